This design comes from an exercise in tuning for small area on the open sky130 flow, not from production work.
Function was checked by simulation only, so behaviour that the tests miss may differ from the original.
The runs stand in the order in which they began. Some may have run side by side, so a run need not build on the results above it, and the first need not be the original design.
Some runs may be left out. An edit can pass the tests and still lose a function that they never use.

`run.sh`:
```
#!/bin/bash
# synth_recipe.tcl (not shown) runs the flow's synth.tcl, then flattens the netlist and writes it again
# the make line also repeats each setting of config.mk as NAME=value (left out here)
make -C /OpenROAD-flow-scripts/flow DESIGN_CONFIG=/design/flow/config.mk WORK_HOME=/design/flow/orfs CLKGATE_MAP_FILE= SYNTH_SCRIPT=/design/flow/synth_recipe.tcl finish
```
`config.mk`:
```
export PLATFORM = sky130hd
export DESIGN_NAME = fft_bfly
export DESIGN_NICKNAME = fft_bfly
export VERILOG_FILES = /design/flow/design.v
export SDC_FILE = /design/flow/constraint.sdc
export NUM_CORES = 4
export LEC_CHECK = 0
export CAP_MARGIN = 20
export CORE_MARGIN = 2
export CORE_UTILIZATION = 40
export SLEW_MARGIN = 20
```
`constraint.sdc`:
```
create_clock -name core_clock -period 40.0 [get_ports {clk}]
set_input_delay 8.0000 -clock core_clock [delete_from_list [all_inputs] [get_ports {clk}]]
set_output_delay 8.0000 -clock core_clock [all_outputs]
set_load 0.01 [all_outputs]
```
`design.v`:
```
module priority_encoder(
			input [24:0] significand,
			input [7:0] Exponent_a,
			output reg [24:0] Significand,
			output [7:0] Exponent_sub
			);
reg [4:0] shift;
always @(significand)
begin
	casex (significand)
		25'b1_1xxx_xxxx_xxxx_xxxx_xxxx_xxxx :	begin
													Significand = significand;
									 				shift = 5'd0;
								 			  	end
		25'b1_01xx_xxxx_xxxx_xxxx_xxxx_xxxx : 	begin						
										 			Significand = significand << 1;
									 				shift = 5'd1;
								 			  	end
		25'b1_001x_xxxx_xxxx_xxxx_xxxx_xxxx : 	begin						
										 			Significand = significand << 2;
									 				shift = 5'd2;
								 				end
		25'b1_0001_xxxx_xxxx_xxxx_xxxx_xxxx : 	begin 							
													Significand = significand << 3;
								 	 				shift = 5'd3;
								 				end
		25'b1_0000_1xxx_xxxx_xxxx_xxxx_xxxx : 	begin						
									 				Significand = significand << 4;
								 	 				shift = 5'd4;
								 				end
		25'b1_0000_01xx_xxxx_xxxx_xxxx_xxxx : 	begin						
									 				Significand = significand << 5;
								 	 				shift = 5'd5;
								 				end
		25'b1_0000_001x_xxxx_xxxx_xxxx_xxxx : 	begin						 
									 				Significand = significand << 6;
								 	 				shift = 5'd6;
								 				end
		25'b1_0000_0001_xxxx_xxxx_xxxx_xxxx : 	begin						 
									 				Significand = significand << 7;
								 	 				shift = 5'd7;
								 				end
		25'b1_0000_0000_1xxx_xxxx_xxxx_xxxx : 	begin						 
									 				Significand = significand << 8;
								 	 				shift = 5'd8;
								 				end
		25'b1_0000_0000_01xx_xxxx_xxxx_xxxx : 	begin						 
									 				Significand = significand << 9;
								 	 				shift = 5'd9;
								 				end
		25'b1_0000_0000_001x_xxxx_xxxx_xxxx : 	begin						 
									 				Significand = significand << 10;
								 	 				shift = 5'd10;
								 				end
		25'b1_0000_0000_0001_xxxx_xxxx_xxxx : 	begin						 
									 				Significand = significand << 11;
								 	 				shift = 5'd11;
								 				end
		25'b1_0000_0000_0000_1xxx_xxxx_xxxx : 	begin						 
									 				Significand = significand << 12;
								 	 				shift = 5'd12;
								 				end
		25'b1_0000_0000_0000_01xx_xxxx_xxxx : 	begin						 
									 				Significand = significand << 13;
								 	 				shift = 5'd13;
								 				end
		25'b1_0000_0000_0000_001x_xxxx_xxxx : 	begin						 
									 				Significand = significand << 14;
								 	 				shift = 5'd14;
								 				end
		25'b1_0000_0000_0000_0001_xxxx_xxxx  : 	begin						 
									 				Significand = significand << 15;
								 	 				shift = 5'd15;
								 				end
		25'b1_0000_0000_0000_0000_1xxx_xxxx : 	begin						 
									 				Significand = significand << 16;
								 	 				shift = 5'd16;
								 				end
		25'b1_0000_0000_0000_0000_01xx_xxxx : 	begin						 
											 		Significand = significand << 17;
										 	 		shift = 5'd17;
												end
		25'b1_0000_0000_0000_0000_001x_xxxx : 	begin						 
									 				Significand = significand << 18;
								 	 				shift = 5'd18;
								 				end
		25'b1_0000_0000_0000_0000_0001_xxxx : 	begin						 
									 				Significand = significand << 19;
								 	 				shift = 5'd19;
												end
		25'b1_0000_0000_0000_0000_0000_1xxx :	begin						 
									 				Significand = significand << 20;
								 					shift = 5'd20;
								 				end
		25'b1_0000_0000_0000_0000_0000_01xx : 	begin						 
									 				Significand = significand << 21;
								 	 				shift = 5'd21;
								 				end
		25'b1_0000_0000_0000_0000_0000_001x : 	begin						 
									 				Significand = significand << 22;
								 	 				shift = 5'd22;
								 				end
		25'b1_0000_0000_0000_0000_0000_0001 : 	begin						 
									 				Significand = significand << 23;
								 	 				shift = 5'd23;
								 				end
		25'b1_0000_0000_0000_0000_0000_0000 : 	begin						 
								 					Significand = significand << 24;
							 	 					shift = 5'd24;
								 				end
		default : 	begin
						Significand = (~significand) + 1'b1;
						shift = 8'd0;
					end
	endcase
end
assign Exponent_sub = Exponent_a - shift;
endmodule
module Addition_Subtraction(
input [31:0] a_operand,b_operand,  
input AddBar_Sub,				   
output [31:0] result               
);
wire Exception;
wire operation_sub_addBar;
wire Comp_enable;
wire output_sign;
wire [31:0] operand_a,operand_b;
wire [23:0] significand_a,significand_b;
wire [7:0] exponent_diff;
wire [23:0] significand_b_add_sub;
wire [7:0] exponent_b_add_sub;
wire [24:0] significand_add;
wire [30:0] add_sum;
wire [23:0] significand_sub_complement;
wire [24:0] significand_sub;
wire [30:0] sub_diff;
wire [24:0] subtraction_diff; 
wire [7:0] exponent_sub;
assign {Comp_enable,operand_a,operand_b} = (a_operand[30:0] < b_operand[30:0]) ? {1'b1,b_operand,a_operand} : {1'b0,a_operand,b_operand};
assign exp_a = operand_a[30:23];
assign exp_b = operand_b[30:23];
assign Exception = (&operand_a[30:23]) | (&operand_b[30:23]);
assign output_sign = AddBar_Sub ? Comp_enable ? !operand_a[31] : operand_a[31] : operand_a[31] ;
assign operation_sub_addBar = AddBar_Sub ? operand_a[31] ^ operand_b[31] : ~(operand_a[31] ^ operand_b[31]);
assign significand_a = (|operand_a[30:23]) ? {1'b1,operand_a[22:0]} : {1'b0,operand_a[22:0]};
assign significand_b = (|operand_b[30:23]) ? {1'b1,operand_b[22:0]} : {1'b0,operand_b[22:0]};
assign exponent_diff = operand_a[30:23] - operand_b[30:23];
assign significand_b_add_sub = significand_b >> exponent_diff;
assign exponent_b_add_sub = operand_b[30:23] + exponent_diff; 
assign perform = (operand_a[30:23] == exponent_b_add_sub);
assign significand_add = (perform & operation_sub_addBar) ? (significand_a + significand_b_add_sub) : 25'd0; 
assign add_sum[22:0] = significand_add[24] ? significand_add[23:1] : significand_add[22:0];
assign add_sum[30:23] = significand_add[24] ? (1'b1 + operand_a[30:23]) : operand_a[30:23];
assign significand_sub_complement = (perform & !operation_sub_addBar) ? ~(significand_b_add_sub) + 24'd1 : 24'd0 ; 
assign significand_sub = perform ? (significand_a + significand_sub_complement) : 25'd0;
priority_encoder pe(significand_sub,operand_a[30:23],subtraction_diff,exponent_sub);
assign sub_diff[30:23] = exponent_sub;
assign sub_diff[22:0] = subtraction_diff[22:0];
assign result = Exception ? 32'b0 : ((!operation_sub_addBar) ? {output_sign,sub_diff} : {output_sign,add_sum});
endmodule
module multiplication( 
				input [31:0] A,
				input [31:0] B,
				output [31:0] Result);
wire Exception,Overflow,Underflow;
wire [8:0] exponent,sum_exponent;
wire [22:0] product_mantissa;
wire [47:0] product,product_normalised;
wire bitandA,bitandB,bitorA,bitorB,pro_man_bitand;
wire sign,product_round,normalised,zero,carry,sign_carry,not_zero,w1;
wire [31:0]ripple_result_1,ripple_result_2,ripple_result_3;
xor (sign,A[31],B[31]);  
bitand_mul C1(.bitandin(A[30:23]),.bitandout(bitandA));
bitand_mul C2(.bitandin(B[30:23]),.bitandout(bitandB));
or(Exception,bitandA,bitandB); 
bitor_mul  C3(.bitorin(A[30:23]),.bitorout(bitorA));
bitor_mul  C4(.bitorin(B[30:23]),.bitorout(bitorB));
assign product = {bitorA,A[22:0]} * {bitorB,B[22:0]};
bitor2_mul C5(.in(product[22:0]),.out(product_round));	
and(normalised,product[47],1'b1);
assign product_normalised = normalised ? product : product << 1;
assign product_mantissa = product_normalised[46:24] + (product_normalised[23] & product_round);
bitand2_mul C6(.in(product_mantissa[22:0]),.out(pro_man_bitand));
mux_mul C7(.fi(pro_man_bitand),.si(1'b0),.SL(Exception),.Y(zero));
rca8bit_mul  C8(.A(A[30:23]),.B(B[30:23]),.Cin(1'b0),.Sum(sum_exponent[7:0]),.Cout(sum_exponent[8]));
rca9bit_mul  C10( .A(sum_exponent[8:0]), .B(9'b110000001), .Cin(normalised),       .Sum(exponent[8:0]), .Cout(sign_carry));
not(Underflow,sign_carry);
and(Overflow,sign_carry,exponent[8]);
mux_multi_mul C13( .A({sign,exponent[7:0],product_mantissa}), .B(32'b00000000000000000000000000000000),       .SL(Exception),    .O(ripple_result_1[31:0]));
mux_multi_mul C14( .A(ripple_result_1[31:0]),                 .B({sign,31'b0000000000000000000000000000000}), .SL(zero),         .O(ripple_result_2[31:0]));
mux_multi_mul C15( .A(ripple_result_2[31:0]),                 .B({sign,31'b1111111100000000000000000000000}), .SL(Overflow),     .O(ripple_result_3[31:0]));
mux_multi_mul C16( .A(ripple_result_3[31:0]),                 .B({sign,31'b0000000000000000000000000000000}), .SL(Underflow),    .O(Result[31:0])         );
endmodule
module bitand_mul(
	 input [7:0]bitandin,
	 output bitandout
	 );
and(bitandout,bitandin[7],bitandin[6],bitandin[5],bitandin[4],bitandin[3],bitandin[2],bitandin[1],bitandin[0]);
endmodule
module bitor_mul(
	 input [7:0]bitorin,
	 output bitorout
	 );
or(bitorout,bitorin[7],bitorin[6],bitorin[5],bitorin[4],bitorin[3],bitorin[2],bitorin[1],bitorin[0]);
endmodule
module bitor2_mul(
	 input [22:0]in,
	 output out
	 );
or(out,in[22],in[21],in[20],in[19],in[18],in[17],in[16],in[15],in[14],in[13],in[12],in[11],in[10],in[9],in[8],in[7],in[6],in[5],in[4],in[3],in[2],in[1],in[0]);
endmodule
module bitand2_mul(
	 input [22:0]in,
	 output out
	 );
and(out,in[22],in[21],in[20],in[19],in[18],in[17],in[16],in[15],in[14],in[13],in[12],in[11],in[10],in[9],in[8],in[7],in[6],in[5],in[4],in[3],in[2],in[1],in[0]);
endmodule
module mux_mul(
	 input fi,
	 input si,
	 input SL,
	 output Y
	 );
wire invSL,and1,and2,or1;
and(and1,SL,si);
not(invSL,SL);
and(and2,invSL,fi);
or(Y,and1,and2);
endmodule
module rca9bit_mul(
    input [8:0] A,
    input [8:0] B,
    input Cin,
    output [8:0] Sum,
    output Cout
    );
rca8bit_mul adder0(.A(A[7:0]),  .B(B[7:0]), .Cin(Cin),  .Sum(Sum[7:0]),  .Cout(ripple));
adder_full_mul fa0(.a(A[8]),  .b(B[8]),  .cin(ripple),  .sum(Sum[8]),  .carry(Cout));
endmodule
module rca8bit_mul(
    input [7:0] A,
    input [7:0] B,
	 input Cin,
	 output [7:0] Sum,
	 output Cout
    );
adder4_mul F0( .a(A[3:0]),  .b(B[3:0]),  .cin(Cin),      .sum(Sum[3:0]),  .carry(ripple));
adder4_mul F1( .a(A[7:4]),  .b(B[7:4]),  .cin(ripple),   .sum(Sum[7:4]),  .carry(Cout));
endmodule
module adder4_mul(
	 input [3:0]a,
	 input [3:0]b,
	 input cin,
	 output [3:0]sum,
	 output carry
	 );
wire w1,w2,w3;
adder_full_mul G0(.a(a[0]),  .b(b[0]),  .cin(cin),  .sum(sum[0]),  .carry(w1));
adder_full_mul G1(.a(a[1]),  .b(b[1]),  .cin(w1),   .sum(sum[1]),  .carry(w2));
adder_full_mul G2(.a(a[2]),  .b(b[2]),  .cin(w2),   .sum(sum[2]),  .carry(w3));
adder_full_mul G3(.a(a[3]),  .b(b[3]),  .cin(w3),   .sum(sum[3]),  .carry(carry));
endmodule
module adder_full_mul(
	 input a,
	 input b,
	 input cin,
	 output sum,
	 output carry
	 );
wire w1,w2,w3;
adder_half_mul H0(.a(a),    .b(b),    .sum(w1),   .carry(w2));
adder_half_mul H1(.a(w1),   .b(cin),  .sum(sum),  .carry(w3));
or(carry,w2,w3);
endmodule
module adder_half_mul(
	 input a,
	 input b,
	 output sum,
	 output carry
	 );
xor(sum,a,b);
and(carry,a,b);
endmodule
module mux_multi_mul(
	 input [31:0]A,
	 input [31:0]B,
	 input SL,
	 output [31:0]O
	 );
mux_mul M01 (.fi(A[31]),.si(B[31]),.SL(SL),.Y(O[31]));
mux_mul M02 (.fi(A[30]),.si(B[30]),.SL(SL),.Y(O[30]));
mux_mul M03 (.fi(A[29]),.si(B[29]),.SL(SL),.Y(O[29]));
mux_mul M04 (.fi(A[28]),.si(B[28]),.SL(SL),.Y(O[28]));
mux_mul M05 (.fi(A[27]),.si(B[27]),.SL(SL),.Y(O[27]));
mux_mul M06 (.fi(A[26]),.si(B[26]),.SL(SL),.Y(O[26]));
mux_mul M07 (.fi(A[25]),.si(B[25]),.SL(SL),.Y(O[25]));
mux_mul M08 (.fi(A[24]),.si(B[24]),.SL(SL),.Y(O[24]));
mux_mul M09 (.fi(A[23]),.si(B[23]),.SL(SL),.Y(O[23]));
mux_mul M10 (.fi(A[22]),.si(B[22]),.SL(SL),.Y(O[22]));
mux_mul M11 (.fi(A[21]),.si(B[21]),.SL(SL),.Y(O[21]));
mux_mul M12 (.fi(A[20]),.si(B[20]),.SL(SL),.Y(O[20]));
mux_mul M13 (.fi(A[19]),.si(B[19]),.SL(SL),.Y(O[19]));
mux_mul M14 (.fi(A[18]),.si(B[18]),.SL(SL),.Y(O[18]));
mux_mul M15 (.fi(A[17]),.si(B[17]),.SL(SL),.Y(O[17]));
mux_mul M16 (.fi(A[16]),.si(B[16]),.SL(SL),.Y(O[16]));
mux_mul M17 (.fi(A[15]),.si(B[15]),.SL(SL),.Y(O[15]));
mux_mul M18 (.fi(A[14]),.si(B[14]),.SL(SL),.Y(O[14]));
mux_mul M19 (.fi(A[13]),.si(B[13]),.SL(SL),.Y(O[13]));
mux_mul M20 (.fi(A[12]),.si(B[12]),.SL(SL),.Y(O[12]));
mux_mul M21 (.fi(A[11]),.si(B[11]),.SL(SL),.Y(O[11]));
mux_mul M22 (.fi(A[10]),.si(B[10]),.SL(SL),.Y(O[10]));
mux_mul M23 (.fi(A[9]) ,.si(B[9]) ,.SL(SL),.Y(O[9]) );
mux_mul M24 (.fi(A[8]) ,.si(B[8]) ,.SL(SL),.Y(O[8]) );
mux_mul M25 (.fi(A[7]) ,.si(B[7]) ,.SL(SL),.Y(O[7]) );
mux_mul M26 (.fi(A[6]) ,.si(B[6]) ,.SL(SL),.Y(O[6]) );
mux_mul M27 (.fi(A[5]) ,.si(B[5]) ,.SL(SL),.Y(O[5]) );
mux_mul M28 (.fi(A[4]) ,.si(B[4]) ,.SL(SL),.Y(O[4]) );
mux_mul M29 (.fi(A[3]) ,.si(B[3]) ,.SL(SL),.Y(O[3]) );
mux_mul M30 (.fi(A[2]) ,.si(B[2]) ,.SL(SL),.Y(O[2]) );
mux_mul M31 (.fi(A[1]) ,.si(B[1]) ,.SL(SL),.Y(O[1]) );
mux_mul M32 (.fi(A[0]) ,.si(B[0]) ,.SL(SL),.Y(O[0]) );
endmodule
module bfly4_4(xr,xi,yr,yi,wr,wi,x0r,x0i,x1r,x1i); 
input signed [31:0]xr,xi,yr,yi;
input signed [31:0]wr,wi;
output [31:0] x0r,x0i,x1r,x1i;
wire [31:0] p1,p2,p3,p4;
wire [31:0] tmp1,tmp2,tmp3,tmp4;
multiplication m1(wr,yr,p1);
multiplication m2(wi,yi,p2);
multiplication m3(wr,yi,p3);
multiplication m4(wi,yr,p4);
Addition_Subtraction t1(p1,p2,1,tmp1);
Addition_Subtraction t2(tmp1,xr,0,x0r);
Addition_Subtraction t3(p3,p4,0,tmp2);
Addition_Subtraction t4(tmp2,xi,0,x0i);
Addition_Subtraction t5(xr,tmp1,1,x1r);
Addition_Subtraction t6(xi,tmp2,1,x1i);
endmodule
module fft_bfly(
    input             clk,
    input      [31:0] xr, xi, yr, yi,
    input      [31:0] wr, wi,
    output reg [31:0] x0r, x0i, x1r, x1i
);
reg  [31:0] xr_q, xi_q, yr_q, yi_q, wr_q, wi_q;
wire [31:0] x0r_d, x0i_d, x1r_d, x1i_d;
always @(posedge clk) begin
    xr_q <= xr;
    xi_q <= xi;
    yr_q <= yr;
    yi_q <= yi;
    wr_q <= wr;
    wi_q <= wi;
end
bfly4_4 u_bfly(xr_q, xi_q, yr_q, yi_q, wr_q, wi_q, x0r_d, x0i_d, x1r_d, x1i_d);
always @(posedge clk) begin
    x0r <= x0r_d;
    x0i <= x0i_d;
    x1r <= x1r_d;
    x1i <= x1i_d;
end
endmodule
```
==> results of run 1 <==
-- cell usage after synthesis, drive strengths merged (93+ instances only) --
| cell | n |
|---|---|
| inv | 2734 |
| nand2 | 2703 |
| fa | 1981 |
| nor2 | 1326 |
| ha | 1265 |
| clkbuf | 1128 |
| and2 | 1036 |
| a21oi | 958 |
| o21ai | 909 |
| xnor2 | 540 |
| nor3 | 533 |
| nand3 | 447 |
| dfxtp | 320 |
| o22ai | 277 |
| mux2i | 235 |
| nand4 | 234 |
| a21o | 229 |
| nor4 | 226 |
| xor2 | 223 |
| a211oi | 199 |
| a31oi | 178 |
| o211ai | 160 |
| and3 | 146 |
| a22oi | 136 |
| o221ai | 134 |
| or3 | 134 |
| nand2b | 133 |
| buf | 130 |
| or2 | 125 |
| a221oi | 120 |
| mux2 | 106 |
| o21bai | 103 |
| o21a | 95 |
| a21boi | 93 |
-- worst min path at each step --
stage             start       to  slack [ns]
6_report       xr_q[31]  x1r[31]        0.77
3_3_place_gp   xr_q[31]  x1r[31]        0.73
4_1_cts        xr_q[31]  x1r[31]        0.76
5_1_grt        xr_q[31]  x1r[31]        0.76
3_5_place_dp   xr_q[31]  x1r[31]        0.74
2_1_floorplan  xi_q[31]  x1i[31]        0.52
-- cells by family (layout without fill, tap and decap cells) --
| group | after synthesis | after routing |
|---|---|---|
| xor+xnor | 767 | 767 |
| flops | 320 | 320 |
| fa+ha+maj | 3249 | 3249 |
| buf+inv | 4005 | 4333 |
| other cells | 0 | 68 |
| mux | 393 | 393 |
| compound gates | 4424 | 4425 |
| simple gates | 7369 | 7369 |
-- cell type report --
cell class / instances / share of cell area
multi-input cells: 16200 / 0.781
repair buffers: 1499 / 0.0729
inverters: 2747 / 0.0602
flip-flops and latches: 320 / 0.0388
well taps: 5038 / 0.0368
clock buffers: 60 / 0.00756
clock inverters: 27 / 0.00202
diodes: 68 / 0.000993
-- cell usage in the layout, fill, tap and decap left out, types with 64 or more instances in the layout --
cell type and n:
sky130_fd_sc_hd__a211oi_1 182, sky130_fd_sc_hd__a21boi_0 64, sky130_fd_sc_hd__a21o_1 229, sky130_fd_sc_hd__a21oi_1 922, sky130_fd_sc_hd__a221oi_1 117, sky130_fd_sc_hd__a22oi_1 135
sky130_fd_sc_hd__a31oi_1 171, sky130_fd_sc_hd__and2_1 1026, sky130_fd_sc_hd__and3_1 145, sky130_fd_sc_hd__buf_4 1119, sky130_fd_sc_hd__clkdlybuf4s50_1 320, sky130_fd_sc_hd__dfxtp_1 230
sky130_fd_sc_hd__diode_2 68, sky130_fd_sc_hd__fa_1 1981, sky130_fd_sc_hd__ha_1 1246, sky130_fd_sc_hd__inv_1 2718, sky130_fd_sc_hd__mux2_2 106, sky130_fd_sc_hd__mux2i_1 228
sky130_fd_sc_hd__nand2_1 2692, sky130_fd_sc_hd__nand2b_1 132, sky130_fd_sc_hd__nand3_1 442, sky130_fd_sc_hd__nand4_1 234, sky130_fd_sc_hd__nor2_1 1313, sky130_fd_sc_hd__nor2b_1 85
sky130_fd_sc_hd__nor3_1 507, sky130_fd_sc_hd__nor4_1 202, sky130_fd_sc_hd__o211ai_1 158, sky130_fd_sc_hd__o21a_1 94, sky130_fd_sc_hd__o21ai_0 834, sky130_fd_sc_hd__o21bai_1 103
sky130_fd_sc_hd__o221ai_1 131, sky130_fd_sc_hd__o22ai_1 276, sky130_fd_sc_hd__o31ai_1 66, sky130_fd_sc_hd__or2_2 116, sky130_fd_sc_hd__or3_1 128, sky130_fd_sc_hd__xnor2_1 525
sky130_fd_sc_hd__xor2_1 209
-- sequential cells by signal, indices dropped and copies added (netlist names) --
signal  flops
x0i        32
xr_q       32
wr_q       32
x1r        32
yr_q       32
wi_q       32
yi_q       32
x0r        32
xi_q       32
x1i        32
-- metrics by stage --
step,util,setup TNS (ns),setup WS (ns),std cells
global route,0.448,-0.402,-0.130,26000
global placement,0.438,-9.32,-0.762,25800
CTS,0.443,0,0.0425,25900
floorplan,-,0,0.0205,20500
finish,0.448,0,1.77,26000
detailed placement,0.438,-9.78,-0.753,25800
-- metal layers --
| metal | GRT usage | vias up | part of all wire |
|---|---|---|---|
| met3 | 0.0774 | 1827 | 0.098 |
| met2 | 0.548 | 8501 | 0.43 |
| met4 | 0.167 | 28 | 0.055 |
| met1 | 0.476 | 78700 | 0.42 |
| li1 | - | 70500 | - |
| met5 | 0 | - | 0.00036 |
-- worst min-delay path, stage by stage, from the launching register on --
cell and delay (ns):
sky130_fd_sc_hd__dfxtp_1 0.42, sky130_fd_sc_hd__nor2_1 0.15, sky130_fd_sc_hd__nor3_1 0.12
-- repair_timing --
action                                  4_1_cts  5_1_grt
endpoints found under the setup margin       57      124
setup buffers                                 1       29
resized for setup                            17      357
cloned                                        0        1
pin swaps                                     1       31
==> results.txt, run 1 <==
outcome complete, no violations; adder and majority gate portion of the synthesized area 0.361; worst path bufs/invs 21; Placeable Area between 0.3 and 0.4 mm2; largest net degree at the start of global routing 66; initial cell density of the core 0.402; Worst path most repeated cell sky130_fd_sc_hd__o21ai_0; Avg Vias per Cell 6.14; maximum buffer depth of the clock tree 3; number of antenna violations at the first check in global routing 59; Mapped Area between 0.15 and 0.2 mm2; required time at the endpoint of the critical path just over 40 ns; clock tree from TritonCTS yes; final-report hold violation count 0; area leader, netlist sky130_fd_sc_hd__fa_1; Sequential Area approximately 0.0066 mm2; H-Tree Depth 2; mux cell area share after synthesis 0.0307; layout filler cell count ~39000; Top FF cell, synth sky130_fd_sc_hd__dfxtp_1; height of the die 624 um; Worst Path Max Fanout 25; largest family of logic cells by synthesized area adder cells; top cells by area, synth sky130_fd_sc_hd__fa_1 26%, sky130_fd_sc_hd__ha_1 10%, sky130_fd_sc_hd__inv_1 6.6%, sky130_fd_sc_hd__nand2_1 6.6%, sky130_fd_sc_hd__and2_1 4.2%; final count of pins violating max slew 0; CP Depth around 170; number of primary I/O pins about 320; critical path's top delay family simple AND/OR/NAND/NOR gates; global-route usage over all layers 0.356; DP Area around 0.17 mm2; proportion of netlist area held by the largest area contributor 0.258; clk slew on worst S/H paths 0.06 ns; WS Path Type flip-flop to flip-flop; violation count after the first detailed-routing iteration 18100; fraction of layout instances using a drive strength above 1 0.0955; capture point of the worst path x1r[30]; number of buffers created by CTS 47; synthesis warning total 13; crit end category flip-flop; multi-input combinational cell area roughly 0.13 mm2; hold-critical path depth 2; slowest cell delay on critical path 0.59 ns; classification of the worst-slack hold path flip-flop to flip-flop; wire length of the first global-routing pass ~1100000 um; via count of the first global-routing pass 158000; share of flip-flops with an asynchronous set or reset after synthesis 0; antenna-violating nets left 0; routed wire length slightly above 700000 um; post-route minimum period around 38 ns; headroom to the max-slew limit 0.130; gate count after technology mapping between 20000 and 25000; kind of start point of the critical path flip-flop; Site Rows roughly 230; vias post-DR approximately 160k; worst hold slack after final layout between 0.7 and 0.8 ns; routability cong. between 1 and 1.5; total congestion overflow after global routing 0; Critical path origin yi_q[10]; post-route clock period utilization 0.956; # setup viols final 0; root buf cell sky130_fd_sc_hd__clkbuf_16; residual DRC count 0; Slew @ Worst Pin ~1.3 ns; count of buffers from port buffering 320; first-pass detailed-route iteration total 12; worst reg-to-reg setup slack roughly 1.8 ns; Max Freq between 0.02 and 0.03 GHz; count of cell types in the netlist approximately 120; area of all placed cells without fillers roughly 0.17 mm2; Reg2Reg Launch Point yi_q[10]; synthesized-area fraction occupied by and/or/nand/nor cells 0.231; cell with the largest stage delay on the worst path sky130_fd_sc_hd__dfxtp_4; arrival time of the worst setup path about 39 ns; die span in x ~620 um; sequential cell area fraction in the yosys report 0.0417; xor/xnor share of the synthesized area 0.0441; number of synthesized flops with an enable pin 0; max-cap violation count 0; area fraction in compound gates after synthesis 0.193; WL per Instance roughly 27 um; number of synthesized register bits between 300 and 400; number of hold-repair buffers added at the cts stage 0; clock latency on the worst-skew pair 0.78 ns; synthesized area per cell around 7.5 um2; net total in the final layout approximately 24000; Net Count, Synth 24000; HPWL reported at the end of detailed placement around 570000 um; worst-case reg-to-reg path depth approximately 170; signed area change from the synthesized netlist to the final layout 11.5%; clock net sink count 320; total die area just under 0.4 mm2; capture point of the worst reg-to-reg path x1r[30]; final worst clock skew about 0.06 ns
Power of run 1 is left out: the tool's default activity adds up to more than one toggle a clock period on the data nets, which glitch-free logic cannot reach.
--- run 2: outline of the changes from run 1 ---
design.v: 364 -> 1840 lines; modules unchanged: 0
  priority_encoder: edited, 118 -> 21 lines
  rca: new, 16 lines
  ltcmp: new, 13 lines
  fp_align: new, 25 lines
  fp_addpath: new, 8 lines
  fp_subpath: new, 16 lines
  Addition_Subtraction: edited, 43 -> 22 lines
  fp_addsub2_a: new, 16 lines
  fp_addsub2_b: new, 23 lines
  multiplication: edited, 33 -> 26 lines
  mul24: new, 1599 lines, shown in part
  bfly4_4_front: new, 9 lines
  bfly4_4_mid: new, 10 lines
  bfly4_4_back: new, 7 lines
  fft_bfly: edited, 24 -> 29 lines
  removed: bitand_mul, bitor_mul, bitor2_mul, bitand2_mul, mux_mul, rca9bit_mul, rca8bit_mul, adder4_mul, adder_full_mul, adder_half_mul, mux_multi_mul, bfly4_4
==> module priority_encoder as of run 2 <==
module priority_encoder(
    input  [23:0] d,
    input         hold,
    output [22:0] m,
    output [4:0]  k,
    output        zero
);
wire s4 = ~hold & ~|d[23:8];
wire [23:0] v1 = s4 ? {d[7:0], 16'd0} : d;
wire s3 = ~hold & ~|v1[23:16];
wire [23:0] v2 = s3 ? {v1[15:0], 8'd0} : v1;
wire s2 = ~hold & ~|v2[23:20];
wire [23:0] v3 = s2 ? {v2[19:0], 4'd0} : v2;
wire s1 = ~hold & ~|v3[23:22];
wire [23:0] v4 = s1 ? {v3[21:0], 2'd0} : v3;
wire s0 = ~hold & ~v4[23];
wire [23:0] v5 = s0 ? {v4[22:0], 1'd0} : v4;
assign m    = v5[22:0];
assign k    = {s4, s3, s2, s1, s0};
assign zero = ~|d;
endmodule
==> module rca as of run 2 <==
module rca #(parameter W = 8) (
    input  [W-1:0] a,
    input  [W-1:0] b,
    input          cin,
    output [W-1:0] s,
    output         cout
);
wire [W:0] c;
assign c[0] = cin;
genvar i;
generate for (i = 0; i < W; i = i + 1) begin : bit_
    assign s[i]   = a[i] ^ b[i] ^ c[i];
    assign c[i+1] = (a[i] & b[i]) | (c[i] & (a[i] ^ b[i]));
end endgenerate
assign cout = c[W];
endmodule
==> module ltcmp as of run 2 <==
module ltcmp #(parameter W = 31) (
    input  [W-1:0] a,
    input  [W-1:0] b,
    output         lt
);
wire [W:0] c;
assign c[0] = 1'b0;
genvar i;
generate for (i = 0; i < W; i = i + 1) begin : bit_
    assign c[i+1] = (~a[i] & b[i]) | (c[i] & ~(a[i] ^ b[i]));
end endgenerate
assign lt = c[W];
endmodule
==> module fp_align as of run 2 <==
module fp_align(
    input  [30:0] a,           
    input  [30:0] b,
    output        swap,        
    output [7:0]  ea,          
    output [23:0] siga,        
    output [23:0] sh,          
    output        z,           
    output        exc
);
ltcmp #(31) u_lt(.a(a), .b(b), .lt(swap));
wire [30:0] A = swap ? b : a;
wire [30:0] B = swap ? a : b;
assign ea   = A[30:23];
wire [7:0] eb = B[30:23];
assign siga = {|ea, A[22:0]};
wire [23:0] sigb = {|eb, B[22:0]};
wire [7:0] diff;
wire unused_c;
rca #(8) u_diff(.a(ea), .b(~eb), .cin(1'b1), .s(diff), .cout(unused_c));
wire [23:0] shr = sigb >> diff[4:0];
assign sh  = (|diff[7:5]) ? 24'd0 : shr;
assign z   = ~|sh;
assign exc = (&a[30:23]) | (&b[30:23]);
endmodule
==> module fp_addpath as of run 2 <==
module fp_addpath(
    input  [7:0]  ea,
    input  [24:0] s,
    output [30:0] r
);
wire [7:0] e1 = ea + 8'd1;
assign r = s[24] ? {e1, s[23:1]} : {ea, s[22:0]};
endmodule
==> module fp_subpath as of run 2 <==
module fp_subpath(
    input  [7:0]  ea,
    input  [23:0] d,
    input         hold,
    output [30:0] r,
    output        dzero
);
wire [22:0] m;
wire [4:0]  k;
priority_encoder u_pe(.d(d), .hold(hold), .m(m), .k(k), .zero(dzero));
wire [7:0] kk = {3'd0, k[4:3], k[2:0] & {3{~dzero}}};
wire [7:0] e;
wire unused_c;
rca #(8) u_e(.a(ea), .b(~kk), .cin(1'b1), .s(e), .cout(unused_c));
assign r = {e, m};
endmodule
==> module Addition_Subtraction as of run 2 <==
module Addition_Subtraction(
    input  [31:0] a_operand,
    input  [31:0] b_operand,
    input         AddBar_Sub,
    output [31:0] result
);
wire        swap, z, exc;
wire [7:0]  ea;
wire [23:0] siga, sh;
fp_align u_al(.a(a_operand[30:0]), .b(b_operand[30:0]), .swap(swap), .ea(ea),
              .siga(siga), .sh(sh), .z(z), .exc(exc));
wire es   = a_operand[31] ^ b_operand[31] ^ AddBar_Sub;
wire sign = swap ? (b_operand[31] ^ AddBar_Sub) : a_operand[31];
wire [23:0] xs;
wire        xc;
rca #(24) u_add(.a(siga), .b(sh ^ {24{es}}), .cin(es & ~z), .s(xs), .cout(xc));
wire [30:0] ra, rs;
wire dzero;
fp_addpath u_ap(.ea(ea), .s({xc, xs}), .r(ra));
fp_subpath u_sp(.ea(ea), .d(xs ^ {24{z}}), .hold(z), .r(rs), .dzero(dzero));
assign result = exc ? 32'd0 : {sign, es ? rs : ra};
endmodule
==> module fp_addsub2_a as of run 2 <==
module fp_addsub2_a(
    input  [31:0] t,
    input  [31:0] x,
    output [61:0] st
);
wire        c, z, exc;
wire [7:0]  ea;
wire [23:0] siga, sh;
fp_align u_al(.a(t[30:0]), .b(x[30:0]), .swap(c), .ea(ea),
              .siga(siga), .sh(sh), .z(z), .exc(exc));
wire [23:0] ss, ds;
wire        sc, dc;
rca #(24) u_add(.a(siga), .b(sh), .cin(1'b0), .s(ss), .cout(sc));
rca #(24) u_sub(.a(siga), .b(~sh), .cin(~z), .s(ds), .cout(dc));
assign st = {t[31], x[31], c, exc, z, ea, sc, ss, ds};
endmodule
==> module fp_addsub2_b as of run 2 <==
module fp_addsub2_b(
    input  [61:0] st,
    output [31:0] x0,
    output [31:0] x1
);
wire        ts  = st[61];
wire        xs  = st[60];
wire        c   = st[59];
wire        exc = st[58];
wire        z   = st[57];
wire [7:0]  ea  = st[56:49];
wire [24:0] s   = st[48:24];
wire [23:0] ds  = st[23:0];
wire [30:0] ra, rs;
wire eq;
fp_addpath u_ap(.ea(ea), .s(s), .r(ra));
fp_subpath u_sp(.ea(ea), .d(ds ^ {24{z}}), .hold(z), .r(rs), .dzero(eq));
wire es0   = ts ^ xs;
wire sign0 = c ? xs : ts;
wire sign1 = (~c & ~eq) ? ~ts : xs;
assign x0 = exc ? 32'd0 : {sign0, es0 ? rs : ra};
assign x1 = exc ? 32'd0 : {sign1, es0 ? ra : rs};
endmodule
==> module multiplication as of run 2 <==
module multiplication(
    input  [31:0] A,
    input  [31:0] B,
    output [31:0] Result
);
wire sign = A[31] ^ B[31];
wire exc  = (&A[30:23]) | (&B[30:23]);
wire ha   = |A[30:23];
wire hb   = |B[30:23];
wire [47:0] p;
mul24 u_mul(.a({ha, A[22:0]}), .b({hb, B[22:0]}), .p(p));
wire norm   = p[47];
wire sticky = |p[22:0];
wire [22:0] top = norm ? p[46:24] : p[45:23];
wire inc        = norm ? (p[23] & sticky) : p[22];
wire [22:0] mant = top + {22'd0, inc};
wire zero = ~exc & (&mant);
wire [9:0] T = {2'b00, A[30:23]} + {2'b00, B[30:23]} + 10'd385 + {9'd0, norm};
wire underflow = ~T[9];
wire overflow  = T[9] & T[8];
assign Result = underflow ? {sign, 31'd0} :
                overflow  ? {sign, 8'hff, 23'd0} :
                zero      ? {sign, 31'd0} :
                exc       ? 32'd0 :
                            {sign, T[7:0], mant};
endmodule
==> module mul24 as of run 2, first 62 of 1599 lines <==
module mul24(input [23:0] a, input [23:0] b, output [47:0] p);
wire pp_0_0 = a[0] & b[0];
wire pp_0_1 = a[0] & b[1];
wire pp_0_2 = a[0] & b[2];
wire pp_0_3 = a[0] & b[3];
wire pp_0_4 = a[0] & b[4];
wire pp_0_5 = a[0] & b[5];
wire pp_0_6 = a[0] & b[6];
wire pp_0_7 = a[0] & b[7];
wire pp_0_8 = a[0] & b[8];
wire pp_0_9 = a[0] & b[9];
wire pp_0_10 = a[0] & b[10];
wire pp_0_11 = a[0] & b[11];
wire pp_0_12 = a[0] & b[12];
wire pp_0_13 = a[0] & b[13];
wire pp_0_14 = a[0] & b[14];
wire pp_0_15 = a[0] & b[15];
wire pp_0_16 = a[0] & b[16];
wire pp_0_17 = a[0] & b[17];
wire pp_0_18 = a[0] & b[18];
wire pp_0_19 = a[0] & b[19];
wire pp_0_20 = a[0] & b[20];
wire pp_0_21 = a[0] & b[21];
wire pp_0_22 = a[0] & b[22];
wire pp_0_23 = a[0] & b[23];
wire pp_1_0 = a[1] & b[0];
wire pp_1_1 = a[1] & b[1];
wire pp_1_2 = a[1] & b[2];
wire pp_1_3 = a[1] & b[3];
wire pp_1_4 = a[1] & b[4];
wire pp_1_5 = a[1] & b[5];
wire pp_1_6 = a[1] & b[6];
wire pp_1_7 = a[1] & b[7];
wire pp_1_8 = a[1] & b[8];
wire pp_1_9 = a[1] & b[9];
wire pp_1_10 = a[1] & b[10];
wire pp_1_11 = a[1] & b[11];
wire pp_1_12 = a[1] & b[12];
wire pp_1_13 = a[1] & b[13];
wire pp_1_14 = a[1] & b[14];
wire pp_1_15 = a[1] & b[15];
wire pp_1_16 = a[1] & b[16];
wire pp_1_17 = a[1] & b[17];
wire pp_1_18 = a[1] & b[18];
wire pp_1_19 = a[1] & b[19];
wire pp_1_20 = a[1] & b[20];
wire pp_1_21 = a[1] & b[21];
wire pp_1_22 = a[1] & b[22];
wire pp_1_23 = a[1] & b[23];
wire pp_2_0 = a[2] & b[0];
wire pp_2_1 = a[2] & b[1];
wire pp_2_2 = a[2] & b[2];
wire pp_2_3 = a[2] & b[3];
wire pp_2_4 = a[2] & b[4];
wire pp_2_5 = a[2] & b[5];
wire pp_2_6 = a[2] & b[6];
wire pp_2_7 = a[2] & b[7];
wire pp_2_8 = a[2] & b[8];
wire pp_2_9 = a[2] & b[9];
wire pp_2_10 = a[2] & b[10];
wire pp_2_11 = a[2] & b[11];
wire pp_2_12 = a[2] & b[12];
==> module bfly4_4_front as of run 2 <==
module bfly4_4_front(
    input  [31:0] yr, yi, wr, wi,
    output [31:0] p1, p2, p3, p4
);
multiplication m1(wr, yr, p1);
multiplication m2(wi, yi, p2);
multiplication m3(wr, yi, p3);
multiplication m4(wi, yr, p4);
endmodule
==> module bfly4_4_mid as of run 2 <==
module bfly4_4_mid(
    input  [31:0] xr, xi, p1, p2, p3, p4,
    output [61:0] str, sti
);
wire [31:0] t1, t2;
Addition_Subtraction u_t1(p1, p2, 1'b1, t1);
Addition_Subtraction u_t2(p3, p4, 1'b0, t2);
fp_addsub2_a u_r(.t(t1), .x(xr), .st(str));
fp_addsub2_a u_i(.t(t2), .x(xi), .st(sti));
endmodule
==> module bfly4_4_back as of run 2 <==
module bfly4_4_back(
    input  [61:0] str, sti,
    output [31:0] x0r, x0i, x1r, x1i
);
fp_addsub2_b u_r(.st(str), .x0(x0r), .x1(x1r));
fp_addsub2_b u_i(.st(sti), .x0(x0i), .x1(x1i));
endmodule
==> module fft_bfly as of run 2 <==
module fft_bfly(
    input             clk,
    input      [31:0] xr, xi, yr, yi,
    input      [31:0] wr, wi,
    output     [31:0] x0r, x0i, x1r, x1i
);
wire [31:0] p1_d, p2_d, p3_d, p4_d;
reg  [31:0] xr_q, xi_q, p1_q, p2_q, p3_q, p4_q;
wire [61:0] str_d, sti_d;
reg  [61:0] str_q, sti_q;
bfly4_4_front u_front(.yr(yr), .yi(yi), .wr(wr), .wi(wi),
                      .p1(p1_d), .p2(p2_d), .p3(p3_d), .p4(p4_d));
always @(posedge clk) begin
    xr_q <= xr;
    xi_q <= xi;
    p1_q <= p1_d;
    p2_q <= p2_d;
    p3_q <= p3_d;
    p4_q <= p4_d;
end
bfly4_4_mid u_mid(.xr(xr_q), .xi(xi_q), .p1(p1_q), .p2(p2_q), .p3(p3_q), .p4(p4_q),
                  .str(str_d), .sti(sti_d));
always @(posedge clk) begin
    str_q <= str_d;
    sti_q <= sti_d;
end
bfly4_4_back u_back(.str(str_q), .sti(sti_q),
                    .x0r(x0r), .x0i(x0i), .x1r(x1r), .x1i(x1i));
endmodule
--- a/config.mk
+++ b/config.mk
@@ -7,5 +7,6 @@
 export LEC_CHECK = 0
+export ABC_AREA = 1
 export CAP_MARGIN = 20
 export CORE_MARGIN = 2
-export CORE_UTILIZATION = 40
+export CORE_UTILIZATION = 50
 export SLEW_MARGIN = 20
==> run 2 against run 1 <==
- critical path depth is 75 higher
- flip-flop and latch count is 4 lower
- critical path type unchanged
- register-to-register slack better by 1.1 ns
- still clean on timing, DRC and antenna
- clock skew is 0.021 ns lower
- first-iteration DRC count is 54% lower
- synthesized area is 33% lower
- cell count is 35% lower
- non-clock buffer count is 955 lower
- critical endpoint is now sti_q[23]
- synthesized cell count is 31% lower
- wire length is 48% lower
==> results.txt, run 2 <==
Sequential Area around 0.0063 mm2; post-route clock period utilization 0.929; cell with the most instances after synthesis sky130_fd_sc_hd__nand2_1; final count of pins violating max slew 0; xor/xnor share of the synthesized area 0.0176; vias post-DR between 90000 and 100k; initial cell density of the core 0.502; outcome complete, no violations; signed area change from the synthesized netlist to the final layout 5.93%; Max Freq around 0.027 GHz; required time at the endpoint of the critical path approximately 40 ns; Worst Path Max Fanout between 40 and 50; final worst clock skew between 0.03 and 0.04 ns; largest family of logic cells by synthesized area adder cells; Placeable Area between 0.2 and 0.25 mm2; classification of the worst-slack hold path flip-flop to flip-flop; first-pass detailed-route iteration total 9; clk slew on worst S/H paths roughly 0.060 ns; post-route minimum period 37.16 ns; fraction of layout instances using a drive strength above 1 0.0369; global-route usage over all layers 0.356; area fraction in compound gates after synthesis 0.0428; residual DRC count 0; critical path's top delay family adder cells; WS Path Type flip-flop to flip-flop; clock latency on the worst-skew pair a little over 0.6 ns; commonest cells after routing, fill and taps aside 4265 x sky130_fd_sc_hd__nand2_1, 3484 x sky130_fd_sc_hd__inv_1, 2272 x sky130_fd_sc_hd__fa_1; routed wire length 373000 um; kind of start point of the critical path flip-flop; antenna-violating nets left 0; count of cell types in the netlist between 50 and 60; share of flip-flops with an asynchronous set or reset after synthesis 0; crit end category flip-flop; number of synthesized register bits 316; sequential cell area fraction in the yosys report 0.0610; clock tree from TritonCTS yes; number of buffers created by CTS 37; HPWL reported at the end of detailed placement ~290000 um; violation count after the first detailed-routing iteration slightly above 8000; # setup viols final 0; multi-input combinational cell area roughly 0.081 mm2; total die area around 0.21 mm2; final-report hold violation count 0; Net Count, Synth ~17000; gate count after technology mapping 14300; area of all placed cells without fillers roughly 0.11 mm2; via count of the first global-routing pass between 90000 and 100k; worst reg-to-reg setup slack between 2 and 3 ns; mux cell area share after synthesis 0.00511; maximum buffer depth of the clock tree 3; arrival time of the worst setup path ~38 ns; max-cap violation count 0; count of buffers from port buffering 320; die span in x around 460 um; Post-Route Setup TNS 0 ns; adder and majority gate portion of the synthesized area 0.480; top cells by area, synth sky130_fd_sc_hd__fa_1 44%, sky130_fd_sc_hd__nand2_1 15%, sky130_fd_sc_hd__inv_1 13%, sky130_fd_sc_hd__dfxtp_1 6.1%, sky130_fd_sc_hd__ha_1 4.1%; largest net degree at the start of global routing between 100 and 150; layout filler cell count 20300; number of synthesized flops with an enable pin 0; registers with the most flip-flops sti_q: 62 flops, str_q: 62 flops; Avg Vias per Cell roughly 5.5; Top FF cell, synth sky130_fd_sc_hd__dfxtp_1; number of antenna violations at the first check in global routing 24; routability cong. approximately 0.96; synthesized-area fraction occupied by and/or/nand/nor cells 0.235; worst path bufs/invs 14; Commonest cells post-synth 4268 x sky130_fd_sc_hd__nand2_1, 3485 x sky130_fd_sc_hd__inv_1, 2272 x sky130_fd_sc_hd__fa_1; Site Rows approximately 170; synthesis warning total 1; Worst path most repeated cell sky130_fd_sc_hd__nand2_1; area leader, netlist sky130_fd_sc_hd__fa_1; number of primary I/O pins ~320; most frequent standard cell in the layout excluding fill and tap cells sky130_fd_sc_hd__nand2_1; proportion of netlist area held by the largest area contributor 0.439; slowest cell delay on critical path roughly 0.45 ns; Slew @ Worst Pin between 1 and 1.5 ns; synthesized area per cell 7.27 um2; Util after Layout 0.532; headroom to the max-slew limit 0.235; WL per Instance ~22 um; Mapped Area 0.104 mm2; total congestion overflow after global routing 0; net total in the final layout about 17000; wire length of the first global-routing pass about 570000 um; H-Tree Depth 2; root buf cell sky130_fd_sc_hd__clkbuf_16; height of the die roughly 460 um; cell with the largest stage delay on the worst path sky130_fd_sc_hd__fa_1; DP Area about 0.11 mm2; clock net sink count about 320
run 2: cell types whose count changed after synthesis, sizes merged, moves of 442 or more:
cell    change
nand2    +1590
and2     -1030
ha        -921
nor2      -838
a21oi     -782
inv       +782
clkbuf    -602
nor3      -485
xnor2     -481
o21ai     -442
run 2: repair_timing:
action,4_1_cts,5_1_grt
hold buffers,0,0
buffers inserted,0,3
hold endpoints to repair,0,0
endpoints found under the setup margin,0,15
gates resized for setup,0,13
run 2: final cells by class:
type                    instances  share of cell area
well taps                    2704              0.0308
diodes                         16            0.000364
multi-input cells            9615               0.737
clock buffers                  48             0.00945
flip-flops and latches        316              0.0576
repair buffers                544              0.0410
repair inverters                1           0.0000456
inverters                    3537               0.121
clock inverters                18             0.00245
run 2: cells by family (layout without fill, tap and decap cells):
family                     after synthesis  count (layout)
AOI/OAI and AO/OA                      806             806
xor gates and xnor gates               208             208
adders and majority gates             2616            2616
buffers and inverters                 4331            4148
DFF                                    316             316
muxes                                   53              53
other                                    0              16
and+or+nand+nor                       5929            5932
run 2: worst paths after layout:
check,start,end,cells after the start
worst max-delay path,p3_q[1],sti_q[23],248
worst min-delay path,xr_q[31],str_q[60],0
worst max register to register,p3_q[1],sti_q[23],248
worst min register to register,xr_q[31],str_q[60],0
run 2: metrics by stage:
stage | hold WS, ns | setup WS [ns] | cells
2_1_floorplan | 0.310 | 5.64 | 14300
4_1_cts | 0.332 | 2.07 | 16800
6_report | 0.328 | 2.84 | 16800
3_3_place_gp | 0.326 | 2.35 | 16700
5_1_grt | 0.333 | -0.0167 | 16800
3_5_place_dp | 0.316 | 2.27 | 16700
run 2: worst reg2reg max path, delay by kind of cell (launching register included):
family          cells  cell delay (ns)
compound gates     14             2.32
xor+xnor            1             0.13
fa+ha+maj          61            21.33
buf+inv            14             1.30
flops               1             0.30
simple gates      158            11.60
run 2: per-layer routing:
metal	wire, um	up-vias	global-route usage
met5	178	-	0
met2	172000	4601	0.586
met1	146000	45400	0.461
met3	35400	982	0.0624
li1	-	40800	-
met4	19900	28	0.157
Power of run 2 is left out for the same reason.
==> run 3, diff against run 2 <==
==> design.v (replaced) <==
module priority_encoder(
    input  [23:0] d,
    input         hold,
    output [22:0] m,
    output [4:0]  k,
    output        zero
);
wire s4 = ~hold & ~|d[23:8];
wire [23:0] v1 = s4 ? {d[7:0], 16'd0} : d;
wire s3 = ~hold & ~|v1[23:16];
wire [23:0] v2 = s3 ? {v1[15:0], 8'd0} : v1;
wire s2 = ~hold & ~|v2[23:20];
wire [23:0] v3 = s2 ? {v2[19:0], 4'd0} : v2;
wire s1 = ~hold & ~|v3[23:22];
wire [23:0] v4 = s1 ? {v3[21:0], 2'd0} : v3;
wire s0 = ~hold & ~v4[23];
wire [23:0] v5 = s0 ? {v4[22:0], 1'd0} : v4;
assign m    = v5[22:0];
assign k    = {s4, s3, s2, s1, s0};
assign zero = ~|d;
endmodule
module rca #(parameter W = 8) (
    input  [W-1:0] a,
    input  [W-1:0] b,
    input          cin,
    output [W-1:0] s,
    output         cout
);
wire [W:0] c;
assign c[0] = cin;
genvar i;
generate for (i = 0; i < W; i = i + 1) begin : bit_
    assign s[i]   = a[i] ^ b[i] ^ c[i];
    assign c[i+1] = (a[i] & b[i]) | (c[i] & (a[i] ^ b[i]));
end endgenerate
assign cout = c[W];
endmodule
module ltcmp #(parameter W = 31) (
    input  [W-1:0] a,
    input  [W-1:0] b,
    output         lt
);
wire [W:0] c;
assign c[0] = 1'b0;
genvar i;
generate for (i = 0; i < W; i = i + 1) begin : bit_
    assign c[i+1] = (~a[i] & b[i]) | (c[i] & ~(a[i] ^ b[i]));
end endgenerate
assign lt = c[W];
endmodule
module fp_align(
    input  [30:0] a,           
    input  [30:0] b,
    output        swap,        
    output [7:0]  ea,          
    output [23:0] siga,        
    output [23:0] sh,          
    output        z,           
    output        exc
);
ltcmp #(31) u_lt(.a(a), .b(b), .lt(swap));
wire [30:0] A = swap ? b : a;
wire [30:0] B = swap ? a : b;
assign ea   = A[30:23];
wire [7:0] eb = B[30:23];
assign siga = {|ea, A[22:0]};
wire [23:0] sigb = {|eb, B[22:0]};
wire [7:0] diff;
wire unused_c;
rca #(8) u_diff(.a(ea), .b(~eb), .cin(1'b1), .s(diff), .cout(unused_c));
wire [23:0] shr = sigb >> diff[4:0];
assign sh  = (|diff[7:5]) ? 24'd0 : shr;
assign z   = ~|sh;
assign exc = (&a[30:23]) | (&b[30:23]);
endmodule
module fp_addpath(
    input  [7:0]  ea,
    input  [24:0] s,
    output [30:0] r
);
wire [7:0] e1 = ea + 8'd1;
assign r = s[24] ? {e1, s[23:1]} : {ea, s[22:0]};
endmodule
module fp_subpath(
    input  [7:0]  ea,
    input  [23:0] d,
    input         hold,
    output [30:0] r,
    output        dzero
);
wire [22:0] m;
wire [4:0]  k;
priority_encoder u_pe(.d(d), .hold(hold), .m(m), .k(k), .zero(dzero));
wire [7:0] kk = {3'd0, k[4:3], k[2:0] & {3{~dzero}}};
wire [7:0] e;
wire unused_c;
rca #(8) u_e(.a(ea), .b(~kk), .cin(1'b1), .s(e), .cout(unused_c));
assign r = {e, m};
endmodule
module Addition_Subtraction(
    input  [31:0] a_operand,
    input  [31:0] b_operand,
    input         AddBar_Sub,
    output [31:0] result
);
wire        swap, z, exc;
wire [7:0]  ea;
wire [23:0] siga, sh;
fp_align u_al(.a(a_operand[30:0]), .b(b_operand[30:0]), .swap(swap), .ea(ea),
              .siga(siga), .sh(sh), .z(z), .exc(exc));
wire es   = a_operand[31] ^ b_operand[31] ^ AddBar_Sub;
wire sign = swap ? (b_operand[31] ^ AddBar_Sub) : a_operand[31];
wire [23:0] xs;
wire        xc;
rca #(24) u_add(.a(siga), .b(sh ^ {24{es}}), .cin(es & ~z), .s(xs), .cout(xc));
wire [30:0] ra, rs;
wire dzero;
fp_addpath u_ap(.ea(ea), .s({xc, xs}), .r(ra));
fp_subpath u_sp(.ea(ea), .d(xs ^ {24{z}}), .hold(z), .r(rs), .dzero(dzero));
assign result = exc ? 32'd0 : {sign, es ? rs : ra};
endmodule
module fp_addsub2_a(
    input  [31:0] t,
    input  [31:0] x,
    output [61:0] st
);
wire        c, z, exc;
wire [7:0]  ea;
wire [23:0] siga, sh;
fp_align u_al(.a(t[30:0]), .b(x[30:0]), .swap(c), .ea(ea),
              .siga(siga), .sh(sh), .z(z), .exc(exc));
wire [23:0] ss, ds;
wire        sc, dc;
rca #(24) u_add(.a(siga), .b(sh), .cin(1'b0), .s(ss), .cout(sc));
rca #(24) u_sub(.a(siga), .b(~sh), .cin(~z), .s(ds), .cout(dc));
assign st = {t[31], x[31], c, exc, z, ea, sc, ss, ds};
endmodule
module fp_addsub2_b(
    input  [61:0] st,
    output [31:0] x0,
    output [31:0] x1
);
wire        ts  = st[61];
wire        xs  = st[60];
wire        c   = st[59];
wire        exc = st[58];
wire        z   = st[57];
wire [7:0]  ea  = st[56:49];
wire [24:0] s   = st[48:24];
wire [23:0] ds  = st[23:0];
wire [30:0] ra, rs;
wire eq;
fp_addpath u_ap(.ea(ea), .s(s), .r(ra));
fp_subpath u_sp(.ea(ea), .d(ds ^ {24{z}}), .hold(z), .r(rs), .dzero(eq));
wire es0   = ts ^ xs;
wire sign0 = c ? xs : ts;
wire sign1 = (~c & ~eq) ? ~ts : xs;
assign x0 = exc ? 32'd0 : {sign0, es0 ? rs : ra};
assign x1 = exc ? 32'd0 : {sign1, es0 ? ra : rs};
endmodule
module multiplication(
    input  [31:0] A,
    input  [31:0] B,
    output [31:0] Result
);
wire sign = A[31] ^ B[31];
wire exc  = (&A[30:23]) | (&B[30:23]);
wire ha   = |A[30:23];
wire hb   = |B[30:23];
wire [47:0] p;
mul24 u_mul(.a({ha, A[22:0]}), .b({hb, B[22:0]}), .p(p));
wire norm   = p[47];
wire sticky = |p[22:0];
wire [22:0] top = norm ? p[46:24] : p[45:23];
wire inc        = norm ? (p[23] & sticky) : p[22];
wire [22:0] mant = top + {22'd0, inc};
wire zero = ~exc & (&mant);
wire [9:0] T = {2'b00, A[30:23]} + {2'b00, B[30:23]} + 10'd385 + {9'd0, norm};
wire underflow = ~T[9];
wire overflow  = T[9] & T[8];
assign Result = underflow ? {sign, 31'd0} :
                overflow  ? {sign, 8'hff, 23'd0} :
                zero      ? {sign, 31'd0} :
                exc       ? 32'd0 :
                            {sign, T[7:0], mant};
endmodule
module mul24(input [23:0] a, input [23:0] b, output [47:0] p);
wire one_0 = b[0] ^ 1'b0;
wire two_0 = (b[1] & ~b[0] & ~1'b0) | (~b[1] & b[0] & 1'b0);
wire neg_0 = b[1];
wire pp_0_0 = ((one_0 & a[0])) ^ neg_0;
wire pp_0_1 = ((one_0 & a[1]) | (two_0 & a[0])) ^ neg_0;
wire pp_0_2 = ((one_0 & a[2]) | (two_0 & a[1])) ^ neg_0;
wire pp_0_3 = ((one_0 & a[3]) | (two_0 & a[2])) ^ neg_0;
wire pp_0_4 = ((one_0 & a[4]) | (two_0 & a[3])) ^ neg_0;
wire pp_0_5 = ((one_0 & a[5]) | (two_0 & a[4])) ^ neg_0;
wire pp_0_6 = ((one_0 & a[6]) | (two_0 & a[5])) ^ neg_0;
wire pp_0_7 = ((one_0 & a[7]) | (two_0 & a[6])) ^ neg_0;
wire pp_0_8 = ((one_0 & a[8]) | (two_0 & a[7])) ^ neg_0;
wire pp_0_9 = ((one_0 & a[9]) | (two_0 & a[8])) ^ neg_0;
wire pp_0_10 = ((one_0 & a[10]) | (two_0 & a[9])) ^ neg_0;
wire pp_0_11 = ((one_0 & a[11]) | (two_0 & a[10])) ^ neg_0;
wire pp_0_12 = ((one_0 & a[12]) | (two_0 & a[11])) ^ neg_0;
wire pp_0_13 = ((one_0 & a[13]) | (two_0 & a[12])) ^ neg_0;
wire pp_0_14 = ((one_0 & a[14]) | (two_0 & a[13])) ^ neg_0;
wire pp_0_15 = ((one_0 & a[15]) | (two_0 & a[14])) ^ neg_0;
wire pp_0_16 = ((one_0 & a[16]) | (two_0 & a[15])) ^ neg_0;
wire pp_0_17 = ((one_0 & a[17]) | (two_0 & a[16])) ^ neg_0;
wire pp_0_18 = ((one_0 & a[18]) | (two_0 & a[17])) ^ neg_0;
wire pp_0_19 = ((one_0 & a[19]) | (two_0 & a[18])) ^ neg_0;
wire pp_0_20 = ((one_0 & a[20]) | (two_0 & a[19])) ^ neg_0;
wire pp_0_21 = ((one_0 & a[21]) | (two_0 & a[20])) ^ neg_0;
wire pp_0_22 = ((one_0 & a[22]) | (two_0 & a[21])) ^ neg_0;
wire pp_0_23 = ((one_0 & a[23]) | (two_0 & a[22])) ^ neg_0;
wire pp_0_24 = ((two_0 & a[23])) ^ neg_0;
wire ns_0 = ~neg_0;
wire one_1 = b[2] ^ b[1];
wire two_1 = (b[3] & ~b[2] & ~b[1]) | (~b[3] & b[2] & b[1]);
wire neg_1 = b[3];
wire pp_1_0 = ((one_1 & a[0])) ^ neg_1;
wire pp_1_1 = ((one_1 & a[1]) | (two_1 & a[0])) ^ neg_1;
wire pp_1_2 = ((one_1 & a[2]) | (two_1 & a[1])) ^ neg_1;
wire pp_1_3 = ((one_1 & a[3]) | (two_1 & a[2])) ^ neg_1;
wire pp_1_4 = ((one_1 & a[4]) | (two_1 & a[3])) ^ neg_1;
wire pp_1_5 = ((one_1 & a[5]) | (two_1 & a[4])) ^ neg_1;
wire pp_1_6 = ((one_1 & a[6]) | (two_1 & a[5])) ^ neg_1;
wire pp_1_7 = ((one_1 & a[7]) | (two_1 & a[6])) ^ neg_1;
wire pp_1_8 = ((one_1 & a[8]) | (two_1 & a[7])) ^ neg_1;
wire pp_1_9 = ((one_1 & a[9]) | (two_1 & a[8])) ^ neg_1;
wire pp_1_10 = ((one_1 & a[10]) | (two_1 & a[9])) ^ neg_1;
wire pp_1_11 = ((one_1 & a[11]) | (two_1 & a[10])) ^ neg_1;
wire pp_1_12 = ((one_1 & a[12]) | (two_1 & a[11])) ^ neg_1;
wire pp_1_13 = ((one_1 & a[13]) | (two_1 & a[12])) ^ neg_1;
wire pp_1_14 = ((one_1 & a[14]) | (two_1 & a[13])) ^ neg_1;
wire pp_1_15 = ((one_1 & a[15]) | (two_1 & a[14])) ^ neg_1;
wire pp_1_16 = ((one_1 & a[16]) | (two_1 & a[15])) ^ neg_1;
wire pp_1_17 = ((one_1 & a[17]) | (two_1 & a[16])) ^ neg_1;
wire pp_1_18 = ((one_1 & a[18]) | (two_1 & a[17])) ^ neg_1;
wire pp_1_19 = ((one_1 & a[19]) | (two_1 & a[18])) ^ neg_1;
wire pp_1_20 = ((one_1 & a[20]) | (two_1 & a[19])) ^ neg_1;
wire pp_1_21 = ((one_1 & a[21]) | (two_1 & a[20])) ^ neg_1;
wire pp_1_22 = ((one_1 & a[22]) | (two_1 & a[21])) ^ neg_1;
wire pp_1_23 = ((one_1 & a[23]) | (two_1 & a[22])) ^ neg_1;
wire pp_1_24 = ((two_1 & a[23])) ^ neg_1;
wire ns_1 = ~neg_1;
wire one_2 = b[4] ^ b[3];
wire two_2 = (b[5] & ~b[4] & ~b[3]) | (~b[5] & b[4] & b[3]);
wire neg_2 = b[5];
wire pp_2_0 = ((one_2 & a[0])) ^ neg_2;
wire pp_2_1 = ((one_2 & a[1]) | (two_2 & a[0])) ^ neg_2;
wire pp_2_2 = ((one_2 & a[2]) | (two_2 & a[1])) ^ neg_2;
wire pp_2_3 = ((one_2 & a[3]) | (two_2 & a[2])) ^ neg_2;
wire pp_2_4 = ((one_2 & a[4]) | (two_2 & a[3])) ^ neg_2;
wire pp_2_5 = ((one_2 & a[5]) | (two_2 & a[4])) ^ neg_2;
wire pp_2_6 = ((one_2 & a[6]) | (two_2 & a[5])) ^ neg_2;
wire pp_2_7 = ((one_2 & a[7]) | (two_2 & a[6])) ^ neg_2;
wire pp_2_8 = ((one_2 & a[8]) | (two_2 & a[7])) ^ neg_2;
wire pp_2_9 = ((one_2 & a[9]) | (two_2 & a[8])) ^ neg_2;
wire pp_2_10 = ((one_2 & a[10]) | (two_2 & a[9])) ^ neg_2;
wire pp_2_11 = ((one_2 & a[11]) | (two_2 & a[10])) ^ neg_2;
wire pp_2_12 = ((one_2 & a[12]) | (two_2 & a[11])) ^ neg_2;
wire pp_2_13 = ((one_2 & a[13]) | (two_2 & a[12])) ^ neg_2;
wire pp_2_14 = ((one_2 & a[14]) | (two_2 & a[13])) ^ neg_2;
wire pp_2_15 = ((one_2 & a[15]) | (two_2 & a[14])) ^ neg_2;
wire pp_2_16 = ((one_2 & a[16]) | (two_2 & a[15])) ^ neg_2;
wire pp_2_17 = ((one_2 & a[17]) | (two_2 & a[16])) ^ neg_2;
wire pp_2_18 = ((one_2 & a[18]) | (two_2 & a[17])) ^ neg_2;
wire pp_2_19 = ((one_2 & a[19]) | (two_2 & a[18])) ^ neg_2;
wire pp_2_20 = ((one_2 & a[20]) | (two_2 & a[19])) ^ neg_2;
wire pp_2_21 = ((one_2 & a[21]) | (two_2 & a[20])) ^ neg_2;
wire pp_2_22 = ((one_2 & a[22]) | (two_2 & a[21])) ^ neg_2;
wire pp_2_23 = ((one_2 & a[23]) | (two_2 & a[22])) ^ neg_2;
wire pp_2_24 = ((two_2 & a[23])) ^ neg_2;
wire ns_2 = ~neg_2;
wire one_3 = b[6] ^ b[5];
wire two_3 = (b[7] & ~b[6] & ~b[5]) | (~b[7] & b[6] & b[5]);
wire neg_3 = b[7];
wire pp_3_0 = ((one_3 & a[0])) ^ neg_3;
wire pp_3_1 = ((one_3 & a[1]) | (two_3 & a[0])) ^ neg_3;
wire pp_3_2 = ((one_3 & a[2]) | (two_3 & a[1])) ^ neg_3;
wire pp_3_3 = ((one_3 & a[3]) | (two_3 & a[2])) ^ neg_3;
wire pp_3_4 = ((one_3 & a[4]) | (two_3 & a[3])) ^ neg_3;
wire pp_3_5 = ((one_3 & a[5]) | (two_3 & a[4])) ^ neg_3;
wire pp_3_6 = ((one_3 & a[6]) | (two_3 & a[5])) ^ neg_3;
wire pp_3_7 = ((one_3 & a[7]) | (two_3 & a[6])) ^ neg_3;
wire pp_3_8 = ((one_3 & a[8]) | (two_3 & a[7])) ^ neg_3;
wire pp_3_9 = ((one_3 & a[9]) | (two_3 & a[8])) ^ neg_3;
wire pp_3_10 = ((one_3 & a[10]) | (two_3 & a[9])) ^ neg_3;
wire pp_3_11 = ((one_3 & a[11]) | (two_3 & a[10])) ^ neg_3;
wire pp_3_12 = ((one_3 & a[12]) | (two_3 & a[11])) ^ neg_3;
wire pp_3_13 = ((one_3 & a[13]) | (two_3 & a[12])) ^ neg_3;
wire pp_3_14 = ((one_3 & a[14]) | (two_3 & a[13])) ^ neg_3;
wire pp_3_15 = ((one_3 & a[15]) | (two_3 & a[14])) ^ neg_3;
wire pp_3_16 = ((one_3 & a[16]) | (two_3 & a[15])) ^ neg_3;
wire pp_3_17 = ((one_3 & a[17]) | (two_3 & a[16])) ^ neg_3;
wire pp_3_18 = ((one_3 & a[18]) | (two_3 & a[17])) ^ neg_3;
wire pp_3_19 = ((one_3 & a[19]) | (two_3 & a[18])) ^ neg_3;
wire pp_3_20 = ((one_3 & a[20]) | (two_3 & a[19])) ^ neg_3;
wire pp_3_21 = ((one_3 & a[21]) | (two_3 & a[20])) ^ neg_3;
wire pp_3_22 = ((one_3 & a[22]) | (two_3 & a[21])) ^ neg_3;
wire pp_3_23 = ((one_3 & a[23]) | (two_3 & a[22])) ^ neg_3;
wire pp_3_24 = ((two_3 & a[23])) ^ neg_3;
wire ns_3 = ~neg_3;
wire one_4 = b[8] ^ b[7];
wire two_4 = (b[9] & ~b[8] & ~b[7]) | (~b[9] & b[8] & b[7]);
wire neg_4 = b[9];
wire pp_4_0 = ((one_4 & a[0])) ^ neg_4;
wire pp_4_1 = ((one_4 & a[1]) | (two_4 & a[0])) ^ neg_4;
wire pp_4_2 = ((one_4 & a[2]) | (two_4 & a[1])) ^ neg_4;
wire pp_4_3 = ((one_4 & a[3]) | (two_4 & a[2])) ^ neg_4;
wire pp_4_4 = ((one_4 & a[4]) | (two_4 & a[3])) ^ neg_4;
wire pp_4_5 = ((one_4 & a[5]) | (two_4 & a[4])) ^ neg_4;
wire pp_4_6 = ((one_4 & a[6]) | (two_4 & a[5])) ^ neg_4;
wire pp_4_7 = ((one_4 & a[7]) | (two_4 & a[6])) ^ neg_4;
wire pp_4_8 = ((one_4 & a[8]) | (two_4 & a[7])) ^ neg_4;
wire pp_4_9 = ((one_4 & a[9]) | (two_4 & a[8])) ^ neg_4;
wire pp_4_10 = ((one_4 & a[10]) | (two_4 & a[9])) ^ neg_4;
wire pp_4_11 = ((one_4 & a[11]) | (two_4 & a[10])) ^ neg_4;
wire pp_4_12 = ((one_4 & a[12]) | (two_4 & a[11])) ^ neg_4;
wire pp_4_13 = ((one_4 & a[13]) | (two_4 & a[12])) ^ neg_4;
wire pp_4_14 = ((one_4 & a[14]) | (two_4 & a[13])) ^ neg_4;
wire pp_4_15 = ((one_4 & a[15]) | (two_4 & a[14])) ^ neg_4;
wire pp_4_16 = ((one_4 & a[16]) | (two_4 & a[15])) ^ neg_4;
wire pp_4_17 = ((one_4 & a[17]) | (two_4 & a[16])) ^ neg_4;
wire pp_4_18 = ((one_4 & a[18]) | (two_4 & a[17])) ^ neg_4;
wire pp_4_19 = ((one_4 & a[19]) | (two_4 & a[18])) ^ neg_4;
wire pp_4_20 = ((one_4 & a[20]) | (two_4 & a[19])) ^ neg_4;
wire pp_4_21 = ((one_4 & a[21]) | (two_4 & a[20])) ^ neg_4;
wire pp_4_22 = ((one_4 & a[22]) | (two_4 & a[21])) ^ neg_4;
wire pp_4_23 = ((one_4 & a[23]) | (two_4 & a[22])) ^ neg_4;
wire pp_4_24 = ((two_4 & a[23])) ^ neg_4;
wire ns_4 = ~neg_4;
wire one_5 = b[10] ^ b[9];
wire two_5 = (b[11] & ~b[10] & ~b[9]) | (~b[11] & b[10] & b[9]);
wire neg_5 = b[11];
wire pp_5_0 = ((one_5 & a[0])) ^ neg_5;
wire pp_5_1 = ((one_5 & a[1]) | (two_5 & a[0])) ^ neg_5;
wire pp_5_2 = ((one_5 & a[2]) | (two_5 & a[1])) ^ neg_5;
wire pp_5_3 = ((one_5 & a[3]) | (two_5 & a[2])) ^ neg_5;
wire pp_5_4 = ((one_5 & a[4]) | (two_5 & a[3])) ^ neg_5;
wire pp_5_5 = ((one_5 & a[5]) | (two_5 & a[4])) ^ neg_5;
wire pp_5_6 = ((one_5 & a[6]) | (two_5 & a[5])) ^ neg_5;
wire pp_5_7 = ((one_5 & a[7]) | (two_5 & a[6])) ^ neg_5;
wire pp_5_8 = ((one_5 & a[8]) | (two_5 & a[7])) ^ neg_5;
wire pp_5_9 = ((one_5 & a[9]) | (two_5 & a[8])) ^ neg_5;
wire pp_5_10 = ((one_5 & a[10]) | (two_5 & a[9])) ^ neg_5;
wire pp_5_11 = ((one_5 & a[11]) | (two_5 & a[10])) ^ neg_5;
wire pp_5_12 = ((one_5 & a[12]) | (two_5 & a[11])) ^ neg_5;
wire pp_5_13 = ((one_5 & a[13]) | (two_5 & a[12])) ^ neg_5;
wire pp_5_14 = ((one_5 & a[14]) | (two_5 & a[13])) ^ neg_5;
wire pp_5_15 = ((one_5 & a[15]) | (two_5 & a[14])) ^ neg_5;
wire pp_5_16 = ((one_5 & a[16]) | (two_5 & a[15])) ^ neg_5;
wire pp_5_17 = ((one_5 & a[17]) | (two_5 & a[16])) ^ neg_5;
wire pp_5_18 = ((one_5 & a[18]) | (two_5 & a[17])) ^ neg_5;
wire pp_5_19 = ((one_5 & a[19]) | (two_5 & a[18])) ^ neg_5;
wire pp_5_20 = ((one_5 & a[20]) | (two_5 & a[19])) ^ neg_5;
wire pp_5_21 = ((one_5 & a[21]) | (two_5 & a[20])) ^ neg_5;
wire pp_5_22 = ((one_5 & a[22]) | (two_5 & a[21])) ^ neg_5;
wire pp_5_23 = ((one_5 & a[23]) | (two_5 & a[22])) ^ neg_5;
wire pp_5_24 = ((two_5 & a[23])) ^ neg_5;
wire ns_5 = ~neg_5;
wire one_6 = b[12] ^ b[11];
wire two_6 = (b[13] & ~b[12] & ~b[11]) | (~b[13] & b[12] & b[11]);
wire neg_6 = b[13];
wire pp_6_0 = ((one_6 & a[0])) ^ neg_6;
wire pp_6_1 = ((one_6 & a[1]) | (two_6 & a[0])) ^ neg_6;
wire pp_6_2 = ((one_6 & a[2]) | (two_6 & a[1])) ^ neg_6;
wire pp_6_3 = ((one_6 & a[3]) | (two_6 & a[2])) ^ neg_6;
wire pp_6_4 = ((one_6 & a[4]) | (two_6 & a[3])) ^ neg_6;
wire pp_6_5 = ((one_6 & a[5]) | (two_6 & a[4])) ^ neg_6;
wire pp_6_6 = ((one_6 & a[6]) | (two_6 & a[5])) ^ neg_6;
wire pp_6_7 = ((one_6 & a[7]) | (two_6 & a[6])) ^ neg_6;
wire pp_6_8 = ((one_6 & a[8]) | (two_6 & a[7])) ^ neg_6;
wire pp_6_9 = ((one_6 & a[9]) | (two_6 & a[8])) ^ neg_6;
wire pp_6_10 = ((one_6 & a[10]) | (two_6 & a[9])) ^ neg_6;
wire pp_6_11 = ((one_6 & a[11]) | (two_6 & a[10])) ^ neg_6;
wire pp_6_12 = ((one_6 & a[12]) | (two_6 & a[11])) ^ neg_6;
wire pp_6_13 = ((one_6 & a[13]) | (two_6 & a[12])) ^ neg_6;
wire pp_6_14 = ((one_6 & a[14]) | (two_6 & a[13])) ^ neg_6;
wire pp_6_15 = ((one_6 & a[15]) | (two_6 & a[14])) ^ neg_6;
wire pp_6_16 = ((one_6 & a[16]) | (two_6 & a[15])) ^ neg_6;
wire pp_6_17 = ((one_6 & a[17]) | (two_6 & a[16])) ^ neg_6;
wire pp_6_18 = ((one_6 & a[18]) | (two_6 & a[17])) ^ neg_6;
wire pp_6_19 = ((one_6 & a[19]) | (two_6 & a[18])) ^ neg_6;
wire pp_6_20 = ((one_6 & a[20]) | (two_6 & a[19])) ^ neg_6;
wire pp_6_21 = ((one_6 & a[21]) | (two_6 & a[20])) ^ neg_6;
wire pp_6_22 = ((one_6 & a[22]) | (two_6 & a[21])) ^ neg_6;
wire pp_6_23 = ((one_6 & a[23]) | (two_6 & a[22])) ^ neg_6;
wire pp_6_24 = ((two_6 & a[23])) ^ neg_6;
wire ns_6 = ~neg_6;
wire one_7 = b[14] ^ b[13];
wire two_7 = (b[15] & ~b[14] & ~b[13]) | (~b[15] & b[14] & b[13]);
wire neg_7 = b[15];
wire pp_7_0 = ((one_7 & a[0])) ^ neg_7;
wire pp_7_1 = ((one_7 & a[1]) | (two_7 & a[0])) ^ neg_7;
wire pp_7_2 = ((one_7 & a[2]) | (two_7 & a[1])) ^ neg_7;
wire pp_7_3 = ((one_7 & a[3]) | (two_7 & a[2])) ^ neg_7;
wire pp_7_4 = ((one_7 & a[4]) | (two_7 & a[3])) ^ neg_7;
wire pp_7_5 = ((one_7 & a[5]) | (two_7 & a[4])) ^ neg_7;
wire pp_7_6 = ((one_7 & a[6]) | (two_7 & a[5])) ^ neg_7;
wire pp_7_7 = ((one_7 & a[7]) | (two_7 & a[6])) ^ neg_7;
wire pp_7_8 = ((one_7 & a[8]) | (two_7 & a[7])) ^ neg_7;
wire pp_7_9 = ((one_7 & a[9]) | (two_7 & a[8])) ^ neg_7;
wire pp_7_10 = ((one_7 & a[10]) | (two_7 & a[9])) ^ neg_7;
wire pp_7_11 = ((one_7 & a[11]) | (two_7 & a[10])) ^ neg_7;
wire pp_7_12 = ((one_7 & a[12]) | (two_7 & a[11])) ^ neg_7;
wire pp_7_13 = ((one_7 & a[13]) | (two_7 & a[12])) ^ neg_7;
wire pp_7_14 = ((one_7 & a[14]) | (two_7 & a[13])) ^ neg_7;
wire pp_7_15 = ((one_7 & a[15]) | (two_7 & a[14])) ^ neg_7;
wire pp_7_16 = ((one_7 & a[16]) | (two_7 & a[15])) ^ neg_7;
wire pp_7_17 = ((one_7 & a[17]) | (two_7 & a[16])) ^ neg_7;
wire pp_7_18 = ((one_7 & a[18]) | (two_7 & a[17])) ^ neg_7;
wire pp_7_19 = ((one_7 & a[19]) | (two_7 & a[18])) ^ neg_7;
wire pp_7_20 = ((one_7 & a[20]) | (two_7 & a[19])) ^ neg_7;
wire pp_7_21 = ((one_7 & a[21]) | (two_7 & a[20])) ^ neg_7;
wire pp_7_22 = ((one_7 & a[22]) | (two_7 & a[21])) ^ neg_7;
wire pp_7_23 = ((one_7 & a[23]) | (two_7 & a[22])) ^ neg_7;
wire pp_7_24 = ((two_7 & a[23])) ^ neg_7;
wire ns_7 = ~neg_7;
wire one_8 = b[16] ^ b[15];
wire two_8 = (b[17] & ~b[16] & ~b[15]) | (~b[17] & b[16] & b[15]);
wire neg_8 = b[17];
wire pp_8_0 = ((one_8 & a[0])) ^ neg_8;
wire pp_8_1 = ((one_8 & a[1]) | (two_8 & a[0])) ^ neg_8;
wire pp_8_2 = ((one_8 & a[2]) | (two_8 & a[1])) ^ neg_8;
wire pp_8_3 = ((one_8 & a[3]) | (two_8 & a[2])) ^ neg_8;
wire pp_8_4 = ((one_8 & a[4]) | (two_8 & a[3])) ^ neg_8;
wire pp_8_5 = ((one_8 & a[5]) | (two_8 & a[4])) ^ neg_8;
wire pp_8_6 = ((one_8 & a[6]) | (two_8 & a[5])) ^ neg_8;
wire pp_8_7 = ((one_8 & a[7]) | (two_8 & a[6])) ^ neg_8;
wire pp_8_8 = ((one_8 & a[8]) | (two_8 & a[7])) ^ neg_8;
wire pp_8_9 = ((one_8 & a[9]) | (two_8 & a[8])) ^ neg_8;
wire pp_8_10 = ((one_8 & a[10]) | (two_8 & a[9])) ^ neg_8;
wire pp_8_11 = ((one_8 & a[11]) | (two_8 & a[10])) ^ neg_8;
wire pp_8_12 = ((one_8 & a[12]) | (two_8 & a[11])) ^ neg_8;
wire pp_8_13 = ((one_8 & a[13]) | (two_8 & a[12])) ^ neg_8;
wire pp_8_14 = ((one_8 & a[14]) | (two_8 & a[13])) ^ neg_8;
wire pp_8_15 = ((one_8 & a[15]) | (two_8 & a[14])) ^ neg_8;
wire pp_8_16 = ((one_8 & a[16]) | (two_8 & a[15])) ^ neg_8;
wire pp_8_17 = ((one_8 & a[17]) | (two_8 & a[16])) ^ neg_8;
wire pp_8_18 = ((one_8 & a[18]) | (two_8 & a[17])) ^ neg_8;
wire pp_8_19 = ((one_8 & a[19]) | (two_8 & a[18])) ^ neg_8;
wire pp_8_20 = ((one_8 & a[20]) | (two_8 & a[19])) ^ neg_8;
wire pp_8_21 = ((one_8 & a[21]) | (two_8 & a[20])) ^ neg_8;
wire pp_8_22 = ((one_8 & a[22]) | (two_8 & a[21])) ^ neg_8;
wire pp_8_23 = ((one_8 & a[23]) | (two_8 & a[22])) ^ neg_8;
wire pp_8_24 = ((two_8 & a[23])) ^ neg_8;
wire ns_8 = ~neg_8;
wire one_9 = b[18] ^ b[17];
wire two_9 = (b[19] & ~b[18] & ~b[17]) | (~b[19] & b[18] & b[17]);
wire neg_9 = b[19];
wire pp_9_0 = ((one_9 & a[0])) ^ neg_9;
wire pp_9_1 = ((one_9 & a[1]) | (two_9 & a[0])) ^ neg_9;
wire pp_9_2 = ((one_9 & a[2]) | (two_9 & a[1])) ^ neg_9;
wire pp_9_3 = ((one_9 & a[3]) | (two_9 & a[2])) ^ neg_9;
wire pp_9_4 = ((one_9 & a[4]) | (two_9 & a[3])) ^ neg_9;
wire pp_9_5 = ((one_9 & a[5]) | (two_9 & a[4])) ^ neg_9;
wire pp_9_6 = ((one_9 & a[6]) | (two_9 & a[5])) ^ neg_9;
wire pp_9_7 = ((one_9 & a[7]) | (two_9 & a[6])) ^ neg_9;
wire pp_9_8 = ((one_9 & a[8]) | (two_9 & a[7])) ^ neg_9;
wire pp_9_9 = ((one_9 & a[9]) | (two_9 & a[8])) ^ neg_9;
wire pp_9_10 = ((one_9 & a[10]) | (two_9 & a[9])) ^ neg_9;
wire pp_9_11 = ((one_9 & a[11]) | (two_9 & a[10])) ^ neg_9;
wire pp_9_12 = ((one_9 & a[12]) | (two_9 & a[11])) ^ neg_9;
wire pp_9_13 = ((one_9 & a[13]) | (two_9 & a[12])) ^ neg_9;
wire pp_9_14 = ((one_9 & a[14]) | (two_9 & a[13])) ^ neg_9;
wire pp_9_15 = ((one_9 & a[15]) | (two_9 & a[14])) ^ neg_9;
wire pp_9_16 = ((one_9 & a[16]) | (two_9 & a[15])) ^ neg_9;
wire pp_9_17 = ((one_9 & a[17]) | (two_9 & a[16])) ^ neg_9;
wire pp_9_18 = ((one_9 & a[18]) | (two_9 & a[17])) ^ neg_9;
wire pp_9_19 = ((one_9 & a[19]) | (two_9 & a[18])) ^ neg_9;
wire pp_9_20 = ((one_9 & a[20]) | (two_9 & a[19])) ^ neg_9;
wire pp_9_21 = ((one_9 & a[21]) | (two_9 & a[20])) ^ neg_9;
wire pp_9_22 = ((one_9 & a[22]) | (two_9 & a[21])) ^ neg_9;
wire pp_9_23 = ((one_9 & a[23]) | (two_9 & a[22])) ^ neg_9;
wire pp_9_24 = ((two_9 & a[23])) ^ neg_9;
wire ns_9 = ~neg_9;
wire one_10 = b[20] ^ b[19];
wire two_10 = (b[21] & ~b[20] & ~b[19]) | (~b[21] & b[20] & b[19]);
wire neg_10 = b[21];
wire pp_10_0 = ((one_10 & a[0])) ^ neg_10;
wire pp_10_1 = ((one_10 & a[1]) | (two_10 & a[0])) ^ neg_10;
wire pp_10_2 = ((one_10 & a[2]) | (two_10 & a[1])) ^ neg_10;
wire pp_10_3 = ((one_10 & a[3]) | (two_10 & a[2])) ^ neg_10;
wire pp_10_4 = ((one_10 & a[4]) | (two_10 & a[3])) ^ neg_10;
wire pp_10_5 = ((one_10 & a[5]) | (two_10 & a[4])) ^ neg_10;
wire pp_10_6 = ((one_10 & a[6]) | (two_10 & a[5])) ^ neg_10;
wire pp_10_7 = ((one_10 & a[7]) | (two_10 & a[6])) ^ neg_10;
wire pp_10_8 = ((one_10 & a[8]) | (two_10 & a[7])) ^ neg_10;
wire pp_10_9 = ((one_10 & a[9]) | (two_10 & a[8])) ^ neg_10;
wire pp_10_10 = ((one_10 & a[10]) | (two_10 & a[9])) ^ neg_10;
wire pp_10_11 = ((one_10 & a[11]) | (two_10 & a[10])) ^ neg_10;
wire pp_10_12 = ((one_10 & a[12]) | (two_10 & a[11])) ^ neg_10;
wire pp_10_13 = ((one_10 & a[13]) | (two_10 & a[12])) ^ neg_10;
wire pp_10_14 = ((one_10 & a[14]) | (two_10 & a[13])) ^ neg_10;
wire pp_10_15 = ((one_10 & a[15]) | (two_10 & a[14])) ^ neg_10;
wire pp_10_16 = ((one_10 & a[16]) | (two_10 & a[15])) ^ neg_10;
wire pp_10_17 = ((one_10 & a[17]) | (two_10 & a[16])) ^ neg_10;
wire pp_10_18 = ((one_10 & a[18]) | (two_10 & a[17])) ^ neg_10;
wire pp_10_19 = ((one_10 & a[19]) | (two_10 & a[18])) ^ neg_10;
wire pp_10_20 = ((one_10 & a[20]) | (two_10 & a[19])) ^ neg_10;
wire pp_10_21 = ((one_10 & a[21]) | (two_10 & a[20])) ^ neg_10;
wire pp_10_22 = ((one_10 & a[22]) | (two_10 & a[21])) ^ neg_10;
wire pp_10_23 = ((one_10 & a[23]) | (two_10 & a[22])) ^ neg_10;
wire pp_10_24 = ((two_10 & a[23])) ^ neg_10;
wire ns_10 = ~neg_10;
wire one_11 = b[22] ^ b[21];
wire two_11 = (b[23] & ~b[22] & ~b[21]) | (~b[23] & b[22] & b[21]);
wire neg_11 = b[23];
wire pp_11_0 = ((one_11 & a[0])) ^ neg_11;
wire pp_11_1 = ((one_11 & a[1]) | (two_11 & a[0])) ^ neg_11;
wire pp_11_2 = ((one_11 & a[2]) | (two_11 & a[1])) ^ neg_11;
wire pp_11_3 = ((one_11 & a[3]) | (two_11 & a[2])) ^ neg_11;
wire pp_11_4 = ((one_11 & a[4]) | (two_11 & a[3])) ^ neg_11;
wire pp_11_5 = ((one_11 & a[5]) | (two_11 & a[4])) ^ neg_11;
wire pp_11_6 = ((one_11 & a[6]) | (two_11 & a[5])) ^ neg_11;
wire pp_11_7 = ((one_11 & a[7]) | (two_11 & a[6])) ^ neg_11;
wire pp_11_8 = ((one_11 & a[8]) | (two_11 & a[7])) ^ neg_11;
wire pp_11_9 = ((one_11 & a[9]) | (two_11 & a[8])) ^ neg_11;
wire pp_11_10 = ((one_11 & a[10]) | (two_11 & a[9])) ^ neg_11;
wire pp_11_11 = ((one_11 & a[11]) | (two_11 & a[10])) ^ neg_11;
wire pp_11_12 = ((one_11 & a[12]) | (two_11 & a[11])) ^ neg_11;
wire pp_11_13 = ((one_11 & a[13]) | (two_11 & a[12])) ^ neg_11;
wire pp_11_14 = ((one_11 & a[14]) | (two_11 & a[13])) ^ neg_11;
wire pp_11_15 = ((one_11 & a[15]) | (two_11 & a[14])) ^ neg_11;
wire pp_11_16 = ((one_11 & a[16]) | (two_11 & a[15])) ^ neg_11;
wire pp_11_17 = ((one_11 & a[17]) | (two_11 & a[16])) ^ neg_11;
wire pp_11_18 = ((one_11 & a[18]) | (two_11 & a[17])) ^ neg_11;
wire pp_11_19 = ((one_11 & a[19]) | (two_11 & a[18])) ^ neg_11;
wire pp_11_20 = ((one_11 & a[20]) | (two_11 & a[19])) ^ neg_11;
wire pp_11_21 = ((one_11 & a[21]) | (two_11 & a[20])) ^ neg_11;
wire pp_11_22 = ((one_11 & a[22]) | (two_11 & a[21])) ^ neg_11;
wire pp_11_23 = ((one_11 & a[23]) | (two_11 & a[22])) ^ neg_11;
wire pp_11_24 = ((two_11 & a[23])) ^ neg_11;
wire ns_11 = ~neg_11;
wire pp_12_0 = a[0] & b[23];
wire pp_12_1 = a[1] & b[23];
wire pp_12_2 = a[2] & b[23];
wire pp_12_3 = a[3] & b[23];
wire pp_12_4 = a[4] & b[23];
wire pp_12_5 = a[5] & b[23];
wire pp_12_6 = a[6] & b[23];
wire pp_12_7 = a[7] & b[23];
wire pp_12_8 = a[8] & b[23];
wire pp_12_9 = a[9] & b[23];
wire pp_12_10 = a[10] & b[23];
wire pp_12_11 = a[11] & b[23];
wire pp_12_12 = a[12] & b[23];
wire pp_12_13 = a[13] & b[23];
wire pp_12_14 = a[14] & b[23];
wire pp_12_15 = a[15] & b[23];
wire pp_12_16 = a[16] & b[23];
wire pp_12_17 = a[17] & b[23];
wire pp_12_18 = a[18] & b[23];
wire pp_12_19 = a[19] & b[23];
wire pp_12_20 = a[20] & b[23];
wire pp_12_21 = a[21] & b[23];
wire pp_12_22 = a[22] & b[23];
wire pp_12_23 = a[23] & b[23];
wire s1 = ns_0 ^ pp_1_23;
wire c2 = ns_0 & pp_1_23;
wire s3 = pp_1_24 ^ pp_2_22;
wire c4 = pp_1_24 & pp_2_22;
wire s5 = pp_0_16 ^ pp_1_14;
wire c6 = pp_0_16 & pp_1_14;
wire s7 = pp_0_17 ^ pp_1_15;
wire c8 = pp_0_17 & pp_1_15;
wire s9 = pp_0_18 ^ pp_1_16 ^ pp_2_14;
wire c10 = (pp_0_18 & pp_1_16) | (pp_2_14 & (pp_0_18 ^ pp_1_16));
wire s11 = pp_3_12 ^ pp_4_10;
wire c12 = pp_3_12 & pp_4_10;
wire s13 = pp_0_19 ^ pp_1_17 ^ pp_2_15;
wire c14 = (pp_0_19 & pp_1_17) | (pp_2_15 & (pp_0_19 ^ pp_1_17));
wire s15 = pp_3_13 ^ pp_4_11;
wire c16 = pp_3_13 & pp_4_11;
wire s17 = pp_0_20 ^ pp_1_18 ^ pp_2_16;
wire c18 = (pp_0_20 & pp_1_18) | (pp_2_16 & (pp_0_20 ^ pp_1_18));
wire s19 = pp_3_14 ^ pp_4_12 ^ pp_5_10;
wire c20 = (pp_3_14 & pp_4_12) | (pp_5_10 & (pp_3_14 ^ pp_4_12));
wire s21 = pp_6_8 ^ pp_7_6;
wire c22 = pp_6_8 & pp_7_6;
wire s23 = pp_0_21 ^ pp_1_19 ^ pp_2_17;
wire c24 = (pp_0_21 & pp_1_19) | (pp_2_17 & (pp_0_21 ^ pp_1_19));
wire s25 = pp_3_15 ^ pp_4_13 ^ pp_5_11;
wire c26 = (pp_3_15 & pp_4_13) | (pp_5_11 & (pp_3_15 ^ pp_4_13));
wire s27 = pp_6_9 ^ pp_7_7;
wire c28 = pp_6_9 & pp_7_7;
wire s29 = pp_0_22 ^ pp_1_20 ^ pp_2_18;
wire c30 = (pp_0_22 & pp_1_20) | (pp_2_18 & (pp_0_22 ^ pp_1_20));
wire s31 = pp_3_16 ^ pp_4_14 ^ pp_5_12;
wire c32 = (pp_3_16 & pp_4_14) | (pp_5_12 & (pp_3_16 ^ pp_4_14));
wire s33 = pp_6_10 ^ pp_7_8 ^ pp_8_6;
wire c34 = (pp_6_10 & pp_7_8) | (pp_8_6 & (pp_6_10 ^ pp_7_8));
wire s35 = pp_9_4 ^ pp_10_2;
wire c36 = pp_9_4 & pp_10_2;
wire s37 = pp_0_23 ^ pp_1_21 ^ pp_2_19;
wire c38 = (pp_0_23 & pp_1_21) | (pp_2_19 & (pp_0_23 ^ pp_1_21));
wire s39 = pp_3_17 ^ pp_4_15 ^ pp_5_13;
wire c40 = (pp_3_17 & pp_4_15) | (pp_5_13 & (pp_3_17 ^ pp_4_15));
wire s41 = pp_6_11 ^ pp_7_9 ^ pp_8_7;
wire c42 = (pp_6_11 & pp_7_9) | (pp_8_7 & (pp_6_11 ^ pp_7_9));
wire s43 = pp_9_5 ^ pp_10_3;
wire c44 = pp_9_5 & pp_10_3;
wire s45 = pp_0_24 ^ pp_1_22 ^ pp_2_20;
wire c46 = (pp_0_24 & pp_1_22) | (pp_2_20 & (pp_0_24 ^ pp_1_22));
wire s47 = pp_3_18 ^ pp_4_16 ^ pp_5_14;
wire c48 = (pp_3_18 & pp_4_16) | (pp_5_14 & (pp_3_18 ^ pp_4_16));
wire s49 = pp_6_12 ^ pp_7_10 ^ pp_8_8;
wire c50 = (pp_6_12 & pp_7_10) | (pp_8_8 & (pp_6_12 ^ pp_7_10));
wire s51 = pp_9_6 ^ pp_10_4 ^ pp_11_2;
wire c52 = (pp_9_6 & pp_10_4) | (pp_11_2 & (pp_9_6 ^ pp_10_4));
wire s53 = pp_2_21 ^ pp_3_19 ^ pp_4_17;
wire c54 = (pp_2_21 & pp_3_19) | (pp_4_17 & (pp_2_21 ^ pp_3_19));
wire s55 = pp_5_15 ^ pp_6_13 ^ pp_7_11;
wire c56 = (pp_5_15 & pp_6_13) | (pp_7_11 & (pp_5_15 ^ pp_6_13));
wire s57 = pp_8_9 ^ pp_9_7 ^ pp_10_5;
wire c58 = (pp_8_9 & pp_9_7) | (pp_10_5 & (pp_8_9 ^ pp_9_7));
wire s59 = pp_11_3 ^ pp_12_1 ^ 1'b1;
wire c60 = (pp_11_3 & pp_12_1) | (1'b1 & (pp_11_3 ^ pp_12_1));
wire s61 = pp_3_20 ^ pp_4_18 ^ pp_5_16;
wire c62 = (pp_3_20 & pp_4_18) | (pp_5_16 & (pp_3_20 ^ pp_4_18));
wire s63 = pp_6_14 ^ pp_7_12 ^ pp_8_10;
wire c64 = (pp_6_14 & pp_7_12) | (pp_8_10 & (pp_6_14 ^ pp_7_12));
wire s65 = pp_9_8 ^ pp_10_6 ^ pp_11_4;
wire c66 = (pp_9_8 & pp_10_6) | (pp_11_4 & (pp_9_8 ^ pp_10_6));
wire s67 = pp_12_2 ^ 1'b1 ^ c2;
wire c68 = (pp_12_2 & 1'b1) | (c2 & (pp_12_2 ^ 1'b1));
wire s69 = ns_1 ^ pp_2_23 ^ pp_3_21;
wire c70 = (ns_1 & pp_2_23) | (pp_3_21 & (ns_1 ^ pp_2_23));
wire s71 = pp_4_19 ^ pp_5_17 ^ pp_6_15;
wire c72 = (pp_4_19 & pp_5_17) | (pp_6_15 & (pp_4_19 ^ pp_5_17));
wire s73 = pp_7_13 ^ pp_8_11 ^ pp_9_9;
wire c74 = (pp_7_13 & pp_8_11) | (pp_9_9 & (pp_7_13 ^ pp_8_11));
wire s75 = pp_10_7 ^ pp_11_5 ^ pp_12_3;
wire c76 = (pp_10_7 & pp_11_5) | (pp_12_3 & (pp_10_7 ^ pp_11_5));
wire s77 = pp_2_24 ^ pp_3_22 ^ pp_4_20;
wire c78 = (pp_2_24 & pp_3_22) | (pp_4_20 & (pp_2_24 ^ pp_3_22));
wire s79 = pp_5_18 ^ pp_6_16 ^ pp_7_14;
wire c80 = (pp_5_18 & pp_6_16) | (pp_7_14 & (pp_5_18 ^ pp_6_16));
wire s81 = pp_8_12 ^ pp_9_10 ^ pp_10_8;
wire c82 = (pp_8_12 & pp_9_10) | (pp_10_8 & (pp_8_12 ^ pp_9_10));
wire s83 = pp_11_6 ^ pp_12_4;
wire c84 = pp_11_6 & pp_12_4;
wire s85 = ns_2 ^ pp_3_23 ^ pp_4_21;
wire c86 = (ns_2 & pp_3_23) | (pp_4_21 & (ns_2 ^ pp_3_23));
wire s87 = pp_5_19 ^ pp_6_17 ^ pp_7_15;
wire c88 = (pp_5_19 & pp_6_17) | (pp_7_15 & (pp_5_19 ^ pp_6_17));
wire s89 = pp_8_13 ^ pp_9_11 ^ pp_10_9;
wire c90 = (pp_8_13 & pp_9_11) | (pp_10_9 & (pp_8_13 ^ pp_9_11));
wire s91 = pp_3_24 ^ pp_4_22 ^ pp_5_20;
wire c92 = (pp_3_24 & pp_4_22) | (pp_5_20 & (pp_3_24 ^ pp_4_22));
wire s93 = pp_6_18 ^ pp_7_16 ^ pp_8_14;
wire c94 = (pp_6_18 & pp_7_16) | (pp_8_14 & (pp_6_18 ^ pp_7_16));
wire s95 = pp_9_12 ^ pp_10_10;
wire c96 = pp_9_12 & pp_10_10;
wire s97 = ns_3 ^ pp_4_23 ^ pp_5_21;
wire c98 = (ns_3 & pp_4_23) | (pp_5_21 & (ns_3 ^ pp_4_23));
wire s99 = pp_6_19 ^ pp_7_17 ^ pp_8_15;
wire c100 = (pp_6_19 & pp_7_17) | (pp_8_15 & (pp_6_19 ^ pp_7_17));
wire s101 = pp_4_24 ^ pp_5_22 ^ pp_6_20;
wire c102 = (pp_4_24 & pp_5_22) | (pp_6_20 & (pp_4_24 ^ pp_5_22));
wire s103 = pp_7_18 ^ pp_8_16;
wire c104 = pp_7_18 & pp_8_16;
wire s105 = ns_4 ^ pp_5_23 ^ pp_6_21;
wire c106 = (ns_4 & pp_5_23) | (pp_6_21 & (ns_4 ^ pp_5_23));
wire s107 = pp_5_24 ^ pp_6_22;
wire c108 = pp_5_24 & pp_6_22;
wire s109 = pp_0_10 ^ pp_1_8;
wire c110 = pp_0_10 & pp_1_8;
wire s111 = pp_0_11 ^ pp_1_9;
wire c112 = pp_0_11 & pp_1_9;
wire s113 = pp_0_12 ^ pp_1_10 ^ pp_2_8;
wire c114 = (pp_0_12 & pp_1_10) | (pp_2_8 & (pp_0_12 ^ pp_1_10));
wire s115 = pp_3_6 ^ pp_4_4;
wire c116 = pp_3_6 & pp_4_4;
wire s117 = pp_0_13 ^ pp_1_11 ^ pp_2_9;
wire c118 = (pp_0_13 & pp_1_11) | (pp_2_9 & (pp_0_13 ^ pp_1_11));
wire s119 = pp_3_7 ^ pp_4_5;
wire c120 = pp_3_7 & pp_4_5;
wire s121 = pp_0_14 ^ pp_1_12 ^ pp_2_10;
wire c122 = (pp_0_14 & pp_1_12) | (pp_2_10 & (pp_0_14 ^ pp_1_12));
wire s123 = pp_3_8 ^ pp_4_6 ^ pp_5_4;
wire c124 = (pp_3_8 & pp_4_6) | (pp_5_4 & (pp_3_8 ^ pp_4_6));
wire s125 = pp_6_2 ^ pp_7_0;
wire c126 = pp_6_2 & pp_7_0;
wire s127 = pp_0_15 ^ pp_1_13 ^ pp_2_11;
wire c128 = (pp_0_15 & pp_1_13) | (pp_2_11 & (pp_0_15 ^ pp_1_13));
wire s129 = pp_3_9 ^ pp_4_7 ^ pp_5_5;
wire c130 = (pp_3_9 & pp_4_7) | (pp_5_5 & (pp_3_9 ^ pp_4_7));
wire s131 = pp_6_3 ^ pp_7_1;
wire c132 = pp_6_3 & pp_7_1;
wire s133 = pp_2_12 ^ pp_3_10 ^ pp_4_8;
wire c134 = (pp_2_12 & pp_3_10) | (pp_4_8 & (pp_2_12 ^ pp_3_10));
wire s135 = pp_5_6 ^ pp_6_4 ^ pp_7_2;
wire c136 = (pp_5_6 & pp_6_4) | (pp_7_2 & (pp_5_6 ^ pp_6_4));
wire s137 = pp_8_0 ^ neg_8 ^ s5;
wire c138 = (pp_8_0 & neg_8) | (s5 & (pp_8_0 ^ neg_8));
wire s139 = pp_2_13 ^ pp_3_11 ^ pp_4_9;
wire c140 = (pp_2_13 & pp_3_11) | (pp_4_9 & (pp_2_13 ^ pp_3_11));
wire s141 = pp_5_7 ^ pp_6_5 ^ pp_7_3;
wire c142 = (pp_5_7 & pp_6_5) | (pp_7_3 & (pp_5_7 ^ pp_6_5));
wire s143 = pp_8_1 ^ c6 ^ s7;
wire c144 = (pp_8_1 & c6) | (s7 & (pp_8_1 ^ c6));
wire s145 = pp_5_8 ^ pp_6_6 ^ pp_7_4;
wire c146 = (pp_5_8 & pp_6_6) | (pp_7_4 & (pp_5_8 ^ pp_6_6));
wire s147 = pp_8_2 ^ pp_9_0 ^ neg_9;
wire c148 = (pp_8_2 & pp_9_0) | (neg_9 & (pp_8_2 ^ pp_9_0));
wire s149 = c8 ^ s9 ^ s11;
wire c150 = (c8 & s9) | (s11 & (c8 ^ s9));
wire s151 = pp_5_9 ^ pp_6_7 ^ pp_7_5;
wire c152 = (pp_5_9 & pp_6_7) | (pp_7_5 & (pp_5_9 ^ pp_6_7));
wire s153 = pp_8_3 ^ pp_9_1 ^ c10;
wire c154 = (pp_8_3 & pp_9_1) | (c10 & (pp_8_3 ^ pp_9_1));
wire s155 = c12 ^ s13 ^ s15;
wire c156 = (c12 & s13) | (s15 & (c12 ^ s13));
wire s157 = pp_8_4 ^ pp_9_2 ^ pp_10_0;
wire c158 = (pp_8_4 & pp_9_2) | (pp_10_0 & (pp_8_4 ^ pp_9_2));
wire s159 = neg_10 ^ c14 ^ c16;
wire c160 = (neg_10 & c14) | (c16 & (neg_10 ^ c14));
wire s161 = s17 ^ s19 ^ s21;
wire c162 = (s17 & s19) | (s21 & (s17 ^ s19));
wire s163 = pp_8_5 ^ pp_9_3 ^ pp_10_1;
wire c164 = (pp_8_5 & pp_9_3) | (pp_10_1 & (pp_8_5 ^ pp_9_3));
wire s165 = c18 ^ c20 ^ c22;
wire c166 = (c18 & c20) | (c22 & (c18 ^ c20));
wire s167 = s23 ^ s25 ^ s27;
wire c168 = (s23 & s25) | (s27 & (s23 ^ s25));
wire s169 = pp_11_0 ^ neg_11 ^ c24;
wire c170 = (pp_11_0 & neg_11) | (c24 & (pp_11_0 ^ neg_11));
wire s171 = c26 ^ c28 ^ s29;
wire c172 = (c26 & c28) | (s29 & (c26 ^ c28));
wire s173 = s31 ^ s33 ^ s35;
wire c174 = (s31 & s33) | (s35 & (s31 ^ s33));
wire s175 = pp_11_1 ^ c30 ^ c32;
wire c176 = (pp_11_1 & c30) | (c32 & (pp_11_1 ^ c30));
wire s177 = c34 ^ c36 ^ s37;
wire c178 = (c34 & c36) | (s37 & (c34 ^ c36));
wire s179 = s39 ^ s41 ^ s43;
wire c180 = (s39 & s41) | (s43 & (s39 ^ s41));
wire s181 = pp_12_0 ^ c38 ^ c40;
wire c182 = (pp_12_0 & c38) | (c40 & (pp_12_0 ^ c38));
wire s183 = c42 ^ c44 ^ s45;
wire c184 = (c42 & c44) | (s45 & (c42 ^ c44));
wire s185 = s47 ^ s49 ^ s51;
wire c186 = (s47 & s49) | (s51 & (s47 ^ s49));
wire s187 = s1 ^ c46 ^ c48;
wire c188 = (s1 & c46) | (c48 & (s1 ^ c46));
wire s189 = c50 ^ c52 ^ s53;
wire c190 = (c50 & c52) | (s53 & (c50 ^ c52));
wire s191 = s55 ^ s57 ^ s59;
wire c192 = (s55 & s57) | (s59 & (s55 ^ s57));
wire s193 = s3 ^ c54 ^ c56;
wire c194 = (s3 & c54) | (c56 & (s3 ^ c54));
wire s195 = c58 ^ c60 ^ s61;
wire c196 = (c58 & c60) | (s61 & (c58 ^ c60));
wire s197 = s63 ^ s65 ^ s67;
wire c198 = (s63 & s65) | (s67 & (s63 ^ s65));
wire s199 = c4 ^ c62 ^ c64;
wire c200 = (c4 & c62) | (c64 & (c4 ^ c62));
wire s201 = c66 ^ c68 ^ s69;
wire c202 = (c66 & c68) | (s69 & (c66 ^ c68));
wire s203 = s71 ^ s73 ^ s75;
wire c204 = (s71 & s73) | (s75 & (s71 ^ s73));
wire s205 = 1'b1 ^ c70 ^ c72;
wire c206 = (1'b1 & c70) | (c72 & (1'b1 ^ c70));
wire s207 = c74 ^ c76 ^ s77;
wire c208 = (c74 & c76) | (s77 & (c74 ^ c76));
wire s209 = s79 ^ s81 ^ s83;
wire c210 = (s79 & s81) | (s83 & (s79 ^ s81));
wire s211 = pp_11_7 ^ pp_12_5 ^ c78;
wire c212 = (pp_11_7 & pp_12_5) | (c78 & (pp_11_7 ^ pp_12_5));
wire s213 = c80 ^ c82 ^ c84;
wire c214 = (c80 & c82) | (c84 & (c80 ^ c82));
wire s215 = s85 ^ s87 ^ s89;
wire c216 = (s85 & s87) | (s89 & (s85 ^ s87));
wire s217 = pp_11_8 ^ pp_12_6 ^ 1'b1;
wire c218 = (pp_11_8 & pp_12_6) | (1'b1 & (pp_11_8 ^ pp_12_6));
wire s219 = c86 ^ c88 ^ c90;
wire c220 = (c86 & c88) | (c90 & (c86 ^ c88));
wire s221 = s91 ^ s93 ^ s95;
wire c222 = (s91 & s93) | (s95 & (s91 ^ s93));
wire s223 = pp_9_13 ^ pp_10_11 ^ pp_11_9;
wire c224 = (pp_9_13 & pp_10_11) | (pp_11_9 & (pp_9_13 ^ pp_10_11));
wire s225 = pp_12_7 ^ c92 ^ c94;
wire c226 = (pp_12_7 & c92) | (c94 & (pp_12_7 ^ c92));
wire s227 = c96 ^ s97 ^ s99;
wire c228 = (c96 & s97) | (s99 & (c96 ^ s97));
wire s229 = pp_9_14 ^ pp_10_12 ^ pp_11_10;
wire c230 = (pp_9_14 & pp_10_12) | (pp_11_10 & (pp_9_14 ^ pp_10_12));
wire s231 = pp_12_8 ^ 1'b1 ^ c98;
wire c232 = (pp_12_8 & 1'b1) | (c98 & (pp_12_8 ^ 1'b1));
wire s233 = c100 ^ s101 ^ s103;
wire c234 = (c100 & s101) | (s103 & (c100 ^ s101));
wire s235 = pp_7_19 ^ pp_8_17 ^ pp_9_15;
wire c236 = (pp_7_19 & pp_8_17) | (pp_9_15 & (pp_7_19 ^ pp_8_17));
wire s237 = pp_10_13 ^ pp_11_11 ^ pp_12_9;
wire c238 = (pp_10_13 & pp_11_11) | (pp_12_9 & (pp_10_13 ^ pp_11_11));
wire s239 = c102 ^ c104 ^ s105;
wire c240 = (c102 & c104) | (s105 & (c102 ^ c104));
wire s241 = pp_7_20 ^ pp_8_18 ^ pp_9_16;
wire c242 = (pp_7_20 & pp_8_18) | (pp_9_16 & (pp_7_20 ^ pp_8_18));
wire s243 = pp_10_14 ^ pp_11_12 ^ pp_12_10;
wire c244 = (pp_10_14 & pp_11_12) | (pp_12_10 & (pp_10_14 ^ pp_11_12));
wire s245 = 1'b1 ^ c106 ^ s107;
wire c246 = (1'b1 & c106) | (s107 & (1'b1 ^ c106));
wire s247 = ns_5 ^ pp_6_23 ^ pp_7_21;
wire c248 = (ns_5 & pp_6_23) | (pp_7_21 & (ns_5 ^ pp_6_23));
wire s249 = pp_8_19 ^ pp_9_17 ^ pp_10_15;
wire c250 = (pp_8_19 & pp_9_17) | (pp_10_15 & (pp_8_19 ^ pp_9_17));
wire s251 = pp_11_13 ^ pp_12_11 ^ c108;
wire c252 = (pp_11_13 & pp_12_11) | (c108 & (pp_11_13 ^ pp_12_11));
wire s253 = pp_6_24 ^ pp_7_22 ^ pp_8_20;
wire c254 = (pp_6_24 & pp_7_22) | (pp_8_20 & (pp_6_24 ^ pp_7_22));
wire s255 = pp_9_18 ^ pp_10_16 ^ pp_11_14;
wire c256 = (pp_9_18 & pp_10_16) | (pp_11_14 & (pp_9_18 ^ pp_10_16));
wire s257 = pp_12_12 ^ 1'b1;
wire c258 = pp_12_12 & 1'b1;
wire s259 = ns_6 ^ pp_7_23 ^ pp_8_21;
wire c260 = (ns_6 & pp_7_23) | (pp_8_21 & (ns_6 ^ pp_7_23));
wire s261 = pp_9_19 ^ pp_10_17 ^ pp_11_15;
wire c262 = (pp_9_19 & pp_10_17) | (pp_11_15 & (pp_9_19 ^ pp_10_17));
wire s263 = pp_7_24 ^ pp_8_22 ^ pp_9_20;
wire c264 = (pp_7_24 & pp_8_22) | (pp_9_20 & (pp_7_24 ^ pp_8_22));
wire s265 = pp_10_18 ^ pp_11_16;
wire c266 = pp_10_18 & pp_11_16;
wire s267 = ns_7 ^ pp_8_23 ^ pp_9_21;
wire c268 = (ns_7 & pp_8_23) | (pp_9_21 & (ns_7 ^ pp_8_23));
wire s269 = pp_8_24 ^ pp_9_22;
wire c270 = pp_8_24 & pp_9_22;
wire s271 = pp_0_6 ^ pp_1_4;
wire c272 = pp_0_6 & pp_1_4;
wire s273 = pp_0_7 ^ pp_1_5;
wire c274 = pp_0_7 & pp_1_5;
wire s275 = pp_0_8 ^ pp_1_6 ^ pp_2_4;
wire c276 = (pp_0_8 & pp_1_6) | (pp_2_4 & (pp_0_8 ^ pp_1_6));
wire s277 = pp_3_2 ^ pp_4_0;
wire c278 = pp_3_2 & pp_4_0;
wire s279 = pp_0_9 ^ pp_1_7 ^ pp_2_5;
wire c280 = (pp_0_9 & pp_1_7) | (pp_2_5 & (pp_0_9 ^ pp_1_7));
wire s281 = pp_3_3 ^ pp_4_1;
wire c282 = pp_3_3 & pp_4_1;
wire s283 = pp_2_6 ^ pp_3_4 ^ pp_4_2;
wire c284 = (pp_2_6 & pp_3_4) | (pp_4_2 & (pp_2_6 ^ pp_3_4));
wire s285 = pp_5_0 ^ neg_5 ^ s109;
wire c286 = (pp_5_0 & neg_5) | (s109 & (pp_5_0 ^ neg_5));
wire s287 = pp_2_7 ^ pp_3_5 ^ pp_4_3;
wire c288 = (pp_2_7 & pp_3_5) | (pp_4_3 & (pp_2_7 ^ pp_3_5));
wire s289 = pp_5_1 ^ c110 ^ s111;
wire c290 = (pp_5_1 & c110) | (s111 & (pp_5_1 ^ c110));
wire s291 = pp_5_2 ^ pp_6_0 ^ neg_6;
wire c292 = (pp_5_2 & pp_6_0) | (neg_6 & (pp_5_2 ^ pp_6_0));
wire s293 = c112 ^ s113 ^ s115;
wire c294 = (c112 & s113) | (s115 & (c112 ^ s113));
wire s295 = pp_5_3 ^ pp_6_1 ^ c114;
wire c296 = (pp_5_3 & pp_6_1) | (c114 & (pp_5_3 ^ pp_6_1));
wire s297 = c116 ^ s117 ^ s119;
wire c298 = (c116 & s117) | (s119 & (c116 ^ s117));
wire s299 = neg_7 ^ c118 ^ c120;
wire c300 = (neg_7 & c118) | (c120 & (neg_7 ^ c118));
wire s301 = s121 ^ s123 ^ s125;
wire c302 = (s121 & s123) | (s125 & (s121 ^ s123));
wire s303 = c122 ^ c124 ^ c126;
wire c304 = (c122 & c124) | (c126 & (c122 ^ c124));
wire s305 = s127 ^ s129 ^ s131;
wire c306 = (s127 & s129) | (s131 & (s127 ^ s129));
wire s307 = c128 ^ c130 ^ c132;
wire c308 = (c128 & c130) | (c132 & (c128 ^ c130));
wire s309 = s133 ^ s135 ^ s137;
wire c310 = (s133 & s135) | (s137 & (s133 ^ s135));
wire s311 = c134 ^ c136 ^ c138;
wire c312 = (c134 & c136) | (c138 & (c134 ^ c136));
wire s313 = s139 ^ s141 ^ s143;
wire c314 = (s139 & s141) | (s143 & (s139 ^ s141));
wire s315 = c140 ^ c142 ^ c144;
wire c316 = (c140 & c142) | (c144 & (c140 ^ c142));
wire s317 = s145 ^ s147 ^ s149;
wire c318 = (s145 & s147) | (s149 & (s145 ^ s147));
wire s319 = c146 ^ c148 ^ c150;
wire c320 = (c146 & c148) | (c150 & (c146 ^ c148));
wire s321 = s151 ^ s153 ^ s155;
wire c322 = (s151 & s153) | (s155 & (s151 ^ s153));
wire s323 = c152 ^ c154 ^ c156;
wire c324 = (c152 & c154) | (c156 & (c152 ^ c154));
wire s325 = s157 ^ s159 ^ s161;
wire c326 = (s157 & s159) | (s161 & (s157 ^ s159));
wire s327 = c158 ^ c160 ^ c162;
wire c328 = (c158 & c160) | (c162 & (c158 ^ c160));
wire s329 = s163 ^ s165 ^ s167;
wire c330 = (s163 & s165) | (s167 & (s163 ^ s165));
wire s331 = c164 ^ c166 ^ c168;
wire c332 = (c164 & c166) | (c168 & (c164 ^ c166));
wire s333 = s169 ^ s171 ^ s173;
wire c334 = (s169 & s171) | (s173 & (s169 ^ s171));
wire s335 = c170 ^ c172 ^ c174;
wire c336 = (c170 & c172) | (c174 & (c170 ^ c172));
wire s337 = s175 ^ s177 ^ s179;
wire c338 = (s175 & s177) | (s179 & (s175 ^ s177));
wire s339 = c176 ^ c178 ^ c180;
wire c340 = (c176 & c178) | (c180 & (c176 ^ c178));
wire s341 = s181 ^ s183 ^ s185;
wire c342 = (s181 & s183) | (s185 & (s181 ^ s183));
wire s343 = c182 ^ c184 ^ c186;
wire c344 = (c182 & c184) | (c186 & (c182 ^ c184));
wire s345 = s187 ^ s189 ^ s191;
wire c346 = (s187 & s189) | (s191 & (s187 ^ s189));
wire s347 = c188 ^ c190 ^ c192;
wire c348 = (c188 & c190) | (c192 & (c188 ^ c190));
wire s349 = s193 ^ s195 ^ s197;
wire c350 = (s193 & s195) | (s197 & (s193 ^ s195));
wire s351 = c194 ^ c196 ^ c198;
wire c352 = (c194 & c196) | (c198 & (c194 ^ c196));
wire s353 = s199 ^ s201 ^ s203;
wire c354 = (s199 & s201) | (s203 & (s199 ^ s201));
wire s355 = c200 ^ c202 ^ c204;
wire c356 = (c200 & c202) | (c204 & (c200 ^ c202));
wire s357 = s205 ^ s207 ^ s209;
wire c358 = (s205 & s207) | (s209 & (s205 ^ s207));
wire s359 = c206 ^ c208 ^ c210;
wire c360 = (c206 & c208) | (c210 & (c206 ^ c208));
wire s361 = s211 ^ s213 ^ s215;
wire c362 = (s211 & s213) | (s215 & (s211 ^ s213));
wire s363 = c212 ^ c214 ^ c216;
wire c364 = (c212 & c214) | (c216 & (c212 ^ c214));
wire s365 = s217 ^ s219 ^ s221;
wire c366 = (s217 & s219) | (s221 & (s217 ^ s219));
wire s367 = c218 ^ c220 ^ c222;
wire c368 = (c218 & c220) | (c222 & (c218 ^ c220));
wire s369 = s223 ^ s225 ^ s227;
wire c370 = (s223 & s225) | (s227 & (s223 ^ s225));
wire s371 = c224 ^ c226 ^ c228;
wire c372 = (c224 & c226) | (c228 & (c224 ^ c226));
wire s373 = s229 ^ s231 ^ s233;
wire c374 = (s229 & s231) | (s233 & (s229 ^ s231));
wire s375 = c230 ^ c232 ^ c234;
wire c376 = (c230 & c232) | (c234 & (c230 ^ c232));
wire s377 = s235 ^ s237 ^ s239;
wire c378 = (s235 & s237) | (s239 & (s235 ^ s237));
wire s379 = c236 ^ c238 ^ c240;
wire c380 = (c236 & c238) | (c240 & (c236 ^ c238));
wire s381 = s241 ^ s243 ^ s245;
wire c382 = (s241 & s243) | (s245 & (s241 ^ s243));
wire s383 = c242 ^ c244 ^ c246;
wire c384 = (c242 & c244) | (c246 & (c242 ^ c244));
wire s385 = s247 ^ s249 ^ s251;
wire c386 = (s247 & s249) | (s251 & (s247 ^ s249));
wire s387 = c248 ^ c250 ^ c252;
wire c388 = (c248 & c250) | (c252 & (c248 ^ c250));
wire s389 = s253 ^ s255 ^ s257;
wire c390 = (s253 & s255) | (s257 & (s253 ^ s255));
wire s391 = pp_12_13 ^ c254 ^ c256;
wire c392 = (pp_12_13 & c254) | (c256 & (pp_12_13 ^ c254));
wire s393 = c258 ^ s259 ^ s261;
wire c394 = (c258 & s259) | (s261 & (c258 ^ s259));
wire s395 = pp_12_14 ^ 1'b1 ^ c260;
wire c396 = (pp_12_14 & 1'b1) | (c260 & (pp_12_14 ^ 1'b1));
wire s397 = c262 ^ s263 ^ s265;
wire c398 = (c262 & s263) | (s265 & (c262 ^ s263));
wire s399 = pp_10_19 ^ pp_11_17 ^ pp_12_15;
wire c400 = (pp_10_19 & pp_11_17) | (pp_12_15 & (pp_10_19 ^ pp_11_17));
wire s401 = c264 ^ c266 ^ s267;
wire c402 = (c264 & c266) | (s267 & (c264 ^ c266));
wire s403 = pp_10_20 ^ pp_11_18 ^ pp_12_16;
wire c404 = (pp_10_20 & pp_11_18) | (pp_12_16 & (pp_10_20 ^ pp_11_18));
wire s405 = 1'b1 ^ c268 ^ s269;
wire c406 = (1'b1 & c268) | (s269 & (1'b1 ^ c268));
wire s407 = ns_8 ^ pp_9_23 ^ pp_10_21;
wire c408 = (ns_8 & pp_9_23) | (pp_10_21 & (ns_8 ^ pp_9_23));
wire s409 = pp_11_19 ^ pp_12_17 ^ c270;
wire c410 = (pp_11_19 & pp_12_17) | (c270 & (pp_11_19 ^ pp_12_17));
wire s411 = pp_9_24 ^ pp_10_22 ^ pp_11_20;
wire c412 = (pp_9_24 & pp_10_22) | (pp_11_20 & (pp_9_24 ^ pp_10_22));
wire s413 = pp_12_18 ^ 1'b1;
wire c414 = pp_12_18 & 1'b1;
wire s415 = ns_9 ^ pp_10_23 ^ pp_11_21;
wire c416 = (ns_9 & pp_10_23) | (pp_11_21 & (ns_9 ^ pp_10_23));
wire s417 = pp_10_24 ^ pp_11_22;
wire c418 = pp_10_24 & pp_11_22;
wire s419 = pp_0_4 ^ pp_1_2;
wire c420 = pp_0_4 & pp_1_2;
wire s421 = pp_0_5 ^ pp_1_3;
wire c422 = pp_0_5 & pp_1_3;
wire s423 = pp_2_2 ^ pp_3_0 ^ neg_3;
wire c424 = (pp_2_2 & pp_3_0) | (neg_3 & (pp_2_2 ^ pp_3_0));
wire s425 = pp_2_3 ^ pp_3_1 ^ c272;
wire c426 = (pp_2_3 & pp_3_1) | (c272 & (pp_2_3 ^ pp_3_1));
wire s427 = neg_4 ^ c274 ^ s275;
wire c428 = (neg_4 & c274) | (s275 & (neg_4 ^ c274));
wire s429 = c276 ^ c278 ^ s279;
wire c430 = (c276 & c278) | (s279 & (c276 ^ c278));
wire s431 = c280 ^ c282 ^ s283;
wire c432 = (c280 & c282) | (s283 & (c280 ^ c282));
wire s433 = c284 ^ c286 ^ s287;
wire c434 = (c284 & c286) | (s287 & (c284 ^ c286));
wire s435 = c288 ^ c290 ^ s291;
wire c436 = (c288 & c290) | (s291 & (c288 ^ c290));
wire s437 = c292 ^ c294 ^ s295;
wire c438 = (c292 & c294) | (s295 & (c292 ^ c294));
wire s439 = c296 ^ c298 ^ s299;
wire c440 = (c296 & c298) | (s299 & (c296 ^ c298));
wire s441 = c300 ^ c302 ^ s303;
wire c442 = (c300 & c302) | (s303 & (c300 ^ c302));
wire s443 = c304 ^ c306 ^ s307;
wire c444 = (c304 & c306) | (s307 & (c304 ^ c306));
wire s445 = c308 ^ c310 ^ s311;
wire c446 = (c308 & c310) | (s311 & (c308 ^ c310));
wire s447 = c312 ^ c314 ^ s315;
wire c448 = (c312 & c314) | (s315 & (c312 ^ c314));
wire s449 = c316 ^ c318 ^ s319;
wire c450 = (c316 & c318) | (s319 & (c316 ^ c318));
wire s451 = c320 ^ c322 ^ s323;
wire c452 = (c320 & c322) | (s323 & (c320 ^ c322));
wire s453 = c324 ^ c326 ^ s327;
wire c454 = (c324 & c326) | (s327 & (c324 ^ c326));
wire s455 = c328 ^ c330 ^ s331;
wire c456 = (c328 & c330) | (s331 & (c328 ^ c330));
wire s457 = c332 ^ c334 ^ s335;
wire c458 = (c332 & c334) | (s335 & (c332 ^ c334));
wire s459 = c336 ^ c338 ^ s339;
wire c460 = (c336 & c338) | (s339 & (c336 ^ c338));
wire s461 = c340 ^ c342 ^ s343;
wire c462 = (c340 & c342) | (s343 & (c340 ^ c342));
wire s463 = c344 ^ c346 ^ s347;
wire c464 = (c344 & c346) | (s347 & (c344 ^ c346));
wire s465 = c348 ^ c350 ^ s351;
wire c466 = (c348 & c350) | (s351 & (c348 ^ c350));
wire s467 = c352 ^ c354 ^ s355;
wire c468 = (c352 & c354) | (s355 & (c352 ^ c354));
wire s469 = c356 ^ c358 ^ s359;
wire c470 = (c356 & c358) | (s359 & (c356 ^ c358));
wire s471 = c360 ^ c362 ^ s363;
wire c472 = (c360 & c362) | (s363 & (c360 ^ c362));
wire s473 = c364 ^ c366 ^ s367;
wire c474 = (c364 & c366) | (s367 & (c364 ^ c366));
wire s475 = c368 ^ c370 ^ s371;
wire c476 = (c368 & c370) | (s371 & (c368 ^ c370));
wire s477 = c372 ^ c374 ^ s375;
wire c478 = (c372 & c374) | (s375 & (c372 ^ c374));
wire s479 = c376 ^ c378 ^ s379;
wire c480 = (c376 & c378) | (s379 & (c376 ^ c378));
wire s481 = c380 ^ c382 ^ s383;
wire c482 = (c380 & c382) | (s383 & (c380 ^ c382));
wire s483 = c384 ^ c386 ^ s387;
wire c484 = (c384 & c386) | (s387 & (c384 ^ c386));
wire s485 = c388 ^ c390 ^ s391;
wire c486 = (c388 & c390) | (s391 & (c388 ^ c390));
wire s487 = c392 ^ c394 ^ s395;
wire c488 = (c392 & c394) | (s395 & (c392 ^ c394));
wire s489 = c396 ^ c398 ^ s399;
wire c490 = (c396 & c398) | (s399 & (c396 ^ c398));
wire s491 = c400 ^ c402 ^ s403;
wire c492 = (c400 & c402) | (s403 & (c400 ^ c402));
wire s493 = c404 ^ c406 ^ s407;
wire c494 = (c404 & c406) | (s407 & (c404 ^ c406));
wire s495 = c408 ^ c410 ^ s411;
wire c496 = (c408 & c410) | (s411 & (c408 ^ c410));
wire s497 = pp_12_19 ^ c412 ^ c414;
wire c498 = (pp_12_19 & c412) | (c414 & (pp_12_19 ^ c412));
wire s499 = pp_12_20 ^ 1'b1 ^ c416;
wire c500 = (pp_12_20 & 1'b1) | (c416 & (pp_12_20 ^ 1'b1));
wire s501 = ns_10 ^ pp_11_23 ^ pp_12_21;
wire c502 = (ns_10 & pp_11_23) | (pp_12_21 & (ns_10 ^ pp_11_23));
wire s503 = pp_11_24 ^ pp_12_22;
wire c504 = pp_11_24 & pp_12_22;
wire s505 = pp_0_2 ^ pp_1_0;
wire c506 = pp_0_2 & pp_1_0;
wire s507 = pp_0_3 ^ pp_1_1;
wire c508 = pp_0_3 & pp_1_1;
wire s509 = pp_2_0 ^ neg_2 ^ s419;
wire c510 = (pp_2_0 & neg_2) | (s419 & (pp_2_0 ^ neg_2));
wire s511 = pp_2_1 ^ c420 ^ s421;
wire c512 = (pp_2_1 & c420) | (s421 & (pp_2_1 ^ c420));
wire s513 = s271 ^ c422 ^ s423;
wire c514 = (s271 & c422) | (s423 & (s271 ^ c422));
wire s515 = s273 ^ c424 ^ s425;
wire c516 = (s273 & c424) | (s425 & (s273 ^ c424));
wire s517 = s277 ^ c426 ^ s427;
wire c518 = (s277 & c426) | (s427 & (s277 ^ c426));
wire s519 = s281 ^ c428 ^ s429;
wire c520 = (s281 & c428) | (s429 & (s281 ^ c428));
wire s521 = s285 ^ c430 ^ s431;
wire c522 = (s285 & c430) | (s431 & (s285 ^ c430));
wire s523 = s289 ^ c432 ^ s433;
wire c524 = (s289 & c432) | (s433 & (s289 ^ c432));
wire s525 = s293 ^ c434 ^ s435;
wire c526 = (s293 & c434) | (s435 & (s293 ^ c434));
wire s527 = s297 ^ c436 ^ s437;
wire c528 = (s297 & c436) | (s437 & (s297 ^ c436));
wire s529 = s301 ^ c438 ^ s439;
wire c530 = (s301 & c438) | (s439 & (s301 ^ c438));
wire s531 = s305 ^ c440 ^ s441;
wire c532 = (s305 & c440) | (s441 & (s305 ^ c440));
wire s533 = s309 ^ c442 ^ s443;
wire c534 = (s309 & c442) | (s443 & (s309 ^ c442));
wire s535 = s313 ^ c444 ^ s445;
wire c536 = (s313 & c444) | (s445 & (s313 ^ c444));
wire s537 = s317 ^ c446 ^ s447;
wire c538 = (s317 & c446) | (s447 & (s317 ^ c446));
wire s539 = s321 ^ c448 ^ s449;
wire c540 = (s321 & c448) | (s449 & (s321 ^ c448));
wire s541 = s325 ^ c450 ^ s451;
wire c542 = (s325 & c450) | (s451 & (s325 ^ c450));
wire s543 = s329 ^ c452 ^ s453;
wire c544 = (s329 & c452) | (s453 & (s329 ^ c452));
wire s545 = s333 ^ c454 ^ s455;
wire c546 = (s333 & c454) | (s455 & (s333 ^ c454));
wire s547 = s337 ^ c456 ^ s457;
wire c548 = (s337 & c456) | (s457 & (s337 ^ c456));
wire s549 = s341 ^ c458 ^ s459;
wire c550 = (s341 & c458) | (s459 & (s341 ^ c458));
wire s551 = s345 ^ c460 ^ s461;
wire c552 = (s345 & c460) | (s461 & (s345 ^ c460));
wire s553 = s349 ^ c462 ^ s463;
wire c554 = (s349 & c462) | (s463 & (s349 ^ c462));
wire s555 = s353 ^ c464 ^ s465;
wire c556 = (s353 & c464) | (s465 & (s353 ^ c464));
wire s557 = s357 ^ c466 ^ s467;
wire c558 = (s357 & c466) | (s467 & (s357 ^ c466));
wire s559 = s361 ^ c468 ^ s469;
wire c560 = (s361 & c468) | (s469 & (s361 ^ c468));
wire s561 = s365 ^ c470 ^ s471;
wire c562 = (s365 & c470) | (s471 & (s365 ^ c470));
wire s563 = s369 ^ c472 ^ s473;
wire c564 = (s369 & c472) | (s473 & (s369 ^ c472));
wire s565 = s373 ^ c474 ^ s475;
wire c566 = (s373 & c474) | (s475 & (s373 ^ c474));
wire s567 = s377 ^ c476 ^ s477;
wire c568 = (s377 & c476) | (s477 & (s377 ^ c476));
wire s569 = s381 ^ c478 ^ s479;
wire c570 = (s381 & c478) | (s479 & (s381 ^ c478));
wire s571 = s385 ^ c480 ^ s481;
wire c572 = (s385 & c480) | (s481 & (s385 ^ c480));
wire s573 = s389 ^ c482 ^ s483;
wire c574 = (s389 & c482) | (s483 & (s389 ^ c482));
wire s575 = s393 ^ c484 ^ s485;
wire c576 = (s393 & c484) | (s485 & (s393 ^ c484));
wire s577 = s397 ^ c486 ^ s487;
wire c578 = (s397 & c486) | (s487 & (s397 ^ c486));
wire s579 = s401 ^ c488 ^ s489;
wire c580 = (s401 & c488) | (s489 & (s401 ^ c488));
wire s581 = s405 ^ c490 ^ s491;
wire c582 = (s405 & c490) | (s491 & (s405 ^ c490));
wire s583 = s409 ^ c492 ^ s493;
wire c584 = (s409 & c492) | (s493 & (s409 ^ c492));
wire s585 = s413 ^ c494 ^ s495;
wire c586 = (s413 & c494) | (s495 & (s413 ^ c494));
wire s587 = s415 ^ c496 ^ s497;
wire c588 = (s415 & c496) | (s497 & (s415 ^ c496));
wire s589 = s417 ^ c498 ^ s499;
wire c590 = (s417 & c498) | (s499 & (s417 ^ c498));
wire s591 = c418 ^ c500 ^ s501;
wire c592 = (c418 & c500) | (s501 & (c418 ^ c500));
wire s593 = 1'b1 ^ c502 ^ s503;
wire c594 = (1'b1 & c502) | (s503 & (1'b1 ^ c502));
wire s595 = ns_11 ^ pp_12_23 ^ c504;
wire c596 = (ns_11 & pp_12_23) | (c504 & (ns_11 ^ pp_12_23));
wire [47:0] ra = {c594, c592, c590, c588, c586, c584, c582, c580, c578, c576, c574, c572, c570, c568, c566, c564, c562, c560, c558, c556, c554, c552, c550, c548, c546, c544, c542, c540, c538, c536, c534, c532, c530, c528, c526, c524, c522, c520, c518, c516, c514, c512, c510, c508, c506, neg_1, pp_0_1, pp_0_0};
wire [47:0] rb = {s595, s593, s591, s589, s587, s585, s583, s581, s579, s577, s575, s573, s571, s569, s567, s565, s563, s561, s559, s557, s555, s553, s551, s549, s547, s545, s543, s541, s539, s537, s535, s533, s531, s529, s527, s525, s523, s521, s519, s517, s515, s513, s511, s509, s507, s505, 1'b0, neg_0};
wire [48:0] cy;
assign cy[0] = 1'b0;
genvar g;
generate for (g = 0; g < 48; g = g + 1) begin : cpa
    assign p[g]    = ra[g] ^ rb[g] ^ cy[g];
    assign cy[g+1] = (ra[g] & rb[g]) | (cy[g] & (ra[g] ^ rb[g]));
end endgenerate
endmodule
module bfly4_4_front(
    input  [31:0] yr, yi, wr, wi,
    output [31:0] p1, p2, p3, p4
);
multiplication m1(wr, yr, p1);
multiplication m2(wi, yi, p2);
multiplication m3(wr, yi, p3);
multiplication m4(wi, yr, p4);
endmodule
module bfly4_4_mid(
    input  [31:0] xr, xi, p1, p2, p3, p4,
    output [61:0] str, sti
);
wire [31:0] t1, t2;
Addition_Subtraction u_t1(p1, p2, 1'b1, t1);
Addition_Subtraction u_t2(p3, p4, 1'b0, t2);
fp_addsub2_a u_r(.t(t1), .x(xr), .st(str));
fp_addsub2_a u_i(.t(t2), .x(xi), .st(sti));
endmodule
module bfly4_4_back(
    input  [61:0] str, sti,
    output [31:0] x0r, x0i, x1r, x1i
);
fp_addsub2_b u_r(.st(str), .x0(x0r), .x1(x1r));
fp_addsub2_b u_i(.st(sti), .x0(x0i), .x1(x1i));
endmodule
module fft_bfly(
    input             clk,
    input      [31:0] xr, xi, yr, yi,
    input      [31:0] wr, wi,
    output     [31:0] x0r, x0i, x1r, x1i
);
wire [31:0] p1_d, p2_d, p3_d, p4_d;
reg  [31:0] xr_q, xi_q, p1_q, p2_q, p3_q, p4_q;
wire [61:0] str_d, sti_d;
reg  [61:0] str_q, sti_q;
bfly4_4_front u_front(.yr(yr), .yi(yi), .wr(wr), .wi(wi),
                      .p1(p1_d), .p2(p2_d), .p3(p3_d), .p4(p4_d));
always @(posedge clk) begin
    xr_q <= xr;
    xi_q <= xi;
    p1_q <= p1_d;
    p2_q <= p2_d;
    p3_q <= p3_d;
    p4_q <= p4_d;
end
bfly4_4_mid u_mid(.xr(xr_q), .xi(xi_q), .p1(p1_q), .p2(p2_q), .p3(p3_q), .p4(p4_q),
                  .str(str_d), .sti(sti_d));
always @(posedge clk) begin
    str_q <= str_d;
    sti_q <= sti_d;
end
bfly4_4_back u_back(.str(str_q), .sti(sti_q),
                    .x0r(x0r), .x0i(x0i), .x1r(x1r), .x1i(x1i));
endmodule
==> run 3 against run 2 <==
- non-clock buffer count rose by 23
- flip-flop and latch count unchanged
- first-iteration DRC count is 6.7% higher
- critical path depth down 7
- via count decreased by 5.6%
- synthesized area down 13%
- wire length is 3.9% lower
- design area down 12%
- setup slack worse by 0.13 ns
- global-route usage increased by 2.5 points
- critical path type unchanged
- largest cell class unchanged
- highest routed layer unchanged
==> results.txt, run 3 <==
slowest cell delay on critical path 0.49 ns; violation count after the first detailed-routing iteration approximately 8900; net total in the final layout roughly 14000; synthesized area per cell between 7 and 8 um2; first-pass detailed-route iteration total 6; share of flip-flops with an asynchronous set or reset after synthesis 0; max-cap violation count 0; root buf cell sky130_fd_sc_hd__clkbuf_16; required time at the endpoint of the critical path approximately 40 ns; count of cell types in the netlist 60; clk slew on worst S/H paths about 0.070 ns; kind of start point of the critical path flip-flop; count of buffers from port buffering between 300 and 400; gate count after technology mapping around 12000; proportion of netlist area held by the largest area contributor 0.292; number of primary I/O pins ~320; number of buffers created by CTS 35; total congestion overflow after global routing 0; largest net degree at the start of global routing 90; routability cong. roughly 1; final worst clock skew around 0.025 ns; initial cell density of the core 0.502; WS Path Type flip-flop to flip-flop; number of synthesized register bits around 320; Placeable Area between 0.15 and 0.2 mm2; # setup viols final 0; worst-case reg-to-reg path depth roughly 240; final count of pins violating max slew 0; commonest cells after routing, fill and taps aside 2053 x sky130_fd_sc_hd__nand2_1, 2038 x sky130_fd_sc_hd__inv_1, 1337 x sky130_fd_sc_hd__xor2_1; WL per Instance 24.8 um; arrival time of the worst setup path ~38 ns; antenna-violating nets left 0; synthesis warning total 1; most frequent standard cell in the layout excluding fill and tap cells sky130_fd_sc_hd__nand2_1; worst slack, placed approximately 2.4 ns; H-Tree Depth 2; classification of the worst-slack hold path flip-flop to flip-flop; startpoint of the most critical hold path xi_q[31]; worst hold slack after final layout 0.323 ns; fraction of layout instances using a drive strength above 1 0.0425; Mapped Area 0.0907 mm2; routed wire length ~360000 um; sequential cell area fraction in the yosys report 0.0697; clock net sink count ~320; total die area 0.185 mm2; hold-critical path depth 0; worst reg-to-reg setup slack between 2 and 3 ns; number of synthesized flops with an enable pin 0; vias post-DR 86700; capture point of the worst reg-to-reg path sti_q[47]; Final WS setup 2.71 ns; top cells by area, synth sky130_fd_sc_hd__fa_1 29%, sky130_fd_sc_hd__xor2_1 13%, sky130_fd_sc_hd__inv_1 8.6%, sky130_fd_sc_hd__nand2_1 8.5%, sky130_fd_sc_hd__o22ai_1 7.6%; Commonest cells post-synth 2076 x sky130_fd_sc_hd__inv_1, 2057 x sky130_fd_sc_hd__nand2_1, 1338 x sky130_fd_sc_hd__xor2_1; crit end category flip-flop; setup repair after global routing missed its margin no; Top FF cell, synth sky130_fd_sc_hd__dfxtp_1; post-route minimum period 37.29 ns; Worst Path Max Fanout 30; signed area change from the synthesized netlist to the final layout 6.49%; post-route clock period utilization 0.932; Post-Route Setup TNS 0 ns; clock tree from TritonCTS yes; wire length of the first global-routing pass about 540000 um; via count of the first global-routing pass 87100; Worst path most repeated cell sky130_fd_sc_hd__nand2_1; clock latency on the worst-skew pair roughly 0.6 ns; cell with the largest stage delay on the worst path sky130_fd_sc_hd__fa_1; die span in x 430 um; maximum buffer depth of the clock tree 3; headroom to the max-slew limit 0.268; Avg Vias per Cell ~6; height of the die around 430 um; global-route usage over all layers 0.381; Site Rows around 160; number of antenna violations at the first check in global routing 10; HPWL reported at the end of detailed placement 265000 um; registers with the most flip-flops sti_q: 62 flops, str_q: 62 flops; outcome complete, no violations; layout filler cell count 17800; end of the worst hold path sti_q[60]; Reg2Reg Launch Point p3_q[1]; final-report hold violation count 0; residual DRC count 0; Max Freq 0.0268 GHz; Net Count, Synth about 14000; area leader, netlist sky130_fd_sc_hd__fa_1; cell with the most instances after synthesis sky130_fd_sc_hd__inv_1; Slew @ Worst Pin between 1 and 1.5 ns
[run 3: layout make-up]
cell class	instances	area, um2	share of cell area
repair buffers	567	4970	0.0514
clock buffers	42	973	0.0101
diodes	6	15.0	0.000155
multi-input cells	8975	73000	0.756
inverters	2152	8090	0.0837
well taps	2370	2970	0.0307
clock inverters	22	244	0.00253
flip-flops and latches	316	6330	0.0655
[run 3: cells by family after synthesis]
kind of cell / Yosys count / synth area share
fa+ha+maj: 1748 / 0.351
buf+inv: 3065 / 0.129
flops: 316 / 0.0697
simple gates: 3729 / 0.175
compound gates: 2027 / 0.133
xor+xnor: 1393 / 0.134
mux: 78 / 0.00861
[run 3: how the worst max path moves through the flow]
stage | from | to | depth (start not counted)
after floorplan | p3_q[1] | sti_q[23] | 250
after global placement | p3_q[1] | sti_q[47] | 240
after detailed placement | p3_q[1] | sti_q[47] | 240
after CTS | p3_q[1] | sti_q[47] | 240
after global routing | p3_q[1] | sti_q[23] | 248
final | p3_q[1] | sti_q[47] | 241
[run 3: through the flow]
stage	area [um2]	cells	util
4_1_cts	96500	14400	0.534
2_1_floorplan	90700	12400	-
3_3_place_gp	95300	14400	0.528
3_5_place_dp	95300	14400	0.528
5_1_grt	96600	14400	0.535
6_report	96600	14500	0.535
[run 3: critical path: cells and delay by family (launching register included)]
family,cells,cell delay (ns)
adders and majority gates,62,21.65
and+or+nand+nor,147,10.68
AOI/OAI and AO/OA,20,3.13
buffers and inverters,12,1.41
DFF,1,0.30
[run 3: what timing repair did]
item | in CTS | in global routing
gates resized for setup | 0 | 15
endpoints found under the hold margin | 0 | 0
hold buffers | 0 | 0
setup endpoints to repair | 0 | 11
buffers inserted | 0 | 7
[run 3: metal layers]
metal / track usage / part of all wire / vias up
li1: - / - / 38600
met1: 0.485 / 0.39 / 41900
met2: 0.609 / 0.45 / 4960
met3: 0.0670 / 0.096 / 1209
met4: 0.220 / 0.069 / 12
met5: 0 / 0.00022 / -
Power of run 3 is left out for the same reason.
==> run 4, diff against run 3 <==
--- a/design.v
+++ b/design.v
@@ -46,3 +46,3 @@
 generate for (i = 0; i < W; i = i + 1) begin : bit_
-    assign c[i+1] = (~a[i] & b[i]) | (c[i] & ~(a[i] ^ b[i]));
+    assign c[i+1] = a[i] ? (b[i] & c[i]) : (b[i] | c[i]);
 end endgenerate
@@ -124,3 +124,3 @@
     input  [31:0] x,
-    output [61:0] st
+    output [60:0] st
 );
@@ -131,10 +131,6 @@
               .siga(siga), .sh(sh), .z(z), .exc(exc));
-wire [23:0] ss, ds;
-wire        sc, dc;
-rca #(24) u_add(.a(siga), .b(sh), .cin(1'b0), .s(ss), .cout(sc));
-rca #(24) u_sub(.a(siga), .b(~sh), .cin(~z), .s(ds), .cout(dc));
-assign st = {t[31], x[31], c, exc, z, ea, sc, ss, ds};
+assign st = {t[31], x[31], c, exc, z, ea, siga, sh};
 endmodule
 module fp_addsub2_b(
-    input  [61:0] st,
+    input  [60:0] st,
     output [31:0] x0,
@@ -142,13 +138,17 @@
 );
-wire        ts  = st[61];
-wire        xs  = st[60];
-wire        c   = st[59];
-wire        exc = st[58];
-wire        z   = st[57];
-wire [7:0]  ea  = st[56:49];
-wire [24:0] s   = st[48:24];
-wire [23:0] ds  = st[23:0];
+wire        ts   = st[60];
+wire        xs   = st[59];
+wire        c    = st[58];
+wire        exc  = st[57];
+wire        z    = st[56];
+wire [7:0]  ea   = st[55:48];
+wire [23:0] siga = st[47:24];
+wire [23:0] sh   = st[23:0];
+wire [23:0] ss, ds;
+wire        sc, dc;
+rca #(24) u_add(.a(siga), .b(sh), .cin(1'b0), .s(ss), .cout(sc));
+rca #(24) u_sub(.a(siga), .b(~sh), .cin(~z), .s(ds), .cout(dc));
 wire [30:0] ra, rs;
 wire eq;
-fp_addpath u_ap(.ea(ea), .s(s), .r(ra));
+fp_addpath u_ap(.ea(ea), .s({sc, ss}), .r(ra));
 fp_subpath u_sp(.ea(ea), .d(ds ^ {24{z}}), .hold(z), .r(rs), .dzero(eq));
@@ -1176,3 +1176,3 @@
     input  [31:0] xr, xi, p1, p2, p3, p4,
-    output [61:0] str, sti
+    output [60:0] str, sti
 );
@@ -1185,3 +1185,3 @@
 module bfly4_4_back(
-    input  [61:0] str, sti,
+    input  [60:0] str, sti,
     output [31:0] x0r, x0i, x1r, x1i
@@ -1199,4 +1199,4 @@
 reg  [31:0] xr_q, xi_q, p1_q, p2_q, p3_q, p4_q;
-wire [61:0] str_d, sti_d;
-reg  [61:0] str_q, sti_q;
+wire [60:0] str_d, sti_d;
+reg  [60:0] str_q, sti_q;
 bfly4_4_front u_front(.yr(yr), .yi(yi), .wr(wr), .wi(wi),
==> flow/run.sh (new file) <==
#!/bin/bash
# Own layout flow: the standard flow (standard.sh) with two changes to
# synthesis, neither of which touches the registers:
#  1. ABC maps the logic with an area-oriented script (flow/area.abc) in place
#     of ORFS's; the synthesis script is otherwise synth_recipe.tcl unchanged.
#  2. flow/fapol.py then chooses each full adder's polarity (a full adder
#     with all inputs inverted gives both outputs inverted) so that fewer
#     inverters sit between the adders, and the layout continues from that
#     netlist.
# Each step writes its full output to a log file of its own in this folder.
set -euo pipefail
W=$(pwd)
F=$W/flow
R=$W/orfs/results/$FLOW_PLATFORM/fft_bfly/base

{ head -n 1 synth_recipe.tcl; cat "$F/abc_override.tcl"; tail -n +2 synth_recipe.tcl; } > "$W/own_synth.tcl"
sed -e "s#SYNTH_SCRIPT=[^ ]*#SYNTH_SCRIPT=$W/own_synth.tcl#" standard.sh > "$W/own.sh"
grep -q "SYNTH_SCRIPT=$W/own_synth.tcl" "$W/own.sh"
export OWN_ABC_SCRIPT=$F/area.abc

bash "$W/own.sh" synth > "$W/log_1_synth.log" 2>&1

cp "$R/1_2_yosys.v" "$W/1_2_yosys.before_fapol.v"
python3 "$F/fapol.py" "$W/1_2_yosys.before_fapol.v" "$W/1_2_yosys.fapol.v" > "$W/log_2_fapol.log" 2>&1
cp "$W/1_2_yosys.fapol.v" "$R/1_2_yosys.v"
touch "$R/1_2_yosys.v"

bash "$W/own.sh" finish > "$W/log_3_layout.log" 2>&1
test -f "$W/out/final.def"
==> flow/abc_override.tcl (new file) <==
# Map with flow/area.abc instead of the script ORFS picks; all else as given.
proc abc {args} {
  set i [lsearch -exact $args -script]
  if { $i >= 0 && [info exists ::env(OWN_ABC_SCRIPT)] } {
    lset args [expr {$i + 1}] $::env(OWN_ABC_SCRIPT)
  }
  yosys abc {*}$args
}
==> flow/area.abc (new file) <==
strash
dch -f
amap
topo
stime -c
buffer -c
dnsize -c
==> flow/fapol.py (new file) <==
#!/usr/bin/env python3
"""Choose the polarity of each full adder in a flat sky130 netlist so as to
need fewer inverters around it. A full adder is self-dual: with all three
inputs inverted its sum and carry come out inverted. Rewrites the netlist in
place, keeping every register and port as it is.

usage: fapol.py IN.v OUT.v
"""
import re
import sys

PFX = "sky130_fd_sc_hd__"
OUT_PINS = {"X", "Y", "Q", "Q_N", "SUM", "COUT", "HI", "LO"}
INV_TYPES = {PFX + "inv_1"}
FA_TYPES = {PFX + "fa_1"}

src = open(sys.argv[1]).read()
m = re.search(r"^  " + PFX, src, re.M)
head, body = src[:m.start()], src[m.start():]
tail_i = body.rindex("endmodule")
body, tail = body[:tail_i], body[tail_i:]
cell_re = re.compile(r"  (" + PFX + r"\w+) (\\\S+ |\S+) \((.*?)\n  \);\n", re.S)
pin_re = re.compile(r"\.(\w+)\(([^()]*)\)")

cells = {}      # name -> [type, {pin: net}]
order = []
pos = 0
for cm in cell_re.finditer(body):
    assert body[pos:cm.start()].strip() == "", body[pos:cm.start()][:200]
    pos = cm.end()
    typ, name, pins = cm.group(1), cm.group(2), cm.group(3)
    cells[name] = [typ, {p: n.strip() for p, n in pin_re.findall(pins)}]
    order.append(name)
assert body[pos:].strip() == ""

ports = set()
for pm in re.finditer(r"^\s*(input|output)\s+(\[[^\]]*\]\s*)?(\S+);", head, re.M):
    ports.add(pm.group(3))

def is_port(net):
    return net.split("[")[0].strip() in ports

drv = {}
loads = {}
def add_conn(name, pin, net):
    if pin in OUT_PINS:
        drv[net] = (name, pin)
    else:
        loads.setdefault(net, set()).add((name, pin))
def del_conn(name, pin, net):
    if pin in OUT_PINS:
        if drv.get(net) == (name, pin):
            del drv[net]
    else:
        loads[net].discard((name, pin))
for name in order:
    typ, pins = cells[name]
    for p, n in pins.items():
        add_conn(name, p, n)

inv_of = {}     # net -> inverter cell whose input it is
for name in order:
    if cells[name][0] in INV_TYPES:
        inv_of.setdefault(cells[name][1]["A"], name)

counter = [0]
new_wires = []
def new_net():
    counter[0] += 1
    n = f"_fp{counter[0]}_"
    new_wires.append(n)
    return n

def connect(name, pin, net):
    old = cells[name][1].get(pin)
    if old is not None:
        del_conn(name, pin, old)
    cells[name][1][pin] = net
    add_conn(name, pin, net)

def remove_cell(name):
    typ, pins = cells.pop(name)
    for p, n in pins.items():
        del_conn(name, p, n)
    if typ in INV_TYPES and inv_of.get(pins["A"]) == name:
        del inv_of[pins["A"]]
        for other, (t2, p2) in cells.items():
            if t2 in INV_TYPES and p2["A"] == pins["A"]:
                inv_of[pins["A"]] = other
                break

def add_inv(a, y):
    counter[0] += 1
    name = f"_fpinv{counter[0]}_"
    cells[name] = [PFX + "inv_1", {}]
    order.append(name)
    connect(name, "A", a)
    connect(name, "Y", y)
    inv_of.setdefault(a, name)
    return name

def driver_inv_input(net):
    d = drv.get(net)
    if d and cells[d[0]][0] in INV_TYPES:
        return cells[d[0]][1]["A"]
    return None

def inverted(net):
    """A net carrying ~net, made with a new inverter if none exists."""
    m = driver_inv_input(net)
    if m is not None:
        return m
    if net in inv_of:
        return cells[inv_of[net]][1]["Y"]
    y = new_net()
    add_inv(net, y)
    return y

def gain(f):
    pins = cells[f][1]
    g = 0
    for p in ("A", "B", "CIN"):
        n = pins[p]
        if driver_inv_input(n) is not None:
            if len(loads.get(n, ())) == 1 and not is_port(n):
                g += 1
        elif n not in inv_of:
            g -= 1
    for p in ("COUT", "SUM"):
        o = pins[p]
        other = 0
        for (c, cp) in loads.get(o, ()):
            if cells[c][0] in INV_TYPES and not is_port(cells[c][1]["Y"]):
                g += 1
            else:
                other += 1
        if other or is_port(o):
            g -= 1
    return g

def flip(f):
    pins = cells[f][1]
    for p in ("A", "B", "CIN"):
        connect(f, p, inverted(pins[p]))
    for p in ("COUT", "SUM"):
        o = pins[p]
        o2 = new_net()
        connect(f, p, o2)
        for (c, cp) in list(loads.get(o, ())):
            if c in cells and cells[c][0] in INV_TYPES and not is_port(cells[c][1]["Y"]):
                r = cells[c][1]["Y"]
                remove_cell(c)
                for (c2, p2) in list(loads.get(r, ())):
                    connect(c2, p2, o2)
        if loads.get(o) or is_port(o):
            add_inv(o2, o)
    # drop inverters left without loads
    for p in ("A", "B", "CIN"):
        pass
    changed = True
    while changed:
        changed = False
        for name in list(cells):
            if name in cells and cells[name][0] in INV_TYPES:
                y = cells[name][1]["Y"]
                if not loads.get(y) and not is_port(y):
                    remove_cell(name)
                    changed = True

def count_inv():
    return sum(1 for c in cells.values() if c[0] in INV_TYPES)

before = count_inv()
for it in range(20):
    flips = 0
    for f in [n for n in order if n in cells and cells[n][0] in FA_TYPES]:
        if gain(f) > 0:
            flip(f)
            flips += 1
    sys.stderr.write(f"pass {it}: {flips} flips, {count_inv()} inverters\n")
    if not flips:
        break
sys.stderr.write(f"inverters: {before} -> {count_inv()}\n")

out = [head]
for w in new_wires:
    if any(w in p.values() for _, p in [cells[c] for c in cells if True][:0]):
        pass
used = set()
for c in cells.values():
    used.update(c[1].values())
for w in new_wires:
    if w in used:
        out.append(f"  wire {w};\n")
for name in order:
    if name not in cells:
        continue
    typ, pins = cells[name]
    conns = ",\n".join(f"    .{p}({n} )" if n.startswith("\\") else f"    .{p}({n})"
                        for p, n in pins.items())
    out.append(f"  {typ} {name.strip()}{' ' if name.startswith(chr(92)) else ''} (\n{conns}\n  );\n")
out.append(tail)
open(sys.argv[2], "w").write("".join(out))
==> standard.sh (new file) <==
#!/bin/bash
# synth_recipe.tcl (not shown) runs the flow's synth.tcl, then flattens the netlist and writes it again
# the make line also repeats each setting of config.mk as NAME=value (left out here)
make -C /OpenROAD-flow-scripts/flow DESIGN_CONFIG=/design/flow/config.mk WORK_HOME=/design/flow/orfs CLKGATE_MAP_FILE= SYNTH_SCRIPT=/design/flow/synth_recipe.tcl "${@:-finish}"
removed: run.sh
==> run 4 against run 3 <==
- setup slack improved by 0.53 ns
- critical path depth fell by 42
- via count fell by 0.30%
- die area fell by 9.7%
- hold slack improved by 0.0037 ns
- design area fell by 9.5%
- register-to-register slack improved by 0.53 ns
- global-route usage rose by 2.2 points
- critical path type unchanged
- critical endpoint is now sti_q[56]
==> results.txt, run 4 <==
# setup viols final 0; signed area change from the synthesized netlist to the final layout 6.76%; Site Rows roughly 150; WL per Instance 27.1 um; initial cell density of the core 0.503; registers with the most flip-flops sti_q: 61 flops, str_q: 61 flops; clock tree from TritonCTS yes; Worst Path Max Fanout 64; cell with the largest stage delay on the worst path sky130_fd_sc_hd__inv_1; height of the die 409 um; outcome complete, no violations; number of primary I/O pins about 320; total congestion overflow after global routing 0; vias post-DR between 80000 and 90000; number of antenna violations at the first check in global routing 10; global-route usage over all layers 0.403; Mapped Area roughly 0.082 mm2; Worst path most repeated cell sky130_fd_sc_hd__a21oi_1; area of all placed cells without fillers ~0.09 mm2; number of buffers created by CTS 36; Final WS setup about 3.2 ns; classification of the worst-slack hold path flip-flop to flip-flop; routed wire length approximately 350000 um; gate count after technology mapping 11100; Slew @ Worst Pin around 1.1 ns; setup repair after global routing missed its margin no; commonest cells after routing, fill and taps aside 1906 x sky130_fd_sc_hd__o22ai_1, 1621 x sky130_fd_sc_hd__nor2_1, 1324 x sky130_fd_sc_hd__fa_1; arrival time of the worst setup path roughly 37 ns; first-pass detailed-route iteration total 9; clk slew on worst S/H paths around 0.060 ns; number of hold-repair buffers added at the cts stage 0; Net Count, Synth ~13000; most frequent standard cell in the layout excluding fill and tap cells sky130_fd_sc_hd__o22ai_1; post-route minimum period 36.76 ns; clock net sink count about 310; max-cap violation count 0; synthesized area per cell around 7.4 um2; H-Tree Depth 2; slowest cell delay on critical path approximately 0.5 ns; crit end category flip-flop; post-route clock period utilization 0.919; Util after Layout 0.537; via count of the first global-routing pass 82800; required time at the endpoint of the critical path roughly 40 ns; final count of pins violating max slew 0; Post-Route Setup TNS 0 ns; DP Area between 0.08 and 0.09 mm2; kind of start point of the critical path flip-flop; net total in the final layout approximately 12000; synthesis warning total 1; antenna-violating nets left 0; Placeable Area 0.163 mm2; fraction of layout instances using a drive strength above 1 0.0479; count of buffers from port buffering 320; clock latency on the worst-skew pair slightly below 0.6 ns; routability cong. between 0.9 and 1; maximum buffer depth of the clock tree 3; root buf cell sky130_fd_sc_hd__clkbuf_16; Avg Vias per Cell about 6.7; die span in x 409 um; total die area 0.167 mm2; largest net degree at the start of global routing roughly 110; final worst clock skew about 0.029 ns; headroom to the max-slew limit 0.272; worst slack, placed 2.91 ns; WS Path Type flip-flop to flip-flop; final-report hold violation count 0; residual DRC count 0; HPWL reported at the end of detailed placement approximately 250000 um; Max Freq 0.0272 GHz; wire length of the first global-routing pass between 500000 and 600000 um; violation count after the first detailed-routing iteration around 10000
[run 4: metrics by stage]
step / std cells / hold WS, ns
finish: 12900 / 0.327
global route: 12800 / 0.334
CTS: 12800 / 0.328
detailed placement: 12800 / 0.312
global placement: 12800 / 0.319
floorplan: 11100 / 0.310
[run 4: area by class of cell]
type,instances,area [um2]
fillers,15600,75400
multi-input cells,8674,68200
flip-flops and latches,314,6290
repair buffers,574,5040
inverters,1034,3890
well taps,2175,2720
clock buffers,40,947
clock inverters,21,250
diodes,19,47.5
[run 4: routing by layer]
metal,vias up,GRT usage,share of wire
li1,38500,-,-
met1,40600,0.511,0.37
met2,5981,0.629,0.44
met3,1320,0.0846,0.11
met4,2,0.251,0.073
met5,-,0,0.000052
[run 4: critical path, delay by kind of cell (launching register included)]
kind	cells	cell delay [ns]
flops	1	0.36
fa+ha+maj	36	11.36
simple gates	37	7.13
compound gates	110	13.38
buf+inv	16	4.36
[run 4: worst paths after layout]
check / from / end / slack (ns) / cells after the start
max: p3_q[1] / sti_q[56] / 3.24 / 199
min: xi_q[31] / sti_q[59] / 0.33 / 0
max reg2reg: p3_q[1] / sti_q[56] / 3.24 / 199
min reg2reg: xi_q[31] / sti_q[59] / 0.33 / 0
[run 4: timing repair]
action,in CTS,in global routing
endpoints found under the hold margin,0,0
buffers inserted,0,4
setup endpoints to repair,0,49
gates resized for setup,0,12
Power of run 4 is left out for the same reason.
==> run 5, diff against run 4 <==
==> flow/run.sh (replaced) <==
#!/bin/bash
# Own layout flow: the standard flow (standard.sh) with changes to
# synthesis only, none of which touches the registers:
#  1. ABC maps the logic with an area-oriented script (flow/area.abc) in place
#     of ORFS's; the synthesis script is otherwise synth_recipe.tcl unchanged.
#  2. flow/fapol.py chooses each full adder's polarity (a full adder with all
#     inputs inverted gives both outputs inverted) so that fewer inverters sit
#     between the adders and the registers.
#  3. Yosys maps the logic between the full/half adders and the registers
#     again with ABC (flow/area.abc), folding the inverters left next to logic
#     gates into them.
#  If step 2 or 3 fails, the layout goes on from the netlist of step 1.
# Each step writes its full output to a log file of its own in this folder.
set -euo pipefail
W=$(pwd)
F=$W/flow
R=$W/orfs/results/$FLOW_PLATFORM/fft_bfly/base
L=$W/orfs/logs/$FLOW_PLATFORM/fft_bfly/base
LIB=$FLOW_HOME/platforms/$FLOW_PLATFORM/lib/sky130_fd_sc_hd__tt_025C_1v80.lib

{ head -n 1 synth_recipe.tcl; cat "$F/abc_override.tcl"; tail -n +2 synth_recipe.tcl; } > "$W/own_synth.tcl"
sed -e "s#SYNTH_SCRIPT=[^ ]*#SYNTH_SCRIPT=$W/own_synth.tcl#" standard.sh > "$W/own.sh"
grep -q "SYNTH_SCRIPT=$W/own_synth.tcl" "$W/own.sh"
export OWN_ABC_SCRIPT=$F/area.abc

bash "$W/own.sh" synth > "$W/log_1_synth.log" 2>&1
cp "$R/1_2_yosys.v" "$W/netlist_1_synth.v"

post() {
  python3 "$F/fapol.py" "$W/netlist_1_synth.v" "$W/netlist_2_fapol.v" > "$W/log_2_fapol.log" 2>&1
  DONT_USE=$(grep -m1 '^abc -script' "$L/1_2_yosys.log" | grep -o -- '-dont_use [^ ]*' | tr '\n' ' ')
  cat > "$W/resyn.ys" <<EOY
read_liberty -ignore_miss_func $LIB
blackbox sky130_fd_sc_hd__fa_1 sky130_fd_sc_hd__ha_1 sky130_fd_sc_hd__conb_1 sky130_fd_sc_hd__dfxtp_1
read_verilog $W/netlist_2_fapol.v
hierarchy -top $FLOW_TOP
flatten
opt_clean
rename -hide w:*.*
abc -liberty $LIB $DONT_USE -script $F/area.abc -D $(awk "BEGIN{print $FLOW_PERIOD_NS*1000}")
opt_clean -purge
stat -liberty $LIB
write_verilog -noattr -noexpr -nohex -nodec $W/netlist_3_resyn.v
EOY
  yosys -l "$W/log_3_resyn.log" -q "$W/resyn.ys" > /dev/null 2>&1
  # the registers must be the same cells with the same names as before
  diff <(grep -o 'sky130_fd_sc_hd__df[a-z0-9_]* [^ ]*' "$W/netlist_1_synth.v" | sort) \
       <(grep -o 'sky130_fd_sc_hd__df[a-z0-9_]* [^ ]*' "$W/netlist_3_resyn.v" | sort) > "$W/log_3_regs.log"
  grep -q 'sky130_fd_sc_hd__fa_1' "$W/netlist_3_resyn.v"
  cp "$W/netlist_3_resyn.v" "$R/1_2_yosys.v"
}
if post; then echo "post-synthesis steps: done" > "$W/log_post.log"
else echo "post-synthesis steps failed: layout of the step 1 netlist" > "$W/log_post.log"
     cp "$W/netlist_1_synth.v" "$R/1_2_yosys.v"; fi
touch "$R/1_2_yosys.v"

bash "$W/own.sh" finish > "$W/log_4_layout.log" 2>&1
test -f "$W/out/final.def"
--- a/flow/fapol.py
+++ b/flow/fapol.py
@@ -60,6 +60,8 @@
 
-inv_of = {}     # net -> inverter cell whose input it is
-for name in order:
-    if cells[name][0] in INV_TYPES:
-        inv_of.setdefault(cells[name][1]["A"], name)
+def inv_of(net):
+    """An inverter cell whose input is net, or None."""
+    for c, p in loads.get(net, ()):
+        if p == "A" and cells[c][0] in INV_TYPES:
+            return c
+    return None
 
@@ -73,4 +75,8 @@
 
+journal = None
+
 def connect(name, pin, net):
     old = cells[name][1].get(pin)
+    if journal is not None:
+        journal.append(("conn", name, pin, old))
     if old is not None:
@@ -81,2 +87,4 @@
 def remove_cell(name):
+    if journal is not None:
+        journal.append(("del", name, cells[name][0], dict(cells[name][1])))
     typ, pins = cells.pop(name)
@@ -84,8 +92,2 @@
         del_conn(name, p, n)
-    if typ in INV_TYPES and inv_of.get(pins["A"]) == name:
-        del inv_of[pins["A"]]
-        for other, (t2, p2) in cells.items():
-            if t2 in INV_TYPES and p2["A"] == pins["A"]:
-                inv_of[pins["A"]] = other
-                break
 
@@ -94,2 +96,4 @@
     name = f"_fpinv{counter[0]}_"
+    if journal is not None:
+        journal.append(("add", name))
     cells[name] = [PFX + "inv_1", {}]
@@ -98,3 +102,2 @@
     connect(name, "Y", y)
-    inv_of.setdefault(a, name)
     return name
@@ -112,4 +115,5 @@
         return m
-    if net in inv_of:
-        return cells[inv_of[net]][1]["Y"]
+    i = inv_of(net)
+    if i is not None:
+        return cells[i][1]["Y"]
     y = new_net()
@@ -126,3 +130,3 @@
                 g += 1
-        elif n not in inv_of:
+        elif inv_of(n) is None:
             g -= 1
@@ -172,13 +176,88 @@
 
+BOX = {PFX + "fa_1", PFX + "ha_1", PFX + "conb_1"}
+def is_box(c):
+    t = cells[c][0]
+    return t in BOX or t.startswith(PFX + "df")
+
+def costly(inv):
+    """An inverter that resynthesis cannot fold into a neighbouring gate."""
+    a, y = cells[inv][1]["A"], cells[inv][1]["Y"]
+    d = drv.get(a)
+    if d is not None and not is_box(d[0]) and cells[d[0]][0] not in INV_TYPES:
+        return False
+    if is_port(y):
+        return True
+    return any(is_box(c) for c, p in loads.get(y, ()))
+
+def hood(f):
+    nets = set(cells[f][1].values())
+    invs = set()
+    for n in list(nets):
+        d = drv.get(n)
+        if d and cells[d[0]][0] in INV_TYPES:
+            invs.add(d[0])
+        for c, p in loads.get(n, ()):
+            if cells[c][0] in INV_TYPES:
+                invs.add(c)
+    for i in list(invs):
+        for n in cells[i][1].values():
+            d = drv.get(n)
+            if d and cells[d[0]][0] in INV_TYPES:
+                invs.add(d[0])
+            for c, p in loads.get(n, ()):
+                if cells[c][0] in INV_TYPES:
+                    invs.add(c)
+    return invs
+
+def local_cost(invs):
+    return sum(1 for i in invs if i in cells and costly(i))
+
+def rollback(j):
+    global journal
+    journal = None
+    for e in reversed(j):
+        if e[0] == "conn":
+            _, name, pin, old = e
+            cur = cells[name][1][pin]
+            del_conn(name, pin, cur)
+            if old is None:
+                del cells[name][1][pin]
+            else:
+                cells[name][1][pin] = old
+                add_conn(name, pin, old)
+        elif e[0] == "add":
+            name = e[1]
+            if name in cells:
+                for p, n in cells[name][1].items():
+                    del_conn(name, p, n)
+                del cells[name]
+        elif e[0] == "del":
+            _, name, typ, pins = e
+            cells[name] = [typ, dict(pins)]
+            for p, n in pins.items():
+                add_conn(name, p, n)
+
+def total_cost():
+    return sum(1 for c in list(cells) if cells[c][0] in INV_TYPES and costly(c))
+
 before = count_inv()
-for it in range(20):
+before_cost = total_cost()
+fas = [n for n in order if n in cells and cells[n][0] in FA_TYPES]
+for it in range(30):
     flips = 0
-    for f in [n for n in order if n in cells and cells[n][0] in FA_TYPES]:
-        if gain(f) > 0:
-            flip(f)
+    for f in fas:
+        h0 = hood(f)
+        c0 = local_cost(h0)
+        journal = []
+        flip(f)
+        j, journal = journal, None
+        c1 = local_cost(h0 | hood(f))
+        if c1 < c0:
             flips += 1
-    sys.stderr.write(f"pass {it}: {flips} flips, {count_inv()} inverters\n")
+        else:
+            rollback(j)
+    sys.stderr.write(f"pass {it}: {flips} flips, {count_inv()} inverters, {total_cost()} costly\n")
     if not flips:
         break
-sys.stderr.write(f"inverters: {before} -> {count_inv()}\n")
+sys.stderr.write(f"inverters: {before} -> {count_inv()}, costly {before_cost} -> {total_cost()}\n")
 
==> run 5 against run 4 <==
- highest routed layer unchanged
- synthesized area decreased by 0.80%
- register-to-register slack worse by 0.46 ns
- flip-flop and latch count unchanged
- setup slack worse by 0.46 ns
- via count rose by 0.36%
- clock skew rose by 0.0060 ns
- global-route usage is 1.9 points higher
- synthesized cell count is 1.4% lower
- first-iteration DRC count up 4.9%
- largest cell class unchanged
- cell count barely moved
==> results.txt, run 5 <==
outcome complete, no violations; total die area roughly 0.17 mm2; end of the worst hold path sti_q[59]; root buf cell sky130_fd_sc_hd__clkbuf_16; synthesis warning total 1; initial cell density of the core 0.505; Placeable Area approximately 0.16 mm2; final worst clock skew between 0.03 and 0.04 ns; residual DRC count 0; global-route usage over all layers 0.421; worst-case reg-to-reg path depth about 210; net total in the final layout about 12000; clock net sink count between 300 and 400; capture point of the worst reg-to-reg path sti_q[56]; # setup viols final 0; fraction of layout instances using a drive strength above 1 0.0543; number of hold-repair buffers added at the cts stage 0; height of the die between 400 and 500 um; number of buffers created by CTS 34; first-pass detailed-route iteration total 7; post-route clock period utilization 0.930; WL per Instance between 20 and 30 um; clock tree from TritonCTS yes; Final WS setup 2.78 ns; largest net degree at the start of global routing slightly below 90; total congestion overflow after global routing 0; gate count after technology mapping 10900; signed area change from the synthesized netlist to the final layout 7.92%; Worst Path Max Fanout 42; cell with the largest stage delay on the worst path sky130_fd_sc_hd__or3b_2; clk slew on worst S/H paths around 0.070 ns; routability cong. ~0.99; die span in x between 400 and 500 um; Site Rows ~150; maximum buffer depth of the clock tree 3; DP Area around 0.086 mm2; max-cap violation count 0; area of all placed cells without fillers 0.0877 mm2; vias post-DR between 80000 and 90000; crit end category flip-flop; Slew @ Worst Pin 1.18 ns; layout filler cell count 15500; routed wire length 359000 um; Post-Route Setup TNS 0 ns; slowest cell delay on critical path approximately 0.53 ns; most frequent standard cell in the layout excluding fill and tap cells sky130_fd_sc_hd__o22ai_1; count of buffers from port buffering 320; startpoint of the most critical hold path xi_q[31]; HPWL reported at the end of detailed placement about 260000 um; commonest cells after routing, fill and taps aside 1726 x sky130_fd_sc_hd__o22ai_1, 1352 x sky130_fd_sc_hd__nand2_1, 1324 x sky130_fd_sc_hd__fa_1; Max Freq ~0.027 GHz; Worst path most repeated cell sky130_fd_sc_hd__nand2_1; wire length of the first global-routing pass approximately 530000 um; final-report hold violation count 0; WS Path Type flip-flop to flip-flop; clock latency on the worst-skew pair between 0.5 and 0.6 ns; antenna-violating nets left 0; post-route minimum period about 37 ns; via count of the first global-routing pass approximately 83000; worst reg-to-reg setup slack between 2 and 3 ns; final count of pins violating max slew 0; classification of the worst-slack hold path flip-flop to flip-flop; arrival time of the worst setup path roughly 38 ns; Critical path origin p3_q[2]; violation count after the first detailed-routing iteration 10900; Net Count, Synth ~13000; H-Tree Depth 2; worst slack, placed about 0.35 ns; Reg2Reg Launch Point p3_q[2]; Mapped Area just over 0.08 mm2; required time at the endpoint of the critical path slightly above 40 ns; registers with the most flip-flops sti_q: 61 flops, str_q: 61 flops; kind of start point of the critical path flip-flop; number of primary I/O pins 321; number of antenna violations at the first check in global routing 13; hold-critical path depth 0; Avg Vias per Cell 6.75; headroom to the max-slew limit 0.208; synthesized area per cell ~7.4 um2
run 5: through the flow:
step	hold WS (ns)	std cells	util
3_3_place_gp	0.311	12800	0.535
4_1_cts	0.330	12800	0.542
5_1_grt	0.342	12800	0.545
6_report	0.331	12800	0.545
2_1_floorplan	0.310	10900	-
3_5_place_dp	0.314	12800	0.535
run 5: worst max-delay path: cells and delay by family, from the launching register on:
family          cells  cell delay, ns
compound gates     67            9.61
fa+ha+maj          36           11.92
buf+inv            15            2.67
flops               1            0.33
simple gates       95           12.55
run 5: metal layers:
layer	vias to the layer above	track usage	share of wire
met5	-	0	0.00033
met4	18	0.288	0.082
met3	1531	0.107	0.12
met2	5962	0.657	0.44
met1	40900	0.513	0.36
li1	38300	-	-
run 5: layout make-up:
class	count	area (um2)	share of cell area
clock buffers	46	967	0.0110
multi-input cells	8817	68700	0.784
repair buffers	620	5470	0.0624
inverters	864	3290	0.0375
repair inverters	6	35.0	0.000400
clock inverters	14	156	0.00178
well taps	2160	2700	0.0308
diodes	8	20.0	0.000228
flip-flops and latches	314	6290	0.0717
run 5: worst max path at each step:
stage | depth (start not counted) | end | slack [ns]
2_1_floorplan | 217 | sti_q[56] | 5.05
3_3_place_gp | 211 | sti_q[56] | 0.66
3_5_place_dp | 211 | sti_q[56] | 0.35
4_1_cts | 212 | sti_q[56] | 0.21
5_1_grt | 231 | str_q[56] | -0.01
6_report | 213 | sti_q[56] | 2.78
run 5: timing repair:
item	4_1_cts	5_1_grt
setup buffers	0	20
endpoints found under the setup margin	0	50
resized for setup	0	51
Power of run 5 is left out for the same reason.
==> run 6, diff against run 5 <==
--- a/flow/run.sh
+++ b/flow/run.sh
@@ -2,3 +2,3 @@
 # Own layout flow: the standard flow (standard.sh) with changes to
-# synthesis only, none of which touches the registers:
+# synthesis, none of which touches the registers, and a smaller port buffer:
 #  1. ABC maps the logic with an area-oriented script (flow/area.abc) in place
@@ -10,4 +10,7 @@
 #     again with ABC (flow/area.abc), folding the inverters left next to logic
-#     gates into them.
+#     gates into them. This is repeated a few times on its own result; the
+#     netlist with the least cell area is kept.
 #  If step 2 or 3 fails, the layout goes on from the netlist of step 1.
+#  4. The layout: standard.sh, with every input and output port buffered by
+#     sky130_fd_sc_hd__buf_1 (BUFFER_PORTS_ARGS).
 # Each step writes its full output to a log file of its own in this folder.
@@ -29,8 +32,12 @@
 post() {
-  python3 "$F/fapol.py" "$W/netlist_1_synth.v" "$W/netlist_2_fapol.v" > "$W/log_2_fapol.log" 2>&1
+  python3 "$F/fapol.py" "$W/netlist_1_synth.v" "$W/netlist_2_fapol.v" > "$W/log_2_fapol.log" 2>&1 || return 1
   DONT_USE=$(grep -m1 '^abc -script' "$L/1_2_yosys.log" | grep -o -- '-dont_use [^ ]*' | tr '\n' ' ')
-  cat > "$W/resyn.ys" <<EOY
+  D_PS=$(awk "BEGIN{print $FLOW_PERIOD_NS*1000}")
+  prev=$W/netlist_2_fapol.v
+  best=""; best_area=""
+  for i in 1 2 3 4; do
+    cat > "$W/resyn_$i.ys" <<EOY
 read_liberty -ignore_miss_func $LIB
 blackbox sky130_fd_sc_hd__fa_1 sky130_fd_sc_hd__ha_1 sky130_fd_sc_hd__conb_1 sky130_fd_sc_hd__dfxtp_1
-read_verilog $W/netlist_2_fapol.v
+read_verilog $prev
 hierarchy -top $FLOW_TOP
@@ -39,13 +46,21 @@
 rename -hide w:*.*
-abc -liberty $LIB $DONT_USE -script $F/area.abc -D $(awk "BEGIN{print $FLOW_PERIOD_NS*1000}")
+abc -liberty $LIB $DONT_USE -script $F/area.abc -D $D_PS
 opt_clean -purge
-stat -liberty $LIB
-write_verilog -noattr -noexpr -nohex -nodec $W/netlist_3_resyn.v
+tee -o $W/resyn_$i.area stat -liberty $LIB
+write_verilog -noattr -noexpr -nohex -nodec $W/netlist_3_resyn_$i.v
 EOY
-  yosys -l "$W/log_3_resyn.log" -q "$W/resyn.ys" > /dev/null 2>&1
+    yosys -l "$W/log_3_resyn_$i.log" -q "$W/resyn_$i.ys" > /dev/null 2>&1 || return 1
+    area=$(grep -m1 'Chip area' "$W/resyn_$i.area" | awk '{print $NF}')
+    echo "resynthesis $i: cell area $area" >> "$W/log_3_resyn.log"
+    if [[ -z "$best" ]] || awk "BEGIN{exit !($area < $best_area)}"; then
+      best=$W/netlist_3_resyn_$i.v; best_area=$area
+    fi
+    prev=$W/netlist_3_resyn_$i.v
+  done
+  echo "kept $best ($best_area)" >> "$W/log_3_resyn.log"
   # the registers must be the same cells with the same names as before
   diff <(grep -o 'sky130_fd_sc_hd__df[a-z0-9_]* [^ ]*' "$W/netlist_1_synth.v" | sort) \
-       <(grep -o 'sky130_fd_sc_hd__df[a-z0-9_]* [^ ]*' "$W/netlist_3_resyn.v" | sort) > "$W/log_3_regs.log"
-  grep -q 'sky130_fd_sc_hd__fa_1' "$W/netlist_3_resyn.v"
-  cp "$W/netlist_3_resyn.v" "$R/1_2_yosys.v"
+       <(grep -o 'sky130_fd_sc_hd__df[a-z0-9_]* [^ ]*' "$best" | sort) > "$W/log_3_regs.log" || return 1
+  grep -q 'sky130_fd_sc_hd__fa_1' "$best" || return 1
+  cp "$best" "$R/1_2_yosys.v" || return 1
 }
@@ -56,3 +71,3 @@
 
-bash "$W/own.sh" finish > "$W/log_4_layout.log" 2>&1
+bash "$W/own.sh" "BUFFER_PORTS_ARGS=-buffer_cell sky130_fd_sc_hd__buf_1" finish > "$W/log_4_layout.log" 2>&1
 test -f "$W/out/final.def"
==> run 6 against run 5 <==
- still clean
- sequential share of layout area grew 0.31 points
- setup slack better by 0.41 ns
- non-clock buffer count shrank 33
- core utilization shrank 1.5 points
- count of clock-buffer cells in the layout decreased by 2
- first-iteration DRC count down 4.6%
- register-to-register slack gained 0.41 ns
- wire length decreased by 3.2%
- design area decreased by 4.1%
- hold slack gained 0.012 ns
==> results.txt, run 6 <==
outcome complete, no violations; number of primary I/O pins around 320; die span in x 404 um; wl on met1 128000 um; # setup viols final 0; number of antenna violations at the first check in global routing 19; root buf cell sky130_fd_sc_hd__clkbuf_16; antenna-violating nets left 0; synthesis warning total 1; multi-input combinational cell area about 0.068 mm2; count of buffers from port buffering 320; H-Tree Depth 2; worst hold slack after final layout approximately 0.34 ns; violation count after the first detailed-routing iteration around 10000; Slew @ Worst Pin 1.11 ns; height of the die between 400 and 500 um; signed area change from the synthesized netlist to the final layout 5.05%; headroom to the max-slew limit 0.249; Avg Vias per Cell ~6.7; crit end category flip-flop; Net Count, Synth around 13000; final-report hold violation count 0; required time at the endpoint of the critical path 40.49 ns; kind of start point of the critical path flip-flop; routed wire length roughly 350000 um; registers with the most flip-flops sti_q: 61 flops, str_q: 61 flops; via count of the first global-routing pass ~81000; synthesized area per cell roughly 7.4 um2; max-cap violation count 0; vias post-DR approximately 85000; initial cell density of the core 0.504; WS Path Type flip-flop to flip-flop; residual DRC count 0; gate count after technology mapping ~11000; final count of pins violating max slew 0; post-route minimum period about 37 ns; largest net degree at the start of global routing 92; Placeable Area 0.159 mm2; wire length of the first global-routing pass approximately 510000 um; met3 wire len 38600 um; net total in the final layout 12300; maximum buffer depth of the clock tree 3; Post-Route Setup TNS 0 ns; number of buffers created by CTS 34; HPWL reported at the end of detailed placement about 250000 um; routability cong. approximately 1; amount of wire on met2 after detailed routing 151000 um; cell with the largest stage delay on the worst path sky130_fd_sc_hd__fa_1; Mapped Area 0.0800 mm2; total congestion overflow after global routing 0; number of hold-repair buffers added at the cts stage 0; Worst Path Max Fanout 58; first-pass detailed-route iteration total 15; global-route usage over all layers 0.415; Site Rows between 100 and 150; fraction of layout instances using a drive strength above 1 0.0498; setup repair after global routing missed its margin no; top sig layer met5; final worst clock skew roughly 0.032 ns; layout filler cell count ~16000; WL per Instance between 20 and 30 um; post-route clock period utilization 0.920; most frequent standard cell in the layout excluding fill and tap cells sky130_fd_sc_hd__o22ai_1; Sequential Area around 0.0063 mm2; arrival time of the worst setup path 37.30 ns; clock net sink count around 310; clock tree from TritonCTS yes; classification of the worst-slack hold path flip-flop to flip-flop; commonest cells after routing, fill and taps aside 1818 x sky130_fd_sc_hd__o22ai_1, 1377 x sky130_fd_sc_hd__nand2_1, 1359 x sky130_fd_sc_hd__o21ai_0; clock latency on the worst-skew pair about 0.58 ns; total die area between 0.15 and 0.2 mm2; Max Freq around 0.027 GHz; clk slew on worst S/H paths roughly 0.060 ns; slowest cell delay on critical path slightly below 0.6 ns
## run 6: per-layer routing
metal,GRT usage,vias to the layer above
li1,-,37800
met1,0.517,39900
met2,0.642,5629
met3,0.0899,1398
met4,0.290,20
met5,0,-
## run 6: final cells by class
type	count	share of cell area
multi-input combinational	8696	0.804
sequential	314	0.0748
timing repair buffer	587	0.0384
inverter	851	0.0383
tap	2072	0.0309
clock buffer	44	0.0112
clock inverter	15	0.00213
antenna	13	0.000387
timing repair inverter	2	0.000119
## run 6: critical path: cells and delay by family, from the launching register on
family	cells	cell delay, ns
AOI/OAI and AO/OA	89	12.27
adders and majority gates	36	11.82
and+or+nand+nor	66	8.60
buffers and inverters	14	3.59
DFF	1	0.30
## run 6: path summary, 6_finish.rpt
path	cells after the start	slack (ns)	start	to
setup / recovery	205	3.19	p3_q[0]	sti_q[56]
hold / removal	0	0.34	xr_q[31]	str_q[59]
setup reg to reg	205	3.19	p3_q[0]	sti_q[56]
hold reg to reg	0	0.34	xr_q[31]	str_q[59]
## run 6: per-stage QoR
step	instance area (um2)	cells	utilization	setup WS, ns
finish	84000	12600	0.530	3.19
global route	84000	12600	0.530	0.0304
CTS	83800	12600	0.529	2.01
detailed placement	82700	12500	0.522	2.13
global placement	82700	12500	0.522	2.46
floorplan	80000	10800	-	5.16
## run 6: repair_timing
action	in CTS	in global routing
setup endpoints to repair	0	50
gates resized for setup	0	29
buffers inserted	0	3
Power of run 6 is left out for the same reason.
==> run 7, diff against run 6 <==
--- a/design.v
+++ b/design.v
@@ -115,7 +115,13 @@
 rca #(24) u_add(.a(siga), .b(sh ^ {24{es}}), .cin(es & ~z), .s(xs), .cout(xc));
-wire [30:0] ra, rs;
-wire dzero;
-fp_addpath u_ap(.ea(ea), .s({xc, xs}), .r(ra));
-fp_subpath u_sp(.ea(ea), .d(xs ^ {24{z}}), .hold(z), .r(rs), .dzero(dzero));
-assign result = exc ? 32'd0 : {sign, es ? rs : ra};
+wire        up = xc & ~es;
+wire [23:0] d  = up ? {1'b1, xs[23:1]} : (xs ^ {24{es & z}});
+wire [22:0] m;
+wire [4:0]  k;
+wire        dzero;
+priority_encoder u_pe(.d(d), .hold(~es | z), .m(m), .k(k), .zero(dzero));
+wire [7:0] kk = up ? 8'hff : {3'd0, k[4:3], k[2:0] & {3{~dzero}}};
+wire [7:0] e;
+wire unused_c;
+rca #(8) u_e(.a(ea), .b(~kk), .cin(1'b1), .s(e), .cout(unused_c));
+assign result = exc ? 32'd0 : {sign, e, m};
 endmodule
@@ -175,4 +181,11 @@
 wire inc        = norm ? (p[23] & sticky) : p[22];
-wire [22:0] mant = top + {22'd0, inc};
-wire zero = ~exc & (&mant);
+wire [23:0] cy;
+assign cy[0] = inc;
+genvar g;
+generate for (g = 0; g < 23; g = g + 1) begin : rnd
+    assign cy[g+1] = top[g] & cy[g];
+end endgenerate
+wire [22:0] mant = top ^ cy[22:0];
+wire ones = (&top[22:1]) & (top[0] ^ inc);
+wire zero = ~exc & ones;
 wire [9:0] T = {2'b00, A[30:23]} + {2'b00, B[30:23]} + 10'd385 + {9'd0, norm};
@@ -180,7 +193,6 @@
 wire overflow  = T[9] & T[8];
-assign Result = underflow ? {sign, 31'd0} :
-                overflow  ? {sign, 8'hff, 23'd0} :
-                zero      ? {sign, 31'd0} :
-                exc       ? 32'd0 :
-                            {sign, T[7:0], mant};
+wire kill      = underflow | overflow | zero | exc;
+assign Result[31]    = sign & (underflow | overflow | ~exc);
+assign Result[30:23] = (overflow & ~underflow) ? 8'hff : (kill ? 8'd0 : T[7:0]);
+assign Result[22:0]  = kill ? 23'd0 : mant;
 endmodule
--- a/config.mk
+++ b/config.mk
@@ -8,5 +8,6 @@
 export ABC_AREA = 1
-export CAP_MARGIN = 20
+export CAP_MARGIN = 5
 export CORE_MARGIN = 2
-export CORE_UTILIZATION = 50
-export SLEW_MARGIN = 20
+export CORE_UTILIZATION = 55
+export CTS_BUF_LIST = sky130_fd_sc_hd__clkbuf_4 sky130_fd_sc_hd__clkbuf_8
+export SLEW_MARGIN = 5
==> run 7 against run 6 <==
- wire length down 6.3%
- clock skew rose by 0.0057 ns
- cell count shrank 4.1%
- count of clock-buffer cells in the layout is 28 higher
- flip-flop and latch count unchanged
- first-iteration DRC count is 2.4% higher
- setup slack got worse by 0.31 ns
- global-route usage up 1.7 points
- via count fell by 1.3%
- design area fell by 1.4%
- core utilization rose by 4.9 points
- critical path depth up 6
- highest routed layer unchanged
==> results.txt, run 7 <==
Site Rows ~140; startpoint of the most critical hold path xi_q[31]; number of antenna violations at the first check in global routing 23; DP Area between 0.08 and 0.09 mm2; final count of pins violating max slew 0; Mapped Area about 0.079 mm2; clock tree from TritonCTS yes; global-route usage over all layers 0.432; number of buffers created by CTS between 40 and 50; Reg2Reg Launch Point p3_q[1]; routed wire length 326000 um; clock net sink count roughly 310; clk slew on worst S/H paths about 0.080 ns; Util after Layout 0.579; first-pass detailed-route iteration total 10; setup repair after global routing missed its margin yes; crit end category flip-flop; signed area change from the synthesized netlist to the final layout 4.73%; arrival time of the worst setup path 37.67 ns; antenna-violating nets left 0; # setup viols final 0; most frequent standard cell in the layout excluding fill and tap cells sky130_fd_sc_hd__o22ai_1; worst reg-to-reg setup slack a little under 3 ns; hold-critical path depth 0; headroom to the max-slew limit 0.0981; Critical path origin p3_q[1]; number of primary I/O pins 321; worst hold slack after final layout between 0.3 and 0.4 ns; number of hold-repair buffers added at the cts stage 0; outcome complete, no violations; root buf cell sky130_fd_sc_hd__clkbuf_8; synthesized area per cell about 7.6 um2; end of the worst hold path sti_q[59]; maximum buffer depth of the clock tree 3; vias post-DR roughly 84000; fraction of layout instances using a drive strength above 1 0.0507; commonest cells after routing, fill and taps aside 1860 x sky130_fd_sc_hd__o22ai_1, 1326 x sky130_fd_sc_hd__fa_1, 1254 x sky130_fd_sc_hd__o21ai_0; worst-case reg-to-reg path depth approximately 210; cell with the largest stage delay on the worst path sky130_fd_sc_hd__or4_1; largest net degree at the start of global routing between 90 and 100; synthesis warning total 1; residual DRC count 0; net total in the final layout 12000; WL per Instance 27.0 um; Worst path most repeated cell sky130_fd_sc_hd__nor2_1; gate count after technology mapping around 10000; Net Count, Synth approximately 12000; area of all placed cells without fillers 0.0828 mm2; max-cap violation count 0; classification of the worst-slack hold path flip-flop to flip-flop; count of buffers from port buffering 320; Worst Path Max Fanout 65; wire length of the first global-routing pass about 490000 um; final-report hold violation count 0; post-route minimum period 37.12 ns; Placeable Area 0.143 mm2; HPWL reported at the end of detailed placement 233000 um; Avg Vias per Cell slightly below 7; routability cong. between 0.9 and 1; Slew @ Worst Pin approximately 1.4 ns; total congestion overflow after global routing 0; H-Tree Depth 2; WS Path Type flip-flop to flip-flop; clock latency on the worst-skew pair approximately 0.66 ns; registers with the most flip-flops sti_q: 61 flops, str_q: 61 flops; slowest cell delay on critical path about 0.52 ns; total die area between 0.1 and 0.15 mm2; post-route clock period utilization 0.928; height of the die approximately 380 um; violation count after the first detailed-routing iteration about 11000; kind of start point of the critical path flip-flop; initial cell density of the core 0.553; capture point of the worst reg-to-reg path sti_q[56]; Max Freq 0.0269 GHz; final worst clock skew around 0.038 ns; via count of the first global-routing pass between 80000 and 90000; die span in x between 300 and 400 um; required time at the endpoint of the critical path 40.55 ns
## run 7: repair_timing
action	4_1_cts	5_1_grt
buffers inserted	0	11
gates resized for setup	0	39
setup endpoints to repair	0	51
## run 7: layout make-up
class,instances,area [um2]
Clock inverter,18,186
Fill cell,13400,60300
Antenna cell,23,57.6
Tap cell,1903,2380
Clock buffer,72,947
Multi-Input combinational cell,8374,66800
Inverter,784,2980
Timing Repair inverter,3,15.0
Timing Repair Buffer,582,3190
Sequential cell,314,6290
## run 7: worst max path at each step
stage | endpoint | depth (start not counted) | slack (ns)
floorplan | sti_q[56] | 207 | 5.95
global placement | sti_q[56] | 208 | 1.07
detailed placement | sti_q[56] | 207 | 0.96
CTS | sti_q[56] | 207 | 0.76
global route | sti_q[56] | 211 | -0.03
finish | sti_q[56] | 211 | 2.88
## run 7: per-stage QoR
step / instances / setup TNS (ns) / setup WS, ns
6_report: 12100 / 0 / 2.88
3_3_place_gp: 11900 / 0 / 1.07
3_5_place_dp: 11900 / 0 / 0.959
4_1_cts: 12000 / 0 / 0.762
5_1_grt: 12100 / -0.0414 / -0.0299
2_1_floorplan: 10400 / 0 / 5.95
## run 7: per-layer routing
metal / global-route usage / up-vias / routed length, um
li1: - / 36600 / -
met1: 0.566 / 39200 / 123000
met2: 0.635 / 6387 / 136000
met3: 0.128 / 1402 / 44300
met4: 0.247 / 10 / 22200
met5: 0 / - / 72
## run 7: worst max-delay path: cells and delay by family, from the launching register on
kind            cells  cell delay [ns]
buf+inv            14             2.84
flops               1             0.31
fa+ha+maj          35            11.18
simple gates       78            10.58
compound gates     84            12.06
Power of run 7 is left out for the same reason.
==> run 8, diff against run 7 <==
--- a/config.mk
+++ b/config.mk
@@ -8,6 +8,5 @@
 export ABC_AREA = 1
-export CAP_MARGIN = 5
+export CAP_MARGIN = 20
 export CORE_MARGIN = 2
-export CORE_UTILIZATION = 55
-export CTS_BUF_LIST = sky130_fd_sc_hd__clkbuf_4 sky130_fd_sc_hd__clkbuf_8
-export SLEW_MARGIN = 5
+export CORE_UTILIZATION = 50
+export SLEW_MARGIN = 20
==> run 8 against run 7 <==
- flip-flop and latch count unchanged
- register-to-register slack improved by 0.21 ns
- via count decreased by 1.3%
- wire length increased by 2.8%
- global-route usage decreased by 2.9 points
- core utilization decreased by 4.9 points
- synthesized area unchanged
- clock skew decreased by 0.011 ns
- non-clock buffer count decreased by 10
- largest cell class unchanged
- highest routed layer unchanged
==> results.txt, run 8 <==
Worst Path Max Fanout 62; number of hold-repair buffers added at the cts stage 0; classification of the worst-slack hold path flip-flop to flip-flop; outcome complete, no violations; fraction of layout instances using a drive strength above 1 0.0468; critical path's top delay family compound AO/OA/AOI/OAI gates; headroom to the max-slew limit 0.162; net total in the final layout roughly 12000; Site Rows approximately 150; number of antenna violations at the first check in global routing 19; crit end category flip-flop; synthesis warning total 1; WS Path Type flip-flop to flip-flop; max-cap violation count 0; wire length of the first global-routing pass between 500000 and 600000 um; gate count after technology mapping between 10000 and 15000; routability cong. roughly 0.99; final count of pins violating max slew 0; setup repair after global routing missed its margin yes; via count of the first global-routing pass ~80000; number of buffers created by CTS 34; final-report hold violation count 0; violation count after the first detailed-routing iteration about 10000; # setup viols final 0; slowest cell delay on critical path 0.52 ns; most frequent standard cell in the layout excluding fill and tap cells sky130_fd_sc_hd__o22ai_1; required time at the endpoint of the critical path about 40 ns; signed area change from the synthesized netlist to the final layout 4.98%; routed wire length around 330000 um; met2 global-route usage 0.609; count of buffers from port buffering 320; clock net sink count between 300 and 400; HPWL reported at the end of detailed placement 240000 um; Mapped Area 0.0791 mm2; die span in x 402 um; global-route usage over all layers 0.403; synthesized area per cell ~7.6 um2; arrival time of the worst setup path ~37 ns; commonest cells after routing, fill and taps aside 1860 x sky130_fd_sc_hd__o22ai_1, 1326 x sky130_fd_sc_hd__fa_1, 1254 x sky130_fd_sc_hd__o21ai_0; post-route clock period utilization 0.923; Avg Vias per Cell 6.78; Placeable Area roughly 0.16 mm2; clock tree from TritonCTS yes; Worst path most repeated cell sky130_fd_sc_hd__nor2_1; Net Count, Synth between 10000 and 15000; post-route minimum period about 37 ns; met1 Use GR 0.531; Util after Layout 0.530; clk slew on worst S/H paths about 0.070 ns; root buf cell sky130_fd_sc_hd__clkbuf_16; final worst clock skew around 0.027 ns; Slew @ Worst Pin between 1 and 1.5 ns; number of primary I/O pins 321; largest net degree at the start of global routing roughly 100; Final WS setup between 3 and 4 ns; kind of start point of the critical path flip-flop; initial cell density of the core 0.505; total congestion overflow after global routing 0; cell with the largest stage delay on the worst path sky130_fd_sc_hd__or4_1; Post-Route Setup TNS 0 ns; WL per Instance between 20 and 30 um; total die area 0.161 mm2; Most Used Layer, Global Route met2; H-Tree Depth 2; residual DRC count 0; registers with the most flip-flops sti_q: 61 flops, str_q: 61 flops; first-pass detailed-route iteration total 7; met3 global-route usage 0.103; worst hold slack after final layout about 0.33 ns; worst slack, placed around 1.1 ns; Max Freq 0.0271 GHz; height of the die approximately 400 um; vias post-DR approximately 83000; maximum buffer depth of the clock tree 3; antenna-violating nets left 0; worst path bufs/invs 15; clock latency on the worst-skew pair approximately 0.56 ns
==> run 8: timing repair <==
item	CTS	global route
endpoints found under the hold margin	0	0
resized for setup	0	37
endpoints found under the setup margin	0	50
setup buffers	0	11
==> run 8: final timing paths <==
check	start	end	slack (ns)	depth (start not counted)
worst min-delay path	xr_q[31]	str_q[59]	0.33	0
worst max-delay path	p3_q[1]	sti_q[56]	3.09	211
worst max register to register	p3_q[1]	sti_q[56]	3.09	211
worst min register to register	xr_q[31]	str_q[59]	0.33	0
==> run 8: per-layer routing <==
layer | up-vias | routed length (um) | part of all wire
li1 | 36500 | - | -
met4 | 18 | 21100 | 0.063
met1 | 39200 | 128000 | 0.38
met5 | - | 167 | 0.00050
met3 | 1081 | 41900 | 0.13
met2 | 5689 | 144000 | 0.43
==> run 8: per-stage QoR <==
| step | instance area [um2] | instances |
|---|---|---|
| final | 83000 | 12200 |
| after global routing | 83000 | 12200 |
| after CTS | 82800 | 12100 |
| after detailed placement | 81600 | 12100 |
| after global placement | 81600 | 12100 |
| after floorplan | 79100 | 10400 |
==> run 8: final cells by class <==
type | instances | area, um2
repair buffers | 572 | 3130
well taps | 2058 | 2570
clock inverters | 15 | 199
multi-input cells | 8374 | 66800
inverters | 784 | 2970
clock buffers | 45 | 1020
repair inverters | 2 | 10.0
diodes | 14 | 35.0
fillers | 15100 | 73700
flip-flops and latches | 314 | 6290
Power of run 8 is left out for the same reason.
==> run 9, diff against run 8 <==
--- a/flow/run.sh
+++ b/flow/run.sh
@@ -11,3 +11,4 @@
 #     gates into them. This is repeated a few times on its own result; the
-#     netlist with the least cell area is kept.
+#     netlist with the least cell area, not counting buffers (the layout
+#     removes them and buffers again), is kept.
 #  If step 2 or 3 fails, the layout goes on from the netlist of step 1.
@@ -37,3 +38,3 @@
   best=""; best_area=""
-  for i in 1 2 3 4; do
+  for i in 1 2 3 4 5 6 7 8; do
     cat > "$W/resyn_$i.ys" <<EOY
@@ -52,3 +53,3 @@
     yosys -l "$W/log_3_resyn_$i.log" -q "$W/resyn_$i.ys" > /dev/null 2>&1 || return 1
-    area=$(grep -m1 'Chip area' "$W/resyn_$i.area" | awk '{print $NF}')
+    area=$(python3 "$F/logic_area.py" "$W/resyn_$i.area") || return 1
     echo "resynthesis $i: cell area $area" >> "$W/log_3_resyn.log"
==> flow/logic_area.py (new file) <==
#!/usr/bin/env python3
"""Print the cell area in a Yosys 'stat -liberty' report, less its buffers."""
import re
import sys

t = open(sys.argv[1]).read()
total = float(re.search(r"Chip area for module .*?: ([\d.]+)", t).group(1))
bufs = sum(float(a) for a in re.findall(
    r"^\s+\d+\s+([\d.E+]+)\s+sky130_fd_sc_hd__(?:clk)?buf_\d+\s*$", t, re.M))
print(f"{total - bufs:.3f}")
==> run 9 against run 8 <==
- setup slack better by 0.20 ns
- critical path type unchanged
- largest cell class unchanged
- core utilization is 0.099 points lower
- first-iteration DRC count is 0.88% higher
- cell count is 0.51% lower
- still clean
- critical endpoint unchanged
==> results.txt, run 9 <==
global-route usage over all layers 0.402; die span in x about 400 um; Post-Route Setup TNS 0 ns; fraction of layout instances using a drive strength above 1 0.0463; required time at the endpoint of the critical path 40.50 ns; height of the die between 400 and 500 um; kind of start point of the critical path flip-flop; gate count after technology mapping around 10000; commonest cells after routing, fill and taps aside 1837 x sky130_fd_sc_hd__o22ai_1, 1326 x sky130_fd_sc_hd__fa_1, 1244 x sky130_fd_sc_hd__o21ai_0; number of buffers created by CTS 29; # setup viols final 0; vias post-DR between 80000 and 90000; Worst path most repeated cell sky130_fd_sc_hd__nor2_1; Avg Vias per Cell approximately 6.8; clock net sink count ~310; clock tree from TritonCTS yes; final worst clock skew 0.0164 ns; signed area change from the synthesized netlist to the final layout 4.82%; routed wire length ~330000 um; violation count after the first detailed-routing iteration between 10000 and 15000; classification of the worst-slack hold path flip-flop to flip-flop; antenna-violating nets left 0; arrival time of the worst setup path 37.21 ns; area of all placed cells without fillers 0.0827 mm2; Net Count, Synth between 10000 and 15000; registers with the most flip-flops sti_q: 61 flops, str_q: 61 flops; layout filler cell count roughly 15000; wire length of the first global-routing pass 497000 um; final count of pins violating max slew 0; most frequent standard cell in the layout excluding fill and tap cells sky130_fd_sc_hd__o22ai_1; residual DRC count 0; Mapped Area between 0.07 and 0.08 mm2; Site Rows 145; first-pass detailed-route iteration total 7; Slew @ Worst Pin approximately 1.2 ns; count of buffers from port buffering 320; number of antenna violations at the first check in global routing 23; total die area roughly 0.16 mm2; post-route minimum period about 37 ns; initial cell density of the core 0.504; cell with the largest stage delay on the worst path sky130_fd_sc_hd__or4_1; HPWL reported at the end of detailed placement between 200000 and 250000 um; via count of the first global-routing pass approximately 79000; routability cong. 0.976; crit end category flip-flop; number of hold-repair buffers added at the cts stage 0; clock latency on the worst-skew pair slightly above 0.6 ns; Max Freq around 0.027 GHz; synthesis warning total 1; setup repair after global routing missed its margin no; Placeable Area approximately 0.16 mm2; root buf cell sky130_fd_sc_hd__clkbuf_16; largest net degree at the start of global routing 96; synthesized area per cell between 7 and 8 um2; number of primary I/O pins about 320; maximum buffer depth of the clock tree 3; WL per Instance approximately 28 um; DP Area 0.0814 mm2; max-cap violation count 0; total congestion overflow after global routing 0; Worst Path Max Fanout 56; clk slew on worst S/H paths about 0.08 ns; WS Path Type flip-flop to flip-flop; H-Tree Depth 1; slowest cell delay on critical path ~0.55 ns; outcome complete, no violations; post-route clock period utilization 0.918; headroom to the max-slew limit 0.175; final-report hold violation count 0; net total in the final layout 11900
==> run 9: worst max-delay path, delay by kind of cell (launching register included) <==
family / cells / cell delay [ns]
simple gates: 80 / 9.19
buf+inv: 17 / 3.74
fa+ha+maj: 35 / 11.28
flops: 1 / 0.30
compound gates: 78 / 12.01
==> run 9: cell type report <==
cell class              count  area, um2  area share
clock inverters            25        327     0.00395
flip-flops and latches    314       6290      0.0760
repair buffers            577       3200      0.0387
inverters                 776       2930      0.0354
well taps                2058       2570      0.0311
diodes                     22       55.1    0.000666
multi-input cells        8315      66600       0.805
clock buffers              29        726     0.00878
==> run 9: timing repair <==
action                     4_1_cts  5_1_grt
gates resized for setup          0       16
setup buffers                    0        5
setup endpoints to repair        0       46
==> run 9: path summary, 6_finish.rpt <==
check	slack (ns)	cells after the start	endpoint	from
worst min register to register	0.34	0	sti_q[59]	xi_q[31]
worst min-delay path	0.34	0	sti_q[59]	xi_q[31]
worst max register to register	3.30	210	sti_q[56]	p4_q[1]
worst max-delay path	3.30	210	sti_q[56]	p4_q[1]
==> run 9: per-layer routing <==
metal | track usage | wire length, um
met2 | 0.604 | 143000
met3 | 0.108 | 41900
met1 | 0.534 | 130000
met4 | 0.205 | 19200
met5 | 0 | 127
==> run 9: per-stage QoR <==
step / cells / hold slack (ns) / utilization / setup slack (ns)
detailed placement: 12000 / 0.316 / 0.521 / 2.36
global placement: 12000 / 0.316 / 0.521 / 2.78
global route: 12100 / 0.352 / 0.528 / 0.00978
finish: 12100 / 0.335 / 0.529 / 3.30
floorplan: 10300 / 0.310 / - / 6.63
CTS: 12100 / 0.336 / 0.528 / 2.29
Power of run 9 is left out for the same reason.
==> run 10, diff against run 9 <==
==> design.v (replaced) <==
module priority_encoder(
    input  [23:0] d,
    input         hold,
    output [22:0] m,
    output [4:0]  k,
    output        zero
);
wire s4 = ~hold & ~|d[23:8];
wire [23:0] v1 = s4 ? {d[7:0], 16'd0} : d;
wire s3 = ~hold & ~|v1[23:16];
wire [23:0] v2 = s3 ? {v1[15:0], 8'd0} : v1;
wire s2 = ~hold & ~|v2[23:20];
wire [23:0] v3 = s2 ? {v2[19:0], 4'd0} : v2;
wire s1 = ~hold & ~|v3[23:22];
wire [23:0] v4 = s1 ? {v3[21:0], 2'd0} : v3;
wire s0 = ~hold & ~v4[23];
wire [23:0] v5 = s0 ? {v4[22:0], 1'd0} : v4;
assign m    = v5[22:0];
assign k    = {s4, s3, s2, s1, s0};
assign zero = ~|d;
endmodule
module rca #(parameter W = 8) (
    input  [W-1:0] a,
    input  [W-1:0] b,
    input          cin,
    output [W-1:0] s,
    output         cout
);
wire [W:0] c;
assign c[0] = cin;
genvar i;
generate for (i = 0; i < W; i = i + 1) begin : bit_
    assign s[i]   = a[i] ^ b[i] ^ c[i];
    assign c[i+1] = (a[i] & b[i]) | (c[i] & (a[i] ^ b[i]));
end endgenerate
assign cout = c[W];
endmodule
module ltcmp #(parameter W = 31) (
    input  [W-1:0] a,
    input  [W-1:0] b,
    output         lt
);
wire [W:0] c;
assign c[0] = 1'b0;
genvar i;
generate for (i = 0; i < W; i = i + 1) begin : bit_
    assign c[i+1] = a[i] ? (b[i] & c[i]) : (b[i] | c[i]);
end endgenerate
assign lt = c[W];
endmodule
module fp_align(
    input  [30:0] a,           
    input  [30:0] b,
    output        swap,        
    output [7:0]  ea,          
    output [23:0] siga,        
    output [23:0] sh,          
    output        z,           
    output        exc
);
ltcmp #(31) u_lt(.a(a), .b(b), .lt(swap));
wire [30:0] A = swap ? b : a;
wire [30:0] B = swap ? a : b;
assign ea   = A[30:23];
wire [7:0] eb = B[30:23];
assign siga = {|ea, A[22:0]};
wire [23:0] sigb = {|eb, B[22:0]};
wire [7:0] diff;
wire unused_c;
rca #(8) u_diff(.a(ea), .b(~eb), .cin(1'b1), .s(diff), .cout(unused_c));
wire [23:0] shr = sigb >> diff[4:0];
assign sh  = (|diff[7:5]) ? 24'd0 : shr;
assign z   = ~|sh;
assign exc = (&a[30:23]) | (&b[30:23]);
endmodule
module fp_addpath(
    input  [7:0]  ea,
    input  [24:0] s,
    output [30:0] r
);
wire [7:0] e1 = ea + 8'd1;
assign r = s[24] ? {e1, s[23:1]} : {ea, s[22:0]};
endmodule
module fp_subpath(
    input  [7:0]  ea,
    input  [23:0] d,
    input         hold,
    output [30:0] r,
    output        dzero
);
wire [22:0] m;
wire [4:0]  k;
priority_encoder u_pe(.d(d), .hold(hold), .m(m), .k(k), .zero(dzero));
wire [7:0] kk = {3'd0, k[4:3], k[2:0] & {3{~dzero}}};
wire [7:0] e;
wire unused_c;
rca #(8) u_e(.a(ea), .b(~kk), .cin(1'b1), .s(e), .cout(unused_c));
assign r = {e, m};
endmodule
module Addition_Subtraction(
    input  [31:0] a_operand,
    input  [31:0] b_operand,
    input         AddBar_Sub,
    output [31:0] result
);
wire        swap, z, exc;
wire [7:0]  ea;
wire [23:0] siga, sh;
fp_align u_al(.a(a_operand[30:0]), .b(b_operand[30:0]), .swap(swap), .ea(ea),
              .siga(siga), .sh(sh), .z(z), .exc(exc));
wire es   = a_operand[31] ^ b_operand[31] ^ AddBar_Sub;
wire sign = swap ? (b_operand[31] ^ AddBar_Sub) : a_operand[31];
wire [23:0] xs;
wire        xc;
rca #(24) u_add(.a(siga), .b(sh ^ {24{es}}), .cin(es & ~z), .s(xs), .cout(xc));
wire        up = xc & ~es;
wire [23:0] d  = up ? {1'b1, xs[23:1]} : (xs ^ {24{es & z}});
wire [22:0] m;
wire [4:0]  k;
wire        dzero;
priority_encoder u_pe(.d(d), .hold(~es | z), .m(m), .k(k), .zero(dzero));
wire [7:0] kk = up ? 8'hff : {3'd0, k[4:3], k[2:0] & {3{~dzero}}};
wire [7:0] e;
wire unused_c;
rca #(8) u_e(.a(ea), .b(~kk), .cin(1'b1), .s(e), .cout(unused_c));
assign result = exc ? 32'd0 : {sign, e, m};
endmodule
module fp_addsub2_a(
    input  [31:0] t,
    input  [31:0] x,
    output [60:0] st
);
wire        c, z, exc;
wire [7:0]  ea;
wire [23:0] siga, sh;
fp_align u_al(.a(t[30:0]), .b(x[30:0]), .swap(c), .ea(ea),
              .siga(siga), .sh(sh), .z(z), .exc(exc));
assign st = {t[31], x[31], c, exc, z, ea, siga, sh};
endmodule
module fp_addsub2_b(
    input  [60:0] st,
    output [31:0] x0,
    output [31:0] x1
);
wire        ts   = st[60];
wire        xs   = st[59];
wire        c    = st[58];
wire        exc  = st[57];
wire        z    = st[56];
wire [7:0]  ea   = st[55:48];
wire [23:0] siga = st[47:24];
wire [23:0] sh   = st[23:0];
wire [23:0] ss, ds;
wire        sc, dc;
rca #(24) u_add(.a(siga), .b(sh), .cin(1'b0), .s(ss), .cout(sc));
rca #(24) u_sub(.a(siga), .b(~sh), .cin(~z), .s(ds), .cout(dc));
wire [30:0] ra, rs;
wire eq;
fp_addpath u_ap(.ea(ea), .s({sc, ss}), .r(ra));
fp_subpath u_sp(.ea(ea), .d(ds ^ {24{z}}), .hold(z), .r(rs), .dzero(eq));
wire es0   = ts ^ xs;
wire sign0 = c ? xs : ts;
wire sign1 = (~c & ~eq) ? ~ts : xs;
assign x0 = exc ? 32'd0 : {sign0, es0 ? rs : ra};
assign x1 = exc ? 32'd0 : {sign1, es0 ? ra : rs};
endmodule
module multiplication(
    input  [31:0] A,
    input  [31:0] B,
    output [31:0] Result
);
wire sign = A[31] ^ B[31];
wire exc  = (&A[30:23]) | (&B[30:23]);
wire ha   = |A[30:23];
wire hb   = |B[30:23];
wire [47:0] p;
mul24 u_mul(.a({ha, A[22:0]}), .b({hb, B[22:0]}), .p(p));
wire norm   = p[47];
wire sticky = |p[22:0];
wire [22:0] top = norm ? p[46:24] : p[45:23];
wire inc        = norm ? (p[23] & sticky) : p[22];
wire [23:0] cy;
assign cy[0] = inc;
genvar g;
generate for (g = 0; g < 23; g = g + 1) begin : rnd
    assign cy[g+1] = top[g] & cy[g];
end endgenerate
wire [22:0] mant = top ^ cy[22:0];
wire ones = (&top[22:1]) & (top[0] ^ inc);
wire zero = ~exc & ones;
wire [9:0] T = {2'b00, A[30:23]} + {2'b00, B[30:23]} + 10'd385 + {9'd0, norm};
wire underflow = ~T[9];
wire overflow  = T[9] & T[8];
wire kill      = underflow | overflow | zero | exc;
assign Result[31]    = sign & (underflow | overflow | ~exc);
assign Result[30:23] = (overflow & ~underflow) ? 8'hff : (kill ? 8'd0 : T[7:0]);
assign Result[22:0]  = kill ? 23'd0 : mant;
endmodule
module mul24(input [23:0] a, input [23:0] b, output [47:0] p);
wire one_0 = b[0] ^ 1'b0;
wire two_0 = (b[1] & ~b[0] & ~1'b0) | (~b[1] & b[0] & 1'b0);
wire neg_0 = b[1];
wire pp_0_0 = ((one_0 & a[0])) ^ neg_0;
wire pp_0_1 = ((one_0 & a[1]) | (two_0 & a[0])) ^ neg_0;
wire pp_0_2 = ((one_0 & a[2]) | (two_0 & a[1])) ^ neg_0;
wire pp_0_3 = ((one_0 & a[3]) | (two_0 & a[2])) ^ neg_0;
wire pp_0_4 = ((one_0 & a[4]) | (two_0 & a[3])) ^ neg_0;
wire pp_0_5 = ((one_0 & a[5]) | (two_0 & a[4])) ^ neg_0;
wire pp_0_6 = ((one_0 & a[6]) | (two_0 & a[5])) ^ neg_0;
wire pp_0_7 = ((one_0 & a[7]) | (two_0 & a[6])) ^ neg_0;
wire pp_0_8 = ((one_0 & a[8]) | (two_0 & a[7])) ^ neg_0;
wire pp_0_9 = ((one_0 & a[9]) | (two_0 & a[8])) ^ neg_0;
wire pp_0_10 = ((one_0 & a[10]) | (two_0 & a[9])) ^ neg_0;
wire pp_0_11 = ((one_0 & a[11]) | (two_0 & a[10])) ^ neg_0;
wire pp_0_12 = ((one_0 & a[12]) | (two_0 & a[11])) ^ neg_0;
wire pp_0_13 = ((one_0 & a[13]) | (two_0 & a[12])) ^ neg_0;
wire pp_0_14 = ((one_0 & a[14]) | (two_0 & a[13])) ^ neg_0;
wire pp_0_15 = ((one_0 & a[15]) | (two_0 & a[14])) ^ neg_0;
wire pp_0_16 = ((one_0 & a[16]) | (two_0 & a[15])) ^ neg_0;
wire pp_0_17 = ((one_0 & a[17]) | (two_0 & a[16])) ^ neg_0;
wire pp_0_18 = ((one_0 & a[18]) | (two_0 & a[17])) ^ neg_0;
wire pp_0_19 = ((one_0 & a[19]) | (two_0 & a[18])) ^ neg_0;
wire pp_0_20 = ((one_0 & a[20]) | (two_0 & a[19])) ^ neg_0;
wire pp_0_21 = ((one_0 & a[21]) | (two_0 & a[20])) ^ neg_0;
wire pp_0_22 = ((one_0 & a[22]) | (two_0 & a[21])) ^ neg_0;
wire pp_0_23 = ((one_0 & a[23]) | (two_0 & a[22])) ^ neg_0;
wire pp_0_24 = ((two_0 & a[23])) ^ neg_0;
wire ns_0 = ~neg_0;
wire one_1 = b[2] ^ b[1];
wire two_1 = (b[3] & ~b[2] & ~b[1]) | (~b[3] & b[2] & b[1]);
wire neg_1 = b[3];
wire pp_1_0 = ((one_1 & a[0])) ^ neg_1;
wire pp_1_1 = ((one_1 & a[1]) | (two_1 & a[0])) ^ neg_1;
wire pp_1_2 = ((one_1 & a[2]) | (two_1 & a[1])) ^ neg_1;
wire pp_1_3 = ((one_1 & a[3]) | (two_1 & a[2])) ^ neg_1;
wire pp_1_4 = ((one_1 & a[4]) | (two_1 & a[3])) ^ neg_1;
wire pp_1_5 = ((one_1 & a[5]) | (two_1 & a[4])) ^ neg_1;
wire pp_1_6 = ((one_1 & a[6]) | (two_1 & a[5])) ^ neg_1;
wire pp_1_7 = ((one_1 & a[7]) | (two_1 & a[6])) ^ neg_1;
wire pp_1_8 = ((one_1 & a[8]) | (two_1 & a[7])) ^ neg_1;
wire pp_1_9 = ((one_1 & a[9]) | (two_1 & a[8])) ^ neg_1;
wire pp_1_10 = ((one_1 & a[10]) | (two_1 & a[9])) ^ neg_1;
wire pp_1_11 = ((one_1 & a[11]) | (two_1 & a[10])) ^ neg_1;
wire pp_1_12 = ((one_1 & a[12]) | (two_1 & a[11])) ^ neg_1;
wire pp_1_13 = ((one_1 & a[13]) | (two_1 & a[12])) ^ neg_1;
wire pp_1_14 = ((one_1 & a[14]) | (two_1 & a[13])) ^ neg_1;
wire pp_1_15 = ((one_1 & a[15]) | (two_1 & a[14])) ^ neg_1;
wire pp_1_16 = ((one_1 & a[16]) | (two_1 & a[15])) ^ neg_1;
wire pp_1_17 = ((one_1 & a[17]) | (two_1 & a[16])) ^ neg_1;
wire pp_1_18 = ((one_1 & a[18]) | (two_1 & a[17])) ^ neg_1;
wire pp_1_19 = ((one_1 & a[19]) | (two_1 & a[18])) ^ neg_1;
wire pp_1_20 = ((one_1 & a[20]) | (two_1 & a[19])) ^ neg_1;
wire pp_1_21 = ((one_1 & a[21]) | (two_1 & a[20])) ^ neg_1;
wire pp_1_22 = ((one_1 & a[22]) | (two_1 & a[21])) ^ neg_1;
wire pp_1_23 = ((one_1 & a[23]) | (two_1 & a[22])) ^ neg_1;
wire pp_1_24 = ((two_1 & a[23])) ^ neg_1;
wire ns_1 = ~neg_1;
wire one_2 = b[4] ^ b[3];
wire two_2 = (b[5] & ~b[4] & ~b[3]) | (~b[5] & b[4] & b[3]);
wire neg_2 = b[5];
wire pp_2_0 = ((one_2 & a[0])) ^ neg_2;
wire pp_2_1 = ((one_2 & a[1]) | (two_2 & a[0])) ^ neg_2;
wire pp_2_2 = ((one_2 & a[2]) | (two_2 & a[1])) ^ neg_2;
wire pp_2_3 = ((one_2 & a[3]) | (two_2 & a[2])) ^ neg_2;
wire pp_2_4 = ((one_2 & a[4]) | (two_2 & a[3])) ^ neg_2;
wire pp_2_5 = ((one_2 & a[5]) | (two_2 & a[4])) ^ neg_2;
wire pp_2_6 = ((one_2 & a[6]) | (two_2 & a[5])) ^ neg_2;
wire pp_2_7 = ((one_2 & a[7]) | (two_2 & a[6])) ^ neg_2;
wire pp_2_8 = ((one_2 & a[8]) | (two_2 & a[7])) ^ neg_2;
wire pp_2_9 = ((one_2 & a[9]) | (two_2 & a[8])) ^ neg_2;
wire pp_2_10 = ((one_2 & a[10]) | (two_2 & a[9])) ^ neg_2;
wire pp_2_11 = ((one_2 & a[11]) | (two_2 & a[10])) ^ neg_2;
wire pp_2_12 = ((one_2 & a[12]) | (two_2 & a[11])) ^ neg_2;
wire pp_2_13 = ((one_2 & a[13]) | (two_2 & a[12])) ^ neg_2;
wire pp_2_14 = ((one_2 & a[14]) | (two_2 & a[13])) ^ neg_2;
wire pp_2_15 = ((one_2 & a[15]) | (two_2 & a[14])) ^ neg_2;
wire pp_2_16 = ((one_2 & a[16]) | (two_2 & a[15])) ^ neg_2;
wire pp_2_17 = ((one_2 & a[17]) | (two_2 & a[16])) ^ neg_2;
wire pp_2_18 = ((one_2 & a[18]) | (two_2 & a[17])) ^ neg_2;
wire pp_2_19 = ((one_2 & a[19]) | (two_2 & a[18])) ^ neg_2;
wire pp_2_20 = ((one_2 & a[20]) | (two_2 & a[19])) ^ neg_2;
wire pp_2_21 = ((one_2 & a[21]) | (two_2 & a[20])) ^ neg_2;
wire pp_2_22 = ((one_2 & a[22]) | (two_2 & a[21])) ^ neg_2;
wire pp_2_23 = ((one_2 & a[23]) | (two_2 & a[22])) ^ neg_2;
wire pp_2_24 = ((two_2 & a[23])) ^ neg_2;
wire ns_2 = ~neg_2;
wire one_3 = b[6] ^ b[5];
wire two_3 = (b[7] & ~b[6] & ~b[5]) | (~b[7] & b[6] & b[5]);
wire neg_3 = b[7];
wire pp_3_0 = ((one_3 & a[0])) ^ neg_3;
wire pp_3_1 = ((one_3 & a[1]) | (two_3 & a[0])) ^ neg_3;
wire pp_3_2 = ((one_3 & a[2]) | (two_3 & a[1])) ^ neg_3;
wire pp_3_3 = ((one_3 & a[3]) | (two_3 & a[2])) ^ neg_3;
wire pp_3_4 = ((one_3 & a[4]) | (two_3 & a[3])) ^ neg_3;
wire pp_3_5 = ((one_3 & a[5]) | (two_3 & a[4])) ^ neg_3;
wire pp_3_6 = ((one_3 & a[6]) | (two_3 & a[5])) ^ neg_3;
wire pp_3_7 = ((one_3 & a[7]) | (two_3 & a[6])) ^ neg_3;
wire pp_3_8 = ((one_3 & a[8]) | (two_3 & a[7])) ^ neg_3;
wire pp_3_9 = ((one_3 & a[9]) | (two_3 & a[8])) ^ neg_3;
wire pp_3_10 = ((one_3 & a[10]) | (two_3 & a[9])) ^ neg_3;
wire pp_3_11 = ((one_3 & a[11]) | (two_3 & a[10])) ^ neg_3;
wire pp_3_12 = ((one_3 & a[12]) | (two_3 & a[11])) ^ neg_3;
wire pp_3_13 = ((one_3 & a[13]) | (two_3 & a[12])) ^ neg_3;
wire pp_3_14 = ((one_3 & a[14]) | (two_3 & a[13])) ^ neg_3;
wire pp_3_15 = ((one_3 & a[15]) | (two_3 & a[14])) ^ neg_3;
wire pp_3_16 = ((one_3 & a[16]) | (two_3 & a[15])) ^ neg_3;
wire pp_3_17 = ((one_3 & a[17]) | (two_3 & a[16])) ^ neg_3;
wire pp_3_18 = ((one_3 & a[18]) | (two_3 & a[17])) ^ neg_3;
wire pp_3_19 = ((one_3 & a[19]) | (two_3 & a[18])) ^ neg_3;
wire pp_3_20 = ((one_3 & a[20]) | (two_3 & a[19])) ^ neg_3;
wire pp_3_21 = ((one_3 & a[21]) | (two_3 & a[20])) ^ neg_3;
wire pp_3_22 = ((one_3 & a[22]) | (two_3 & a[21])) ^ neg_3;
wire pp_3_23 = ((one_3 & a[23]) | (two_3 & a[22])) ^ neg_3;
wire pp_3_24 = ((two_3 & a[23])) ^ neg_3;
wire ns_3 = ~neg_3;
wire one_4 = b[8] ^ b[7];
wire two_4 = (b[9] & ~b[8] & ~b[7]) | (~b[9] & b[8] & b[7]);
wire neg_4 = b[9];
wire pp_4_0 = ((one_4 & a[0])) ^ neg_4;
wire pp_4_1 = ((one_4 & a[1]) | (two_4 & a[0])) ^ neg_4;
wire pp_4_2 = ((one_4 & a[2]) | (two_4 & a[1])) ^ neg_4;
wire pp_4_3 = ((one_4 & a[3]) | (two_4 & a[2])) ^ neg_4;
wire pp_4_4 = ((one_4 & a[4]) | (two_4 & a[3])) ^ neg_4;
wire pp_4_5 = ((one_4 & a[5]) | (two_4 & a[4])) ^ neg_4;
wire pp_4_6 = ((one_4 & a[6]) | (two_4 & a[5])) ^ neg_4;
wire pp_4_7 = ((one_4 & a[7]) | (two_4 & a[6])) ^ neg_4;
wire pp_4_8 = ((one_4 & a[8]) | (two_4 & a[7])) ^ neg_4;
wire pp_4_9 = ((one_4 & a[9]) | (two_4 & a[8])) ^ neg_4;
wire pp_4_10 = ((one_4 & a[10]) | (two_4 & a[9])) ^ neg_4;
wire pp_4_11 = ((one_4 & a[11]) | (two_4 & a[10])) ^ neg_4;
wire pp_4_12 = ((one_4 & a[12]) | (two_4 & a[11])) ^ neg_4;
wire pp_4_13 = ((one_4 & a[13]) | (two_4 & a[12])) ^ neg_4;
wire pp_4_14 = ((one_4 & a[14]) | (two_4 & a[13])) ^ neg_4;
wire pp_4_15 = ((one_4 & a[15]) | (two_4 & a[14])) ^ neg_4;
wire pp_4_16 = ((one_4 & a[16]) | (two_4 & a[15])) ^ neg_4;
wire pp_4_17 = ((one_4 & a[17]) | (two_4 & a[16])) ^ neg_4;
wire pp_4_18 = ((one_4 & a[18]) | (two_4 & a[17])) ^ neg_4;
wire pp_4_19 = ((one_4 & a[19]) | (two_4 & a[18])) ^ neg_4;
wire pp_4_20 = ((one_4 & a[20]) | (two_4 & a[19])) ^ neg_4;
wire pp_4_21 = ((one_4 & a[21]) | (two_4 & a[20])) ^ neg_4;
wire pp_4_22 = ((one_4 & a[22]) | (two_4 & a[21])) ^ neg_4;
wire pp_4_23 = ((one_4 & a[23]) | (two_4 & a[22])) ^ neg_4;
wire pp_4_24 = ((two_4 & a[23])) ^ neg_4;
wire ns_4 = ~neg_4;
wire one_5 = b[10] ^ b[9];
wire two_5 = (b[11] & ~b[10] & ~b[9]) | (~b[11] & b[10] & b[9]);
wire neg_5 = b[11];
wire pp_5_0 = ((one_5 & a[0])) ^ neg_5;
wire pp_5_1 = ((one_5 & a[1]) | (two_5 & a[0])) ^ neg_5;
wire pp_5_2 = ((one_5 & a[2]) | (two_5 & a[1])) ^ neg_5;
wire pp_5_3 = ((one_5 & a[3]) | (two_5 & a[2])) ^ neg_5;
wire pp_5_4 = ((one_5 & a[4]) | (two_5 & a[3])) ^ neg_5;
wire pp_5_5 = ((one_5 & a[5]) | (two_5 & a[4])) ^ neg_5;
wire pp_5_6 = ((one_5 & a[6]) | (two_5 & a[5])) ^ neg_5;
wire pp_5_7 = ((one_5 & a[7]) | (two_5 & a[6])) ^ neg_5;
wire pp_5_8 = ((one_5 & a[8]) | (two_5 & a[7])) ^ neg_5;
wire pp_5_9 = ((one_5 & a[9]) | (two_5 & a[8])) ^ neg_5;
wire pp_5_10 = ((one_5 & a[10]) | (two_5 & a[9])) ^ neg_5;
wire pp_5_11 = ((one_5 & a[11]) | (two_5 & a[10])) ^ neg_5;
wire pp_5_12 = ((one_5 & a[12]) | (two_5 & a[11])) ^ neg_5;
wire pp_5_13 = ((one_5 & a[13]) | (two_5 & a[12])) ^ neg_5;
wire pp_5_14 = ((one_5 & a[14]) | (two_5 & a[13])) ^ neg_5;
wire pp_5_15 = ((one_5 & a[15]) | (two_5 & a[14])) ^ neg_5;
wire pp_5_16 = ((one_5 & a[16]) | (two_5 & a[15])) ^ neg_5;
wire pp_5_17 = ((one_5 & a[17]) | (two_5 & a[16])) ^ neg_5;
wire pp_5_18 = ((one_5 & a[18]) | (two_5 & a[17])) ^ neg_5;
wire pp_5_19 = ((one_5 & a[19]) | (two_5 & a[18])) ^ neg_5;
wire pp_5_20 = ((one_5 & a[20]) | (two_5 & a[19])) ^ neg_5;
wire pp_5_21 = ((one_5 & a[21]) | (two_5 & a[20])) ^ neg_5;
wire pp_5_22 = ((one_5 & a[22]) | (two_5 & a[21])) ^ neg_5;
wire pp_5_23 = ((one_5 & a[23]) | (two_5 & a[22])) ^ neg_5;
wire pp_5_24 = ((two_5 & a[23])) ^ neg_5;
wire ns_5 = ~neg_5;
wire one_6 = b[12] ^ b[11];
wire two_6 = (b[13] & ~b[12] & ~b[11]) | (~b[13] & b[12] & b[11]);
wire neg_6 = b[13];
wire pp_6_0 = ((one_6 & a[0])) ^ neg_6;
wire pp_6_1 = ((one_6 & a[1]) | (two_6 & a[0])) ^ neg_6;
wire pp_6_2 = ((one_6 & a[2]) | (two_6 & a[1])) ^ neg_6;
wire pp_6_3 = ((one_6 & a[3]) | (two_6 & a[2])) ^ neg_6;
wire pp_6_4 = ((one_6 & a[4]) | (two_6 & a[3])) ^ neg_6;
wire pp_6_5 = ((one_6 & a[5]) | (two_6 & a[4])) ^ neg_6;
wire pp_6_6 = ((one_6 & a[6]) | (two_6 & a[5])) ^ neg_6;
wire pp_6_7 = ((one_6 & a[7]) | (two_6 & a[6])) ^ neg_6;
wire pp_6_8 = ((one_6 & a[8]) | (two_6 & a[7])) ^ neg_6;
wire pp_6_9 = ((one_6 & a[9]) | (two_6 & a[8])) ^ neg_6;
wire pp_6_10 = ((one_6 & a[10]) | (two_6 & a[9])) ^ neg_6;
wire pp_6_11 = ((one_6 & a[11]) | (two_6 & a[10])) ^ neg_6;
wire pp_6_12 = ((one_6 & a[12]) | (two_6 & a[11])) ^ neg_6;
wire pp_6_13 = ((one_6 & a[13]) | (two_6 & a[12])) ^ neg_6;
wire pp_6_14 = ((one_6 & a[14]) | (two_6 & a[13])) ^ neg_6;
wire pp_6_15 = ((one_6 & a[15]) | (two_6 & a[14])) ^ neg_6;
wire pp_6_16 = ((one_6 & a[16]) | (two_6 & a[15])) ^ neg_6;
wire pp_6_17 = ((one_6 & a[17]) | (two_6 & a[16])) ^ neg_6;
wire pp_6_18 = ((one_6 & a[18]) | (two_6 & a[17])) ^ neg_6;
wire pp_6_19 = ((one_6 & a[19]) | (two_6 & a[18])) ^ neg_6;
wire pp_6_20 = ((one_6 & a[20]) | (two_6 & a[19])) ^ neg_6;
wire pp_6_21 = ((one_6 & a[21]) | (two_6 & a[20])) ^ neg_6;
wire pp_6_22 = ((one_6 & a[22]) | (two_6 & a[21])) ^ neg_6;
wire pp_6_23 = ((one_6 & a[23]) | (two_6 & a[22])) ^ neg_6;
wire pp_6_24 = ((two_6 & a[23])) ^ neg_6;
wire ns_6 = ~neg_6;
wire one_7 = b[14] ^ b[13];
wire two_7 = (b[15] & ~b[14] & ~b[13]) | (~b[15] & b[14] & b[13]);
wire neg_7 = b[15];
wire pp_7_0 = ((one_7 & a[0])) ^ neg_7;
wire pp_7_1 = ((one_7 & a[1]) | (two_7 & a[0])) ^ neg_7;
wire pp_7_2 = ((one_7 & a[2]) | (two_7 & a[1])) ^ neg_7;
wire pp_7_3 = ((one_7 & a[3]) | (two_7 & a[2])) ^ neg_7;
wire pp_7_4 = ((one_7 & a[4]) | (two_7 & a[3])) ^ neg_7;
wire pp_7_5 = ((one_7 & a[5]) | (two_7 & a[4])) ^ neg_7;
wire pp_7_6 = ((one_7 & a[6]) | (two_7 & a[5])) ^ neg_7;
wire pp_7_7 = ((one_7 & a[7]) | (two_7 & a[6])) ^ neg_7;
wire pp_7_8 = ((one_7 & a[8]) | (two_7 & a[7])) ^ neg_7;
wire pp_7_9 = ((one_7 & a[9]) | (two_7 & a[8])) ^ neg_7;
wire pp_7_10 = ((one_7 & a[10]) | (two_7 & a[9])) ^ neg_7;
wire pp_7_11 = ((one_7 & a[11]) | (two_7 & a[10])) ^ neg_7;
wire pp_7_12 = ((one_7 & a[12]) | (two_7 & a[11])) ^ neg_7;
wire pp_7_13 = ((one_7 & a[13]) | (two_7 & a[12])) ^ neg_7;
wire pp_7_14 = ((one_7 & a[14]) | (two_7 & a[13])) ^ neg_7;
wire pp_7_15 = ((one_7 & a[15]) | (two_7 & a[14])) ^ neg_7;
wire pp_7_16 = ((one_7 & a[16]) | (two_7 & a[15])) ^ neg_7;
wire pp_7_17 = ((one_7 & a[17]) | (two_7 & a[16])) ^ neg_7;
wire pp_7_18 = ((one_7 & a[18]) | (two_7 & a[17])) ^ neg_7;
wire pp_7_19 = ((one_7 & a[19]) | (two_7 & a[18])) ^ neg_7;
wire pp_7_20 = ((one_7 & a[20]) | (two_7 & a[19])) ^ neg_7;
wire pp_7_21 = ((one_7 & a[21]) | (two_7 & a[20])) ^ neg_7;
wire pp_7_22 = ((one_7 & a[22]) | (two_7 & a[21])) ^ neg_7;
wire pp_7_23 = ((one_7 & a[23]) | (two_7 & a[22])) ^ neg_7;
wire pp_7_24 = ((two_7 & a[23])) ^ neg_7;
wire ns_7 = ~neg_7;
wire one_8 = b[16] ^ b[15];
wire two_8 = (b[17] & ~b[16] & ~b[15]) | (~b[17] & b[16] & b[15]);
wire neg_8 = b[17];
wire pp_8_0 = ((one_8 & a[0])) ^ neg_8;
wire pp_8_1 = ((one_8 & a[1]) | (two_8 & a[0])) ^ neg_8;
wire pp_8_2 = ((one_8 & a[2]) | (two_8 & a[1])) ^ neg_8;
wire pp_8_3 = ((one_8 & a[3]) | (two_8 & a[2])) ^ neg_8;
wire pp_8_4 = ((one_8 & a[4]) | (two_8 & a[3])) ^ neg_8;
wire pp_8_5 = ((one_8 & a[5]) | (two_8 & a[4])) ^ neg_8;
wire pp_8_6 = ((one_8 & a[6]) | (two_8 & a[5])) ^ neg_8;
wire pp_8_7 = ((one_8 & a[7]) | (two_8 & a[6])) ^ neg_8;
wire pp_8_8 = ((one_8 & a[8]) | (two_8 & a[7])) ^ neg_8;
wire pp_8_9 = ((one_8 & a[9]) | (two_8 & a[8])) ^ neg_8;
wire pp_8_10 = ((one_8 & a[10]) | (two_8 & a[9])) ^ neg_8;
wire pp_8_11 = ((one_8 & a[11]) | (two_8 & a[10])) ^ neg_8;
wire pp_8_12 = ((one_8 & a[12]) | (two_8 & a[11])) ^ neg_8;
wire pp_8_13 = ((one_8 & a[13]) | (two_8 & a[12])) ^ neg_8;
wire pp_8_14 = ((one_8 & a[14]) | (two_8 & a[13])) ^ neg_8;
wire pp_8_15 = ((one_8 & a[15]) | (two_8 & a[14])) ^ neg_8;
wire pp_8_16 = ((one_8 & a[16]) | (two_8 & a[15])) ^ neg_8;
wire pp_8_17 = ((one_8 & a[17]) | (two_8 & a[16])) ^ neg_8;
wire pp_8_18 = ((one_8 & a[18]) | (two_8 & a[17])) ^ neg_8;
wire pp_8_19 = ((one_8 & a[19]) | (two_8 & a[18])) ^ neg_8;
wire pp_8_20 = ((one_8 & a[20]) | (two_8 & a[19])) ^ neg_8;
wire pp_8_21 = ((one_8 & a[21]) | (two_8 & a[20])) ^ neg_8;
wire pp_8_22 = ((one_8 & a[22]) | (two_8 & a[21])) ^ neg_8;
wire pp_8_23 = ((one_8 & a[23]) | (two_8 & a[22])) ^ neg_8;
wire pp_8_24 = ((two_8 & a[23])) ^ neg_8;
wire ns_8 = ~neg_8;
wire one_9 = b[18] ^ b[17];
wire two_9 = (b[19] & ~b[18] & ~b[17]) | (~b[19] & b[18] & b[17]);
wire neg_9 = b[19];
wire pp_9_0 = ((one_9 & a[0])) ^ neg_9;
wire pp_9_1 = ((one_9 & a[1]) | (two_9 & a[0])) ^ neg_9;
wire pp_9_2 = ((one_9 & a[2]) | (two_9 & a[1])) ^ neg_9;
wire pp_9_3 = ((one_9 & a[3]) | (two_9 & a[2])) ^ neg_9;
wire pp_9_4 = ((one_9 & a[4]) | (two_9 & a[3])) ^ neg_9;
wire pp_9_5 = ((one_9 & a[5]) | (two_9 & a[4])) ^ neg_9;
wire pp_9_6 = ((one_9 & a[6]) | (two_9 & a[5])) ^ neg_9;
wire pp_9_7 = ((one_9 & a[7]) | (two_9 & a[6])) ^ neg_9;
wire pp_9_8 = ((one_9 & a[8]) | (two_9 & a[7])) ^ neg_9;
wire pp_9_9 = ((one_9 & a[9]) | (two_9 & a[8])) ^ neg_9;
wire pp_9_10 = ((one_9 & a[10]) | (two_9 & a[9])) ^ neg_9;
wire pp_9_11 = ((one_9 & a[11]) | (two_9 & a[10])) ^ neg_9;
wire pp_9_12 = ((one_9 & a[12]) | (two_9 & a[11])) ^ neg_9;
wire pp_9_13 = ((one_9 & a[13]) | (two_9 & a[12])) ^ neg_9;
wire pp_9_14 = ((one_9 & a[14]) | (two_9 & a[13])) ^ neg_9;
wire pp_9_15 = ((one_9 & a[15]) | (two_9 & a[14])) ^ neg_9;
wire pp_9_16 = ((one_9 & a[16]) | (two_9 & a[15])) ^ neg_9;
wire pp_9_17 = ((one_9 & a[17]) | (two_9 & a[16])) ^ neg_9;
wire pp_9_18 = ((one_9 & a[18]) | (two_9 & a[17])) ^ neg_9;
wire pp_9_19 = ((one_9 & a[19]) | (two_9 & a[18])) ^ neg_9;
wire pp_9_20 = ((one_9 & a[20]) | (two_9 & a[19])) ^ neg_9;
wire pp_9_21 = ((one_9 & a[21]) | (two_9 & a[20])) ^ neg_9;
wire pp_9_22 = ((one_9 & a[22]) | (two_9 & a[21])) ^ neg_9;
wire pp_9_23 = ((one_9 & a[23]) | (two_9 & a[22])) ^ neg_9;
wire pp_9_24 = ((two_9 & a[23])) ^ neg_9;
wire ns_9 = ~neg_9;
wire one_10 = b[20] ^ b[19];
wire two_10 = (b[21] & ~b[20] & ~b[19]) | (~b[21] & b[20] & b[19]);
wire neg_10 = b[21];
wire pp_10_0 = ((one_10 & a[0])) ^ neg_10;
wire pp_10_1 = ((one_10 & a[1]) | (two_10 & a[0])) ^ neg_10;
wire pp_10_2 = ((one_10 & a[2]) | (two_10 & a[1])) ^ neg_10;
wire pp_10_3 = ((one_10 & a[3]) | (two_10 & a[2])) ^ neg_10;
wire pp_10_4 = ((one_10 & a[4]) | (two_10 & a[3])) ^ neg_10;
wire pp_10_5 = ((one_10 & a[5]) | (two_10 & a[4])) ^ neg_10;
wire pp_10_6 = ((one_10 & a[6]) | (two_10 & a[5])) ^ neg_10;
wire pp_10_7 = ((one_10 & a[7]) | (two_10 & a[6])) ^ neg_10;
wire pp_10_8 = ((one_10 & a[8]) | (two_10 & a[7])) ^ neg_10;
wire pp_10_9 = ((one_10 & a[9]) | (two_10 & a[8])) ^ neg_10;
wire pp_10_10 = ((one_10 & a[10]) | (two_10 & a[9])) ^ neg_10;
wire pp_10_11 = ((one_10 & a[11]) | (two_10 & a[10])) ^ neg_10;
wire pp_10_12 = ((one_10 & a[12]) | (two_10 & a[11])) ^ neg_10;
wire pp_10_13 = ((one_10 & a[13]) | (two_10 & a[12])) ^ neg_10;
wire pp_10_14 = ((one_10 & a[14]) | (two_10 & a[13])) ^ neg_10;
wire pp_10_15 = ((one_10 & a[15]) | (two_10 & a[14])) ^ neg_10;
wire pp_10_16 = ((one_10 & a[16]) | (two_10 & a[15])) ^ neg_10;
wire pp_10_17 = ((one_10 & a[17]) | (two_10 & a[16])) ^ neg_10;
wire pp_10_18 = ((one_10 & a[18]) | (two_10 & a[17])) ^ neg_10;
wire pp_10_19 = ((one_10 & a[19]) | (two_10 & a[18])) ^ neg_10;
wire pp_10_20 = ((one_10 & a[20]) | (two_10 & a[19])) ^ neg_10;
wire pp_10_21 = ((one_10 & a[21]) | (two_10 & a[20])) ^ neg_10;
wire pp_10_22 = ((one_10 & a[22]) | (two_10 & a[21])) ^ neg_10;
wire pp_10_23 = ((one_10 & a[23]) | (two_10 & a[22])) ^ neg_10;
wire pp_10_24 = ((two_10 & a[23])) ^ neg_10;
wire ns_10 = ~neg_10;
wire one_11 = b[22] ^ b[21];
wire two_11 = b[22] & b[21];
wire pp_11_0 = (one_11 & a[0]);
wire pp_11_1 = (one_11 & a[1]) | (two_11 & a[0]);
wire pp_11_2 = (one_11 & a[2]) | (two_11 & a[1]);
wire pp_11_3 = (one_11 & a[3]) | (two_11 & a[2]);
wire pp_11_4 = (one_11 & a[4]) | (two_11 & a[3]);
wire pp_11_5 = (one_11 & a[5]) | (two_11 & a[4]);
wire pp_11_6 = (one_11 & a[6]) | (two_11 & a[5]);
wire pp_11_7 = (one_11 & a[7]) | (two_11 & a[6]);
wire pp_11_8 = (one_11 & a[8]) | (two_11 & a[7]);
wire pp_11_9 = (one_11 & a[9]) | (two_11 & a[8]);
wire pp_11_10 = (one_11 & a[10]) | (two_11 & a[9]);
wire pp_11_11 = (one_11 & a[11]) | (two_11 & a[10]);
wire pp_11_12 = (one_11 & a[12]) | (two_11 & a[11]);
wire pp_11_13 = (one_11 & a[13]) | (two_11 & a[12]);
wire pp_11_14 = (one_11 & a[14]) | (two_11 & a[13]);
wire pp_11_15 = (one_11 & a[15]) | (two_11 & a[14]);
wire pp_11_16 = (one_11 & a[16]) | (two_11 & a[15]);
wire pp_11_17 = (one_11 & a[17]) | (two_11 & a[16]);
wire pp_11_18 = (one_11 & a[18]) | (two_11 & a[17]);
wire pp_11_19 = (one_11 & a[19]) | (two_11 & a[18]);
wire pp_11_20 = (one_11 & a[20]) | (two_11 & a[19]);
wire pp_11_21 = (one_11 & a[21]) | (two_11 & a[20]);
wire pp_11_22 = (one_11 & a[22]) | (two_11 & a[21]);
wire pp_11_23 = (one_11 & a[23]) | (two_11 & a[22]);
wire pp_11_24 = (two_11 & a[23]);
wire pt_0 = a[0] & b[23];
wire pt_1 = a[1] & b[23];
wire pt_2 = a[2] & b[23];
wire pt_3 = a[3] & b[23];
wire pt_4 = a[4] & b[23];
wire pt_5 = a[5] & b[23];
wire pt_6 = a[6] & b[23];
wire pt_7 = a[7] & b[23];
wire pt_8 = a[8] & b[23];
wire pt_9 = a[9] & b[23];
wire pt_10 = a[10] & b[23];
wire pt_11 = a[11] & b[23];
wire pt_12 = a[12] & b[23];
wire pt_13 = a[13] & b[23];
wire pt_14 = a[14] & b[23];
wire pt_15 = a[15] & b[23];
wire pt_16 = a[16] & b[23];
wire pt_17 = a[17] & b[23];
wire pt_18 = a[18] & b[23];
wire pt_19 = a[19] & b[23];
wire pt_20 = a[20] & b[23];
wire pt_21 = a[21] & b[23];
wire pt_22 = a[22] & b[23];
wire pt_23 = a[23] & b[23];
wire s1 = ns_0 ^ pp_1_23;
wire c2 = ns_0 & pp_1_23;
wire s3 = pp_1_24 ^ pp_2_22;
wire c4 = pp_1_24 & pp_2_22;
wire s5 = pp_0_16 ^ pp_1_14;
wire c6 = pp_0_16 & pp_1_14;
wire s7 = pp_0_17 ^ pp_1_15;
wire c8 = pp_0_17 & pp_1_15;
wire s9 = pp_0_18 ^ pp_1_16 ^ pp_2_14;
wire c10 = (pp_0_18 & pp_1_16) | (pp_2_14 & (pp_0_18 ^ pp_1_16));
wire s11 = pp_3_12 ^ pp_4_10;
wire c12 = pp_3_12 & pp_4_10;
wire s13 = pp_0_19 ^ pp_1_17 ^ pp_2_15;
wire c14 = (pp_0_19 & pp_1_17) | (pp_2_15 & (pp_0_19 ^ pp_1_17));
wire s15 = pp_3_13 ^ pp_4_11;
wire c16 = pp_3_13 & pp_4_11;
wire s17 = pp_0_20 ^ pp_1_18 ^ pp_2_16;
wire c18 = (pp_0_20 & pp_1_18) | (pp_2_16 & (pp_0_20 ^ pp_1_18));
wire s19 = pp_3_14 ^ pp_4_12 ^ pp_5_10;
wire c20 = (pp_3_14 & pp_4_12) | (pp_5_10 & (pp_3_14 ^ pp_4_12));
wire s21 = pp_6_8 ^ pp_7_6;
wire c22 = pp_6_8 & pp_7_6;
wire s23 = pp_0_21 ^ pp_1_19 ^ pp_2_17;
wire c24 = (pp_0_21 & pp_1_19) | (pp_2_17 & (pp_0_21 ^ pp_1_19));
wire s25 = pp_3_15 ^ pp_4_13 ^ pp_5_11;
wire c26 = (pp_3_15 & pp_4_13) | (pp_5_11 & (pp_3_15 ^ pp_4_13));
wire s27 = pp_6_9 ^ pp_7_7;
wire c28 = pp_6_9 & pp_7_7;
wire s29 = pp_0_22 ^ pp_1_20 ^ pp_2_18;
wire c30 = (pp_0_22 & pp_1_20) | (pp_2_18 & (pp_0_22 ^ pp_1_20));
wire s31 = pp_3_16 ^ pp_4_14 ^ pp_5_12;
wire c32 = (pp_3_16 & pp_4_14) | (pp_5_12 & (pp_3_16 ^ pp_4_14));
wire s33 = pp_6_10 ^ pp_7_8 ^ pp_8_6;
wire c34 = (pp_6_10 & pp_7_8) | (pp_8_6 & (pp_6_10 ^ pp_7_8));
wire s35 = pp_0_23 ^ pp_1_21 ^ pp_2_19;
wire c36 = (pp_0_23 & pp_1_21) | (pp_2_19 & (pp_0_23 ^ pp_1_21));
wire s37 = pp_3_17 ^ pp_4_15 ^ pp_5_13;
wire c38 = (pp_3_17 & pp_4_15) | (pp_5_13 & (pp_3_17 ^ pp_4_15));
wire s39 = pp_6_11 ^ pp_7_9 ^ pp_8_7;
wire c40 = (pp_6_11 & pp_7_9) | (pp_8_7 & (pp_6_11 ^ pp_7_9));
wire s41 = pp_9_5 ^ pp_10_3;
wire c42 = pp_9_5 & pp_10_3;
wire s43 = pp_0_24 ^ pp_1_22 ^ pp_2_20;
wire c44 = (pp_0_24 & pp_1_22) | (pp_2_20 & (pp_0_24 ^ pp_1_22));
wire s45 = pp_3_18 ^ pp_4_16 ^ pp_5_14;
wire c46 = (pp_3_18 & pp_4_16) | (pp_5_14 & (pp_3_18 ^ pp_4_16));
wire s47 = pp_6_12 ^ pp_7_10 ^ pp_8_8;
wire c48 = (pp_6_12 & pp_7_10) | (pp_8_8 & (pp_6_12 ^ pp_7_10));
wire s49 = pp_9_6 ^ pp_10_4 ^ pp_11_2;
wire c50 = (pp_9_6 & pp_10_4) | (pp_11_2 & (pp_9_6 ^ pp_10_4));
wire s51 = pp_2_21 ^ pp_3_19 ^ pp_4_17;
wire c52 = (pp_2_21 & pp_3_19) | (pp_4_17 & (pp_2_21 ^ pp_3_19));
wire s53 = pp_5_15 ^ pp_6_13 ^ pp_7_11;
wire c54 = (pp_5_15 & pp_6_13) | (pp_7_11 & (pp_5_15 ^ pp_6_13));
wire s55 = pp_8_9 ^ pp_9_7 ^ pp_10_5;
wire c56 = (pp_8_9 & pp_9_7) | (pp_10_5 & (pp_8_9 ^ pp_9_7));
wire s57 = pp_11_3 ^ pt_2 ^ 1'b1;
wire c58 = (pp_11_3 & pt_2) | (1'b1 & (pp_11_3 ^ pt_2));
wire s59 = pp_3_20 ^ pp_4_18 ^ pp_5_16;
wire c60 = (pp_3_20 & pp_4_18) | (pp_5_16 & (pp_3_20 ^ pp_4_18));
wire s61 = pp_6_14 ^ pp_7_12 ^ pp_8_10;
wire c62 = (pp_6_14 & pp_7_12) | (pp_8_10 & (pp_6_14 ^ pp_7_12));
wire s63 = pp_9_8 ^ pp_10_6 ^ pp_11_4;
wire c64 = (pp_9_8 & pp_10_6) | (pp_11_4 & (pp_9_8 ^ pp_10_6));
wire s65 = pt_3 ^ 1'b1 ^ c2;
wire c66 = (pt_3 & 1'b1) | (c2 & (pt_3 ^ 1'b1));
wire s67 = ns_1 ^ pp_2_23 ^ pp_3_21;
wire c68 = (ns_1 & pp_2_23) | (pp_3_21 & (ns_1 ^ pp_2_23));
wire s69 = pp_4_19 ^ pp_5_17 ^ pp_6_15;
wire c70 = (pp_4_19 & pp_5_17) | (pp_6_15 & (pp_4_19 ^ pp_5_17));
wire s71 = pp_7_13 ^ pp_8_11 ^ pp_9_9;
wire c72 = (pp_7_13 & pp_8_11) | (pp_9_9 & (pp_7_13 ^ pp_8_11));
wire s73 = pp_10_7 ^ pp_11_5 ^ pt_4;
wire c74 = (pp_10_7 & pp_11_5) | (pt_4 & (pp_10_7 ^ pp_11_5));
wire s75 = pp_2_24 ^ pp_3_22 ^ pp_4_20;
wire c76 = (pp_2_24 & pp_3_22) | (pp_4_20 & (pp_2_24 ^ pp_3_22));
wire s77 = pp_5_18 ^ pp_6_16 ^ pp_7_14;
wire c78 = (pp_5_18 & pp_6_16) | (pp_7_14 & (pp_5_18 ^ pp_6_16));
wire s79 = pp_8_12 ^ pp_9_10 ^ pp_10_8;
wire c80 = (pp_8_12 & pp_9_10) | (pp_10_8 & (pp_8_12 ^ pp_9_10));
wire s81 = pp_11_6 ^ pt_5;
wire c82 = pp_11_6 & pt_5;
wire s83 = ns_2 ^ pp_3_23 ^ pp_4_21;
wire c84 = (ns_2 & pp_3_23) | (pp_4_21 & (ns_2 ^ pp_3_23));
wire s85 = pp_5_19 ^ pp_6_17 ^ pp_7_15;
wire c86 = (pp_5_19 & pp_6_17) | (pp_7_15 & (pp_5_19 ^ pp_6_17));
wire s87 = pp_8_13 ^ pp_9_11 ^ pp_10_9;
wire c88 = (pp_8_13 & pp_9_11) | (pp_10_9 & (pp_8_13 ^ pp_9_11));
wire s89 = pp_3_24 ^ pp_4_22 ^ pp_5_20;
wire c90 = (pp_3_24 & pp_4_22) | (pp_5_20 & (pp_3_24 ^ pp_4_22));
wire s91 = pp_6_18 ^ pp_7_16 ^ pp_8_14;
wire c92 = (pp_6_18 & pp_7_16) | (pp_8_14 & (pp_6_18 ^ pp_7_16));
wire s93 = pp_9_12 ^ pp_10_10;
wire c94 = pp_9_12 & pp_10_10;
wire s95 = ns_3 ^ pp_4_23 ^ pp_5_21;
wire c96 = (ns_3 & pp_4_23) | (pp_5_21 & (ns_3 ^ pp_4_23));
wire s97 = pp_6_19 ^ pp_7_17 ^ pp_8_15;
wire c98 = (pp_6_19 & pp_7_17) | (pp_8_15 & (pp_6_19 ^ pp_7_17));
wire s99 = pp_4_24 ^ pp_5_22 ^ pp_6_20;
wire c100 = (pp_4_24 & pp_5_22) | (pp_6_20 & (pp_4_24 ^ pp_5_22));
wire s101 = pp_7_18 ^ pp_8_16;
wire c102 = pp_7_18 & pp_8_16;
wire s103 = ns_4 ^ pp_5_23 ^ pp_6_21;
wire c104 = (ns_4 & pp_5_23) | (pp_6_21 & (ns_4 ^ pp_5_23));
wire s105 = pp_5_24 ^ pp_6_22;
wire c106 = pp_5_24 & pp_6_22;
wire s107 = pp_0_10 ^ pp_1_8;
wire c108 = pp_0_10 & pp_1_8;
wire s109 = pp_0_11 ^ pp_1_9;
wire c110 = pp_0_11 & pp_1_9;
wire s111 = pp_0_12 ^ pp_1_10 ^ pp_2_8;
wire c112 = (pp_0_12 & pp_1_10) | (pp_2_8 & (pp_0_12 ^ pp_1_10));
wire s113 = pp_3_6 ^ pp_4_4;
wire c114 = pp_3_6 & pp_4_4;
wire s115 = pp_0_13 ^ pp_1_11 ^ pp_2_9;
wire c116 = (pp_0_13 & pp_1_11) | (pp_2_9 & (pp_0_13 ^ pp_1_11));
wire s117 = pp_3_7 ^ pp_4_5;
wire c118 = pp_3_7 & pp_4_5;
wire s119 = pp_0_14 ^ pp_1_12 ^ pp_2_10;
wire c120 = (pp_0_14 & pp_1_12) | (pp_2_10 & (pp_0_14 ^ pp_1_12));
wire s121 = pp_3_8 ^ pp_4_6 ^ pp_5_4;
wire c122 = (pp_3_8 & pp_4_6) | (pp_5_4 & (pp_3_8 ^ pp_4_6));
wire s123 = pp_6_2 ^ pp_7_0;
wire c124 = pp_6_2 & pp_7_0;
wire s125 = pp_0_15 ^ pp_1_13 ^ pp_2_11;
wire c126 = (pp_0_15 & pp_1_13) | (pp_2_11 & (pp_0_15 ^ pp_1_13));
wire s127 = pp_3_9 ^ pp_4_7 ^ pp_5_5;
wire c128 = (pp_3_9 & pp_4_7) | (pp_5_5 & (pp_3_9 ^ pp_4_7));
wire s129 = pp_6_3 ^ pp_7_1;
wire c130 = pp_6_3 & pp_7_1;
wire s131 = pp_2_12 ^ pp_3_10 ^ pp_4_8;
wire c132 = (pp_2_12 & pp_3_10) | (pp_4_8 & (pp_2_12 ^ pp_3_10));
wire s133 = pp_5_6 ^ pp_6_4 ^ pp_7_2;
wire c134 = (pp_5_6 & pp_6_4) | (pp_7_2 & (pp_5_6 ^ pp_6_4));
wire s135 = pp_8_0 ^ neg_8 ^ s5;
wire c136 = (pp_8_0 & neg_8) | (s5 & (pp_8_0 ^ neg_8));
wire s137 = pp_2_13 ^ pp_3_11 ^ pp_4_9;
wire c138 = (pp_2_13 & pp_3_11) | (pp_4_9 & (pp_2_13 ^ pp_3_11));
wire s139 = pp_5_7 ^ pp_6_5 ^ pp_7_3;
wire c140 = (pp_5_7 & pp_6_5) | (pp_7_3 & (pp_5_7 ^ pp_6_5));
wire s141 = pp_8_1 ^ c6 ^ s7;
wire c142 = (pp_8_1 & c6) | (s7 & (pp_8_1 ^ c6));
wire s143 = pp_5_8 ^ pp_6_6 ^ pp_7_4;
wire c144 = (pp_5_8 & pp_6_6) | (pp_7_4 & (pp_5_8 ^ pp_6_6));
wire s145 = pp_8_2 ^ pp_9_0 ^ neg_9;
wire c146 = (pp_8_2 & pp_9_0) | (neg_9 & (pp_8_2 ^ pp_9_0));
wire s147 = c8 ^ s9 ^ s11;
wire c148 = (c8 & s9) | (s11 & (c8 ^ s9));
wire s149 = pp_5_9 ^ pp_6_7 ^ pp_7_5;
wire c150 = (pp_5_9 & pp_6_7) | (pp_7_5 & (pp_5_9 ^ pp_6_7));
wire s151 = pp_8_3 ^ pp_9_1 ^ c10;
wire c152 = (pp_8_3 & pp_9_1) | (c10 & (pp_8_3 ^ pp_9_1));
wire s153 = c12 ^ s13 ^ s15;
wire c154 = (c12 & s13) | (s15 & (c12 ^ s13));
wire s155 = pp_8_4 ^ pp_9_2 ^ pp_10_0;
wire c156 = (pp_8_4 & pp_9_2) | (pp_10_0 & (pp_8_4 ^ pp_9_2));
wire s157 = neg_10 ^ c14 ^ c16;
wire c158 = (neg_10 & c14) | (c16 & (neg_10 ^ c14));
wire s159 = s17 ^ s19 ^ s21;
wire c160 = (s17 & s19) | (s21 & (s17 ^ s19));
wire s161 = pp_8_5 ^ pp_9_3 ^ pp_10_1;
wire c162 = (pp_8_5 & pp_9_3) | (pp_10_1 & (pp_8_5 ^ pp_9_3));
wire s163 = c18 ^ c20 ^ c22;
wire c164 = (c18 & c20) | (c22 & (c18 ^ c20));
wire s165 = s23 ^ s25 ^ s27;
wire c166 = (s23 & s25) | (s27 & (s23 ^ s25));
wire s167 = pp_9_4 ^ pp_10_2 ^ pp_11_0;
wire c168 = (pp_9_4 & pp_10_2) | (pp_11_0 & (pp_9_4 ^ pp_10_2));
wire s169 = c24 ^ c26 ^ c28;
wire c170 = (c24 & c26) | (c28 & (c24 ^ c26));
wire s171 = s29 ^ s31 ^ s33;
wire c172 = (s29 & s31) | (s33 & (s29 ^ s31));
wire s173 = pp_11_1 ^ pt_0 ^ c30;
wire c174 = (pp_11_1 & pt_0) | (c30 & (pp_11_1 ^ pt_0));
wire s175 = c32 ^ c34 ^ s35;
wire c176 = (c32 & c34) | (s35 & (c32 ^ c34));
wire s177 = s37 ^ s39 ^ s41;
wire c178 = (s37 & s39) | (s41 & (s37 ^ s39));
wire s179 = pt_1 ^ c36 ^ c38;
wire c180 = (pt_1 & c36) | (c38 & (pt_1 ^ c36));
wire s181 = c40 ^ c42 ^ s43;
wire c182 = (c40 & c42) | (s43 & (c40 ^ c42));
wire s183 = s45 ^ s47 ^ s49;
wire c184 = (s45 & s47) | (s49 & (s45 ^ s47));
wire s185 = s1 ^ c44 ^ c46;
wire c186 = (s1 & c44) | (c46 & (s1 ^ c44));
wire s187 = c48 ^ c50 ^ s51;
wire c188 = (c48 & c50) | (s51 & (c48 ^ c50));
wire s189 = s53 ^ s55 ^ s57;
wire c190 = (s53 & s55) | (s57 & (s53 ^ s55));
wire s191 = s3 ^ c52 ^ c54;
wire c192 = (s3 & c52) | (c54 & (s3 ^ c52));
wire s193 = c56 ^ c58 ^ s59;
wire c194 = (c56 & c58) | (s59 & (c56 ^ c58));
wire s195 = s61 ^ s63 ^ s65;
wire c196 = (s61 & s63) | (s65 & (s61 ^ s63));
wire s197 = c4 ^ c60 ^ c62;
wire c198 = (c4 & c60) | (c62 & (c4 ^ c60));
wire s199 = c64 ^ c66 ^ s67;
wire c200 = (c64 & c66) | (s67 & (c64 ^ c66));
wire s201 = s69 ^ s71 ^ s73;
wire c202 = (s69 & s71) | (s73 & (s69 ^ s71));
wire s203 = 1'b1 ^ c68 ^ c70;
wire c204 = (1'b1 & c68) | (c70 & (1'b1 ^ c68));
wire s205 = c72 ^ c74 ^ s75;
wire c206 = (c72 & c74) | (s75 & (c72 ^ c74));
wire s207 = s77 ^ s79 ^ s81;
wire c208 = (s77 & s79) | (s81 & (s77 ^ s79));
wire s209 = pp_11_7 ^ pt_6 ^ c76;
wire c210 = (pp_11_7 & pt_6) | (c76 & (pp_11_7 ^ pt_6));
wire s211 = c78 ^ c80 ^ c82;
wire c212 = (c78 & c80) | (c82 & (c78 ^ c80));
wire s213 = s83 ^ s85 ^ s87;
wire c214 = (s83 & s85) | (s87 & (s83 ^ s85));
wire s215 = pp_11_8 ^ pt_7 ^ 1'b1;
wire c216 = (pp_11_8 & pt_7) | (1'b1 & (pp_11_8 ^ pt_7));
wire s217 = c84 ^ c86 ^ c88;
wire c218 = (c84 & c86) | (c88 & (c84 ^ c86));
wire s219 = s89 ^ s91 ^ s93;
wire c220 = (s89 & s91) | (s93 & (s89 ^ s91));
wire s221 = pp_9_13 ^ pp_10_11 ^ pp_11_9;
wire c222 = (pp_9_13 & pp_10_11) | (pp_11_9 & (pp_9_13 ^ pp_10_11));
wire s223 = pt_8 ^ c90 ^ c92;
wire c224 = (pt_8 & c90) | (c92 & (pt_8 ^ c90));
wire s225 = c94 ^ s95 ^ s97;
wire c226 = (c94 & s95) | (s97 & (c94 ^ s95));
wire s227 = pp_9_14 ^ pp_10_12 ^ pp_11_10;
wire c228 = (pp_9_14 & pp_10_12) | (pp_11_10 & (pp_9_14 ^ pp_10_12));
wire s229 = pt_9 ^ 1'b1 ^ c96;
wire c230 = (pt_9 & 1'b1) | (c96 & (pt_9 ^ 1'b1));
wire s231 = c98 ^ s99 ^ s101;
wire c232 = (c98 & s99) | (s101 & (c98 ^ s99));
wire s233 = pp_7_19 ^ pp_8_17 ^ pp_9_15;
wire c234 = (pp_7_19 & pp_8_17) | (pp_9_15 & (pp_7_19 ^ pp_8_17));
wire s235 = pp_10_13 ^ pp_11_11 ^ pt_10;
wire c236 = (pp_10_13 & pp_11_11) | (pt_10 & (pp_10_13 ^ pp_11_11));
wire s237 = c100 ^ c102 ^ s103;
wire c238 = (c100 & c102) | (s103 & (c100 ^ c102));
wire s239 = pp_7_20 ^ pp_8_18 ^ pp_9_16;
wire c240 = (pp_7_20 & pp_8_18) | (pp_9_16 & (pp_7_20 ^ pp_8_18));
wire s241 = pp_10_14 ^ pp_11_12 ^ pt_11;
wire c242 = (pp_10_14 & pp_11_12) | (pt_11 & (pp_10_14 ^ pp_11_12));
wire s243 = 1'b1 ^ c104 ^ s105;
wire c244 = (1'b1 & c104) | (s105 & (1'b1 ^ c104));
wire s245 = ns_5 ^ pp_6_23 ^ pp_7_21;
wire c246 = (ns_5 & pp_6_23) | (pp_7_21 & (ns_5 ^ pp_6_23));
wire s247 = pp_8_19 ^ pp_9_17 ^ pp_10_15;
wire c248 = (pp_8_19 & pp_9_17) | (pp_10_15 & (pp_8_19 ^ pp_9_17));
wire s249 = pp_11_13 ^ pt_12 ^ c106;
wire c250 = (pp_11_13 & pt_12) | (c106 & (pp_11_13 ^ pt_12));
wire s251 = pp_6_24 ^ pp_7_22 ^ pp_8_20;
wire c252 = (pp_6_24 & pp_7_22) | (pp_8_20 & (pp_6_24 ^ pp_7_22));
wire s253 = pp_9_18 ^ pp_10_16 ^ pp_11_14;
wire c254 = (pp_9_18 & pp_10_16) | (pp_11_14 & (pp_9_18 ^ pp_10_16));
wire s255 = pt_13 ^ 1'b1;
wire c256 = pt_13 & 1'b1;
wire s257 = ns_6 ^ pp_7_23 ^ pp_8_21;
wire c258 = (ns_6 & pp_7_23) | (pp_8_21 & (ns_6 ^ pp_7_23));
wire s259 = pp_9_19 ^ pp_10_17 ^ pp_11_15;
wire c260 = (pp_9_19 & pp_10_17) | (pp_11_15 & (pp_9_19 ^ pp_10_17));
wire s261 = pp_7_24 ^ pp_8_22 ^ pp_9_20;
wire c262 = (pp_7_24 & pp_8_22) | (pp_9_20 & (pp_7_24 ^ pp_8_22));
wire s263 = pp_10_18 ^ pp_11_16;
wire c264 = pp_10_18 & pp_11_16;
wire s265 = ns_7 ^ pp_8_23 ^ pp_9_21;
wire c266 = (ns_7 & pp_8_23) | (pp_9_21 & (ns_7 ^ pp_8_23));
wire s267 = pp_8_24 ^ pp_9_22;
wire c268 = pp_8_24 & pp_9_22;
wire s269 = pp_0_6 ^ pp_1_4;
wire c270 = pp_0_6 & pp_1_4;
wire s271 = pp_0_7 ^ pp_1_5;
wire c272 = pp_0_7 & pp_1_5;
wire s273 = pp_0_8 ^ pp_1_6 ^ pp_2_4;
wire c274 = (pp_0_8 & pp_1_6) | (pp_2_4 & (pp_0_8 ^ pp_1_6));
wire s275 = pp_3_2 ^ pp_4_0;
wire c276 = pp_3_2 & pp_4_0;
wire s277 = pp_0_9 ^ pp_1_7 ^ pp_2_5;
wire c278 = (pp_0_9 & pp_1_7) | (pp_2_5 & (pp_0_9 ^ pp_1_7));
wire s279 = pp_3_3 ^ pp_4_1;
wire c280 = pp_3_3 & pp_4_1;
wire s281 = pp_2_6 ^ pp_3_4 ^ pp_4_2;
wire c282 = (pp_2_6 & pp_3_4) | (pp_4_2 & (pp_2_6 ^ pp_3_4));
wire s283 = pp_5_0 ^ neg_5 ^ s107;
wire c284 = (pp_5_0 & neg_5) | (s107 & (pp_5_0 ^ neg_5));
wire s285 = pp_2_7 ^ pp_3_5 ^ pp_4_3;
wire c286 = (pp_2_7 & pp_3_5) | (pp_4_3 & (pp_2_7 ^ pp_3_5));
wire s287 = pp_5_1 ^ c108 ^ s109;
wire c288 = (pp_5_1 & c108) | (s109 & (pp_5_1 ^ c108));
wire s289 = pp_5_2 ^ pp_6_0 ^ neg_6;
wire c290 = (pp_5_2 & pp_6_0) | (neg_6 & (pp_5_2 ^ pp_6_0));
wire s291 = c110 ^ s111 ^ s113;
wire c292 = (c110 & s111) | (s113 & (c110 ^ s111));
wire s293 = pp_5_3 ^ pp_6_1 ^ c112;
wire c294 = (pp_5_3 & pp_6_1) | (c112 & (pp_5_3 ^ pp_6_1));
wire s295 = c114 ^ s115 ^ s117;
wire c296 = (c114 & s115) | (s117 & (c114 ^ s115));
wire s297 = neg_7 ^ c116 ^ c118;
wire c298 = (neg_7 & c116) | (c118 & (neg_7 ^ c116));
wire s299 = s119 ^ s121 ^ s123;
wire c300 = (s119 & s121) | (s123 & (s119 ^ s121));
wire s301 = c120 ^ c122 ^ c124;
wire c302 = (c120 & c122) | (c124 & (c120 ^ c122));
wire s303 = s125 ^ s127 ^ s129;
wire c304 = (s125 & s127) | (s129 & (s125 ^ s127));
wire s305 = c126 ^ c128 ^ c130;
wire c306 = (c126 & c128) | (c130 & (c126 ^ c128));
wire s307 = s131 ^ s133 ^ s135;
wire c308 = (s131 & s133) | (s135 & (s131 ^ s133));
wire s309 = c132 ^ c134 ^ c136;
wire c310 = (c132 & c134) | (c136 & (c132 ^ c134));
wire s311 = s137 ^ s139 ^ s141;
wire c312 = (s137 & s139) | (s141 & (s137 ^ s139));
wire s313 = c138 ^ c140 ^ c142;
wire c314 = (c138 & c140) | (c142 & (c138 ^ c140));
wire s315 = s143 ^ s145 ^ s147;
wire c316 = (s143 & s145) | (s147 & (s143 ^ s145));
wire s317 = c144 ^ c146 ^ c148;
wire c318 = (c144 & c146) | (c148 & (c144 ^ c146));
wire s319 = s149 ^ s151 ^ s153;
wire c320 = (s149 & s151) | (s153 & (s149 ^ s151));
wire s321 = c150 ^ c152 ^ c154;
wire c322 = (c150 & c152) | (c154 & (c150 ^ c152));
wire s323 = s155 ^ s157 ^ s159;
wire c324 = (s155 & s157) | (s159 & (s155 ^ s157));
wire s325 = c156 ^ c158 ^ c160;
wire c326 = (c156 & c158) | (c160 & (c156 ^ c158));
wire s327 = s161 ^ s163 ^ s165;
wire c328 = (s161 & s163) | (s165 & (s161 ^ s163));
wire s329 = c162 ^ c164 ^ c166;
wire c330 = (c162 & c164) | (c166 & (c162 ^ c164));
wire s331 = s167 ^ s169 ^ s171;
wire c332 = (s167 & s169) | (s171 & (s167 ^ s169));
wire s333 = c168 ^ c170 ^ c172;
wire c334 = (c168 & c170) | (c172 & (c168 ^ c170));
wire s335 = s173 ^ s175 ^ s177;
wire c336 = (s173 & s175) | (s177 & (s173 ^ s175));
wire s337 = c174 ^ c176 ^ c178;
wire c338 = (c174 & c176) | (c178 & (c174 ^ c176));
wire s339 = s179 ^ s181 ^ s183;
wire c340 = (s179 & s181) | (s183 & (s179 ^ s181));
wire s341 = c180 ^ c182 ^ c184;
wire c342 = (c180 & c182) | (c184 & (c180 ^ c182));
wire s343 = s185 ^ s187 ^ s189;
wire c344 = (s185 & s187) | (s189 & (s185 ^ s187));
wire s345 = c186 ^ c188 ^ c190;
wire c346 = (c186 & c188) | (c190 & (c186 ^ c188));
wire s347 = s191 ^ s193 ^ s195;
wire c348 = (s191 & s193) | (s195 & (s191 ^ s193));
wire s349 = c192 ^ c194 ^ c196;
wire c350 = (c192 & c194) | (c196 & (c192 ^ c194));
wire s351 = s197 ^ s199 ^ s201;
wire c352 = (s197 & s199) | (s201 & (s197 ^ s199));
wire s353 = c198 ^ c200 ^ c202;
wire c354 = (c198 & c200) | (c202 & (c198 ^ c200));
wire s355 = s203 ^ s205 ^ s207;
wire c356 = (s203 & s205) | (s207 & (s203 ^ s205));
wire s357 = c204 ^ c206 ^ c208;
wire c358 = (c204 & c206) | (c208 & (c204 ^ c206));
wire s359 = s209 ^ s211 ^ s213;
wire c360 = (s209 & s211) | (s213 & (s209 ^ s211));
wire s361 = c210 ^ c212 ^ c214;
wire c362 = (c210 & c212) | (c214 & (c210 ^ c212));
wire s363 = s215 ^ s217 ^ s219;
wire c364 = (s215 & s217) | (s219 & (s215 ^ s217));
wire s365 = c216 ^ c218 ^ c220;
wire c366 = (c216 & c218) | (c220 & (c216 ^ c218));
wire s367 = s221 ^ s223 ^ s225;
wire c368 = (s221 & s223) | (s225 & (s221 ^ s223));
wire s369 = c222 ^ c224 ^ c226;
wire c370 = (c222 & c224) | (c226 & (c222 ^ c224));
wire s371 = s227 ^ s229 ^ s231;
wire c372 = (s227 & s229) | (s231 & (s227 ^ s229));
wire s373 = c228 ^ c230 ^ c232;
wire c374 = (c228 & c230) | (c232 & (c228 ^ c230));
wire s375 = s233 ^ s235 ^ s237;
wire c376 = (s233 & s235) | (s237 & (s233 ^ s235));
wire s377 = c234 ^ c236 ^ c238;
wire c378 = (c234 & c236) | (c238 & (c234 ^ c236));
wire s379 = s239 ^ s241 ^ s243;
wire c380 = (s239 & s241) | (s243 & (s239 ^ s241));
wire s381 = c240 ^ c242 ^ c244;
wire c382 = (c240 & c242) | (c244 & (c240 ^ c242));
wire s383 = s245 ^ s247 ^ s249;
wire c384 = (s245 & s247) | (s249 & (s245 ^ s247));
wire s385 = c246 ^ c248 ^ c250;
wire c386 = (c246 & c248) | (c250 & (c246 ^ c248));
wire s387 = s251 ^ s253 ^ s255;
wire c388 = (s251 & s253) | (s255 & (s251 ^ s253));
wire s389 = pt_14 ^ c252 ^ c254;
wire c390 = (pt_14 & c252) | (c254 & (pt_14 ^ c252));
wire s391 = c256 ^ s257 ^ s259;
wire c392 = (c256 & s257) | (s259 & (c256 ^ s257));
wire s393 = pt_15 ^ 1'b1 ^ c258;
wire c394 = (pt_15 & 1'b1) | (c258 & (pt_15 ^ 1'b1));
wire s395 = c260 ^ s261 ^ s263;
wire c396 = (c260 & s261) | (s263 & (c260 ^ s261));
wire s397 = pp_10_19 ^ pp_11_17 ^ pt_16;
wire c398 = (pp_10_19 & pp_11_17) | (pt_16 & (pp_10_19 ^ pp_11_17));
wire s399 = c262 ^ c264 ^ s265;
wire c400 = (c262 & c264) | (s265 & (c262 ^ c264));
wire s401 = pp_10_20 ^ pp_11_18 ^ pt_17;
wire c402 = (pp_10_20 & pp_11_18) | (pt_17 & (pp_10_20 ^ pp_11_18));
wire s403 = 1'b1 ^ c266 ^ s267;
wire c404 = (1'b1 & c266) | (s267 & (1'b1 ^ c266));
wire s405 = ns_8 ^ pp_9_23 ^ pp_10_21;
wire c406 = (ns_8 & pp_9_23) | (pp_10_21 & (ns_8 ^ pp_9_23));
wire s407 = pp_11_19 ^ pt_18 ^ c268;
wire c408 = (pp_11_19 & pt_18) | (c268 & (pp_11_19 ^ pt_18));
wire s409 = pp_9_24 ^ pp_10_22 ^ pp_11_20;
wire c410 = (pp_9_24 & pp_10_22) | (pp_11_20 & (pp_9_24 ^ pp_10_22));
wire s411 = pt_19 ^ 1'b1;
wire c412 = pt_19 & 1'b1;
wire s413 = ns_9 ^ pp_10_23 ^ pp_11_21;
wire c414 = (ns_9 & pp_10_23) | (pp_11_21 & (ns_9 ^ pp_10_23));
wire s415 = pp_10_24 ^ pp_11_22;
wire c416 = pp_10_24 & pp_11_22;
wire s417 = pp_0_4 ^ pp_1_2;
wire c418 = pp_0_4 & pp_1_2;
wire s419 = pp_0_5 ^ pp_1_3;
wire c420 = pp_0_5 & pp_1_3;
wire s421 = pp_2_2 ^ pp_3_0 ^ neg_3;
wire c422 = (pp_2_2 & pp_3_0) | (neg_3 & (pp_2_2 ^ pp_3_0));
wire s423 = pp_2_3 ^ pp_3_1 ^ c270;
wire c424 = (pp_2_3 & pp_3_1) | (c270 & (pp_2_3 ^ pp_3_1));
wire s425 = neg_4 ^ c272 ^ s273;
wire c426 = (neg_4 & c272) | (s273 & (neg_4 ^ c272));
wire s427 = c274 ^ c276 ^ s277;
wire c428 = (c274 & c276) | (s277 & (c274 ^ c276));
wire s429 = c278 ^ c280 ^ s281;
wire c430 = (c278 & c280) | (s281 & (c278 ^ c280));
wire s431 = c282 ^ c284 ^ s285;
wire c432 = (c282 & c284) | (s285 & (c282 ^ c284));
wire s433 = c286 ^ c288 ^ s289;
wire c434 = (c286 & c288) | (s289 & (c286 ^ c288));
wire s435 = c290 ^ c292 ^ s293;
wire c436 = (c290 & c292) | (s293 & (c290 ^ c292));
wire s437 = c294 ^ c296 ^ s297;
wire c438 = (c294 & c296) | (s297 & (c294 ^ c296));
wire s439 = c298 ^ c300 ^ s301;
wire c440 = (c298 & c300) | (s301 & (c298 ^ c300));
wire s441 = c302 ^ c304 ^ s305;
wire c442 = (c302 & c304) | (s305 & (c302 ^ c304));
wire s443 = c306 ^ c308 ^ s309;
wire c444 = (c306 & c308) | (s309 & (c306 ^ c308));
wire s445 = c310 ^ c312 ^ s313;
wire c446 = (c310 & c312) | (s313 & (c310 ^ c312));
wire s447 = c314 ^ c316 ^ s317;
wire c448 = (c314 & c316) | (s317 & (c314 ^ c316));
wire s449 = c318 ^ c320 ^ s321;
wire c450 = (c318 & c320) | (s321 & (c318 ^ c320));
wire s451 = c322 ^ c324 ^ s325;
wire c452 = (c322 & c324) | (s325 & (c322 ^ c324));
wire s453 = c326 ^ c328 ^ s329;
wire c454 = (c326 & c328) | (s329 & (c326 ^ c328));
wire s455 = c330 ^ c332 ^ s333;
wire c456 = (c330 & c332) | (s333 & (c330 ^ c332));
wire s457 = c334 ^ c336 ^ s337;
wire c458 = (c334 & c336) | (s337 & (c334 ^ c336));
wire s459 = c338 ^ c340 ^ s341;
wire c460 = (c338 & c340) | (s341 & (c338 ^ c340));
wire s461 = c342 ^ c344 ^ s345;
wire c462 = (c342 & c344) | (s345 & (c342 ^ c344));
wire s463 = c346 ^ c348 ^ s349;
wire c464 = (c346 & c348) | (s349 & (c346 ^ c348));
wire s465 = c350 ^ c352 ^ s353;
wire c466 = (c350 & c352) | (s353 & (c350 ^ c352));
wire s467 = c354 ^ c356 ^ s357;
wire c468 = (c354 & c356) | (s357 & (c354 ^ c356));
wire s469 = c358 ^ c360 ^ s361;
wire c470 = (c358 & c360) | (s361 & (c358 ^ c360));
wire s471 = c362 ^ c364 ^ s365;
wire c472 = (c362 & c364) | (s365 & (c362 ^ c364));
wire s473 = c366 ^ c368 ^ s369;
wire c474 = (c366 & c368) | (s369 & (c366 ^ c368));
wire s475 = c370 ^ c372 ^ s373;
wire c476 = (c370 & c372) | (s373 & (c370 ^ c372));
wire s477 = c374 ^ c376 ^ s377;
wire c478 = (c374 & c376) | (s377 & (c374 ^ c376));
wire s479 = c378 ^ c380 ^ s381;
wire c480 = (c378 & c380) | (s381 & (c378 ^ c380));
wire s481 = c382 ^ c384 ^ s385;
wire c482 = (c382 & c384) | (s385 & (c382 ^ c384));
wire s483 = c386 ^ c388 ^ s389;
wire c484 = (c386 & c388) | (s389 & (c386 ^ c388));
wire s485 = c390 ^ c392 ^ s393;
wire c486 = (c390 & c392) | (s393 & (c390 ^ c392));
wire s487 = c394 ^ c396 ^ s397;
wire c488 = (c394 & c396) | (s397 & (c394 ^ c396));
wire s489 = c398 ^ c400 ^ s401;
wire c490 = (c398 & c400) | (s401 & (c398 ^ c400));
wire s491 = c402 ^ c404 ^ s405;
wire c492 = (c402 & c404) | (s405 & (c402 ^ c404));
wire s493 = c406 ^ c408 ^ s409;
wire c494 = (c406 & c408) | (s409 & (c406 ^ c408));
wire s495 = pt_20 ^ c410 ^ c412;
wire c496 = (pt_20 & c410) | (c412 & (pt_20 ^ c410));
wire s497 = pt_21 ^ 1'b1 ^ c414;
wire c498 = (pt_21 & 1'b1) | (c414 & (pt_21 ^ 1'b1));
wire s499 = ns_10 ^ pp_11_23 ^ pt_22;
wire c500 = (ns_10 & pp_11_23) | (pt_22 & (ns_10 ^ pp_11_23));
wire s501 = pp_11_24 ^ pt_23;
wire c502 = pp_11_24 & pt_23;
wire s503 = pp_0_2 ^ pp_1_0;
wire c504 = pp_0_2 & pp_1_0;
wire s505 = pp_0_3 ^ pp_1_1;
wire c506 = pp_0_3 & pp_1_1;
wire s507 = pp_2_0 ^ neg_2 ^ s417;
wire c508 = (pp_2_0 & neg_2) | (s417 & (pp_2_0 ^ neg_2));
wire s509 = pp_2_1 ^ c418 ^ s419;
wire c510 = (pp_2_1 & c418) | (s419 & (pp_2_1 ^ c418));
wire s511 = s269 ^ c420 ^ s421;
wire c512 = (s269 & c420) | (s421 & (s269 ^ c420));
wire s513 = s271 ^ c422 ^ s423;
wire c514 = (s271 & c422) | (s423 & (s271 ^ c422));
wire s515 = s275 ^ c424 ^ s425;
wire c516 = (s275 & c424) | (s425 & (s275 ^ c424));
wire s517 = s279 ^ c426 ^ s427;
wire c518 = (s279 & c426) | (s427 & (s279 ^ c426));
wire s519 = s283 ^ c428 ^ s429;
wire c520 = (s283 & c428) | (s429 & (s283 ^ c428));
wire s521 = s287 ^ c430 ^ s431;
wire c522 = (s287 & c430) | (s431 & (s287 ^ c430));
wire s523 = s291 ^ c432 ^ s433;
wire c524 = (s291 & c432) | (s433 & (s291 ^ c432));
wire s525 = s295 ^ c434 ^ s435;
wire c526 = (s295 & c434) | (s435 & (s295 ^ c434));
wire s527 = s299 ^ c436 ^ s437;
wire c528 = (s299 & c436) | (s437 & (s299 ^ c436));
wire s529 = s303 ^ c438 ^ s439;
wire c530 = (s303 & c438) | (s439 & (s303 ^ c438));
wire s531 = s307 ^ c440 ^ s441;
wire c532 = (s307 & c440) | (s441 & (s307 ^ c440));
wire s533 = s311 ^ c442 ^ s443;
wire c534 = (s311 & c442) | (s443 & (s311 ^ c442));
wire s535 = s315 ^ c444 ^ s445;
wire c536 = (s315 & c444) | (s445 & (s315 ^ c444));
wire s537 = s319 ^ c446 ^ s447;
wire c538 = (s319 & c446) | (s447 & (s319 ^ c446));
wire s539 = s323 ^ c448 ^ s449;
wire c540 = (s323 & c448) | (s449 & (s323 ^ c448));
wire s541 = s327 ^ c450 ^ s451;
wire c542 = (s327 & c450) | (s451 & (s327 ^ c450));
wire s543 = s331 ^ c452 ^ s453;
wire c544 = (s331 & c452) | (s453 & (s331 ^ c452));
wire s545 = s335 ^ c454 ^ s455;
wire c546 = (s335 & c454) | (s455 & (s335 ^ c454));
wire s547 = s339 ^ c456 ^ s457;
wire c548 = (s339 & c456) | (s457 & (s339 ^ c456));
wire s549 = s343 ^ c458 ^ s459;
wire c550 = (s343 & c458) | (s459 & (s343 ^ c458));
wire s551 = s347 ^ c460 ^ s461;
wire c552 = (s347 & c460) | (s461 & (s347 ^ c460));
wire s553 = s351 ^ c462 ^ s463;
wire c554 = (s351 & c462) | (s463 & (s351 ^ c462));
wire s555 = s355 ^ c464 ^ s465;
wire c556 = (s355 & c464) | (s465 & (s355 ^ c464));
wire s557 = s359 ^ c466 ^ s467;
wire c558 = (s359 & c466) | (s467 & (s359 ^ c466));
wire s559 = s363 ^ c468 ^ s469;
wire c560 = (s363 & c468) | (s469 & (s363 ^ c468));
wire s561 = s367 ^ c470 ^ s471;
wire c562 = (s367 & c470) | (s471 & (s367 ^ c470));
wire s563 = s371 ^ c472 ^ s473;
wire c564 = (s371 & c472) | (s473 & (s371 ^ c472));
wire s565 = s375 ^ c474 ^ s475;
wire c566 = (s375 & c474) | (s475 & (s375 ^ c474));
wire s567 = s379 ^ c476 ^ s477;
wire c568 = (s379 & c476) | (s477 & (s379 ^ c476));
wire s569 = s383 ^ c478 ^ s479;
wire c570 = (s383 & c478) | (s479 & (s383 ^ c478));
wire s571 = s387 ^ c480 ^ s481;
wire c572 = (s387 & c480) | (s481 & (s387 ^ c480));
wire s573 = s391 ^ c482 ^ s483;
wire c574 = (s391 & c482) | (s483 & (s391 ^ c482));
wire s575 = s395 ^ c484 ^ s485;
wire c576 = (s395 & c484) | (s485 & (s395 ^ c484));
wire s577 = s399 ^ c486 ^ s487;
wire c578 = (s399 & c486) | (s487 & (s399 ^ c486));
wire s579 = s403 ^ c488 ^ s489;
wire c580 = (s403 & c488) | (s489 & (s403 ^ c488));
wire s581 = s407 ^ c490 ^ s491;
wire c582 = (s407 & c490) | (s491 & (s407 ^ c490));
wire s583 = s411 ^ c492 ^ s493;
wire c584 = (s411 & c492) | (s493 & (s411 ^ c492));
wire s585 = s413 ^ c494 ^ s495;
wire c586 = (s413 & c494) | (s495 & (s413 ^ c494));
wire s587 = s415 ^ c496 ^ s497;
wire c588 = (s415 & c496) | (s497 & (s415 ^ c496));
wire s589 = c416 ^ c498 ^ s499;
wire c590 = (c416 & c498) | (s499 & (c416 ^ c498));
wire s591 = 1'b1 ^ c500 ^ s501;
wire c592 = (1'b1 & c500) | (s501 & (1'b1 ^ c500));
wire s593 = 1'b1 ^ c502;
wire c594 = 1'b1 & c502;
wire [47:0] ra = {c592, c590, c588, c586, c584, c582, c580, c578, c576, c574, c572, c570, c568, c566, c564, c562, c560, c558, c556, c554, c552, c550, c548, c546, c544, c542, c540, c538, c536, c534, c532, c530, c528, c526, c524, c522, c520, c518, c516, c514, c512, c510, c508, c506, c504, neg_1, pp_0_1, pp_0_0};
wire [47:0] rb = {s593, s591, s589, s587, s585, s583, s581, s579, s577, s575, s573, s571, s569, s567, s565, s563, s561, s559, s557, s555, s553, s551, s549, s547, s545, s543, s541, s539, s537, s535, s533, s531, s529, s527, s525, s523, s521, s519, s517, s515, s513, s511, s509, s507, s505, s503, 1'b0, neg_0};
wire [48:0] cy;
assign cy[0] = 1'b0;
genvar g;
generate for (g = 0; g < 48; g = g + 1) begin : cpa
    assign p[g]    = ra[g] ^ rb[g] ^ cy[g];
    assign cy[g+1] = (ra[g] & rb[g]) | (cy[g] & (ra[g] ^ rb[g]));
end endgenerate
endmodule
module bfly4_4_front(
    input  [31:0] yr, yi, wr, wi,
    output [31:0] p1, p2, p3, p4
);
multiplication m1(wr, yr, p1);
multiplication m2(wi, yi, p2);
multiplication m3(wr, yi, p3);
multiplication m4(wi, yr, p4);
endmodule
module bfly4_4_mid(
    input  [31:0] xr, xi, p1, p2, p3, p4,
    output [60:0] str, sti
);
wire [31:0] t1, t2;
Addition_Subtraction u_t1(p1, p2, 1'b1, t1);
Addition_Subtraction u_t2(p3, p4, 1'b0, t2);
fp_addsub2_a u_r(.t(t1), .x(xr), .st(str));
fp_addsub2_a u_i(.t(t2), .x(xi), .st(sti));
endmodule
module bfly4_4_back(
    input  [60:0] str, sti,
    output [31:0] x0r, x0i, x1r, x1i
);
fp_addsub2_b u_r(.st(str), .x0(x0r), .x1(x1r));
fp_addsub2_b u_i(.st(sti), .x0(x0i), .x1(x1i));
endmodule
module fft_bfly(
    input             clk,
    input      [31:0] xr, xi, yr, yi,
    input      [31:0] wr, wi,
    output     [31:0] x0r, x0i, x1r, x1i
);
wire [31:0] p1_d, p2_d, p3_d, p4_d;
reg  [31:0] xr_q, xi_q, p1_q, p2_q, p3_q, p4_q;
wire [60:0] str_d, sti_d;
reg  [60:0] str_q, sti_q;
bfly4_4_front u_front(.yr(yr), .yi(yi), .wr(wr), .wi(wi),
                      .p1(p1_d), .p2(p2_d), .p3(p3_d), .p4(p4_d));
always @(posedge clk) begin
    xr_q <= xr;
    xi_q <= xi;
    p1_q <= p1_d;
    p2_q <= p2_d;
    p3_q <= p3_d;
    p4_q <= p4_d;
end
bfly4_4_mid u_mid(.xr(xr_q), .xi(xi_q), .p1(p1_q), .p2(p2_q), .p3(p3_q), .p4(p4_q),
                  .str(str_d), .sti(sti_d));
always @(posedge clk) begin
    str_q <= str_d;
    sti_q <= sti_d;
end
bfly4_4_back u_back(.str(str_q), .sti(sti_q),
                    .x0r(x0r), .x0i(x0i), .x1r(x1r), .x1i(x1i));
endmodule
==> run 10 against run 9 <==
- still clean
- synthesized area down 1.2%
- global-route usage about the same
- maximum frequency about the same
- design area down 1.1%
- clock skew up 0.0018 ns
- critical path depth down 13
- flip-flop and latch count unchanged
- register-to-register slack about the same
- synthesized cell count down 3.0%
==> results.txt, run 10 <==
outcome complete, no violations; HPWL reported at the end of detailed placement 237000 um; # setup viols final 0; Mapped Area around 0.078 mm2; post-route minimum period between 30 and 40 ns; classification of the worst-slack hold path flip-flop to flip-flop; Worst Path Max Fanout 61; headroom to the max-slew limit 0.151; maximum buffer depth of the clock tree 3; residual DRC count 0; number of antenna violations at the first check in global routing 11; fraction of layout instances using a drive strength above 1 0.0523; worst hold slack after final layout about 0.33 ns; via count of the first global-routing pass a little under 80000; signed area change from the synthesized netlist to the final layout 4.97%; synthesized area per cell 7.78 um2; slowest cell delay on critical path 0.52 ns; total congestion overflow after global routing 0; routability cong. 0.988; largest net degree at the start of global routing 75; met1 Use GR 0.501; required time at the endpoint of the critical path ~40 ns; synthesis warning total 1; Max Freq 0.0273 GHz; routed wire length around 330000 um; number of primary I/O pins 321; Most Used Layer, Global Route met2; max-cap violation count 0; net total in the final layout approximately 12000; Site Rows approximately 140; most frequent standard cell in the layout excluding fill and tap cells sky130_fd_sc_hd__o22ai_1; global-route usage over all layers 0.402; Final WS setup approximately 3.3 ns; registers with the most flip-flops sti_q: 61 flops, str_q: 61 flops; Avg Vias per Cell 6.73; hold-critical path depth 0; clock net sink count 314; initial cell density of the core 0.505; first-pass detailed-route iteration total 7; final count of pins violating max slew 0; clock latency on the worst-skew pair approximately 0.59 ns; arrival time of the worst setup path around 37 ns; WL per Instance 27.7 um; kind of start point of the critical path flip-flop; WS Path Type flip-flop to flip-flop; Util after Layout 0.530; gate count after technology mapping ~10000; H-Tree Depth 2; number of buffers created by CTS 34; clock tree from TritonCTS yes; clk slew on worst S/H paths approximately 0.08 ns; cell with the largest stage delay on the worst path sky130_fd_sc_hd__or2_2; Placeable Area ~0.15 mm2; count of buffers from port buffering 320; Net Count, Synth about 12000; met2 global-route usage 0.637; layout filler cell count 14700; root buf cell sky130_fd_sc_hd__clkbuf_16; vias post-DR between 70000 and 80000; crit end category flip-flop; wire length of the first global-routing pass approximately 490000 um; final worst clock skew roughly 0.018 ns; met3 global-route usage 0.0908; antenna-violating nets left 0; Worst path most repeated cell sky130_fd_sc_hd__fa_1; number of hold-repair buffers added at the cts stage 0; worst slack, placed roughly 1.9 ns; worst-case reg-to-reg path depth between 150 and 200; commonest cells after routing, fill and taps aside 1858 x sky130_fd_sc_hd__o22ai_1, 1330 x sky130_fd_sc_hd__fa_1, 1307 x sky130_fd_sc_hd__o21ai_0; setup repair after global routing missed its margin no; total die area roughly 0.16 mm2; final-report hold violation count 0; worst reg-to-reg setup slack between 3 and 4 ns; post-route clock period utilization 0.917; die span in x between 300 and 400 um; Post-Route Setup TNS 0 ns; violation count after the first detailed-routing iteration around 9500; height of the die roughly 400 um; Slew @ Worst Pin 1.26 ns
run 10: changes by cell type in the layout (fill, tap and decap cells not counted), moves of 20 or more:
| cell | delta |
|---|---|
| sky130_fd_sc_hd__o21ai_0 | +63 |
| sky130_fd_sc_hd__nor2_1 | -221 |
| sky130_fd_sc_hd__a22oi_1 | +39 |
| sky130_fd_sc_hd__a21oi_1 | -198 |
| sky130_fd_sc_hd__o22a_1 | +32 |
| sky130_fd_sc_hd__or2_2 | +27 |
| sky130_fd_sc_hd__nand4_1 | -20 |
| sky130_fd_sc_hd__o22ai_1 | +21 |
| sky130_fd_sc_hd__nor3_1 | -30 |
| sky130_fd_sc_hd__nand2_1 | -37 |
run 10: final timing paths:
check                    to      from
setup / recovery  sti_q[56]   p4_q[1]
hold reg to reg   sti_q[59]  xi_q[31]
hold / removal    sti_q[59]  xi_q[31]
setup reg to reg  sti_q[56]   p4_q[1]
run 10: per-stage QoR:
stage / cells / instance area [um2]
6_report: 11800 / 81800
5_1_grt: 11800 / 81800
4_1_cts: 11800 / 81600
3_5_place_dp: 11700 / 80400
3_3_place_gp: 11700 / 80400
2_1_floorplan: 10000 / 77900
run 10: metal layers:
layer,up-vias,share of wire
li1,35300,-
met1,37700,0.37
met2,5129,0.45
met3,1148,0.11
met4,16,0.071
met5,-,0.00032
run 10: critical path, delay by kind of cell (launching register included):
family / cells / cell delay (ns)
compound gates: 87 / 13.22
flops: 1 / 0.38
buf+inv: 14 / 3.14
fa+ha+maj: 36 / 11.51
simple gates: 60 / 8.18
run 10: what timing repair did:
action                                 CTS  global route
buffers inserted                         0             7
endpoints found under the hold margin    0             0
resized for setup                        0            23
setup endpoints to repair                0            50
run 10: cell type report:
class,count,area (um2),share of cell area
Sequential cell,314,6290,0.0768
Antenna cell,8,20.0,0.000245
Clock inverter,23,312,0.00381
Inverter,789,2990,0.0366
Clock buffer,39,890,0.0109
Timing Repair Buffer,573,3110,0.0380
Multi-Input combinational cell,7995,65600,0.802
Timing Repair inverter,2,10.0,0.000122
Tap cell,2044,2560,0.0313
Power of run 10 is left out for the same reason.

[what the ideal ports hide]
The results above use ideal ports. As a check the final layouts listed here were re-extracted and re-timed, cells and wires unchanged.
Step 1 assumes that a clkbuf_16 drives the clock port and a buf_2 every other input.
Step 2 adds t to the input delays and takes it off the output delays; t is the mean of the earliest and latest rising clock arrival at the registers after step 1. Input paths then give back, and output paths get back, about the clock's delay inside the block.
Slacks: no drivers / after step 1 / after step 2; pairs: no drivers / after step 1.
run | t (ns) | slack for setup (ns) | worst setup path after step 2 | clock arrival spread, ns | slew at the worst register clock pin (ns)
run 1 | 0.857 | 1.766 / 1.766 / 1.766 | register to register | 0.063 / 0.063 | 0.08 / 0.08
run 2 | 0.672 | 2.840 / 2.840 / 2.840 | register to register | 0.039 / 0.039 | 0.07 / 0.07
run 3 | 0.659 | 2.711 / 2.711 / 2.711 | register to register | 0.030 / 0.031 | 0.07 / 0.07
run 4 | 0.643 | 3.242 / 3.242 / 3.242 | register to register | 0.030 / 0.029 | 0.08 / 0.08
run 5 | 0.643 | 2.785 / 2.785 / 2.785 | register to register | 0.035 / 0.035 | 0.07 / 0.07
run 6 | 0.639 | 3.193 / 3.193 / 3.193 | register to register | 0.033 / 0.032 | 0.08 / 0.08
run 7 | 0.705 | 2.880 / 2.880 / 2.880 | register to register | 0.043 / 0.043 | 0.09 / 0.09
run 8 | 0.613 | 3.092 / 3.092 / 3.092 | register to register | 0.028 / 0.028 | 0.07 / 0.07
run 9 | 0.682 | 3.296 / 3.296 / 3.296 | register to register | 0.017 / 0.017 | 0.08 / 0.08
run 10 | 0.647 | 3.308 / 3.308 / 3.308 | register to register | 0.021 / 0.021 | 0.08 / 0.08
After both steps setup and hold are still met in every run listed.
